Background: an optimization exercise with open tools, aiming at small area and a short achievable clock period. Do not read the settings as production practice.
At most, simulation tests tie the RTL to the original design; equivalence was not proved.
Runs are listed by start time; runs that overlapped did not see each other's results, and the first one shown may already differ from the original design.
Not every run is shown, and edits may drop behaviour that the tests do not exercise.
For runs 2, 3, 6, 8, 9 and 11, only the layout was checked, not whether the RTL still works.
Power is estimated from default activity; no workload was simulated.

[flow/run.sh]
#!/bin/bash
# synth_recipe.tcl (not shown) runs the flow's synth.tcl, then flattens the netlist and writes it again
# the make line also repeats each setting of config.mk as NAME=value (left out here)
make -C /OpenROAD-flow-scripts/flow DESIGN_CONFIG=/design/flow/config.mk WORK_HOME=/design/flow/orfs CLKGATE_MAP_FILE= SYNTH_SCRIPT=/design/flow/synth_recipe.tcl finish
[flow/config.mk]
export PLATFORM = sky130hd
export DESIGN_NAME = enigma_part3
export DESIGN_NICKNAME = enigma_part3
export VERILOG_FILES = /design/flow/design.v
export SDC_FILE = /design/flow/constraint.sdc
export NUM_CORES = 8
export LEC_CHECK = 0
export CAP_MARGIN = 20
export CORE_MARGIN = 2
export CORE_UTILIZATION = 20
export PLACE_DENSITY = 0.3
export SLEW_MARGIN = 20
[flow/constraint.sdc]
create_clock -name core_clock -period 30.0 [get_ports {clk}]
set_input_delay 6.0000 -clock core_clock [delete_from_list [all_inputs] [get_ports {clk}]]
set_output_delay 6.0000 -clock core_clock [all_outputs]
set_load 0.01 [all_outputs]
[flow/design.v]
module enigma_part3(clk, srst_n, load, encrypt, crypt_mode, table_idx, code_in, code_out, code_valid);
input clk;                
input srst_n;             
input load;               
input encrypt;            
input crypt_mode;         
input [2-1:0] table_idx;  
input [6-1:0] code_in;		 
output reg [6-1:0] code_out;    
output reg code_valid;          
parameter IDLE = 2'b00, LOAD = 2'b01, READY = 2'b10;
integer i, j, k;
reg [1:0] state, n_state;
reg [6-1:0] index, n_index;
reg [6-1:0] plug_board_table[0:64-1];
reg [6-1:0] n_plug_board_table[0:64-1];
reg [6-1:0] rotorA_table[0:64-1];
reg [6-1:0] n_rotorA_table[0:64-1];
reg [6-1:0] rotorB_table[0:64-1];
reg [6-1:0] n_rotorB_table[0:64-1];
reg [6-1:0] t_rotorB_table[0:64-1];
reg [6-1:0] reflector_table[0:64-1];
reg [6-1:0] PB_o;
reg [6-1:0] rotA_o;
reg [6-1:0] rotB_o;
reg [6-1:0] ref_o;
reg [6-1:0] rotA_b;
reg [6-1:0] rotB_b;
reg swap, n_swap;
reg [6-1:0] swap_temp, n_swap_temp;
reg [2-1:0] rotA_mode;
reg [3-1:0] rotB_mode;
reg [6-1:0] n_code_out;
reg n_code_valid;
always @*  begin
	case(state)
		IDLE: n_state = LOAD;
		LOAD: begin
			if (load)  n_state = LOAD;
			else      n_state = READY;
		end
		READY: n_state = READY;
		default: n_state = LOAD;
	endcase
  for (i=0; i<64; i=i+1) reflector_table[i] = 63-i;
end
always @* begin
	for (k=63; k>=0; k=k-1) begin
    n_rotorA_table[k] = rotorA_table[k];
    n_rotorB_table[k] = rotorB_table[k];
    n_plug_board_table[k] = plug_board_table[k];
  end
  n_swap = swap; 
  n_swap_temp = swap_temp;
  n_index = index;
	n_code_out = code_out;
	n_code_valid = code_valid;
	if(state == LOAD) begin
		if(((index < 63)&(table_idx != 2'b00))|((index < 31)&(table_idx == 2'b00))) n_index = index + 1;
		else n_index = 0;
		case(table_idx)
      2'b00:begin
        if(load) begin
          if(!swap) begin
            n_swap = 1'b1;
            n_swap_temp = plug_board_table[code_in];
          end
          else begin
            n_swap = 1'b0;
            n_swap_temp = 0;
            n_plug_board_table[swap_temp] = plug_board_table[code_in];
            n_plug_board_table[code_in] = swap_temp; 
          end
        end
        n_rotorA_table[index] = rotorA_table[index];
        n_rotorB_table[index] = rotorB_table[index];
        n_code_out = 0;
        n_code_valid = 0;
      end      
			2'b01:begin
				if(load) n_rotorA_table[index] = code_in;
        n_rotorB_table[index] = rotorB_table[index];
        n_plug_board_table[index] = plug_board_table[index];
				n_code_out = 0;
				n_code_valid = 0;
			end
      2'b10:begin
				if(load) n_rotorB_table[index] = code_in;
        n_rotorA_table[index] = rotorA_table[index];
        n_plug_board_table[index] = plug_board_table[index];
				n_code_out = 0;
				n_code_valid = 0;
			end
			default:begin
				n_rotorA_table[index] = rotorA_table[index];
        n_rotorB_table[index] = rotorB_table[index];
        n_plug_board_table[index] = plug_board_table[index];
				n_code_out = 0;
				n_code_valid = 0;
			end
		endcase
	end
	else if(state == READY) begin
		n_index = 0;
		if(encrypt) begin
      PB_o = plug_board_table[code_in];
      rotA_o = rotorA_table[PB_o]; 
      rotB_o = rotorB_table[rotA_o];  
      ref_o = reflector_table[rotB_o];
      rotB_b = 0;
      rotA_b = 0;
      for (j=0; j<64; j=j+1)
        if(rotorB_table[j] == ref_o) rotB_b = j;
      for(j=0; j<64; j=j+1)
        if(rotorA_table[j] == rotB_b) rotA_b = j;
      for (j=0; j<64; j=j+1)
        if(plug_board_table[j] == rotA_b) n_code_out = j;
			n_code_valid = 1;
      if(!crypt_mode) begin
        rotA_mode = rotA_o%4;
        rotB_mode = rotB_o%8;
      end
      else begin
        rotA_mode = rotB_b%4;
        rotB_mode = ref_o%8;
      end
			case (rotA_mode)
				2'b01:begin
					n_rotorA_table[0] = rotorA_table[63];
					for (k=62; k>=0; k=k-1) n_rotorA_table[k+1] = rotorA_table[k];
				end
				2'b10:begin
					n_rotorA_table[0] = rotorA_table[62];
					n_rotorA_table[1] = rotorA_table[63];
					for (k=61; k>=0; k=k-1) n_rotorA_table[k+2] = rotorA_table[k];
				end
				2'b11:begin
					n_rotorA_table[0] = rotorA_table[61];
					n_rotorA_table[1] = rotorA_table[62];
					n_rotorA_table[2] = rotorA_table[63];
					for (k=60; k>=0; k=k-1) n_rotorA_table[k+3] = rotorA_table[k];
				end
				default:begin
					for (k=63; k>=0; k=k-1) n_rotorA_table[k] = rotorA_table[k];
				end
			endcase
      case(rotB_mode)
        3'd0 : begin
          for(j=0; j<8; j=j+1) begin
            t_rotorB_table[0+(8*j)] = rotorB_table[0+(8*j)];
            t_rotorB_table[1+(8*j)] = rotorB_table[1+(8*j)];
            t_rotorB_table[2+(8*j)] = rotorB_table[2+(8*j)];
            t_rotorB_table[3+(8*j)] = rotorB_table[3+(8*j)];
            t_rotorB_table[4+(8*j)] = rotorB_table[4+(8*j)];
            t_rotorB_table[5+(8*j)] = rotorB_table[5+(8*j)];
            t_rotorB_table[6+(8*j)] = rotorB_table[6+(8*j)];
            t_rotorB_table[7+(8*j)] = rotorB_table[7+(8*j)];
          end
        end
        3'd1 : begin
          for(j=0; j<8; j=j+1) begin
            t_rotorB_table[0+(8*j)] = rotorB_table[1+(8*j)];
            t_rotorB_table[1+(8*j)] = rotorB_table[0+(8*j)];
            t_rotorB_table[2+(8*j)] = rotorB_table[3+(8*j)];
            t_rotorB_table[3+(8*j)] = rotorB_table[2+(8*j)];
            t_rotorB_table[4+(8*j)] = rotorB_table[5+(8*j)];
            t_rotorB_table[5+(8*j)] = rotorB_table[4+(8*j)];
            t_rotorB_table[6+(8*j)] = rotorB_table[7+(8*j)];
            t_rotorB_table[7+(8*j)] = rotorB_table[6+(8*j)];
          end
        end
        3'd2 : begin
          for(j=0; j<8; j=j+1) begin
            t_rotorB_table[0+(8*j)] = rotorB_table[2+(8*j)];   
            t_rotorB_table[1+(8*j)] = rotorB_table[3+(8*j)];
            t_rotorB_table[2+(8*j)] = rotorB_table[0+(8*j)];
            t_rotorB_table[3+(8*j)] = rotorB_table[1+(8*j)];
            t_rotorB_table[4+(8*j)] = rotorB_table[6+(8*j)];
            t_rotorB_table[5+(8*j)] = rotorB_table[7+(8*j)];
            t_rotorB_table[6+(8*j)] = rotorB_table[4+(8*j)];
            t_rotorB_table[7+(8*j)] = rotorB_table[5+(8*j)];
          end
        end
        3'd3 : begin
          for(j=0; j<8; j=j+1) begin
            t_rotorB_table[0+(8*j)] = rotorB_table[0+(8*j)];    
            t_rotorB_table[1+(8*j)] = rotorB_table[4+(8*j)];
            t_rotorB_table[2+(8*j)] = rotorB_table[5+(8*j)];
            t_rotorB_table[3+(8*j)] = rotorB_table[6+(8*j)];
            t_rotorB_table[4+(8*j)] = rotorB_table[1+(8*j)];
            t_rotorB_table[5+(8*j)] = rotorB_table[2+(8*j)];
            t_rotorB_table[6+(8*j)] = rotorB_table[3+(8*j)];
            t_rotorB_table[7+(8*j)] = rotorB_table[7+(8*j)];
          end
        end
        3'd4 : begin
          for(j=0; j<8; j=j+1) begin
            t_rotorB_table[0+(8*j)] = rotorB_table[4+(8*j)];    
            t_rotorB_table[1+(8*j)] = rotorB_table[5+(8*j)];
            t_rotorB_table[2+(8*j)] = rotorB_table[6+(8*j)];
            t_rotorB_table[3+(8*j)] = rotorB_table[7+(8*j)];
            t_rotorB_table[4+(8*j)] = rotorB_table[0+(8*j)];
            t_rotorB_table[5+(8*j)] = rotorB_table[1+(8*j)];
            t_rotorB_table[6+(8*j)] = rotorB_table[2+(8*j)];
            t_rotorB_table[7+(8*j)] = rotorB_table[3+(8*j)];
          end
        end
        3'd5 : begin
          for(j=0; j<8; j=j+1) begin
            t_rotorB_table[0+(8*j)] = rotorB_table[5+(8*j)];    
            t_rotorB_table[1+(8*j)] = rotorB_table[6+(8*j)];
            t_rotorB_table[2+(8*j)] = rotorB_table[7+(8*j)];
            t_rotorB_table[3+(8*j)] = rotorB_table[3+(8*j)];
            t_rotorB_table[4+(8*j)] = rotorB_table[4+(8*j)];
            t_rotorB_table[5+(8*j)] = rotorB_table[0+(8*j)];
            t_rotorB_table[6+(8*j)] = rotorB_table[1+(8*j)];
            t_rotorB_table[7+(8*j)] = rotorB_table[2+(8*j)];
          end
        end
        3'd6 : begin
          for(j=0; j<8; j=j+1) begin
            t_rotorB_table[0+(8*j)] = rotorB_table[6+(8*j)];    
            t_rotorB_table[1+(8*j)] = rotorB_table[7+(8*j)];
            t_rotorB_table[2+(8*j)] = rotorB_table[3+(8*j)];
            t_rotorB_table[3+(8*j)] = rotorB_table[2+(8*j)];
            t_rotorB_table[4+(8*j)] = rotorB_table[5+(8*j)];
            t_rotorB_table[5+(8*j)] = rotorB_table[4+(8*j)];
            t_rotorB_table[6+(8*j)] = rotorB_table[0+(8*j)];
            t_rotorB_table[7+(8*j)] = rotorB_table[1+(8*j)];
          end
        end
        3'd7 : begin
          for(j=0; j<8; j=j+1) begin
            t_rotorB_table[0+(8*j)] = rotorB_table[7+(8*j)];    
            t_rotorB_table[1+(8*j)] = rotorB_table[6+(8*j)];
            t_rotorB_table[2+(8*j)] = rotorB_table[5+(8*j)];
            t_rotorB_table[3+(8*j)] = rotorB_table[4+(8*j)];
            t_rotorB_table[4+(8*j)] = rotorB_table[3+(8*j)];
            t_rotorB_table[5+(8*j)] = rotorB_table[2+(8*j)];
            t_rotorB_table[6+(8*j)] = rotorB_table[1+(8*j)];
            t_rotorB_table[7+(8*j)] = rotorB_table[0+(8*j)];
          end
        end
        default : begin
          for(j=0; j<8; j=j+1) begin
            t_rotorB_table[0+(8*j)] = rotorB_table[0+(8*j)];    
            t_rotorB_table[1+(8*j)] = rotorB_table[1+(8*j)];
            t_rotorB_table[2+(8*j)] = rotorB_table[2+(8*j)];
            t_rotorB_table[3+(8*j)] = rotorB_table[3+(8*j)];
            t_rotorB_table[4+(8*j)] = rotorB_table[4+(8*j)];
            t_rotorB_table[5+(8*j)] = rotorB_table[5+(8*j)];
            t_rotorB_table[6+(8*j)] = rotorB_table[6+(8*j)];
            t_rotorB_table[7+(8*j)] = rotorB_table[7+(8*j)];
          end
        end
      endcase
      n_rotorB_table[0]  = t_rotorB_table[20];
      n_rotorB_table[1]  = t_rotorB_table[50];
      n_rotorB_table[2]  = t_rotorB_table[8];
      n_rotorB_table[3]  = t_rotorB_table[36];
      n_rotorB_table[4]  = t_rotorB_table[48];
      n_rotorB_table[5]  = t_rotorB_table[26];
      n_rotorB_table[6]  = t_rotorB_table[55];
      n_rotorB_table[7]  = t_rotorB_table[13];
      n_rotorB_table[8]  = t_rotorB_table[44];
      n_rotorB_table[9]  = t_rotorB_table[43];
      n_rotorB_table[10] = t_rotorB_table[10];
      n_rotorB_table[11] = t_rotorB_table[52];
      n_rotorB_table[12] = t_rotorB_table[54];
      n_rotorB_table[13] = t_rotorB_table[25];
      n_rotorB_table[14] = t_rotorB_table[41];
      n_rotorB_table[15] = t_rotorB_table[0];
      n_rotorB_table[16] = t_rotorB_table[63];
      n_rotorB_table[17] = t_rotorB_table[16];
      n_rotorB_table[18] = t_rotorB_table[34];
      n_rotorB_table[19] = t_rotorB_table[6];
      n_rotorB_table[20] = t_rotorB_table[61];
      n_rotorB_table[21] = t_rotorB_table[30];
      n_rotorB_table[22] = t_rotorB_table[7];
      n_rotorB_table[23] = t_rotorB_table[5];
      n_rotorB_table[24] = t_rotorB_table[47];
      n_rotorB_table[25] = t_rotorB_table[17];
      n_rotorB_table[26] = t_rotorB_table[11];
      n_rotorB_table[27] = t_rotorB_table[38];
      n_rotorB_table[28] = t_rotorB_table[12];
      n_rotorB_table[29] = t_rotorB_table[27];
      n_rotorB_table[30] = t_rotorB_table[3];
      n_rotorB_table[31] = t_rotorB_table[9];
      n_rotorB_table[32] = t_rotorB_table[35];
      n_rotorB_table[33] = t_rotorB_table[14];
      n_rotorB_table[34] = t_rotorB_table[40];
      n_rotorB_table[35] = t_rotorB_table[56];
      n_rotorB_table[36] = t_rotorB_table[32];
      n_rotorB_table[37] = t_rotorB_table[57];
      n_rotorB_table[38] = t_rotorB_table[49];
      n_rotorB_table[39] = t_rotorB_table[21];
      n_rotorB_table[40] = t_rotorB_table[19];
      n_rotorB_table[41] = t_rotorB_table[45];
      n_rotorB_table[42] = t_rotorB_table[18];
      n_rotorB_table[43] = t_rotorB_table[60];
      n_rotorB_table[44] = t_rotorB_table[15];
      n_rotorB_table[45] = t_rotorB_table[22];
      n_rotorB_table[46] = t_rotorB_table[53];
      n_rotorB_table[47] = t_rotorB_table[4];
      n_rotorB_table[48] = t_rotorB_table[1];
      n_rotorB_table[49] = t_rotorB_table[46];
      n_rotorB_table[50] = t_rotorB_table[2];
      n_rotorB_table[51] = t_rotorB_table[62];
      n_rotorB_table[52] = t_rotorB_table[28];
      n_rotorB_table[53] = t_rotorB_table[31];
      n_rotorB_table[54] = t_rotorB_table[23];
      n_rotorB_table[55] = t_rotorB_table[58];
      n_rotorB_table[56] = t_rotorB_table[29];
      n_rotorB_table[57] = t_rotorB_table[33];
      n_rotorB_table[58] = t_rotorB_table[51];
      n_rotorB_table[59] = t_rotorB_table[42];
      n_rotorB_table[60] = t_rotorB_table[24];
      n_rotorB_table[61] = t_rotorB_table[39];
      n_rotorB_table[62] = t_rotorB_table[37];
      n_rotorB_table[63] = t_rotorB_table[59];
      for(j=0;j<64;j=j+1) n_plug_board_table[j] = plug_board_table[j];
		end
	end
	else begin
		for (k=63; k>=0; k=k-1) begin
      n_rotorA_table[k] = 0;
      n_rotorB_table[k] = 0;
      n_plug_board_table[k] = plug_board_table[k];
    end
    n_index = 0;
		n_code_out = 0;
		n_code_valid = 0;
	end
end
always @(posedge clk) begin
	if (~srst_n) begin
    swap <= 0;
    swap_temp <= 0;
		state <= IDLE;
		index <= 0;
		code_out <= 0;
		code_valid <= 0;
		for(i=0;i<64;i=i+1) begin
      rotorA_table[i] <= 0;
      rotorB_table[i] <= 0;
      plug_board_table[i] <= i;
    end
	end
	else begin
    swap <= n_swap;
    swap_temp <= n_swap_temp;
		state <= n_state;
		index <= n_index;
		code_out <= n_code_out;
		code_valid <= n_code_valid;
		for(i=0;i<64;i=i+1) begin
      rotorA_table[i] <= n_rotorA_table[i];
      rotorB_table[i] <= n_rotorB_table[i];
      plug_board_table[i] <= n_plug_board_table[i];
    end
  end
end
endmodule
==> summary.md, run 1 <==
| Metric | Value |
|---|---|
| Global Route Usage Sum | `47.8%` |
| Setup Buffers After CTS | `0` |
| Fin crit period | `27,080 ps` |
| Yosys cell types | `124` |
| Post-route ant nets | `0` |
| Starting DRT DRC Count | `33,565` |
| Ys flop type | `dfxtp_1` |
| Vias in the first global route | `144,072` |
| Setup_tns | `0 ps` |
| CP max stage delay | `roughly 1100 ps` |
| Synth Net Count | `16,470` |
| Final core occ | `24.2%` |
| Cts hold-fix bufs | `0` |
| Critical path origin | `code_in[0]` |
| Share of layout cells above drive strength 1 | `16.9%` |
| Max FO, Critical Path | `36` |
| Die area | `579,000 µm²` |
| Max_cap viols | `0` |
| RSZ-0062 raised after global routing | `no` |
| Mapped cell area | `115,000 µm²` |
| Worst r2r src | `plug_board_table[20][3]` |
| Arrival time at the worst endpoint | `27,960 ps` |
| Skew-Pair Late Insertion Delay | `between 1000 and 1500 ps` |
| Setup crit start kind | `primary input` |
| Die Y | `761 µm` |
| Total gr overflow | `0` |
| DR vias | `around 170k` |
| Hold Slack | `497 ps` |
| Status | `finished clean` |
| Sink Count | `1,174` |
| Final period util | `roughly 90%` |
| Yosys reg bits | `1,174` |
| Initial antenna violation count | `406` |
| Critical path's slowest cell | `nor4_1` |
| Core area | `572,000 µm²` |
| Fmax | `36.9 MHz` |
| Final slew viol count | `0` |
| DR pass1 iterations | `11` |
| Leading area contributor after synthesis | `dfxtp_1` |
| Most frequent cell after synthesis | `clkbuf_1` |
| Synth top area share | `20.5%` |
| Critical Path End Type | `flop` |
| Starting Density | `between 20% and 30%` |
| WP data required | `30,880 ps` |
| Fillers | `between 60,000 and 70,000` |
| Post-synthesis async set-or-reset flop share | `0%` |
| Synth Warn # | `9` |
| Ports | `20` |
| R2r setup slk | `8960 ps` |
| Largest net degree at the start of global routing | `209` |
| Syn_area_per_cell | `6.97 µm²` |
| DP HPWL | `1090 mm` |
| Setup crit end | `code_out[2]` |
| Hold Fails Final Rpt | `0` |
| WS Path Type | `primary input to flop` |
| Commonest cells post-synth | `clkbuf_1 (1,882), nand2_1 (1,839), o21ai_0 (1,526)` |
| Std cell rows | `278` |
| Area growth from synthesis to layout | `21.0%` |
| Post-CTS Resized | `0` |
| Min-delay worst type | `flop to flop` |
| I/O Buffers | `19` |
| Drt drc | `0` |
| First-pass GRT wire length | `1800 mm` |
| DR WL/cell | `60.8 µm` |
| Post-Route Skew | `99.9 ps` |
| Syn Inst Count | `16,450` |
| Register area share after synthesis | `20.5%` |
| CTS tree | `built` |
| Nets@finish | `between 15,000 and 20,000` |
| Slew at the pin with the worst max-slew slack | `1480 ps` |
| Die width | `approximately 760 µm` |
| Mean number of vias per cell | `7.03` |
| Num CTS Buffers | `183` |
| Largest cells by area after synthesis | `dfxtp_1 (20%), o21ai_0 (6.7%), clkbuf_1 (6.2%), nand2_1 (6.0%), o211ai_1 (6.0%)` |
| Clk root buf | `clkbuf_16` |
| Setup violators final | `0` |
| RePlAce Congestion | `1.16` |
| Clk slew on worst S/H paths | `60 ps` |
| # H-tree levels | `4` |
| Worst path most repeated cell | `buf_4` |
| Reg2Reg Depth | `50` |
| Reg-to-Reg End | `code_out[2]` |
| Post-synth EDFFs | `0` |
| Clock Tree Buf Depth | `4` |
| Final WL | `1460 mm` |
| Rel. slew slack | `1.59%` |
==> registers in the layout (all words and copies together) (netlist names) <==
signal            cells
swap_temp             6
plug_board_table    384
state                 2
rotorA_table        384
code_out              6
swap                  1
rotorB_table        384
code_valid            1
index                 6
==> area by class of cell <==
class	count	area, µm²	share of cell area (%)
Tap cell	7560	9460	6.82
Multi-Input combinational cell	12744	83300	60.1
Timing Repair Buffer	1912	15200	11.0
Antenna cell	259	648	0.467
Clock buffer	267	5390	3.88
Clock inverter	56	756	0.545
Sequential cell	1174	23600	17.0
Inverter	106	398	0.287
==> per-stage QoR <==
step                      cell area, µm²  instances  setup slack, ps
after floorplan                   115000      16450            12370
after global placement            132000      23485             2320
after detailed placement          132000      23492             3670
after CTS                         138000      23815             4650
after global routing              138000      23890             4070
final                             139000      24078             2920
==> cell usage in the layout (no fill, tap or decap), types with 61 or more instances in the layout <==
cell type | Yosys | routed
a2111oi_0 | 71 | 64
a211oi_1 | 151 | 87
a211oi_2 | 3 | 61
a21oi_1 | 521 | 503
a221oi_1 | 147 | 146
a222oi_1 | 278 | 278
a22o_1 | 159 | 159
a22oi_1 | 699 | 697
a31oi_1 | 844 | 843
and3_1 | 244 | 244
and4_1 | 61 | 61
buf_12 | 0 | 64
buf_4 | 52 | 1821
clkbuf_16 | 0 | 184
dfxtp_1 | 1174 | 1145
diode_2 | 0 | 259
inv_1 | 105 | 105
mux2i_1 | 498 | 496
nand2_1 | 1839 | 1823
nand3_1 | 975 | 974
nand4_1 | 300 | 300
nor2_1 | 829 | 730
nor2_4 | 2 | 90
nor3_1 | 235 | 221
nor4_1 | 181 | 157
o2111ai_1 | 67 | 67
o211a_1 | 185 | 184
o211ai_1 | 919 | 919
o21ai_0 | 1526 | 1490
or3_1 | 66 | 64
xnor2_1 | 653 | 649
xor2_1 | 181 | 177
==> how the worst min path moves through the flow <==
stage | startpoint | endpoint | slack [ps] | depth (start not counted)
2_1_floorplan | index[0] | index[0] | 440 | 1
3_3_place_gp | index[0] | index[0] | 470 | 1
3_5_place_dp | index[0] | index[0] | 480 | 1
4_1_cts | index[0] | index[0] | 490 | 1
5_1_grt | plug_board_table[43][2] | plug_board_table[43][2] | 530 | 1
6_report | index[0] | index[0] | 500 | 1
==> logic make-up after synthesis <==
family          count (synthesis)  synth area share [%]
compound gates               6236                  37.7
xor+xnor                      836                  6.40
fa+ha+maj                       8                0.0851
buf+inv                      2532                  8.91
flops                        1174                  20.5
mux                           565                  5.10
simple gates                 5099                  21.3
==> worst max-delay path, delay by kind of cell <==
family	cells	cell delay, ps
AO/OA/AOI/OAI	20	8870
buffers and inverters	16	5290
AND/OR/NAND/NOR	16	7090
XOR/XNOR	2	310
==> layer usage <==
layer  global-route usage (%)  part of all wire, %  vias up
met5                     5.82                 0.34        -
met1                     60.0                   40    87211
met4                     32.6                  8.3      155
met2                     61.9                   37    15713
li1                         -                    -    62119
met3                     24.3                   14     4072
Power of run 1 is not shown: the default activity estimate is doubtful for this run.
==> inputs of run 2 (changes only) <==
==> flow/design.v (replaced) <==
module enigma_part3(clk, srst_n, load, encrypt, crypt_mode, table_idx, code_in, code_out, code_valid);
input clk;
input srst_n;
input load;
input encrypt;
input crypt_mode;
input [1:0] table_idx;
input [5:0] code_in;
output [5:0] code_out;
output code_valid;
integer k;
reg idle_q, ready_q;
reg valid_q;
reg cm_q;
reg [5:0] off_q;
reg [1:0] dA_q;
reg [5:0] rB_q;
reg [5:0] pb [0:31];
reg [5:0] a0 [0:63];
reg [5:0] br [0:63];
wire [5:0] bn [0:63];
wire in_load = ~idle_q & ~ready_q & load;
wire ld_pb = in_load & (table_idx == 2'd0);
wire ld_a  = in_load & (table_idx == 2'd1);
wire ld_b  = in_load & (table_idx == 2'd2);
wire sym   = ready_q & encrypt;
assign code_valid = valid_q;
wire [5:0] ref_v = ~rB_q;
reg [5:0] rotB_b;
reg [5:0] ka;
always @* begin
  rotB_b = 6'd0;
  for (k = 0; k < 64; k = k + 1)
    if (br[k] == ref_v) rotB_b = rotB_b | k[5:0];
  ka = 6'd0;
  for (k = 0; k < 64; k = k + 1)
    if (a0[k] == rotB_b) ka = ka | k[5:0];
end
wire [5:0] rotA_b = ka + off_q;
reg [5:0] pb_b;
reg hit_b;
always @* begin
  pb_b = 6'd0; hit_b = 1'b0;
  for (k = 0; k < 32; k = k + 1)
    if (pb[k] == rotA_b) begin pb_b = pb_b | pb[k ^ 1]; hit_b = 1'b1; end
end
assign code_out = {6{valid_q}} & (hit_b ? pb_b : rotA_b);
wire [1:0] d_a = valid_q ? (cm_q ? rotB_b[1:0] : dA_q) : 2'd0;
wire [5:0] off_e = off_q + {4'd0, d_a};
wire [2:0] m_e = valid_q ? (rB_q[2:0] ^ {3{cm_q}}) : 3'd0;
reg [5:0] pb_f;
reg hit_f;
always @* begin
  pb_f = 6'd0; hit_f = 1'b0;
  for (k = 0; k < 32; k = k + 1)
    if (pb[k] == code_in) begin pb_f = pb_f | pb[k ^ 1]; hit_f = 1'b1; end
end
wire [5:0] pbo = hit_f ? pb_f : code_in;
wire [5:0] aidx = pbo - off_e;
wire [5:0] rotA_o = a0[aidx];
wire [5:0] rotB_o = bn[rotA_o];
assign bn[0] = (m_e == 3'd0) ? br[20] : (m_e == 3'd1) ? br[21] : (m_e == 3'd2) ? br[22] : (m_e == 3'd3) ? br[17] : (m_e == 3'd4) ? br[16] : (m_e == 3'd5) ? br[20] : (m_e == 3'd6) ? br[21] : br[19];
assign bn[1] = (m_e == 3'd0) ? br[50] : (m_e == 3'd1) ? br[51] : (m_e == 3'd2) ? br[48] : (m_e == 3'd3) ? br[53] : (m_e == 3'd4) ? br[54] : (m_e == 3'd5) ? br[55] : (m_e == 3'd6) ? br[51] : br[53];
assign bn[2] = (m_e == 3'd0) ? br[8] : (m_e == 3'd1) ? br[9] : (m_e == 3'd2) ? br[10] : (m_e == 3'd3) ? br[8] : (m_e == 3'd4) ? br[12] : (m_e == 3'd5) ? br[13] : (m_e == 3'd6) ? br[14] : br[15];
assign bn[3] = (m_e == 3'd0) ? br[36] : (m_e == 3'd1) ? br[37] : (m_e == 3'd2) ? br[38] : (m_e == 3'd3) ? br[33] : (m_e == 3'd4) ? br[32] : (m_e == 3'd5) ? br[36] : (m_e == 3'd6) ? br[37] : br[35];
assign bn[4] = (m_e == 3'd0) ? br[48] : (m_e == 3'd1) ? br[49] : (m_e == 3'd2) ? br[50] : (m_e == 3'd3) ? br[48] : (m_e == 3'd4) ? br[52] : (m_e == 3'd5) ? br[53] : (m_e == 3'd6) ? br[54] : br[55];
assign bn[5] = (m_e == 3'd0) ? br[26] : (m_e == 3'd1) ? br[27] : (m_e == 3'd2) ? br[24] : (m_e == 3'd3) ? br[29] : (m_e == 3'd4) ? br[30] : (m_e == 3'd5) ? br[31] : (m_e == 3'd6) ? br[27] : br[29];
assign bn[6] = (m_e == 3'd0) ? br[55] : (m_e == 3'd1) ? br[54] : (m_e == 3'd2) ? br[53] : (m_e == 3'd3) ? br[55] : (m_e == 3'd4) ? br[51] : (m_e == 3'd5) ? br[50] : (m_e == 3'd6) ? br[49] : br[48];
assign bn[7] = (m_e == 3'd0) ? br[13] : (m_e == 3'd1) ? br[12] : (m_e == 3'd2) ? br[15] : (m_e == 3'd3) ? br[10] : (m_e == 3'd4) ? br[9] : (m_e == 3'd5) ? br[8] : (m_e == 3'd6) ? br[12] : br[10];
assign bn[8] = (m_e == 3'd0) ? br[44] : (m_e == 3'd1) ? br[45] : (m_e == 3'd2) ? br[46] : (m_e == 3'd3) ? br[41] : (m_e == 3'd4) ? br[40] : (m_e == 3'd5) ? br[44] : (m_e == 3'd6) ? br[45] : br[43];
assign bn[9] = (m_e == 3'd0) ? br[43] : (m_e == 3'd1) ? br[42] : (m_e == 3'd2) ? br[41] : (m_e == 3'd3) ? br[46] : (m_e == 3'd4) ? br[47] : (m_e == 3'd5) ? br[43] : (m_e == 3'd6) ? br[42] : br[44];
assign bn[10] = (m_e == 3'd0) ? br[10] : (m_e == 3'd1) ? br[11] : (m_e == 3'd2) ? br[8] : (m_e == 3'd3) ? br[13] : (m_e == 3'd4) ? br[14] : (m_e == 3'd5) ? br[15] : (m_e == 3'd6) ? br[11] : br[13];
assign bn[11] = (m_e == 3'd0) ? br[52] : (m_e == 3'd1) ? br[53] : (m_e == 3'd2) ? br[54] : (m_e == 3'd3) ? br[49] : (m_e == 3'd4) ? br[48] : (m_e == 3'd5) ? br[52] : (m_e == 3'd6) ? br[53] : br[51];
assign bn[12] = (m_e == 3'd0) ? br[54] : (m_e == 3'd1) ? br[55] : (m_e == 3'd2) ? br[52] : (m_e == 3'd3) ? br[51] : (m_e == 3'd4) ? br[50] : (m_e == 3'd5) ? br[49] : (m_e == 3'd6) ? br[48] : br[49];
assign bn[13] = (m_e == 3'd0) ? br[25] : (m_e == 3'd1) ? br[24] : (m_e == 3'd2) ? br[27] : (m_e == 3'd3) ? br[28] : (m_e == 3'd4) ? br[29] : (m_e == 3'd5) ? br[30] : (m_e == 3'd6) ? br[31] : br[30];
assign bn[14] = (m_e == 3'd0) ? br[41] : (m_e == 3'd1) ? br[40] : (m_e == 3'd2) ? br[43] : (m_e == 3'd3) ? br[44] : (m_e == 3'd4) ? br[45] : (m_e == 3'd5) ? br[46] : (m_e == 3'd6) ? br[47] : br[46];
assign bn[15] = (m_e == 3'd0) ? br[0] : (m_e == 3'd1) ? br[1] : (m_e == 3'd2) ? br[2] : (m_e == 3'd3) ? br[0] : (m_e == 3'd4) ? br[4] : (m_e == 3'd5) ? br[5] : (m_e == 3'd6) ? br[6] : br[7];
assign bn[16] = (m_e == 3'd0) ? br[63] : (m_e == 3'd1) ? br[62] : (m_e == 3'd2) ? br[61] : (m_e == 3'd3) ? br[63] : (m_e == 3'd4) ? br[59] : (m_e == 3'd5) ? br[58] : (m_e == 3'd6) ? br[57] : br[56];
assign bn[17] = (m_e == 3'd0) ? br[16] : (m_e == 3'd1) ? br[17] : (m_e == 3'd2) ? br[18] : (m_e == 3'd3) ? br[16] : (m_e == 3'd4) ? br[20] : (m_e == 3'd5) ? br[21] : (m_e == 3'd6) ? br[22] : br[23];
assign bn[18] = (m_e == 3'd0) ? br[34] : (m_e == 3'd1) ? br[35] : (m_e == 3'd2) ? br[32] : (m_e == 3'd3) ? br[37] : (m_e == 3'd4) ? br[38] : (m_e == 3'd5) ? br[39] : (m_e == 3'd6) ? br[35] : br[37];
assign bn[19] = (m_e == 3'd0) ? br[6] : (m_e == 3'd1) ? br[7] : (m_e == 3'd2) ? br[4] : (m_e == 3'd3) ? br[3] : (m_e == 3'd4) ? br[2] : (m_e == 3'd5) ? br[1] : (m_e == 3'd6) ? br[0] : br[1];
assign bn[20] = (m_e == 3'd0) ? br[61] : (m_e == 3'd1) ? br[60] : (m_e == 3'd2) ? br[63] : (m_e == 3'd3) ? br[58] : (m_e == 3'd4) ? br[57] : (m_e == 3'd5) ? br[56] : (m_e == 3'd6) ? br[60] : br[58];
assign bn[21] = (m_e == 3'd0) ? br[30] : (m_e == 3'd1) ? br[31] : (m_e == 3'd2) ? br[28] : (m_e == 3'd3) ? br[27] : (m_e == 3'd4) ? br[26] : (m_e == 3'd5) ? br[25] : (m_e == 3'd6) ? br[24] : br[25];
assign bn[22] = (m_e == 3'd0) ? br[7] : (m_e == 3'd1) ? br[6] : (m_e == 3'd2) ? br[5] : (m_e == 3'd3) ? br[7] : (m_e == 3'd4) ? br[3] : (m_e == 3'd5) ? br[2] : (m_e == 3'd6) ? br[1] : br[0];
assign bn[23] = (m_e == 3'd0) ? br[5] : (m_e == 3'd1) ? br[4] : (m_e == 3'd2) ? br[7] : (m_e == 3'd3) ? br[2] : (m_e == 3'd4) ? br[1] : (m_e == 3'd5) ? br[0] : (m_e == 3'd6) ? br[4] : br[2];
assign bn[24] = (m_e == 3'd0) ? br[47] : (m_e == 3'd1) ? br[46] : (m_e == 3'd2) ? br[45] : (m_e == 3'd3) ? br[47] : (m_e == 3'd4) ? br[43] : (m_e == 3'd5) ? br[42] : (m_e == 3'd6) ? br[41] : br[40];
assign bn[25] = (m_e == 3'd0) ? br[17] : (m_e == 3'd1) ? br[16] : (m_e == 3'd2) ? br[19] : (m_e == 3'd3) ? br[20] : (m_e == 3'd4) ? br[21] : (m_e == 3'd5) ? br[22] : (m_e == 3'd6) ? br[23] : br[22];
assign bn[26] = (m_e == 3'd0) ? br[11] : (m_e == 3'd1) ? br[10] : (m_e == 3'd2) ? br[9] : (m_e == 3'd3) ? br[14] : (m_e == 3'd4) ? br[15] : (m_e == 3'd5) ? br[11] : (m_e == 3'd6) ? br[10] : br[12];
assign bn[27] = (m_e == 3'd0) ? br[38] : (m_e == 3'd1) ? br[39] : (m_e == 3'd2) ? br[36] : (m_e == 3'd3) ? br[35] : (m_e == 3'd4) ? br[34] : (m_e == 3'd5) ? br[33] : (m_e == 3'd6) ? br[32] : br[33];
assign bn[28] = (m_e == 3'd0) ? br[12] : (m_e == 3'd1) ? br[13] : (m_e == 3'd2) ? br[14] : (m_e == 3'd3) ? br[9] : (m_e == 3'd4) ? br[8] : (m_e == 3'd5) ? br[12] : (m_e == 3'd6) ? br[13] : br[11];
assign bn[29] = (m_e == 3'd0) ? br[27] : (m_e == 3'd1) ? br[26] : (m_e == 3'd2) ? br[25] : (m_e == 3'd3) ? br[30] : (m_e == 3'd4) ? br[31] : (m_e == 3'd5) ? br[27] : (m_e == 3'd6) ? br[26] : br[28];
assign bn[30] = (m_e == 3'd0) ? br[3] : (m_e == 3'd1) ? br[2] : (m_e == 3'd2) ? br[1] : (m_e == 3'd3) ? br[6] : (m_e == 3'd4) ? br[7] : (m_e == 3'd5) ? br[3] : (m_e == 3'd6) ? br[2] : br[4];
assign bn[31] = (m_e == 3'd0) ? br[9] : (m_e == 3'd1) ? br[8] : (m_e == 3'd2) ? br[11] : (m_e == 3'd3) ? br[12] : (m_e == 3'd4) ? br[13] : (m_e == 3'd5) ? br[14] : (m_e == 3'd6) ? br[15] : br[14];
assign bn[32] = (m_e == 3'd0) ? br[35] : (m_e == 3'd1) ? br[34] : (m_e == 3'd2) ? br[33] : (m_e == 3'd3) ? br[38] : (m_e == 3'd4) ? br[39] : (m_e == 3'd5) ? br[35] : (m_e == 3'd6) ? br[34] : br[36];
assign bn[33] = (m_e == 3'd0) ? br[14] : (m_e == 3'd1) ? br[15] : (m_e == 3'd2) ? br[12] : (m_e == 3'd3) ? br[11] : (m_e == 3'd4) ? br[10] : (m_e == 3'd5) ? br[9] : (m_e == 3'd6) ? br[8] : br[9];
assign bn[34] = (m_e == 3'd0) ? br[40] : (m_e == 3'd1) ? br[41] : (m_e == 3'd2) ? br[42] : (m_e == 3'd3) ? br[40] : (m_e == 3'd4) ? br[44] : (m_e == 3'd5) ? br[45] : (m_e == 3'd6) ? br[46] : br[47];
assign bn[35] = (m_e == 3'd0) ? br[56] : (m_e == 3'd1) ? br[57] : (m_e == 3'd2) ? br[58] : (m_e == 3'd3) ? br[56] : (m_e == 3'd4) ? br[60] : (m_e == 3'd5) ? br[61] : (m_e == 3'd6) ? br[62] : br[63];
assign bn[36] = (m_e == 3'd0) ? br[32] : (m_e == 3'd1) ? br[33] : (m_e == 3'd2) ? br[34] : (m_e == 3'd3) ? br[32] : (m_e == 3'd4) ? br[36] : (m_e == 3'd5) ? br[37] : (m_e == 3'd6) ? br[38] : br[39];
assign bn[37] = (m_e == 3'd0) ? br[57] : (m_e == 3'd1) ? br[56] : (m_e == 3'd2) ? br[59] : (m_e == 3'd3) ? br[60] : (m_e == 3'd4) ? br[61] : (m_e == 3'd5) ? br[62] : (m_e == 3'd6) ? br[63] : br[62];
assign bn[38] = (m_e == 3'd0) ? br[49] : (m_e == 3'd1) ? br[48] : (m_e == 3'd2) ? br[51] : (m_e == 3'd3) ? br[52] : (m_e == 3'd4) ? br[53] : (m_e == 3'd5) ? br[54] : (m_e == 3'd6) ? br[55] : br[54];
assign bn[39] = (m_e == 3'd0) ? br[21] : (m_e == 3'd1) ? br[20] : (m_e == 3'd2) ? br[23] : (m_e == 3'd3) ? br[18] : (m_e == 3'd4) ? br[17] : (m_e == 3'd5) ? br[16] : (m_e == 3'd6) ? br[20] : br[18];
assign bn[40] = (m_e == 3'd0) ? br[19] : (m_e == 3'd1) ? br[18] : (m_e == 3'd2) ? br[17] : (m_e == 3'd3) ? br[22] : (m_e == 3'd4) ? br[23] : (m_e == 3'd5) ? br[19] : (m_e == 3'd6) ? br[18] : br[20];
assign bn[41] = (m_e == 3'd0) ? br[45] : (m_e == 3'd1) ? br[44] : (m_e == 3'd2) ? br[47] : (m_e == 3'd3) ? br[42] : (m_e == 3'd4) ? br[41] : (m_e == 3'd5) ? br[40] : (m_e == 3'd6) ? br[44] : br[42];
assign bn[42] = (m_e == 3'd0) ? br[18] : (m_e == 3'd1) ? br[19] : (m_e == 3'd2) ? br[16] : (m_e == 3'd3) ? br[21] : (m_e == 3'd4) ? br[22] : (m_e == 3'd5) ? br[23] : (m_e == 3'd6) ? br[19] : br[21];
assign bn[43] = (m_e == 3'd0) ? br[60] : (m_e == 3'd1) ? br[61] : (m_e == 3'd2) ? br[62] : (m_e == 3'd3) ? br[57] : (m_e == 3'd4) ? br[56] : (m_e == 3'd5) ? br[60] : (m_e == 3'd6) ? br[61] : br[59];
assign bn[44] = (m_e == 3'd0) ? br[15] : (m_e == 3'd1) ? br[14] : (m_e == 3'd2) ? br[13] : (m_e == 3'd3) ? br[15] : (m_e == 3'd4) ? br[11] : (m_e == 3'd5) ? br[10] : (m_e == 3'd6) ? br[9] : br[8];
assign bn[45] = (m_e == 3'd0) ? br[22] : (m_e == 3'd1) ? br[23] : (m_e == 3'd2) ? br[20] : (m_e == 3'd3) ? br[19] : (m_e == 3'd4) ? br[18] : (m_e == 3'd5) ? br[17] : (m_e == 3'd6) ? br[16] : br[17];
assign bn[46] = (m_e == 3'd0) ? br[53] : (m_e == 3'd1) ? br[52] : (m_e == 3'd2) ? br[55] : (m_e == 3'd3) ? br[50] : (m_e == 3'd4) ? br[49] : (m_e == 3'd5) ? br[48] : (m_e == 3'd6) ? br[52] : br[50];
assign bn[47] = (m_e == 3'd0) ? br[4] : (m_e == 3'd1) ? br[5] : (m_e == 3'd2) ? br[6] : (m_e == 3'd3) ? br[1] : (m_e == 3'd4) ? br[0] : (m_e == 3'd5) ? br[4] : (m_e == 3'd6) ? br[5] : br[3];
assign bn[48] = (m_e == 3'd0) ? br[1] : (m_e == 3'd1) ? br[0] : (m_e == 3'd2) ? br[3] : (m_e == 3'd3) ? br[4] : (m_e == 3'd4) ? br[5] : (m_e == 3'd5) ? br[6] : (m_e == 3'd6) ? br[7] : br[6];
assign bn[49] = (m_e == 3'd0) ? br[46] : (m_e == 3'd1) ? br[47] : (m_e == 3'd2) ? br[44] : (m_e == 3'd3) ? br[43] : (m_e == 3'd4) ? br[42] : (m_e == 3'd5) ? br[41] : (m_e == 3'd6) ? br[40] : br[41];
assign bn[50] = (m_e == 3'd0) ? br[2] : (m_e == 3'd1) ? br[3] : (m_e == 3'd2) ? br[0] : (m_e == 3'd3) ? br[5] : (m_e == 3'd4) ? br[6] : (m_e == 3'd5) ? br[7] : (m_e == 3'd6) ? br[3] : br[5];
assign bn[51] = (m_e == 3'd0) ? br[62] : (m_e == 3'd1) ? br[63] : (m_e == 3'd2) ? br[60] : (m_e == 3'd3) ? br[59] : (m_e == 3'd4) ? br[58] : (m_e == 3'd5) ? br[57] : (m_e == 3'd6) ? br[56] : br[57];
assign bn[52] = (m_e == 3'd0) ? br[28] : (m_e == 3'd1) ? br[29] : (m_e == 3'd2) ? br[30] : (m_e == 3'd3) ? br[25] : (m_e == 3'd4) ? br[24] : (m_e == 3'd5) ? br[28] : (m_e == 3'd6) ? br[29] : br[27];
assign bn[53] = (m_e == 3'd0) ? br[31] : (m_e == 3'd1) ? br[30] : (m_e == 3'd2) ? br[29] : (m_e == 3'd3) ? br[31] : (m_e == 3'd4) ? br[27] : (m_e == 3'd5) ? br[26] : (m_e == 3'd6) ? br[25] : br[24];
assign bn[54] = (m_e == 3'd0) ? br[23] : (m_e == 3'd1) ? br[22] : (m_e == 3'd2) ? br[21] : (m_e == 3'd3) ? br[23] : (m_e == 3'd4) ? br[19] : (m_e == 3'd5) ? br[18] : (m_e == 3'd6) ? br[17] : br[16];
assign bn[55] = (m_e == 3'd0) ? br[58] : (m_e == 3'd1) ? br[59] : (m_e == 3'd2) ? br[56] : (m_e == 3'd3) ? br[61] : (m_e == 3'd4) ? br[62] : (m_e == 3'd5) ? br[63] : (m_e == 3'd6) ? br[59] : br[61];
assign bn[56] = (m_e == 3'd0) ? br[29] : (m_e == 3'd1) ? br[28] : (m_e == 3'd2) ? br[31] : (m_e == 3'd3) ? br[26] : (m_e == 3'd4) ? br[25] : (m_e == 3'd5) ? br[24] : (m_e == 3'd6) ? br[28] : br[26];
assign bn[57] = (m_e == 3'd0) ? br[33] : (m_e == 3'd1) ? br[32] : (m_e == 3'd2) ? br[35] : (m_e == 3'd3) ? br[36] : (m_e == 3'd4) ? br[37] : (m_e == 3'd5) ? br[38] : (m_e == 3'd6) ? br[39] : br[38];
assign bn[58] = (m_e == 3'd0) ? br[51] : (m_e == 3'd1) ? br[50] : (m_e == 3'd2) ? br[49] : (m_e == 3'd3) ? br[54] : (m_e == 3'd4) ? br[55] : (m_e == 3'd5) ? br[51] : (m_e == 3'd6) ? br[50] : br[52];
assign bn[59] = (m_e == 3'd0) ? br[42] : (m_e == 3'd1) ? br[43] : (m_e == 3'd2) ? br[40] : (m_e == 3'd3) ? br[45] : (m_e == 3'd4) ? br[46] : (m_e == 3'd5) ? br[47] : (m_e == 3'd6) ? br[43] : br[45];
assign bn[60] = (m_e == 3'd0) ? br[24] : (m_e == 3'd1) ? br[25] : (m_e == 3'd2) ? br[26] : (m_e == 3'd3) ? br[24] : (m_e == 3'd4) ? br[28] : (m_e == 3'd5) ? br[29] : (m_e == 3'd6) ? br[30] : br[31];
assign bn[61] = (m_e == 3'd0) ? br[39] : (m_e == 3'd1) ? br[38] : (m_e == 3'd2) ? br[37] : (m_e == 3'd3) ? br[39] : (m_e == 3'd4) ? br[35] : (m_e == 3'd5) ? br[34] : (m_e == 3'd6) ? br[33] : br[32];
assign bn[62] = (m_e == 3'd0) ? br[37] : (m_e == 3'd1) ? br[36] : (m_e == 3'd2) ? br[39] : (m_e == 3'd3) ? br[34] : (m_e == 3'd4) ? br[33] : (m_e == 3'd5) ? br[32] : (m_e == 3'd6) ? br[36] : br[34];
assign bn[63] = (m_e == 3'd0) ? br[59] : (m_e == 3'd1) ? br[58] : (m_e == 3'd2) ? br[57] : (m_e == 3'd3) ? br[62] : (m_e == 3'd4) ? br[63] : (m_e == 3'd5) ? br[59] : (m_e == 3'd6) ? br[58] : br[60];
always @(posedge clk) begin
  if (~srst_n) begin
    idle_q <= 1'b1;
    ready_q <= 1'b0;
    valid_q <= 1'b0;
    off_q <= 6'd0;
  end else begin
    idle_q <= 1'b0;
    if (~idle_q & ~load) ready_q <= 1'b1;
    if (sym) begin
      valid_q <= 1'b1;
      off_q <= off_e;
    end
  end
end
always @(posedge clk) begin
  if (sym) begin
    cm_q <= crypt_mode;
    dA_q <= rotA_o[1:0];
    rB_q <= rotB_o;
  end
end
always @(posedge clk) begin
  if (ld_pb) begin
    for (k = 0; k < 31; k = k + 1) pb[k] <= pb[k + 1];
    pb[31] <= code_in;
  end
end
always @(posedge clk) begin
  if (ld_a) begin
    for (k = 0; k < 63; k = k + 1) a0[k] <= a0[k + 1];
    a0[63] <= code_in;
  end
end
always @(posedge clk) begin
  if (ld_b) begin
    br[20] <= br[50];
    br[50] <= br[8];
    br[8] <= br[36];
    br[36] <= br[48];
    br[48] <= br[26];
    br[26] <= br[55];
    br[55] <= br[13];
    br[13] <= br[44];
    br[44] <= br[43];
    br[43] <= br[10];
    br[10] <= br[52];
    br[52] <= br[54];
    br[54] <= br[25];
    br[25] <= br[41];
    br[41] <= br[0];
    br[0] <= br[63];
    br[63] <= br[16];
    br[16] <= br[34];
    br[34] <= br[6];
    br[6] <= br[61];
    br[61] <= br[30];
    br[30] <= br[7];
    br[7] <= br[5];
    br[5] <= br[47];
    br[47] <= br[17];
    br[17] <= br[11];
    br[11] <= br[38];
    br[38] <= br[12];
    br[12] <= br[27];
    br[27] <= br[3];
    br[3] <= br[9];
    br[9] <= br[35];
    br[35] <= br[14];
    br[14] <= br[40];
    br[40] <= br[56];
    br[56] <= br[32];
    br[32] <= br[57];
    br[57] <= br[49];
    br[49] <= br[21];
    br[21] <= br[19];
    br[19] <= br[45];
    br[45] <= br[18];
    br[18] <= br[60];
    br[60] <= br[15];
    br[15] <= br[22];
    br[22] <= br[53];
    br[53] <= br[4];
    br[4] <= br[1];
    br[1] <= br[46];
    br[46] <= br[2];
    br[2] <= br[62];
    br[62] <= br[28];
    br[28] <= br[31];
    br[31] <= br[23];
    br[23] <= br[58];
    br[58] <= br[29];
    br[29] <= br[33];
    br[33] <= br[51];
    br[51] <= br[42];
    br[42] <= br[24];
    br[24] <= br[39];
    br[39] <= br[37];
    br[37] <= br[59];
    br[59] <= code_in;
  end else if (sym) begin
    for (k = 0; k < 64; k = k + 1) br[k] <= bn[k];
  end
end
endmodule
==> summary.md, run 2 <==
| Metric | Value |
|---|---|
| Clk slew on worst S/H paths | `approximately 60 ps` |
| R2r setup slk | `15,320 ps` |
| Hold Fails Final Rpt | `0` |
| Slew at the pin with the worst max-slew slack | `~1200 ps` |
| CP max stage delay | `860 ps` |
| Arrival time at the worst endpoint | `14,450 ps` |
| Syn Inst Count | `about 11,000` |
| Yosys reg bits | `978` |
| Critical path's slowest cell | `buf_4` |
| Clk root buf | `clkbuf_16` |
| WS Path Type | `flop to primary output` |
| Starting Density | `20.1%` |
| Most frequent cell after synthesis | `nor2_1` |
| Mean number of vias per cell | `5.81` |
| # H-tree levels | `4` |
| Register area share after synthesis | `34.1%` |
| Num CTS Buffers | `142` |
| Critical path origin | `rB_q[4]` |
| RePlAce Congestion | `1.00` |
| CTS tree | `built` |
| Largest regs | `a0 x384, br x384, pb x192` |
| Ys flop type | `edfxtp_1` |
| Syn_area_per_cell | `7.85 µm²` |
| Clock Tree Buf Depth | `4` |
| Die Y | `659 µm` |
| Setup crit start kind | `flop` |
| Post-route ant nets | `0` |
| Drt drc | `0` |
| Fin crit period | `20,450 ps` |
| Area growth from synthesis to layout | `12.5%` |
| Setup Buffers After CTS | `0` |
| Commonest non-fill, non-tap cell in the layout | `nor2_1` |
| Core area | `427,000 µm²` |
| Largest cells by area after synthesis | `edfxtp_1 (34%), a21oi_1 (6.6%), nor2_1 (6.1%), nand2_1 (5.7%), xnor2_1 (5.6%)` |
| Post-synth EDFFs | `969` |
| Max FO, Critical Path | `69` |
| DR WL/cell | `41.0 µm` |
| Global Route Usage Sum | `29.0%` |
| Ports | `20` |
| Cts hold-fix bufs | `0` |
| Nets@finish | `10,225` |
| Final period util | `68.2%` |
| Worst r2r src | `rB_q[3]` |
| Synth Warn # | `4` |
| Synth Net Count | `10,960` |
| DP HPWL | `464 mm` |
| Rel. slew slack | `18.2%` |
| Post-Route Skew | `67.8 ps` |
| Leading area contributor after synthesis | `edfxtp_1` |
| Min-delay worst type | `flop to flop` |
| Max_cap viols | `0` |
| Vias in the first global route | `86,320` |
| Initial antenna violation count | `49` |
| Post-synthesis async set-or-reset flop share | `0%` |
| Mapped cell area | `about 86,000 µm²` |
| Total gr overflow | `0` |
| Starting DRT DRC Count | `11,961` |
| Reg-to-Reg End | `rB_q[4]` |
| Std cell rows | `240` |
| Setup_tns | `0 ps` |
| Die width | `659 µm` |
| WP data required | `24,000 ps` |
| I/O Buffers | `19` |
| Status | `finished clean` |
| RSZ-0062 raised after global routing | `no` |
| Critical Path End Type | `primary output` |
| Synth top area share | `between 30% and 40%` |
| Commonest cells post-synth | `nor2_1 (1,391), nand2_1 (1,304), a21oi_1 (1,129)` |
| Final slew viol count | `0` |
| Sink Count | `978` |
| Post-CTS Resized | `0` |
| Largest net degree at the start of global routing | `136` |
| Highest-count cells in the layout ignoring fill and taps | `nor2_1 (1,377), nand2_1 (1,294), a21oi_1 (1,129)` |
| Die area | `434,000 µm²` |
| DR vias | `92,938` |
| DR pass1 iterations | `7` |
| First-pass GRT wire length | `~860 mm` |
| Fmax | `48.9 MHz` |
| Share of layout cells above drive strength 1 | `8.74%` |
| Final WL | `656 mm` |
| Reg2Reg Depth | `33` |
| Setup crit end | `code_out[3]` |
| Yosys cell types | `roughly 110` |
| Setup violators final | `0` |
| Skew-Pair Late Insertion Delay | `880 ps` |
## run 2: per-layer routing
layer	global-route usage, %	vias up	part of all wire (%)
met2	46.9	5307	46
li1	-	38684	-
met5	0	-	0.022
met1	37.6	47743	42
met3	4.18	1190	6.7
met4	14.5	14	5.9
## run 2: layout make-up
type | instances | area (µm²)
Inverter | 48 | 181
Timing Repair Buffer | 527 | 4180
Clock inverter | 74 | 881
Multi-Input combinational cell | 8500 | 51000
Fill cell | 46997 | 330000
Clock buffer | 173 | 3800
Tap cell | 5687 | 7120
Sequential cell | 978 | 29300
Antenna cell | 22 | 55.1
## run 2: worst min-delay path by stage
stage,from,end,slack (ps),cells after the start
5_1_grt,a0[52][4],a0[51][4],510,0
3_5_place_dp,a0[55][4],a0[54][4],480,0
6_report,a0[39][0],a0[38][0],490,0
3_3_place_gp,a0[57][1],a0[56][1],480,0
2_1_floorplan,pb[11][5],pb[10][5],420,0
4_1_cts,a0[55][4],a0[54][4],500,0
## run 2: through the flow
step	hold slack [ps]	cell area (µm²)	util [%]	instances	setup WS, ps
global route	510	96500	22.6	15992	9090
finish	492	96500	22.6	16009	9550
floorplan	421	85800	-	10932	8350
CTS	496	96400	22.6	15986	9600
global placement	476	91700	21.5	15737	10340
detailed placement	481	91800	21.5	15739	10530
## run 2: worst max-delay path: cells and delay by family (launching register included)
family / cells / cell delay [ps]
compound gates: 9 / 2890
xor+xnor: 3 / 460
simple gates: 15 / 5920
buf+inv: 5 / 2930
flops: 1 / 810
fa+ha+maj: 1 / 280
## run 2: cells by family after synthesis
| group | share of synthesized area, % |
|---|---|
| AND/OR/NAND/NOR | 21.5 |
| AO/OA/AOI/OAI | 24.5 |
| buffers and inverters | 7.05 |
| XOR/XNOR | 11.1 |
| flip-flops | 34.1 |
| multiplexers | 1.42 |
| adder cells (fa/ha/maj) | 0.245 |
Power of run 2 is not shown: the default activity estimate is doubtful for this run.
==> inputs of run 3 (changes only) <==
==> flow/design.v (replaced) <==
module enigma_part3(clk, srst_n, load, encrypt, crypt_mode, table_idx, code_in, code_out, code_valid);
input clk;
input srst_n;
input load;
input encrypt;
input crypt_mode;
input [1:0] table_idx;
input [5:0] code_in;
output [5:0] code_out;
output code_valid;
integer k;
reg idle_q, ready_q;
reg valid_q;
reg cm_q;
reg par_q;
reg [5:0] z_q;
reg [1:0] dA_q;
reg [5:0] rB_q;
reg [5:0] pb [0:31];
reg [5:0] a0 [0:63];
reg [5:0] br [0:63];
wire [5:0] bx [0:63];
wire in_load = ~idle_q & ~ready_q & load;
wire ld_pb = in_load & (table_idx == 2'd0);
wire ld_a  = in_load & (table_idx == 2'd1);
wire ld_b  = in_load & (table_idx == 2'd2);
wire sym   = ready_q & encrypt;
assign code_valid = valid_q;
function [5:0] pbl;
  input [5:0] x;
  input par;
  reg [31:0] mt;
  reg [5:0] r;
  integer q;
  begin
    for (q = 0; q < 32; q = q + 1) mt[q] = (pb[q] == x);
    r = 6'd0;
    for (q = 0; q < 32; q = q + 1)
      if (par ? mt[(q & 1) ? (q + 1) % 32 : (q + 31) % 32] : mt[q ^ 1]) r = r | pb[q];
    pbl = (|mt) ? r : x;
  end
endfunction
wire [5:0] ref_v = ~rB_q;
reg [5:0] rotB_b;
reg [5:0] ka;
always @* begin
  rotB_b = 6'd0;
  for (k = 0; k < 64; k = k + 1)
    if (br[k] == ref_v) rotB_b = rotB_b | k[5:0];
  ka = 6'd0;
  for (k = 0; k < 64; k = k + 1)
    if (a0[k] == rotB_b) ka = ka | k[5:0];
end
wire [5:0] rotA_b = ka + z_q;
assign code_out = {6{valid_q}} & pbl(rotA_b, par_q);
wire [1:0] d_a = valid_q ? (cm_q ? rotB_b[1:0] : dA_q) : 2'd0;
wire [5:0] y_f = z_q + {4'd0, d_a};
wire [2:0] m_e = valid_q ? (rB_q[2:0] ^ {3{cm_q}}) : 3'd0;
wire [7:0] oh = {8{sym}} & (8'd1 << m_e);
wire hold = ~sym & ~ld_b;
wire [5:0] pbo = pbl(code_in, par_q);
wire [5:0] aidx = pbo - y_f;
wire [5:0] rotA_o = a0[aidx];
wire [5:0] rotB_o = bx[rotA_o];
assign bx[0] = ({6{oh[0]|oh[5]}} & br[20]) | ({6{oh[1]|oh[6]}} & br[21]) | ({6{oh[2]}} & br[22]) | ({6{oh[3]}} & br[17]) | ({6{oh[4]}} & br[16]) | ({6{oh[7]}} & br[19]) | ({6{hold}} & br[0]) | ({6{ld_b}} & br[63]);
assign bx[1] = ({6{oh[0]}} & br[50]) | ({6{oh[1]|oh[6]}} & br[51]) | ({6{oh[2]}} & br[48]) | ({6{oh[3]|oh[7]}} & br[53]) | ({6{oh[4]}} & br[54]) | ({6{oh[5]}} & br[55]) | ({6{hold}} & br[1]) | ({6{ld_b}} & br[46]);
assign bx[2] = ({6{oh[0]|oh[3]}} & br[8]) | ({6{oh[1]}} & br[9]) | ({6{oh[2]}} & br[10]) | ({6{oh[4]}} & br[12]) | ({6{oh[5]}} & br[13]) | ({6{oh[6]}} & br[14]) | ({6{oh[7]}} & br[15]) | ({6{hold}} & br[2]) | ({6{ld_b}} & br[62]);
assign bx[3] = ({6{oh[0]|oh[5]}} & br[36]) | ({6{oh[1]|oh[6]}} & br[37]) | ({6{oh[2]}} & br[38]) | ({6{oh[3]}} & br[33]) | ({6{oh[4]}} & br[32]) | ({6{oh[7]}} & br[35]) | ({6{hold}} & br[3]) | ({6{ld_b}} & br[9]);
assign bx[4] = ({6{oh[0]|oh[3]}} & br[48]) | ({6{oh[1]}} & br[49]) | ({6{oh[2]}} & br[50]) | ({6{oh[4]}} & br[52]) | ({6{oh[5]}} & br[53]) | ({6{oh[6]}} & br[54]) | ({6{oh[7]}} & br[55]) | ({6{hold}} & br[4]) | ({6{ld_b}} & br[1]);
assign bx[5] = ({6{oh[0]}} & br[26]) | ({6{oh[1]|oh[6]}} & br[27]) | ({6{oh[2]}} & br[24]) | ({6{oh[3]|oh[7]}} & br[29]) | ({6{oh[4]}} & br[30]) | ({6{oh[5]}} & br[31]) | ({6{hold}} & br[5]) | ({6{ld_b}} & br[47]);
assign bx[6] = ({6{oh[0]|oh[3]}} & br[55]) | ({6{oh[1]}} & br[54]) | ({6{oh[2]}} & br[53]) | ({6{oh[4]}} & br[51]) | ({6{oh[5]}} & br[50]) | ({6{oh[6]}} & br[49]) | ({6{oh[7]}} & br[48]) | ({6{hold}} & br[6]) | ({6{ld_b}} & br[61]);
assign bx[7] = ({6{oh[0]}} & br[13]) | ({6{oh[1]|oh[6]}} & br[12]) | ({6{oh[2]}} & br[15]) | ({6{oh[3]|oh[7]}} & br[10]) | ({6{oh[4]}} & br[9]) | ({6{oh[5]}} & br[8]) | ({6{hold}} & br[7]) | ({6{ld_b}} & br[5]);
assign bx[8] = ({6{oh[0]|oh[5]}} & br[44]) | ({6{oh[1]|oh[6]}} & br[45]) | ({6{oh[2]}} & br[46]) | ({6{oh[3]}} & br[41]) | ({6{oh[4]}} & br[40]) | ({6{oh[7]}} & br[43]) | ({6{hold}} & br[8]) | ({6{ld_b}} & br[36]);
assign bx[9] = ({6{oh[0]|oh[5]}} & br[43]) | ({6{oh[1]|oh[6]}} & br[42]) | ({6{oh[2]}} & br[41]) | ({6{oh[3]}} & br[46]) | ({6{oh[4]}} & br[47]) | ({6{oh[7]}} & br[44]) | ({6{hold}} & br[9]) | ({6{ld_b}} & br[35]);
assign bx[10] = ({6{oh[0]|hold}} & br[10]) | ({6{oh[1]|oh[6]}} & br[11]) | ({6{oh[2]}} & br[8]) | ({6{oh[3]|oh[7]}} & br[13]) | ({6{oh[4]}} & br[14]) | ({6{oh[5]}} & br[15]) | ({6{ld_b}} & br[52]);
assign bx[11] = ({6{oh[0]|oh[5]}} & br[52]) | ({6{oh[1]|oh[6]}} & br[53]) | ({6{oh[2]}} & br[54]) | ({6{oh[3]}} & br[49]) | ({6{oh[4]}} & br[48]) | ({6{oh[7]}} & br[51]) | ({6{hold}} & br[11]) | ({6{ld_b}} & br[38]);
assign bx[12] = ({6{oh[0]}} & br[54]) | ({6{oh[1]}} & br[55]) | ({6{oh[2]}} & br[52]) | ({6{oh[3]}} & br[51]) | ({6{oh[4]}} & br[50]) | ({6{oh[5]|oh[7]}} & br[49]) | ({6{oh[6]}} & br[48]) | ({6{hold}} & br[12]) | ({6{ld_b}} & br[27]);
assign bx[13] = ({6{oh[0]}} & br[25]) | ({6{oh[1]}} & br[24]) | ({6{oh[2]}} & br[27]) | ({6{oh[3]}} & br[28]) | ({6{oh[4]}} & br[29]) | ({6{oh[5]|oh[7]}} & br[30]) | ({6{oh[6]}} & br[31]) | ({6{hold}} & br[13]) | ({6{ld_b}} & br[44]);
assign bx[14] = ({6{oh[0]}} & br[41]) | ({6{oh[1]|ld_b}} & br[40]) | ({6{oh[2]}} & br[43]) | ({6{oh[3]}} & br[44]) | ({6{oh[4]}} & br[45]) | ({6{oh[5]|oh[7]}} & br[46]) | ({6{oh[6]}} & br[47]) | ({6{hold}} & br[14]);
assign bx[15] = ({6{oh[0]|oh[3]}} & br[0]) | ({6{oh[1]}} & br[1]) | ({6{oh[2]}} & br[2]) | ({6{oh[4]}} & br[4]) | ({6{oh[5]}} & br[5]) | ({6{oh[6]}} & br[6]) | ({6{oh[7]}} & br[7]) | ({6{hold}} & br[15]) | ({6{ld_b}} & br[22]);
assign bx[16] = ({6{oh[0]|oh[3]}} & br[63]) | ({6{oh[1]}} & br[62]) | ({6{oh[2]}} & br[61]) | ({6{oh[4]}} & br[59]) | ({6{oh[5]}} & br[58]) | ({6{oh[6]}} & br[57]) | ({6{oh[7]}} & br[56]) | ({6{hold}} & br[16]) | ({6{ld_b}} & br[34]);
assign bx[17] = ({6{oh[0]|oh[3]}} & br[16]) | ({6{oh[1]|hold}} & br[17]) | ({6{oh[2]}} & br[18]) | ({6{oh[4]}} & br[20]) | ({6{oh[5]}} & br[21]) | ({6{oh[6]}} & br[22]) | ({6{oh[7]}} & br[23]) | ({6{ld_b}} & br[11]);
assign bx[18] = ({6{oh[0]}} & br[34]) | ({6{oh[1]|oh[6]}} & br[35]) | ({6{oh[2]}} & br[32]) | ({6{oh[3]|oh[7]}} & br[37]) | ({6{oh[4]}} & br[38]) | ({6{oh[5]}} & br[39]) | ({6{hold}} & br[18]) | ({6{ld_b}} & br[60]);
assign bx[19] = ({6{oh[0]}} & br[6]) | ({6{oh[1]}} & br[7]) | ({6{oh[2]}} & br[4]) | ({6{oh[3]}} & br[3]) | ({6{oh[4]}} & br[2]) | ({6{oh[5]|oh[7]}} & br[1]) | ({6{oh[6]}} & br[0]) | ({6{hold}} & br[19]) | ({6{ld_b}} & br[45]);
assign bx[20] = ({6{oh[0]}} & br[61]) | ({6{oh[1]|oh[6]}} & br[60]) | ({6{oh[2]}} & br[63]) | ({6{oh[3]|oh[7]}} & br[58]) | ({6{oh[4]}} & br[57]) | ({6{oh[5]}} & br[56]) | ({6{hold}} & br[20]) | ({6{ld_b}} & br[50]);
assign bx[21] = ({6{oh[0]}} & br[30]) | ({6{oh[1]}} & br[31]) | ({6{oh[2]}} & br[28]) | ({6{oh[3]}} & br[27]) | ({6{oh[4]}} & br[26]) | ({6{oh[5]|oh[7]}} & br[25]) | ({6{oh[6]}} & br[24]) | ({6{hold}} & br[21]) | ({6{ld_b}} & br[19]);
assign bx[22] = ({6{oh[0]|oh[3]}} & br[7]) | ({6{oh[1]}} & br[6]) | ({6{oh[2]}} & br[5]) | ({6{oh[4]}} & br[3]) | ({6{oh[5]}} & br[2]) | ({6{oh[6]}} & br[1]) | ({6{oh[7]}} & br[0]) | ({6{hold}} & br[22]) | ({6{ld_b}} & br[53]);
assign bx[23] = ({6{oh[0]}} & br[5]) | ({6{oh[1]|oh[6]}} & br[4]) | ({6{oh[2]}} & br[7]) | ({6{oh[3]|oh[7]}} & br[2]) | ({6{oh[4]}} & br[1]) | ({6{oh[5]}} & br[0]) | ({6{hold}} & br[23]) | ({6{ld_b}} & br[58]);
assign bx[24] = ({6{oh[0]|oh[3]}} & br[47]) | ({6{oh[1]}} & br[46]) | ({6{oh[2]}} & br[45]) | ({6{oh[4]}} & br[43]) | ({6{oh[5]}} & br[42]) | ({6{oh[6]}} & br[41]) | ({6{oh[7]}} & br[40]) | ({6{hold}} & br[24]) | ({6{ld_b}} & br[39]);
assign bx[25] = ({6{oh[0]}} & br[17]) | ({6{oh[1]}} & br[16]) | ({6{oh[2]}} & br[19]) | ({6{oh[3]}} & br[20]) | ({6{oh[4]}} & br[21]) | ({6{oh[5]|oh[7]}} & br[22]) | ({6{oh[6]}} & br[23]) | ({6{hold}} & br[25]) | ({6{ld_b}} & br[41]);
assign bx[26] = ({6{oh[0]|oh[5]}} & br[11]) | ({6{oh[1]|oh[6]}} & br[10]) | ({6{oh[2]}} & br[9]) | ({6{oh[3]}} & br[14]) | ({6{oh[4]}} & br[15]) | ({6{oh[7]}} & br[12]) | ({6{hold}} & br[26]) | ({6{ld_b}} & br[55]);
assign bx[27] = ({6{oh[0]}} & br[38]) | ({6{oh[1]}} & br[39]) | ({6{oh[2]}} & br[36]) | ({6{oh[3]}} & br[35]) | ({6{oh[4]}} & br[34]) | ({6{oh[5]|oh[7]}} & br[33]) | ({6{oh[6]}} & br[32]) | ({6{hold}} & br[27]) | ({6{ld_b}} & br[3]);
assign bx[28] = ({6{oh[0]|oh[5]}} & br[12]) | ({6{oh[1]|oh[6]}} & br[13]) | ({6{oh[2]}} & br[14]) | ({6{oh[3]}} & br[9]) | ({6{oh[4]}} & br[8]) | ({6{oh[7]}} & br[11]) | ({6{hold}} & br[28]) | ({6{ld_b}} & br[31]);
assign bx[29] = ({6{oh[0]|oh[5]}} & br[27]) | ({6{oh[1]|oh[6]}} & br[26]) | ({6{oh[2]}} & br[25]) | ({6{oh[3]}} & br[30]) | ({6{oh[4]}} & br[31]) | ({6{oh[7]}} & br[28]) | ({6{hold}} & br[29]) | ({6{ld_b}} & br[33]);
assign bx[30] = ({6{oh[0]|oh[5]}} & br[3]) | ({6{oh[1]|oh[6]}} & br[2]) | ({6{oh[2]}} & br[1]) | ({6{oh[3]}} & br[6]) | ({6{oh[4]|ld_b}} & br[7]) | ({6{oh[7]}} & br[4]) | ({6{hold}} & br[30]);
assign bx[31] = ({6{oh[0]}} & br[9]) | ({6{oh[1]}} & br[8]) | ({6{oh[2]}} & br[11]) | ({6{oh[3]}} & br[12]) | ({6{oh[4]}} & br[13]) | ({6{oh[5]|oh[7]}} & br[14]) | ({6{oh[6]}} & br[15]) | ({6{hold}} & br[31]) | ({6{ld_b}} & br[23]);
assign bx[32] = ({6{oh[0]|oh[5]}} & br[35]) | ({6{oh[1]|oh[6]}} & br[34]) | ({6{oh[2]}} & br[33]) | ({6{oh[3]}} & br[38]) | ({6{oh[4]}} & br[39]) | ({6{oh[7]}} & br[36]) | ({6{hold}} & br[32]) | ({6{ld_b}} & br[57]);
assign bx[33] = ({6{oh[0]}} & br[14]) | ({6{oh[1]}} & br[15]) | ({6{oh[2]}} & br[12]) | ({6{oh[3]}} & br[11]) | ({6{oh[4]}} & br[10]) | ({6{oh[5]|oh[7]}} & br[9]) | ({6{oh[6]}} & br[8]) | ({6{hold}} & br[33]) | ({6{ld_b}} & br[51]);
assign bx[34] = ({6{oh[0]|oh[3]}} & br[40]) | ({6{oh[1]}} & br[41]) | ({6{oh[2]}} & br[42]) | ({6{oh[4]}} & br[44]) | ({6{oh[5]}} & br[45]) | ({6{oh[6]}} & br[46]) | ({6{oh[7]}} & br[47]) | ({6{hold}} & br[34]) | ({6{ld_b}} & br[6]);
assign bx[35] = ({6{oh[0]|oh[3]}} & br[56]) | ({6{oh[1]}} & br[57]) | ({6{oh[2]}} & br[58]) | ({6{oh[4]}} & br[60]) | ({6{oh[5]}} & br[61]) | ({6{oh[6]}} & br[62]) | ({6{oh[7]}} & br[63]) | ({6{hold}} & br[35]) | ({6{ld_b}} & br[14]);
assign bx[36] = ({6{oh[0]|oh[3]}} & br[32]) | ({6{oh[1]}} & br[33]) | ({6{oh[2]}} & br[34]) | ({6{oh[4]|hold}} & br[36]) | ({6{oh[5]}} & br[37]) | ({6{oh[6]}} & br[38]) | ({6{oh[7]}} & br[39]) | ({6{ld_b}} & br[48]);
assign bx[37] = ({6{oh[0]}} & br[57]) | ({6{oh[1]}} & br[56]) | ({6{oh[2]|ld_b}} & br[59]) | ({6{oh[3]}} & br[60]) | ({6{oh[4]}} & br[61]) | ({6{oh[5]|oh[7]}} & br[62]) | ({6{oh[6]}} & br[63]) | ({6{hold}} & br[37]);
assign bx[38] = ({6{oh[0]}} & br[49]) | ({6{oh[1]}} & br[48]) | ({6{oh[2]}} & br[51]) | ({6{oh[3]}} & br[52]) | ({6{oh[4]}} & br[53]) | ({6{oh[5]|oh[7]}} & br[54]) | ({6{oh[6]}} & br[55]) | ({6{hold}} & br[38]) | ({6{ld_b}} & br[12]);
assign bx[39] = ({6{oh[0]}} & br[21]) | ({6{oh[1]|oh[6]}} & br[20]) | ({6{oh[2]}} & br[23]) | ({6{oh[3]|oh[7]}} & br[18]) | ({6{oh[4]}} & br[17]) | ({6{oh[5]}} & br[16]) | ({6{hold}} & br[39]) | ({6{ld_b}} & br[37]);
assign bx[40] = ({6{oh[0]|oh[5]}} & br[19]) | ({6{oh[1]|oh[6]}} & br[18]) | ({6{oh[2]}} & br[17]) | ({6{oh[3]}} & br[22]) | ({6{oh[4]}} & br[23]) | ({6{oh[7]}} & br[20]) | ({6{hold}} & br[40]) | ({6{ld_b}} & br[56]);
assign bx[41] = ({6{oh[0]}} & br[45]) | ({6{oh[1]|oh[6]}} & br[44]) | ({6{oh[2]}} & br[47]) | ({6{oh[3]|oh[7]}} & br[42]) | ({6{oh[4]|hold}} & br[41]) | ({6{oh[5]}} & br[40]) | ({6{ld_b}} & br[0]);
assign bx[42] = ({6{oh[0]}} & br[18]) | ({6{oh[1]|oh[6]}} & br[19]) | ({6{oh[2]}} & br[16]) | ({6{oh[3]|oh[7]}} & br[21]) | ({6{oh[4]}} & br[22]) | ({6{oh[5]}} & br[23]) | ({6{hold}} & br[42]) | ({6{ld_b}} & br[24]);
assign bx[43] = ({6{oh[0]|oh[5]}} & br[60]) | ({6{oh[1]|oh[6]}} & br[61]) | ({6{oh[2]}} & br[62]) | ({6{oh[3]}} & br[57]) | ({6{oh[4]}} & br[56]) | ({6{oh[7]}} & br[59]) | ({6{hold}} & br[43]) | ({6{ld_b}} & br[10]);
assign bx[44] = ({6{oh[0]|oh[3]}} & br[15]) | ({6{oh[1]}} & br[14]) | ({6{oh[2]}} & br[13]) | ({6{oh[4]}} & br[11]) | ({6{oh[5]}} & br[10]) | ({6{oh[6]}} & br[9]) | ({6{oh[7]}} & br[8]) | ({6{hold}} & br[44]) | ({6{ld_b}} & br[43]);
assign bx[45] = ({6{oh[0]}} & br[22]) | ({6{oh[1]}} & br[23]) | ({6{oh[2]}} & br[20]) | ({6{oh[3]}} & br[19]) | ({6{oh[4]|ld_b}} & br[18]) | ({6{oh[5]|oh[7]}} & br[17]) | ({6{oh[6]}} & br[16]) | ({6{hold}} & br[45]);
assign bx[46] = ({6{oh[0]}} & br[53]) | ({6{oh[1]|oh[6]}} & br[52]) | ({6{oh[2]}} & br[55]) | ({6{oh[3]|oh[7]}} & br[50]) | ({6{oh[4]}} & br[49]) | ({6{oh[5]}} & br[48]) | ({6{hold}} & br[46]) | ({6{ld_b}} & br[2]);
assign bx[47] = ({6{oh[0]|oh[5]}} & br[4]) | ({6{oh[1]|oh[6]}} & br[5]) | ({6{oh[2]}} & br[6]) | ({6{oh[3]}} & br[1]) | ({6{oh[4]}} & br[0]) | ({6{oh[7]}} & br[3]) | ({6{hold}} & br[47]) | ({6{ld_b}} & br[17]);
assign bx[48] = ({6{oh[0]}} & br[1]) | ({6{oh[1]}} & br[0]) | ({6{oh[2]}} & br[3]) | ({6{oh[3]}} & br[4]) | ({6{oh[4]}} & br[5]) | ({6{oh[5]|oh[7]}} & br[6]) | ({6{oh[6]}} & br[7]) | ({6{hold}} & br[48]) | ({6{ld_b}} & br[26]);
assign bx[49] = ({6{oh[0]}} & br[46]) | ({6{oh[1]}} & br[47]) | ({6{oh[2]}} & br[44]) | ({6{oh[3]}} & br[43]) | ({6{oh[4]}} & br[42]) | ({6{oh[5]|oh[7]}} & br[41]) | ({6{oh[6]}} & br[40]) | ({6{hold}} & br[49]) | ({6{ld_b}} & br[21]);
assign bx[50] = ({6{oh[0]}} & br[2]) | ({6{oh[1]|oh[6]}} & br[3]) | ({6{oh[2]}} & br[0]) | ({6{oh[3]|oh[7]}} & br[5]) | ({6{oh[4]}} & br[6]) | ({6{oh[5]}} & br[7]) | ({6{hold}} & br[50]) | ({6{ld_b}} & br[8]);
assign bx[51] = ({6{oh[0]}} & br[62]) | ({6{oh[1]}} & br[63]) | ({6{oh[2]}} & br[60]) | ({6{oh[3]}} & br[59]) | ({6{oh[4]}} & br[58]) | ({6{oh[5]|oh[7]}} & br[57]) | ({6{oh[6]}} & br[56]) | ({6{hold}} & br[51]) | ({6{ld_b}} & br[42]);
assign bx[52] = ({6{oh[0]|oh[5]}} & br[28]) | ({6{oh[1]|oh[6]}} & br[29]) | ({6{oh[2]}} & br[30]) | ({6{oh[3]}} & br[25]) | ({6{oh[4]}} & br[24]) | ({6{oh[7]}} & br[27]) | ({6{hold}} & br[52]) | ({6{ld_b}} & br[54]);
assign bx[53] = ({6{oh[0]|oh[3]}} & br[31]) | ({6{oh[1]}} & br[30]) | ({6{oh[2]}} & br[29]) | ({6{oh[4]}} & br[27]) | ({6{oh[5]}} & br[26]) | ({6{oh[6]}} & br[25]) | ({6{oh[7]}} & br[24]) | ({6{hold}} & br[53]) | ({6{ld_b}} & br[4]);
assign bx[54] = ({6{oh[0]|oh[3]}} & br[23]) | ({6{oh[1]}} & br[22]) | ({6{oh[2]}} & br[21]) | ({6{oh[4]}} & br[19]) | ({6{oh[5]}} & br[18]) | ({6{oh[6]}} & br[17]) | ({6{oh[7]}} & br[16]) | ({6{hold}} & br[54]) | ({6{ld_b}} & br[25]);
assign bx[55] = ({6{oh[0]}} & br[58]) | ({6{oh[1]|oh[6]}} & br[59]) | ({6{oh[2]}} & br[56]) | ({6{oh[3]|oh[7]}} & br[61]) | ({6{oh[4]}} & br[62]) | ({6{oh[5]}} & br[63]) | ({6{hold}} & br[55]) | ({6{ld_b}} & br[13]);
assign bx[56] = ({6{oh[0]}} & br[29]) | ({6{oh[1]|oh[6]}} & br[28]) | ({6{oh[2]}} & br[31]) | ({6{oh[3]|oh[7]}} & br[26]) | ({6{oh[4]}} & br[25]) | ({6{oh[5]}} & br[24]) | ({6{hold}} & br[56]) | ({6{ld_b}} & br[32]);
assign bx[57] = ({6{oh[0]}} & br[33]) | ({6{oh[1]}} & br[32]) | ({6{oh[2]}} & br[35]) | ({6{oh[3]}} & br[36]) | ({6{oh[4]}} & br[37]) | ({6{oh[5]|oh[7]}} & br[38]) | ({6{oh[6]}} & br[39]) | ({6{hold}} & br[57]) | ({6{ld_b}} & br[49]);
assign bx[58] = ({6{oh[0]|oh[5]}} & br[51]) | ({6{oh[1]|oh[6]}} & br[50]) | ({6{oh[2]}} & br[49]) | ({6{oh[3]}} & br[54]) | ({6{oh[4]}} & br[55]) | ({6{oh[7]}} & br[52]) | ({6{hold}} & br[58]) | ({6{ld_b}} & br[29]);
assign bx[59] = ({6{oh[0]}} & br[42]) | ({6{oh[1]|oh[6]}} & br[43]) | ({6{oh[2]}} & br[40]) | ({6{oh[3]|oh[7]}} & br[45]) | ({6{oh[4]}} & br[46]) | ({6{oh[5]}} & br[47]) | ({6{hold}} & br[59]) | ({6{ld_b}} & code_in);
assign bx[60] = ({6{oh[0]|oh[3]}} & br[24]) | ({6{oh[1]}} & br[25]) | ({6{oh[2]}} & br[26]) | ({6{oh[4]}} & br[28]) | ({6{oh[5]}} & br[29]) | ({6{oh[6]}} & br[30]) | ({6{oh[7]}} & br[31]) | ({6{hold}} & br[60]) | ({6{ld_b}} & br[15]);
assign bx[61] = ({6{oh[0]|oh[3]}} & br[39]) | ({6{oh[1]}} & br[38]) | ({6{oh[2]}} & br[37]) | ({6{oh[4]}} & br[35]) | ({6{oh[5]}} & br[34]) | ({6{oh[6]}} & br[33]) | ({6{oh[7]}} & br[32]) | ({6{hold}} & br[61]) | ({6{ld_b}} & br[30]);
assign bx[62] = ({6{oh[0]}} & br[37]) | ({6{oh[1]|oh[6]}} & br[36]) | ({6{oh[2]}} & br[39]) | ({6{oh[3]|oh[7]}} & br[34]) | ({6{oh[4]}} & br[33]) | ({6{oh[5]}} & br[32]) | ({6{hold}} & br[62]) | ({6{ld_b}} & br[28]);
assign bx[63] = ({6{oh[0]|oh[5]}} & br[59]) | ({6{oh[1]|oh[6]}} & br[58]) | ({6{oh[2]}} & br[57]) | ({6{oh[3]}} & br[62]) | ({6{oh[4]|hold}} & br[63]) | ({6{oh[7]}} & br[60]) | ({6{ld_b}} & br[16]);
always @(posedge clk) begin
  if (~srst_n) begin
    idle_q <= 1'b1;
    ready_q <= 1'b0;
    valid_q <= 1'b0;
  end else begin
    idle_q <= 1'b0;
    if (~idle_q & ~load) ready_q <= 1'b1;
    if (sym) valid_q <= 1'b1;
  end
end
always @(posedge clk) begin
  par_q <= ~ld_pb & ~par_q;
  z_q <= ld_a ? 6'd0 : (sym ? y_f : z_q) + 6'd1;
  if (sym) begin
    cm_q <= crypt_mode;
    dA_q <= rotA_o[1:0];
    rB_q <= rotB_o;
  end
end
always @(posedge clk) begin
  for (k = 0; k < 31; k = k + 1) pb[k] <= pb[k + 1];
  pb[31] <= ld_pb ? code_in : pb[0];
  for (k = 0; k < 63; k = k + 1) a0[k] <= a0[k + 1];
  a0[63] <= ld_a ? code_in : a0[0];
  for (k = 0; k < 64; k = k + 1) br[k] <= bx[k];
end
endmodule
==> flow/flow/run.sh (new file) <==
#!/bin/bash
# Standard layout through standard.sh, with timing repair asked for a
# setup margin so that the gates on the long paths get sized up.
cd "$(dirname "$0")/.."
bash standard.sh SETUP_SLACK_MARGIN=18 finish > standard.log 2>&1
==> flow/standard.sh (new file) <==
#!/bin/bash
# synth_recipe.tcl (not shown) runs the flow's synth.tcl, then flattens the netlist and writes it again
# the make line also repeats each setting of config.mk as NAME=value (left out here)
make -C /OpenROAD-flow-scripts/flow DESIGN_CONFIG=/design/flow/config.mk WORK_HOME=/design/flow/orfs CLKGATE_MAP_FILE= SYNTH_SCRIPT=/design/flow/synth_recipe.tcl "${@:-finish}"
--- a/flow/config.mk
+++ b/flow/config.mk
@@ -8,5 +8,6 @@
 export CAP_MARGIN = 20
 export CORE_MARGIN = 2
-export CORE_UTILIZATION = 20
-export PLACE_DENSITY = 0.3
+export CORE_UTILIZATION = 35
+export MIN_ROUTING_LAYER = met2
+export PLACE_DENSITY = 0.5
 export SLEW_MARGIN = 20
removed: flow/run.sh
==> summary.md, run 3 <==
| Metric | Value |
|---|---|
| Die Y | `434 µm` |
| Synth Net Count | `7,987` |
| Die width | `434 µm` |
| Syn_area_per_cell | `8.13 µm²` |
| Placed Cells incl. Taps | `9,750` |
| Std cell rows | `157` |
| Stop Error | `[ERROR GRT-0116] Global routing finished with congestion. Check the congestion regions in the DRC Viewer.` |
| Failed at | `global routing` |
| Yosys cell types | `96` |
| Leading area contributor after synthesis | `dfxtp_1` |
| Starting Density | `35.3%` |
| Largest net degree at the start of global routing | `163` |
| Synth Warn # | `4` |
| DP HPWL | `~340 mm` |
| Num CTS Buffers | `116` |
| Commonest cells post-synth | `dfxtp_1 (970), nand2_1 (859), clkbuf_1 (746)` |
| Global Route Usage Sum | `89.1%` |
| Total gr overflow | `1,582` |
| Sink Count | `979` |
| Clock Tree Buf Depth | `3` |
| I/O Buffers | `19` |
| RePlAce Congestion | `approximately 1.4` |
| Clk root buf | `clkbuf_16` |
| Synth top area share | `30.0%` |
| Post-synthesis async set-or-reset flop share | `0%` |
| Largest cells by area after synthesis | `dfxtp_1 (30%), xnor2_1 (7.9%), xor2_1 (7.4%), a22oi_1 (7.3%), a221oi_1 (6.1%)` |
| Yosys reg bits | `approximately 980` |
| Post-synth EDFFs | `9` |
| Syn Inst Count | `7,958` |
| Mapped cell area | `64,700 µm²` |
| Register area share after synthesis | `30.4%` |
| Vias in the first global route | `123,095` |
| First-pass GRT wire length | `802 mm` |
| # H-tree levels | `3` |
| Ys flop type | `dfxtp_1` |
| Status | `stopped before the end` |
| Ports | `20` |
| Most frequent cell after synthesis | `dfxtp_1` |
[run 3: metal layers]
metal  global-route usage (%)  GRT overflow
met2                     90.0           251
met4                     80.5           252
met1                        -             -
met5                     81.8           156
met3                     93.9           923
[run 3: worst min path at each step]
stage,startpoint,to,slack (ps),depth (start not counted)
4_1_cts,a0[28][0],a0[27][0],350,0
3_5_place_dp,a0[37][2],a0[36][2],360,0
3_3_place_gp,a0[37][2],a0[36][2],360,0
2_1_floorplan,pb[9][5],pb[8][5],330,0
[run 3: logic make-up after synthesis]
| logic type | count (synthesis) | synth area share (%) |
|---|---|---|
| adders and majority gates | 16 | 0.344 |
| buffers and inverters | 1102 | 6.95 |
| AOI/OAI and AO/OA | 2205 | 26.6 |
| xor gates and xnor gates | 1132 | 15.4 |
| muxes | 46 | 0.762 |
| and+or+nand+nor | 2478 | 19.5 |
| DFF | 979 | 30.4 |
[run 3: what timing repair did]
item | CTS
pin swaps | 188
hold buffers | 0
setup buffers | 353
gates resized for setup | 740
setup endpoints to repair | 14
cloned | 42
[run 3: stage by stage]
stage                     area, µm²  util, %  setup slack, ps  hold WS, ps
after floorplan               65900        -            16890          326
after global placement        67600     36.9            11820          358
after detailed placement      67800     37.0            12060          360
after CTS                     80300     43.8            14550          352
==> inputs of run 4 (changes only) <==
--- a/flow/design.v
+++ b/flow/design.v
@@ -16,5 +16,6 @@
 reg [5:0] z_q;
 reg [1:0] dA_q;
-reg [5:0] rB_q;
+reg [2:0] rB_q;
+reg [63:0] hb_q;
 reg [5:0] pb [0:31];
 reg [5:0] a0 [0:63];
@@ -41,5 +42,4 @@
   end
 endfunction
-wire [5:0] ref_v = ~rB_q;
 reg [5:0] rotB_b;
 reg [5:0] ka;
@@ -47,5 +47,5 @@
   rotB_b = 6'd0;
   for (k = 0; k < 64; k = k + 1)
-    if (br[k] == ref_v) rotB_b = rotB_b | k[5:0];
+    if (hb_q[k]) rotB_b = rotB_b | k[5:0];
   ka = 6'd0;
   for (k = 0; k < 64; k = k + 1)
@@ -63,4 +63,6 @@
 wire [5:0] rotA_o = a0[aidx];
 wire [5:0] rotB_o = bx[rotA_o];
+reg [63:0] hb;
+always @* for (k = 0; k < 64; k = k + 1) hb[k] = (bx[k] == ~rotB_o);
 assign bx[0] = ({6{oh[0]|oh[5]}} & br[20]) | ({6{oh[1]|oh[6]}} & br[21]) | ({6{oh[2]}} & br[22]) | ({6{oh[3]}} & br[17]) | ({6{oh[4]}} & br[16]) | ({6{oh[7]}} & br[19]) | ({6{hold}} & br[0]) | ({6{ld_b}} & br[63]);
 assign bx[1] = ({6{oh[0]}} & br[50]) | ({6{oh[1]|oh[6]}} & br[51]) | ({6{oh[2]}} & br[48]) | ({6{oh[3]|oh[7]}} & br[53]) | ({6{oh[4]}} & br[54]) | ({6{oh[5]}} & br[55]) | ({6{hold}} & br[1]) | ({6{ld_b}} & br[46]);
@@ -144,5 +146,6 @@
     cm_q <= crypt_mode;
     dA_q <= rotA_o[1:0];
-    rB_q <= rotB_o;
+    rB_q <= rotB_o[2:0];
+    hb_q <= hb;
   end
 end
==> flow/flow/run.sh (replaced) <==
#!/bin/bash
# Layout through standard.sh, with timing repair asked for a setup
# margin so that the gates on the long paths get sized up.
cd "$(dirname "$0")/.."
bash standard.sh SETUP_SLACK_MARGIN=17 finish > standard.log 2>&1
--- a/flow/config.mk
+++ b/flow/config.mk
@@ -9,5 +9,6 @@
 export CORE_MARGIN = 2
 export CORE_UTILIZATION = 35
-export MIN_ROUTING_LAYER = met2
+export CTS_BUF_LIST = sky130_fd_sc_hd__clkbuf_8
 export PLACE_DENSITY = 0.5
 export SLEW_MARGIN = 20
+export TNS_END_PERCENT = 5
==> summary.md, run 4 <==
| Metric | Value |
|---|---|
| Leading area contributor after synthesis | `dfxtp_1` |
| Drt drc | `0` |
| WP data required | `30,830 ps` |
| DR vias | `between 90,000 and 100k` |
| Synth top area share | `26.4%` |
| Status | `finished clean` |
| Die width | `462 µm` |
| Sink Count | `1,039` |
| Post-route insts no fill | `12,096` |
| Worst path most repeated cell | `buf_12` |
| Fmax | `around 67 MHz` |
| Num CTS Buffers | `about 190` |
| Total gr overflow | `0` |
| Area growth from synthesis to layout | `22.1%` |
| WS Path Type | `primary input to flop` |
| Mean number of vias per cell | `7.57` |
| Hold Fails Final Rpt | `0` |
| Largest regs | `a0 x384, br x384, pb x192` |
| Core area | `between 200,000 and 250,000 µm²` |
| Bufs and invs on worst path | `14` |
| Placed Cells incl. Taps | `11,355` |
| Post-Route Skew | `90.4 ps` |
| Final WL | `556 mm` |
| Register area share after synthesis | `29.2%` |
| Die area | `~210,000 µm²` |
| # H-tree levels | `4` |
| Clock Tree Buf Depth | `3` |
| Syn Inst Count | `9,331` |
| Commonest cells post-synth | `dfxtp_1 (970), nand2_1 (862), clkbuf_1 (833)` |
| Largest net degree at the start of global routing | `118` |
| Starting DRT DRC Count | `19,527` |
| Ys flop type | `dfxtp_1` |
| Vias in the first global route | `~83,000` |
| Rel. slew slack | `14.9%` |
| Syn_area_per_cell | `7.88 µm²` |
| Highest-count cells in the layout ignoring fill and taps | `dfxtp_1 (969), nand2_1 (818), nand3_1 (548)` |
| Arrival time at the worst endpoint | `between 15,000 and 20,000 ps` |
| RePlAce Congestion | `1.14` |
| Commonest non-fill, non-tap cell in the layout | `dfxtp_1` |
| Post-route ant nets | `0` |
| Slew at the pin with the worst max-slew slack | `between 1000 and 1500 ps` |
| DP HPWL | `approximately 360 mm` |
| Setup slack after layout | `15,030 ps` |
| Clk slew on worst S/H paths | `60 ps` |
| Most frequent cell after synthesis | `dfxtp_1` |
| Global Route Usage Sum | `49.8%` |
| Max_cap viols | `0` |
| Largest cells by area after synthesis | `dfxtp_1 (26%), xnor2_1 (5.3%), xor2_1 (4.7%), a222oi_1 (4.4%), nand2_1 (4.4%)` |
| Mapped cell area | `around 74,000 µm²` |
| Std cell rows | `between 150 and 200` |
| DR pass1 iterations | `14` |
| Final slew viol count | `0` |
| Synth Net Count | `9,360` |
| I/O Buffers | `19` |
| Setup_tns | `0 ps` |
| DR WL/cell | `46.0 µm` |
| Yosys cell types | `114` |
| CTS tree | `built` |
| Yosys reg bits | `a little over 1,000` |
| Critical path's slowest cell | `nand4_1` |
| Initial antenna violation count | `59` |
| Post-synth EDFFs | `69` |
| Final core occ | `42.9%` |
| Setup violators final | `0` |
| Max FO, Critical Path | `31` |
| Starting Density | `35.1%` |
| Clk root buf | `clkbuf_8` |
| Share of layout cells above drive strength 1 | `19.0%` |
| Final period util | `49.9%` |
| Skew-Pair Late Insertion Delay | `1090 ps` |
| Die Y | `462 µm` |
| Critical Path End Type | `flop` |
| Place WS | `10,600 ps` |
| Min-delay worst type | `flop to flop` |
| Crit-path leading delay family | `simple AND/OR/NAND/NOR gates` |
| Synth Warn # | `4` |
| Nets@finish | `approximately 9,100` |
| Post-synthesis async set-or-reset flop share | `0%` |
| CP max stage delay | `930 ps` |
| Ports | `20` |
| RSZ-0062 raised after global routing | `yes` |
| Fin crit period | `~15,000 ps` |
| First-pass GRT wire length | `743 mm` |
| Setup crit start kind | `primary input` |
[run 4: changes by cell type after synthesis, sizes merged, moves of 120 or more]
cell     delta
a222oi    +162
a22oi     -267
inv       +209
mux2i     +127
nand3     +276
nor2      +198
nor4      +228
o2111ai   +120
o21ai     +212
xnor2     -139
xor2      -152
[run 4: area by class of cell]
type	count	area, µm²
multi-input combinational	6869	50800
antenna	42	105
sequential	1039	21500
inverter	259	978
clock buffer	242	3330
timing repair buffer	727	8580
tap	2805	3510
clock inverter	113	926
fill	20891	119000
[run 4: worst reg2reg max path, delay by kind of cell (launching register included)]
kind / cells / cell delay, ps
AND/OR/NAND/NOR: 13 / 4160
AO/OA/AOI/OAI: 8 / 1920
multiplexers: 1 / 190
buffers and inverters: 12 / 3370
adder cells (fa/ha/maj): 1 / 500
flip-flops: 1 / 440
[run 4: timing repair]
item                                    CTS  global route
hold buffers                              0             0
endpoints found under the setup margin   73            72
setup buffers                           203            59
gates cloned                             67            11
hold endpoints to repair                  0             0
resized for setup                       850           159
pin swaps                               162            52
[run 4: cell families (layout without fill, tap and decap cells)]
| logic type | Yosys count | in the layout | synth area share, % |
|---|---|---|---|
| other cells | 0 | 42 | 0 |
| flops | 1039 | 1039 | 29.2 |
| xor+xnor | 840 | 840 | 10.0 |
| fa+ha+maj | 16 | 16 | 0.303 |
| compound gates | 2612 | 2614 | 27.4 |
| simple gates | 3204 | 3215 | 22.4 |
| buf+inv | 1436 | 1341 | 8.02 |
| mux | 184 | 184 | 2.59 |
[run 4: per-layer routing]
| layer | GRT usage [%] | vias to the layer above | share of wire [%] | wire [µm] |
|---|---|---|---|---|
| li1 | - | 35328 | - | - |
| met1 | 59.0 | 44692 | 35 | 196000 |
| met2 | 71.1 | 8830 | 40 | 222000 |
| met3 | 17.8 | 2696 | 13 | 74700 |
| met4 | 42.9 | 34 | 11 | 62800 |
| met5 | 0.973 | - | 0.082 | 458 |
[run 4: final timing paths]
| path | cells after the start | end | startpoint | slack [ps] |
|---|---|---|---|---|
| min reg2reg | 0 | a0[50][1] | a0[51][1] | 360 |
| max reg2reg | 35 | hb_q[20] | par_q | 19160 |
| max | 39 | hb_q[20] | code_in[4] | 15030 |
| min | 0 | a0[50][1] | a0[51][1] | 360 |
[run 4: stage by stage]
stage	cell area, µm²	hold slack (ps)
2_1_floorplan	73900	326
3_3_place_gp	75800	368
3_5_place_dp	75800	371
4_1_cts	88000	353
5_1_grt	89700	355
6_report	89800	360
Power of run 4 is left out: the tool's default activity adds up to more than one toggle a clock period on the data nets, which glitch-free logic cannot reach.
==> inputs of run 5 (changes only) <==
--- a/flow/config.mk
+++ b/flow/config.mk
@@ -8,7 +8,7 @@
 export CAP_MARGIN = 20
 export CORE_MARGIN = 2
-export CORE_UTILIZATION = 35
+export CORE_UTILIZATION = 25
 export CTS_BUF_LIST = sky130_fd_sc_hd__clkbuf_8
-export PLACE_DENSITY = 0.5
+export PLACE_DENSITY = 0.35
 export SLEW_MARGIN = 20
 export TNS_END_PERCENT = 5
==> summary.md, run 5 <==
| Metric | Value |
|---|---|
| Arrival time at the worst endpoint | `15,560 ps` |
| Num CTS Buffers | `212` |
| Syn Inst Count | `9,331` |
| Largest net degree at the start of global routing | `approximately 120` |
| RePlAce Congestion | `roughly 1.0` |
| Register Area | `21,500 µm²` |
| DR vias | `around 91,000` |
| CP max stage delay | `630 ps` |
| Final slew viol count | `0` |
| Setup_tns | `0 ps` |
| Nets@finish | `9,321` |
| Setup violators final | `0` |
| Vias in the first global route | `83,670` |
| Largest regs | `a0 x384, br x384, pb x192` |
| Status | `finished clean` |
| # H-tree levels | `4` |
| Hold Fails Final Rpt | `0` |
| Rel. slew slack | `15.5%` |
| Initial antenna violation count | `48` |
| Fin crit period | `14,770 ps` |
| Reg2Reg Depth | `39` |
| Slew at the pin with the worst max-slew slack | `1270 ps` |
| Yosys reg bits | `1,039` |
| Setup crit start kind | `primary input` |
| Most frequent cell after synthesis | `dfxtp_1` |
| Yosys cell types | `114` |
| Sink Count | `around 1,000` |
| DP HPWL | `a little over 400 mm` |
| Total gr overflow | `0` |
| Leading area contributor after synthesis | `dfxtp_1` |
| Clk root buf | `clkbuf_8` |
| Std cell rows | `199` |
| RSZ-0062 raised after global routing | `yes` |
| Critical Path End Type | `flop` |
| First-pass GRT wire length | `806 mm` |
| Register area share after synthesis | `between 20 and 30%` |
| Die width | `546 µm` |
| Clock Tree Buf Depth | `4` |
| Area of the multi-input gates | `51,200 µm²` |
| Area growth from synthesis to layout | `27.6%` |
| Mapped cell area | `73,500 µm²` |
| Final WL | `613 mm` |
| Fmax | `67.7 MHz` |
| Post-synth EDFFs | `69` |
| Mean number of vias per cell | `6.76` |
| Post-synthesis async set-or-reset flop share | `0%` |
| Starting Density | `25.1%` |
| Commonest cells post-synth | `dfxtp_1 (970), nand2_1 (862), clkbuf_1 (833)` |
| R2r setup slk | `19,050 ps` |
| Largest cells by area after synthesis | `dfxtp_1 (26%), xnor2_1 (5.3%), xor2_1 (4.7%), a222oi_1 (4.4%), nand2_1 (4.4%)` |
| Skew-Pair Late Insertion Delay | `1110 ps` |
| Reg-to-Reg End | `hb_q[28]` |
| Post-route ant nets | `0` |
| I/O Buffers | `19` |
| Post-Route Skew | `between 100 and 150 ps` |
| Die area | `298,000 µm²` |
| Worst path most repeated cell | `buf_12` |
| WS Path Type | `primary input to flop` |
| Ys flop type | `dfxtp_1` |
| Max_cap viols | `0` |
| Critical path's slowest cell | `or4_4` |
| Ports | `20` |
| Global Route Usage Sum | `38.8%` |
| Starting DRT DRC Count | `15,811` |
| Die Y | `~550 µm` |
| Synth top area share | `approximately a quarter` |
| Synth Warn # | `4` |
| Drt drc | `0` |
| Core area | `between 200,000 and 300,000 µm²` |
| Fillers | `between 30,000 and 40,000` |
| Max FO, Critical Path | `18` |
| DR pass1 iterations | `9` |
| Clk slew on worst S/H paths | `70 ps` |
| Setup crit end | `hb_q[28]` |
| Share of layout cells above drive strength 1 | `21.2%` |
| Syn_area_per_cell | `7.88 µm²` |
| CTS tree | `built` |
| Critical path origin | `code_in[2]` |
| Synth Net Count | `9,360` |
| WP data required | `just over 30,000 ps` |
| Final period util | `49.2%` |
| Commonest non-fill, non-tap cell in the layout | `dfxtp_1` |
| Min-delay worst type | `flop to flop` |
| Worst r2r src | `par_q` |
| DR WL/cell | `45.7 µm` |
| Highest-count cells in the layout ignoring fill and taps | `dfxtp_1 (969), nand2_1 (813), buf_4 (644)` |
-- run 5: critical path, delay by kind of cell --
kind	cells	cell delay [ps]
simple gates	14	3650
mux	1	190
fa+ha+maj	1	620
compound gates	7	2180
buf+inv	16	2510
xor+xnor	1	290
-- run 5: kinds of logic after synthesis --
logic type,after synthesis,synth area share [%]
adder cells (fa/ha/maj),16,0.303
buffers and inverters,1436,8.02
multiplexers,184,2.59
AND/OR/NAND/NOR,3204,22.4
flip-flops,1039,29.2
XOR/XNOR,840,10.0
AO/OA/AOI/OAI,2612,27.4
-- run 5: worst min-delay path by stage --
stage | from | to | slack (ps) | depth (start not counted)
after floorplan | pb[26][5] | pb[25][5] | 330 | 0
after global placement | a0[25][4] | a0[24][4] | 370 | 0
after detailed placement | a0[20][4] | a0[19][4] | 370 | 0
after CTS | a0[53][5] | a0[52][5] | 340 | 0
after global routing | a0[41][4] | a0[40][4] | 360 | 0
final | a0[53][5] | a0[52][5] | 350 | 0
-- run 5: through the flow --
stage | util (%) | std cells | hold WS, ps | instance area [µm²] | setup WS [ps]
5_1_grt | 31.9 | 13389 | 363 | 93700 | 15440
2_1_floorplan | - | 9331 | 326 | 73900 | 16370
6_report | 32.0 | 13419 | 345 | 93800 | 15240
3_5_place_dp | 26.5 | 12514 | 371 | 77700 | 10500
3_3_place_gp | 26.5 | 12512 | 366 | 77700 | 10110
4_1_cts | 31.2 | 13260 | 338 | 91500 | 15700
-- run 5: cell type report --
| class | count | area share (%) |
|---|---|---|
| diodes | 35 | 0.0934 |
| clock buffers | 257 | 3.77 |
| clock inverters | 130 | 1.30 |
| inverters | 259 | 1.08 |
| multi-input cells | 6871 | 54.6 |
| flip-flops and latches | 1039 | 22.9 |
| well taps | 3919 | 5.23 |
| repair buffers | 909 | 11.0 |
-- run 5: per-layer routing --
layer / vias up / routed length (µm) / GRT usage [%]
met5: - / 207 / 0
met4: 28 / 58800 / 29.1
met3: 2018 / 62600 / 9.46
met2: 7183 / 258000 / 58.3
met1: 45709 / 233000 / 47.9
li1: 35750 / - / -
-- run 5: timing repair --
action | CTS | global route
setup buffers | 294 | 102
resized for setup | 968 | 168
setup endpoints to repair | 74 | 72
gates cloned | 65 | 18
pin swaps | 227 | 119
hold buffers | 0 | 0
Power of run 5 is left out for the same reason.
==> inputs of run 6 (changes only) <==
--- a/flow/design.v
+++ b/flow/design.v
@@ -60,6 +60,11 @@
 wire hold = ~sym & ~ld_b;
 wire [5:0] pbo = pbl(code_in, par_q);
-wire [5:0] aidx = pbo - y_f;
-wire [5:0] rotA_o = a0[aidx];
+wire [5:0] w_f = -y_f;
+wire [3:0] alo = {1'b0, pbo[2:0]} + {1'b0, w_f[2:0]};
+wire [2:0] ahi0 = pbo[5:3] + w_f[5:3];
+wire [2:0] ahi1 = ahi0 + 3'd1;
+reg [5:0] ag [0:7];
+always @* for (k = 0; k < 8; k = k + 1) ag[k] = a0[{k[2:0], alo[2:0]}];
+wire [5:0] rotA_o = alo[3] ? ag[ahi1] : ag[ahi0];
 wire [5:0] rotB_o = bx[rotA_o];
 reg [63:0] hb;
==> flow/flow/run.sh (replaced) <==
#!/bin/bash
# Layout through standard.sh. Synthesis is the standard flow's script with abc run on
# flow/yos.abc (yosys's default mapping script) instead of ORFS's speed script;
# clock tree without dummy loads; timing repair is asked for a setup margin so
# the long paths get sized up.
cd "$(dirname "$0")/.."
export MY_ABC_SCRIPT=$PWD/flow/yos.abc
bash standard.sh SYNTH_SCRIPT=$PWD/flow/my_synth.tcl synth > synth.log 2>&1
bash standard.sh SETUP_SLACK_MARGIN=15 "CTS_ARGS=-sink_clustering_enable -repair_clock_nets -dont_use_dummy_load -buf_list sky130_fd_sc_hd__clkbuf_4" finish > standard.log 2>&1
==> flow/flow/my_synth.tcl (new file) <==
# The standard flow's synthesis script (synth_recipe.tcl), with abc run on the script named in MY_ABC_SCRIPT.
proc synth {args} { yosys synth -nofsm -noshare {*}$args }

proc abc {args} {
  set i [lsearch -exact $args -script]
  if {$i >= 0 && [info exists ::env(MY_ABC_SCRIPT)] && $::env(MY_ABC_SCRIPT) ne ""} {
    set args [lreplace $args [expr {$i + 1}] [expr {$i + 1}] $::env(MY_ABC_SCRIPT)]
  }
  if {[info exists ::env(MY_ABC_DONT_USE)]} {
    foreach c $::env(MY_ABC_DONT_USE) { lappend args -dont_use $c }
  }
  puts "abc (own script): $args"
  yosys abc {*}$args
}
source $::env(SCRIPTS_DIR)/synth.tcl
# left out here: clear keep_hierarchy, flatten, clean up, hide names made inside functions, write 1_2_yosys.v
==> flow/flow/yos.abc (new file) <==
strash
&get -n
&fraig -x
&put
scorr
dc2
dretime
strash
&get -n
&dch -f
&nf
&put
buffer
upsize
dnsize
stime -p
--- a/flow/config.mk
+++ b/flow/config.mk
@@ -9,5 +9,4 @@
 export CORE_MARGIN = 2
 export CORE_UTILIZATION = 25
-export CTS_BUF_LIST = sky130_fd_sc_hd__clkbuf_8
 export PLACE_DENSITY = 0.35
 export SLEW_MARGIN = 20
==> summary.md, run 6 <==
| Metric | Value |
|---|---|
| DR pass1 iterations | `14` |
| Mapped cell area | `60,700 µm²` |
| Post-route ant nets | `0` |
| Post-synth EDFFs | `69` |
| Critical Path End Type | `flop` |
| # H-tree levels | `5` |
| Fmax | `between 60 and 70 MHz` |
| Max_cap viols | `0` |
| Critical path's slowest cell | `a222oi_1` |
| Synth top area share | `32.0%` |
| Share of power burned in registers | `21.1%` |
| Rel. slew slack | `21.0%` |
| Die area | `between 200,000 and 250,000 µm²` |
| R2r setup slk | `18,740 ps` |
| Hold Fails Final Rpt | `0` |
| Largest net degree at the start of global routing | `around 120` |
| DP HPWL | `313 mm` |
| Arrival time at the worst endpoint | `16,590 ps` |
| Commonest cells post-synth | `dfxtp_1 (970), a222oi_1 (946), clkbuf_1 (541)` |
| Yosys reg bits | `1,039` |
| Total gr overflow | `0` |
| Cts hold-fix bufs | `0` |
| Syn Inst Count | `6,813` |
| Final WL | `450 mm` |
| Leading area contributor after synthesis | `dfxtp_1` |
| Mean number of vias per cell | `6.92` |
| Clk slew on worst S/H paths | `60 ps` |
| Min-delay worst type | `flop to flop` |
| Worst path most repeated cell | `buf_4` |
| First-pass GRT wire length | `606 mm` |
| Starting Density | `~25%` |
| Num CTS Buffers | `337` |
| Die Y | `a little under 500 µm` |
| Worst r2r src | `par_q` |
| Die width | `roughly 500 µm` |
| Clk root buf | `clkbuf_4` |
| Ys flop type | `dfxtp_1` |
| RePlAce Congestion | `1.07` |
| Slew at the pin with the worst max-slew slack | `1170 ps` |
| DR WL/cell | `approximately 45 µm` |
| CTS tree | `built` |
| Core area | `241,000 µm²` |
| Post-Route Skew | `around 150 ps` |
| Skew-Pair Late Insertion Delay | `1500 ps` |
| Clock Tree Buf Depth | `4` |
| NetSw | `between 4 and 5 mW` |
| Synth Net Count | `6,845` |
| Initial antenna violation count | `47` |
| Min-delay src | `a0[15][4]` |
| Setup_tns | `0 ps` |
| I/O Buffers | `19` |
| Internal power | `3.46 mW` |
| Most frequent cell after synthesis | `dfxtp_1` |
| Post-synthesis async set-or-reset flop share | `0%` |
| Total chip power | `7.82 mW` |
| Global Route Usage Sum | `34.7%` |
| Final slew viol count | `0` |
| Setup crit start kind | `primary input` |
| Max FO, Critical Path | `between 40 and 50` |
| Syn_area_per_cell | `between 8 and 9 µm²` |
| Register Area | `21,500 µm²` |
| DR vias | `roughly 70,000` |
| Register area share after synthesis | `35.4%` |
| Status | `finished clean` |
| Largest cells by area after synthesis | `dfxtp_1 (32%), a222oi_1 (16%), xnor2_1 (7.7%), xor2_1 (4.8%), a22oi_1 (3.6%)` |
| RSZ-0062 raised after global routing | `yes` |
| Largest regs | `a0 x384, br x384, pb x192` |
| Sink Count | `1,039` |
| Clock power frac | `14.9%` |
| Comb power frac | `64.0%` |
| Yosys cell types | `89` |
| Final period util | `51.2%` |
| Commonest non-fill, non-tap cell in the layout | `dfxtp_1` |
| WP data required | `31,210 ps` |
| Ports | `20` |
| Peak supply drop | `approximately 170 µV` |
| Fin crit period | `15,370 ps` |
| Std cell rows | `180` |
| Net Sw Frac | `55.8%` |
| Vias in the first global route | `65,460` |
| Synth Warn # | `5` |
| Starting DRT DRC Count | `17,496` |
| Area growth from synthesis to layout | `17.9%` |
| Fillers | `between 20,000 and 30,000` |
| Setup violators final | `0` |
| CP max stage delay | `750 ps` |
| PD cells | `roughly 110 nW/µm²` |
| WS Path Type | `primary input to flop` |
| Critical path origin | `code_in[3]` |
| Static leakage | `25.5 nW` |
| Highest-count cells in the layout ignoring fill and taps | `dfxtp_1 (969), a222oi_1 (946), xnor2_1 (522)` |
| Area of the multi-input gates | `37,400 µm²` |
| Nets@finish | `just under 7,000` |
| Drt drc | `0` |
| Share of layout cells above drive strength 1 | `17.4%` |
[run 6: worst paths after layout]
kind | endpoint | depth (start not counted)
min | a0[14][4] | 0
max | hb_q[12] | 37
max reg2reg | hb_q[12] | 34
min reg2reg | a0[14][4] | 0
[run 6: worst max-delay path: cells and delay by family]
| kind | cells | cell delay, ps |
|---|---|---|
| buf+inv | 9 | 2260 |
| simple gates | 15 | 4130 |
| fa+ha+maj | 1 | 640 |
| compound gates | 9 | 2610 |
| xor+xnor | 3 | 790 |
[run 6: final cells by class]
type | instances | area share, %
diodes | 23 | 0.0804
clock buffers | 337 | 3.53
inverters | 256 | 1.37
multi-input cells | 4764 | 52.2
flip-flops and latches | 1039 | 30.0
well taps | 3185 | 5.57
repair buffers | 497 | 7.22
repair inverters | 1 | 0.00699
[run 6: power by group through the flow]
stage / combinational [mW] / clock [mW] / sequential [mW]
floorplan: 2.63 / 0 / 1.54
global placement: 4.31 / 0 / 1.67
detailed placement: 4.24 / 0 / 1.66
CTS: 4.63 / 1.20 / 1.64
global route: 5.03 / 1.26 / 1.65
finish: 5.01 / 1.16 / 1.65
[run 6: repair_timing]
action	in CTS	in global routing
gates resized for setup	399	97
pin swaps	78	61
gates cloned	30	1
setup buffers	148	37
endpoints found under the setup margin	72	72
[run 6: per-stage QoR]
step | util [%] | setup WS, ps | hold WS, ps | cell area [µm²] | instances
2_1_floorplan | - | 16200 | 358 | 60700 | 6813
3_3_place_gp | 26.7 | 10540 | 371 | 64300 | 9522
3_5_place_dp | 26.7 | 10840 | 369 | 64300 | 9524
4_1_cts | 29.4 | 14730 | 278 | 70800 | 10039
5_1_grt | 29.7 | 14530 | 267 | 71600 | 10088
6_report | 29.7 | 14630 | 310 | 71600 | 10102
[run 6: cell families after synthesis]
family / Yosys count / synth area share, %
buf+inv: 1012 / 6.74
flops: 1039 / 35.4
compound gates: 2172 / 30.2
fa+ha+maj: 19 / 0.441
xor+xnor: 864 / 12.5
mux: 40 / 0.690
simple gates: 1667 / 14.1
[run 6: layer usage]
layer	share of wire, %	track usage [%]
met3	12	10.2
met5	0.042	0
met4	4.2	12.1
met2	41	49.8
met1	43	48.9
==> inputs of run 7 (changes only) <==
--- a/flow/design.v
+++ b/flow/design.v
@@ -60,11 +60,6 @@
 wire hold = ~sym & ~ld_b;
 wire [5:0] pbo = pbl(code_in, par_q);
-wire [5:0] w_f = -y_f;
-wire [3:0] alo = {1'b0, pbo[2:0]} + {1'b0, w_f[2:0]};
-wire [2:0] ahi0 = pbo[5:3] + w_f[5:3];
-wire [2:0] ahi1 = ahi0 + 3'd1;
-reg [5:0] ag [0:7];
-always @* for (k = 0; k < 8; k = k + 1) ag[k] = a0[{k[2:0], alo[2:0]}];
-wire [5:0] rotA_o = alo[3] ? ag[ahi1] : ag[ahi0];
+wire [5:0] aidx = pbo - y_f;
+wire [5:0] rotA_o = a0[aidx];
 wire [5:0] rotB_o = bx[rotA_o];
 reg [63:0] hb;
==> flow/flow/run.sh (replaced) <==
#!/bin/bash
# Layout through standard.sh. Synthesis is the standard flow's script with abc run on
# flow/yos.abc (yosys's default mapping script) instead of ORFS's speed script;
# timing repair is asked for a setup margin so the long paths get sized up.
cd "$(dirname "$0")/.."
export MY_ABC_SCRIPT=$PWD/flow/yos.abc
bash standard.sh SYNTH_SCRIPT=$PWD/flow/my_synth.tcl synth > synth.log 2>&1
bash standard.sh SETUP_SLACK_MARGIN=16 finish > standard.log 2>&1
--- a/flow/config.mk
+++ b/flow/config.mk
@@ -9,4 +9,5 @@
 export CORE_MARGIN = 2
 export CORE_UTILIZATION = 25
+export CTS_BUF_LIST = sky130_fd_sc_hd__clkbuf_8
 export PLACE_DENSITY = 0.35
 export SLEW_MARGIN = 20
==> summary.md, run 7 <==
| Metric | Value |
|---|---|
| Slew at the pin with the worst max-slew slack | `1120 ps` |
| Met3 Use GR | `10.2%` |
| Core area | `246,000 µm²` |
| Initial antenna violation count | `52` |
| Highest-count cells in the layout ignoring fill and taps | `dfxtp_1 (969), a222oi_1 (885), xnor2_1 (518)` |
| Final core occ | `31.0%` |
| Reg2Reg Depth | `31` |
| Hold depth | `0` |
| Clk slew on worst S/H paths | `roughly 60 ps` |
| Most frequent cell after synthesis | `dfxtp_1` |
| Clock Tree Buf Depth | `3` |
| Area share of fa/ha/maj cells after synthesis | `0.360%` |
| Mean number of vias per cell | `approximately 7.0` |
| Worst r2r src | `par_q` |
| Largest net degree at the start of global routing | `109` |
| Grt met1 use | `52.0%` |
| Commonest cells post-synth | `dfxtp_1 (970), a222oi_1 (885), xnor2_1 (563)` |
| Setup violators final | `0` |
| Die Y | `501 µm` |
| Total gr overflow | `0` |
| Syn_area_per_cell | `8.92 µm²` |
| Largest regs | `a0 x384, br x384, pb x192` |
| Post-synthesis async set-or-reset flop share | `0%` |
| Synth Warn # | `4` |
| Drt drc | `0` |
| R2r setup slk | `18,840 ps` |
| Final slew viol count | `0` |
| # H-tree levels | `4` |
| Mapped cell area | `61,900 µm²` |
| Post-synth EDFFs | `69` |
| Top Usage Layer GRT | `met1` |
| Min-delay worst type | `flop to flop` |
| RSZ-0062 raised after global routing | `yes` |
| Compound-gate portion of the synthesized area | `30.7%` |
| Arrival time at the worst endpoint | `15,990 ps` |
| Die area | `251,000 µm²` |
| CTS tree | `built` |
| Global Route Usage Sum | `36.5%` |
| Synth Net Count | `6,964` |
| Met2 global-route usage | `between 50% and 60%` |
| Starting Density | `25.2%` |
| Skew-Pair Late Insertion Delay | `1040 ps` |
| DR WL/cell | `46.5 µm` |
| Nets@finish | `6,951` |
| Largest cells by area after synthesis | `dfxtp_1 (31%), a222oi_1 (14%), xnor2_1 (8.0%), a22oi_1 (4.1%), xor2_1 (3.7%)` |
| Post-route ant nets | `0` |
| Critical Path End Type | `flop` |
| Syn Inst Count | `a little under 7,000` |
| RePlAce Congestion | `1.04` |
| Final WL | `just under 500 mm` |
| Ys flop type | `dfxtp_1` |
| Stages on the worst setup path | `36` |
| Area growth from synthesis to layout | `23.4%` |
| CP max stage delay | `810 ps` |
| Register area share after synthesis | `34.7%` |
| WP data required | `30,740 ps` |
| DP HPWL | `336 mm` |
| Leading area contributor after synthesis | `dfxtp_1` |
| Std cell rows | `182` |
| Fmax | `about 66 MHz` |
| Num CTS Buffers | `a little over 200` |
| Bufs and invs on worst path | `8` |
| Hold Fails Final Rpt | `0` |
| Reg-to-Reg End | `hb_q[1]` |
| Synth top area share | `31.4%` |
| Setup_tns | `0 ps` |
| Max FO, Critical Path | `21` |
| XOR/XNOR Fraction of Synth Area | `around an eighth` |
| Crit-path leading delay family | `simple AND/OR/NAND/NOR gates` |
| Min-delay src | `a0[56][5]` |
| I/O Buffers | `19` |
| Starting DRT DRC Count | `18,581` |
| Synth Area in Simple Gates | `14.9%` |
| Share of layout cells above drive strength 1 | `18.7%` |
| First-pass GRT wire length | `638 mm` |
| Final period util | `50.9%` |
| DR pass1 iterations | `17` |
| Status | `finished clean` |
| Commonest non-fill, non-tap cell in the layout | `dfxtp_1` |
| Die width | `501 µm` |
| WS Path Type | `primary input to flop` |
| Setup crit start kind | `primary input` |
| Clk root buf | `clkbuf_8` |
| Post-synthesis mux area share | `0.388%` |
| Hold EP | `a0[55][5]` |
| Fin crit period | `~15,000 ps` |
| Yosys reg bits | `~1,000` |
| Sink Count | `1,039` |
| Rel. slew slack | `24.6%` |
| Yosys cell types | `94` |
| Hold Slack | `348 ps` |
| DR vias | `71,761` |
| Vias in the first global route | `66,057` |
| Ports | `20` |
| Post-Route Skew | `81.5 ps` |
| Critical path's slowest cell | `nor4_2` |
| Main combinational cell family by area after synthesis | `compound AO/OA/AOI/OAI gates` |
| Max_cap viols | `0` |
==> run 7: area by class of cell <==
type / instances / area [µm²]
Fill cell: 25586 / 170000
Multi-Input combinational cell: 4819 / 39000
Tap cell: 3220 / 4030
Inverter: 328 / 1280
Clock inverter: 108 / 903
Timing Repair Buffer: 531 / 6080
Clock buffer: 257 / 3540
Sequential cell: 1039 / 21500
Antenna cell: 20 / 50.0
==> run 7: worst register-to-register path: cells and delay by family (launching register included) <==
| family | cells | cell delay, ps |
|---|---|---|
| buffers and inverters | 5 | 1880 |
| DFF | 1 | 850 |
| AOI/OAI and AO/OA | 11 | 3120 |
| and+or+nand+nor | 13 | 4420 |
| adders and majority gates | 1 | 310 |
| xor gates and xnor gates | 1 | 260 |
==> run 7: worst max path at each step <==
stage                           from          end  slack [ps]
after global routing        hb_q[25]  code_out[3]       14890
after global placement    code_in[1]     hb_q[17]        9770
after CTS                   hb_q[47]  code_out[4]       15280
final                     code_in[4]      hb_q[1]       14740
after floorplan           code_in[3]     hb_q[58]       15990
after detailed placement  code_in[1]     hb_q[17]        9950
==> run 7: metrics by stage <==
stage          setup WS (ps)  std cells  area (µm²)
2_1_floorplan          15990       6935       61900
3_3_place_gp            9770       9665       65200
3_5_place_dp            9950       9668       65200
4_1_cts                15280      10250       75300
5_1_grt                14890      10303       76300
6_report               14740      10322       76400
==> run 7: what timing repair did <==
item | CTS | global route
endpoints found under the setup margin | 72 | 72
pin swaps | 141 | 59
cloned | 42 | 3
buffers inserted | 175 | 48
gates resized for setup | 607 | 92
hold buffers | 0 | 0
==> run 7: kinds of logic after synthesis <==
group | Yosys count
mux | 22
xor+xnor | 826
compound gates | 2219
fa+ha+maj | 16
flops | 1039
buf+inv | 1079
simple gates | 1734
==> run 7: layer usage <==
metal	wire [µm]	share of wire, %
met4	21000	4.4
met2	194000	41
met3	58400	12
met5	122	0.025
met1	206000	43
Power of run 7 is not shown: the default activity estimate is doubtful for this run.
==> inputs of run 8 (changes only) <==
--- a/flow/design.v
+++ b/flow/design.v
@@ -13,5 +13,4 @@
 reg valid_q;
 reg cm_q;
-reg par_q;
 reg [5:0] z_q;
 reg [1:0] dA_q;
@@ -30,5 +29,4 @@
 function [5:0] pbl;
   input [5:0] x;
-  input par;
   reg [31:0] mt;
   reg [5:0] r;
@@ -38,5 +36,5 @@
     r = 6'd0;
     for (q = 0; q < 32; q = q + 1)
-      if (par ? mt[(q & 1) ? (q + 1) % 32 : (q + 31) % 32] : mt[q ^ 1]) r = r | pb[q];
+      if (mt[q ^ 1]) r = r | pb[q];
     pbl = (|mt) ? r : x;
   end
@@ -53,5 +51,5 @@
 end
 wire [5:0] rotA_b = ka + z_q;
-assign code_out = {6{valid_q}} & pbl(rotA_b, par_q);
+assign code_out = {6{valid_q}} & pbl(rotA_b);
 wire [1:0] d_a = valid_q ? (cm_q ? rotB_b[1:0] : dA_q) : 2'd0;
 wire [5:0] y_f = z_q + {4'd0, d_a};
@@ -59,7 +57,12 @@
 wire [7:0] oh = {8{sym}} & (8'd1 << m_e);
 wire hold = ~sym & ~ld_b;
-wire [5:0] pbo = pbl(code_in, par_q);
-wire [5:0] aidx = pbo - y_f;
-wire [5:0] rotA_o = a0[aidx];
+wire [5:0] pbo = pbl(code_in);
+wire [5:0] w_f = -y_f;
+wire [3:0] alo = {1'b0, pbo[2:0]} + {1'b0, w_f[2:0]};
+wire [2:0] ahi0 = pbo[5:3] + w_f[5:3];
+wire [2:0] ahi1 = ahi0 + 3'd1;
+reg [5:0] ag [0:7];
+always @* for (k = 0; k < 8; k = k + 1) ag[k] = a0[{k[2:0], alo[2:0]}];
+wire [5:0] rotA_o = alo[3] ? ag[ahi1] : ag[ahi0];
 wire [5:0] rotB_o = bx[rotA_o];
 reg [63:0] hb;
@@ -141,5 +144,4 @@
 end
 always @(posedge clk) begin
-  par_q <= ~ld_pb & ~par_q;
   z_q <= ld_a ? 6'd0 : (sym ? y_f : z_q) + 6'd1;
   if (sym) begin
@@ -151,6 +153,8 @@
 end
 always @(posedge clk) begin
-  for (k = 0; k < 31; k = k + 1) pb[k] <= pb[k + 1];
-  pb[31] <= ld_pb ? code_in : pb[0];
+  if (ld_pb) begin
+    for (k = 0; k < 31; k = k + 1) pb[k] <= pb[k + 1];
+    pb[31] <= code_in;
+  end
   for (k = 0; k < 63; k = k + 1) a0[k] <= a0[k + 1];
   a0[63] <= ld_a ? code_in : a0[0];
==> flow/flow/run.sh (replaced) <==
#!/bin/bash
# Layout through standard.sh. Synthesis is the standard flow's script with abc run on
# flow/yos.abc (yosys's default mapping script) instead of ORFS's speed script;
# clock tree without dummy loads; timing repair is asked for a setup margin so
# the long paths get sized up.
cd "$(dirname "$0")/.."
export MY_ABC_SCRIPT=$PWD/flow/yos.abc
bash standard.sh SYNTH_SCRIPT=$PWD/flow/my_synth.tcl synth > synth.log 2>&1
bash standard.sh SETUP_SLACK_MARGIN=15 "CTS_ARGS=-sink_clustering_enable -repair_clock_nets -dont_use_dummy_load -buf_list sky130_fd_sc_hd__clkbuf_4" finish > standard.log 2>&1
--- a/flow/config.mk
+++ b/flow/config.mk
@@ -9,5 +9,4 @@
 export CORE_MARGIN = 2
 export CORE_UTILIZATION = 25
-export CTS_BUF_LIST = sky130_fd_sc_hd__clkbuf_8
 export PLACE_DENSITY = 0.35
 export SLEW_MARGIN = 20
==> summary.md, run 8 <==
| Metric | Value |
|---|---|
| Status | `finished clean` |
| Clock power frac | `14.4%` |
| Drt drc | `0` |
| Cts hold-fix bufs | `0` |
| Std cell rows | `around 180` |
| Arrival time at the worst endpoint | `9190 ps` |
| Area growth from synthesis to layout | `15.6%` |
| Synth top area share | `25.2%` |
| Nets@finish | `between 6,000 and 7,000` |
| Final WL | `420 mm` |
| Syn_area_per_cell | `9.29 µm²` |
| Highest-count cells in the layout ignoring fill and taps | `a222oi_1 (954), dfxtp_1 (777), xnor2_1 (561)` |
| Commonest non-fill, non-tap cell in the layout | `a222oi_1` |
| RSZ-0062 raised after global routing | `yes` |
| Share of power burned in registers | `21.3%` |
| Mapped cell area | `61,700 µm²` |
| CTS tree | `built` |
| Post-Route Skew | `199 ps` |
| Global Route Usage Sum | `32.0%` |
| Max_cap viols | `0` |
| First-pass GRT wire length | `571 mm` |
| Fillers | `25,793` |
| DR vias | `~67,000` |
| Critical path's slowest cell | `a222oi_1` |
| Hold Fails Final Rpt | `0` |
| Num CTS Buffers | `332` |
| Largest cells by area after synthesis | `dfxtp_1 (25%), a222oi_1 (15%), edfxtp_1 (13%), xnor2_1 (8.2%), xor2_1 (4.9%)` |
| Starting DRT DRC Count | `16,731` |
| Register area share after synthesis | `37.9%` |
| Internal power | `3.52 mW` |
| # H-tree levels | `5` |
| Starting Density | `25.1%` |
| Reg-to-Reg End | `hb_q[22]` |
| Clock Tree Buf Depth | `4` |
| Ys flop type | `dfxtp_1` |
| PD cells | `110 nW/µm²` |
| Die width | `501 µm` |
| Hold depth | `0` |
| Mean number of vias per cell | `6.79` |
| Worst r2r src | `hb_q[6]` |
| Setup violators final | `0` |
| DR pass1 iterations | `15` |
| Static leakage | `24.8 nW` |
| Reg2Reg Depth | `35` |
| Synth Warn # | `5` |
| Vias in the first global route | `63,390` |
| Area of the multi-input gates | `between 30,000 and 40,000 µm²` |
| Largest net degree at the start of global routing | `130` |
| Clk root buf | `clkbuf_4` |
| Min-delay src | `a0[14][3]` |
| CP max stage delay | `640 ps` |
| Yosys reg bits | `approximately 1,000` |
| Ports | `20` |
| Rel. slew slack | `approximately 18%` |
| Die Y | `501 µm` |
| Setup_tns | `0 ps` |
| Max FO, Critical Path | `8` |
| Peak supply drop | `roughly 180 µV` |
| Final slew viol count | `0` |
| Most frequent cell after synthesis | `a222oi_1` |
| RePlAce Congestion | `between 1 and 1.5` |
| I/O Buffers | `19` |
| NetSw | `~4.4 mW` |
| Total gr overflow | `0` |
| Syn Inst Count | `about 6,600` |
| Post-synthesis async set-or-reset flop share | `0%` |
| Final period util | `50.6%` |
| Fin crit period | `15,190 ps` |
| Post-route ant nets | `0` |
| Total chip power | `7.88 mW` |
| Sink Count | `1,038` |
| Skew-Pair Late Insertion Delay | `1470 ps` |
| Comb power frac | `64.3%` |
| WP data required | `24,000 ps` |
| Fmax | `about 66 MHz` |
| WS Path Type | `flop to primary output` |
| Setup crit start kind | `flop` |
| Synth Net Count | `6,672` |
| Die area | `251,000 µm²` |
| Critical Path End Type | `primary output` |
| Share of layout cells above drive strength 1 | `15.3%` |
| Core area | `about 250,000 µm²` |
| Slew at the pin with the worst max-slew slack | `between 1000 and 1500 ps` |
| Largest regs | `a0 x384, br x384, pb x192` |
| Post-synth EDFFs | `261` |
| Clk slew on worst S/H paths | `60 ps` |
| Initial antenna violation count | `37` |
| DP HPWL | `285 mm` |
| Leading area contributor after synthesis | `dfxtp_1` |
| Commonest cells post-synth | `a222oi_1 (954), dfxtp_1 (777), xnor2_1 (581)` |
| Hold EP | `a0[13][3]` |
| Yosys cell types | `93` |
| DR WL/cell | `around 42 µm` |
| R2r setup slk | `19,030 ps` |
| Register Area | `23,400 µm²` |
| Min-delay worst type | `flop to flop` |
| Net Sw Frac | `55.4%` |
==> run 8: changes by cell type in the layout (fill, tap and decap cells not counted), sizes merged, moves of 54 or more <==
cell	change
o22ai	-54
dfxtp	-193
a222oi	+69
inv	-128
nor3	+70
buf	-102
clkbuf	+79
and3	-133
nand3	+130
xor2	+80
edfxtp	+192
==> run 8: how the worst max path moves through the flow <==
stage               startpoint     endpoint  slack [ps]  depth (start not counted)
floorplan                 load     pb[0][0]       15940                          2
global placement    code_in[1]     hb_q[31]       10470                         34
detailed placement  code_in[1]     hb_q[43]       10560                         34
CTS                 code_in[4]     hb_q[38]       14920                         36
global route          hb_q[47]  code_out[4]       14600                         33
finish                hb_q[63]  code_out[5]       14810                         32
==> run 8: final cells by class <==
class / instances / area share, %
diodes: 23 / 0.0806
clock buffers: 332 / 3.49
inverters: 258 / 1.37
multi-input cells: 4632 / 50.3
flip-flops and latches: 1038 / 32.8
well taps: 3220 / 5.65
repair buffers: 426 / 6.29
==> run 8: per-stage QoR <==
stage               hold WS (ps)  std cells  cell area (µm²)  util, %  worst slack [ps]
floorplan                    359       6640            61700        -             15940
global placement             369       9420            65400     26.6             10470
global route                 297       9914            71300     29.0             14600
CTS                          290       9876            70800     28.8             14920
finish                       294       9929            71400     29.0             14810
detailed placement           372       9421            65400     26.6             10560
==> run 8: layer usage <==
layer | up-vias | GRT usage (%) | wire length [µm] | share of wire, %
met2 | 5392 | 45.9 | 173000 | 41
met3 | 893 | 9.77 | 50100 | 12
met5 | - | 0 | 172 | 0.041
li1 | 26911 | - | - | -
met1 | 34178 | 45.0 | 180000 | 43
met4 | 24 | 11.1 | 16500 | 3.9
==> run 8: cells by family (layout without fill, tap and decap cells) <==
group | Yosys count | after routing | synth area share (%)
buffers and inverters | 974 | 1016 | 6.44
other | 0 | 23 | 0
AO/OA/AOI/OAI | 2038 | 2042 | 28.3
multiplexers | 1 | 1 | 0.0162
adder cells (fa/ha/maj) | 19 | 19 | 0.434
flip-flops | 1038 | 1038 | 37.9
AND/OR/NAND/NOR | 1646 | 1646 | 13.8
XOR/XNOR | 924 | 924 | 13.1
==> run 8: power by group through the flow <==
stage | combinational [mW] | clock (mW) | sequential, mW
2_1_floorplan | 2.87 | 0 | 1.58
3_3_place_gp | 4.52 | 0 | 1.70
3_5_place_dp | 4.49 | 0 | 1.70
4_1_cts | 4.80 | 1.17 | 1.67
5_1_grt | 5.11 | 1.23 | 1.68
6_report | 5.07 | 1.13 | 1.68
==> run 8: what timing repair did <==
action                     in CTS  in global routing
pin swaps                      73                 45
resized for setup             249                 62
setup endpoints to repair      72                 69
gates cloned                   26                  0
buffers inserted               97                 27
==> run 8: critical path: cells and delay by family (launching register included) <==
| kind | cells | cell delay [ps] |
|---|---|---|
| AOI/OAI and AO/OA | 7 | 1880 |
| xor gates and xnor gates | 4 | 600 |
| adders and majority gates | 1 | 240 |
| buffers and inverters | 9 | 1860 |
| DFF | 1 | 470 |
| and+or+nand+nor | 11 | 2740 |
==> inputs of run 9 (changes only) <==
--- a/flow/design.v
+++ b/flow/design.v
@@ -16,5 +16,5 @@
 reg [1:0] dA_q;
 reg [2:0] rB_q;
-reg [63:0] hb_q;
+reg [7:0] bhi_q, blo_q;
 reg [5:0] pb [0:31];
 reg [5:0] a0 [0:63];
@@ -41,14 +41,21 @@
 endfunction
 reg [5:0] rotB_b;
+always @* begin
+  rotB_b = 6'd0;
+  for (k = 0; k < 8; k = k + 1) begin
+    if (bhi_q[k]) rotB_b[5:3] = rotB_b[5:3] | k[2:0];
+    if (blo_q[k]) rotB_b[2:0] = rotB_b[2:0] | k[2:0];
+  end
+end
 reg [5:0] ka;
 always @* begin
-  rotB_b = 6'd0;
-  for (k = 0; k < 64; k = k + 1)
-    if (hb_q[k]) rotB_b = rotB_b | k[5:0];
   ka = 6'd0;
   for (k = 0; k < 64; k = k + 1)
     if (a0[k] == rotB_b) ka = ka | k[5:0];
 end
-wire [5:0] rotA_b = ka + z_q;
+wire [3:0] blo_s = {1'b0, ka[2:0]} + {1'b0, z_q[2:0]};
+wire [2:0] bhi_s0 = ka[5:3] + z_q[5:3];
+wire [2:0] bhi_s1 = bhi_s0 + 3'd1;
+wire [5:0] rotA_b = {blo_s[3] ? bhi_s1 : bhi_s0, blo_s[2:0]};
 assign code_out = {6{valid_q}} & pbl(rotA_b);
 wire [1:0] d_a = valid_q ? (cm_q ? rotB_b[1:0] : dA_q) : 2'd0;
@@ -66,6 +73,12 @@
 wire [5:0] rotA_o = alo[3] ? ag[ahi1] : ag[ahi0];
 wire [5:0] rotB_o = bx[rotA_o];
-reg [63:0] hb;
-always @* for (k = 0; k < 64; k = k + 1) hb[k] = (bx[k] == ~rotB_o);
+reg [7:0] bhi, blo;
+always @* begin
+  bhi = 8'd0; blo = 8'd0;
+  for (k = 0; k < 64; k = k + 1) if (bx[k] == ~rotB_o) begin
+    bhi[k >> 3] = 1'b1;
+    blo[k & 7] = 1'b1;
+  end
+end
 assign bx[0] = ({6{oh[0]|oh[5]}} & br[20]) | ({6{oh[1]|oh[6]}} & br[21]) | ({6{oh[2]}} & br[22]) | ({6{oh[3]}} & br[17]) | ({6{oh[4]}} & br[16]) | ({6{oh[7]}} & br[19]) | ({6{hold}} & br[0]) | ({6{ld_b}} & br[63]);
 assign bx[1] = ({6{oh[0]}} & br[50]) | ({6{oh[1]|oh[6]}} & br[51]) | ({6{oh[2]}} & br[48]) | ({6{oh[3]|oh[7]}} & br[53]) | ({6{oh[4]}} & br[54]) | ({6{oh[5]}} & br[55]) | ({6{hold}} & br[1]) | ({6{ld_b}} & br[46]);
@@ -149,5 +162,6 @@
     dA_q <= rotA_o[1:0];
     rB_q <= rotB_o[2:0];
-    hb_q <= hb;
+    bhi_q <= bhi;
+    blo_q <= blo;
   end
 end
==> flow/flow/run.sh (replaced) <==
#!/bin/bash
# Layout through standard.sh. Synthesis is the standard flow's script with abc run on
# flow/yos.abc (yosys's default mapping script) instead of ORFS's speed script;
# ports buffered with buf_4; clock tree without dummy loads; timing repair is asked for a setup margin so
# the long paths get sized up.
cd "$(dirname "$0")/.."
export MY_ABC_SCRIPT=$PWD/flow/yos.abc
bash standard.sh SYNTH_SCRIPT=$PWD/flow/my_synth.tcl synth > synth.log 2>&1
bash standard.sh SETUP_SLACK_MARGIN=15 "BUFFER_PORTS_ARGS=-inputs -outputs -buffer_cell sky130_fd_sc_hd__buf_4" "CTS_ARGS=-sink_clustering_enable -repair_clock_nets -dont_use_dummy_load -buf_list sky130_fd_sc_hd__clkbuf_4" finish > standard.log 2>&1
==> summary.md, run 9 <==
| Metric | Value |
|---|---|
| Status | `finished clean` |
| Final period util | `50.6%` |
| Die area | `244,000 µm²` |
| CP max stage delay | `around 640 ps` |
| First-pass GRT wire length | `569 mm` |
| Share of layout cells above drive strength 1 | `13.7%` |
| Highest-count cells in the layout ignoring fill and taps | `a222oi_1 (939), dfxtp_1 (777), xnor2_1 (566)` |
| Met3 Use GR | `a little under a tenth` |
| Grt met1 use | `47.1%` |
| Syn Inst Count | `6,547` |
| DP HPWL | `302 mm` |
| Die width | `about 490 µm` |
| Area growth from synthesis to layout | `13.5%` |
| Critical path's slowest cell | `xnor2_1` |
| Max_cap viols | `0` |
| Placed Area | `63,300 µm²` |
| Starting Density | `between 20% and 30%` |
| Clk slew on worst S/H paths | `60 ps` |
| I/O Buffers | `19` |
| Critical path origin | `code_in[3]` |
| Yosys cell types | `85` |
| Top Usage Layer GRT | `met1` |
| Syn_area_per_cell | `about 9.1 µm²` |
| Post-route cell area | `68,000 µm²` |
| Starting DRT DRC Count | `17,039` |
| Most frequent cell after synthesis | `a222oi_1` |
| DR WL/cell | `44.2 µm` |
| Fillers | `25,160` |
| Largest regs | `a0 x384, br x384, pb x192` |
| Vias in the first global route | `about 62,000` |
| Synth top area share | `26.0%` |
| Commonest cells post-synth | `a222oi_1 (939), dfxtp_1 (777), xnor2_1 (584)` |
| Sink Count | `989` |
| Commonest non-fill, non-tap cell in the layout | `a222oi_1` |
| Fin crit period | `approximately 15,000 ps` |
| Final slew viol count | `0` |
| WS Path Type | `primary input to flop` |
| # H-tree levels | `5` |
| Largest net degree at the start of global routing | `153` |
| Fmax | `65.9 MHz` |
| PD cells | `roughly 130 nW/µm²` |
| Total chip power | `8.59 mW` |
| Nets@finish | `6,498` |
| Core area | `238,000 µm²` |
| Post-synth EDFFs | `212` |
| Slew at the pin with the worst max-slew slack | `~1400 ps` |
| Arrival time at the worst endpoint | `about 16,000 ps` |
| Post-synthesis async set-or-reset flop share | `0%` |
| Critical Path End Type | `flop` |
| Post-Route Skew | `141 ps` |
| Cts hold-fix bufs | `0` |
| Met2 global-route usage | `a little under half` |
| Global Route Usage Sum | `33.1%` |
| RePlAce Congestion | `1.07` |
| Peak supply drop | `179 µV` |
| Hold Fails Final Rpt | `0` |
| Largest cells by area after synthesis | `dfxtp_1 (26%), a222oi_1 (16%), edfxtp_1 (11%), xnor2_1 (8.5%), a22oi_1 (5.1%)` |
| Setup_tns | `0 ps` |
| Post-route ant nets | `0` |
| DR vias | `around 67,000` |
| Mapped cell area | `59,900 µm²` |
| Die Y | `494 µm` |
| Min-delay worst type | `flop to flop` |
| Static leakage | `23.0 nW` |
| Yosys reg bits | `slightly below 1,000` |
| WP data required | `around 31,000 ps` |
| Skew-Pair Late Insertion Delay | `1460 ps` |
| Min-delay src | `a0[4][4]` |
| Setup crit start kind | `primary input` |
| Total gr overflow | `0` |
| Mean number of vias per cell | `6.93` |
| DR pass1 iterations | `15` |
| RSZ-0062 raised after global routing | `yes` |
| Register area share after synthesis | `about 37%` |
| Drt drc | `0` |
| Std cell rows | `179` |
| Ys flop type | `dfxtp_1` |
| Worst r2r src | `blo_q[7]` |
| Final WL | `between 400 and 500 mm` |
| Num CTS Buffers | `324` |
| Rel. slew slack | `under 10%` |
| Ports | `20` |
| Max FO, Critical Path | `35` |
| Place WS | `10,530 ps` |
| Worst path most repeated cell | `nand4_1` |
| Synth Net Count | `between 6,000 and 7,000` |
| CTS tree | `built` |
| Setup slack after layout | `~15,000 ps` |
| Synth Warn # | `5` |
| Initial antenna violation count | `45` |
| Setup violators final | `0` |
| Clock Tree Buf Depth | `4` |
| Hold Slack | `278 ps` |
| Clk root buf | `clkbuf_4` |
| Leading area contributor after synthesis | `dfxtp_1` |
==> run 9: cell types whose count changed in the layout (fill, tap and decap cells not counted), moves of 31 or more <==
cell	change
xor2_1	-79
a221oi_1	+31
and3_1	+76
nand3_1	-97
o2111ai_1	-33
buf_4	-47
o21ai_0	-51
o22ai_1	+67
a21oi_1	-41
a22oi_1	+81
edfxtp_1	-49
==> run 9: path summary, 6_finish.rpt <==
path / end / slack (ps) / cells after the start
max: bhi_q[5] / 14820 / 37
min: a0[3][4] / 280 / 0
max reg2reg: bhi_q[5] / 18900 / 36
min reg2reg: a0[3][4] / 280 / 0
==> run 9: metrics by stage <==
step	cells	utilization [%]
after global routing	9638	28.6
after CTS	9593	28.2
after global placement	9244	26.6
final	9645	28.6
after floorplan	6547	-
after detailed placement	9246	26.6
==> run 9: report_power, final <==
group	switching, mW	internal [mW]	total, mW	leakage [nW]
clock	0.618	0.487	1.11	1.49
combinational	4.27	1.64	5.92	13.3
sequential	0.148	1.41	1.56	8.21
total	5.04	3.55	8.59	23.0
==> run 9: logic make-up (layout without fill, tap and decap cells) <==
group / after synthesis / in the layout / share of synthesized area (%)
AOI/OAI and AO/OA: 2109 / 2111 / 30.3
and+or+nand+nor: 1605 / 1605 / 13.5
DFF: 989 / 989 / 36.6
buffers and inverters: 972 / 886 / 6.60
xor gates and xnor gates: 851 / 851 / 12.4
adders and majority gates: 20 / 20 / 0.480
muxes: 1 / 1 / 0.0167
other: 0 / 15 / 0
==> run 9: cell type report <==
type / instances / area (µm²) / area share, %
multi-input cells: 4588 / 35600 / 52.3
flip-flops and latches: 989 / 21900 / 32.2
well taps: 3167 / 3960 / 5.83
repair buffers: 327 / 3160 / 4.65
clock buffers: 324 / 2430 / 3.58
inverters: 235 / 900 / 1.32
diodes: 15 / 37.5 / 0.0552
==> run 9: critical path: cells and delay by family <==
kind	cells	cell delay, ps
simple gates	18	4720
buf+inv	7	1530
compound gates	9	2480
fa+ha+maj	2	800
xor+xnor	1	640
==> run 9: per-layer routing <==
metal	vias up	wire (µm)
met5	-	256
met4	36	19000
met3	885	49800
met2	5304	174000
met1	34178	183000
li1	26449	-
==> run 9: repair_timing <==
action	4_1_cts	5_1_grt
endpoints found under the setup margin	23	20
buffers inserted	22	30
gates resized for setup	237	103
cloned	1	7
pin swaps	14	30
==> inputs of run 10 (changes only) <==
--- a/flow/design.v
+++ b/flow/design.v
@@ -54,8 +54,5 @@
     if (a0[k] == rotB_b) ka = ka | k[5:0];
 end
-wire [3:0] blo_s = {1'b0, ka[2:0]} + {1'b0, z_q[2:0]};
-wire [2:0] bhi_s0 = ka[5:3] + z_q[5:3];
-wire [2:0] bhi_s1 = bhi_s0 + 3'd1;
-wire [5:0] rotA_b = {blo_s[3] ? bhi_s1 : bhi_s0, blo_s[2:0]};
+wire [5:0] rotA_b = ka + z_q;
 assign code_out = {6{valid_q}} & pbl(rotA_b);
 wire [1:0] d_a = valid_q ? (cm_q ? rotB_b[1:0] : dA_q) : 2'd0;
==> flow/flow/run.sh (replaced) <==
#!/bin/bash
# Layout through standard.sh. Synthesis is the standard flow's script with abc run on
# flow/yos.abc (yosys's default mapping script) instead of ORFS's speed script;
# clock tree without dummy loads; timing repair is asked for a setup margin so
# the long paths get sized up.
cd "$(dirname "$0")/.."
export MY_ABC_SCRIPT=$PWD/flow/yos.abc
bash standard.sh SYNTH_SCRIPT=$PWD/flow/my_synth.tcl synth > synth.log 2>&1
bash standard.sh SETUP_SLACK_MARGIN=15 "CTS_ARGS=-sink_clustering_enable -repair_clock_nets -dont_use_dummy_load -buf_list sky130_fd_sc_hd__clkbuf_4" finish > standard.log 2>&1
==> summary.md, run 10 <==
| Metric | Value |
|---|---|
| Starting Density | `25.1%` |
| Nets@finish | `~6,300` |
| Register Area | `approximately 22,000 µm²` |
| Die width | `a little under 500 µm` |
| Max FO, Critical Path | `23` |
| Post-Route Skew | `174 ps` |
| Arrival time at the worst endpoint | `~16,000 ps` |
| Peak supply drop | `~180 µV` |
| Ys flop type | `dfxtp_1` |
| Post-synthesis async set-or-reset flop share | `0%` |
| Min-delay src | `a0[60][0]` |
| Clk slew on worst S/H paths | `about 60 ps` |
| DR vias | `between 60,000 and 70,000` |
| Final period util | `roughly half` |
| Leading area contributor after synthesis | `dfxtp_1` |
| Drt drc | `0` |
| CP max stage delay | `570 ps` |
| Mapped cell area | `60,200 µm²` |
| Area of the multi-input gates | `35,700 µm²` |
| Commonest cells post-synth | `a222oi_1 (1,077), dfxtp_1 (777), xnor2_1 (582)` |
| Die Y | `495 µm` |
| WP data required | `31,200 ps` |
| Synth Net Count | `6,400` |
| Static leakage | `22.9 nW` |
| Highest-count cells in the layout ignoring fill and taps | `a222oi_1 (1,077), dfxtp_1 (777), xnor2_1 (560)` |
| Fillers | `25,443` |
| Sink Count | `989` |
| Total gr overflow | `0` |
| First-pass GRT wire length | `a little under 600 mm` |
| Syn_area_per_cell | `9.45 µm²` |
| Hold Slack | `322 ps` |
| Critical path's slowest cell | `or4_1` |
| Die area | `approximately 240,000 µm²` |
| Ports | `20` |
| Fmax | `65.9 MHz` |
| Synth Warn # | `5` |
| Largest regs | `a0 x384, br x384, pb x192` |
| Post-synth EDFFs | `212` |
| Final WL | `435 mm` |
| Setup violators final | `0` |
| Synth top area share | `roughly a quarter` |
| Worst r2r src | `blo_q[5]` |
| Register area share after synthesis | `36.4%` |
| DR WL/cell | `between 40 and 50 µm` |
| Area growth from synthesis to layout | `13.9%` |
| Largest cells by area after synthesis | `dfxtp_1 (26%), a222oi_1 (18%), edfxtp_1 (11%), xnor2_1 (8.5%), a22oi_1 (4.1%)` |
| Most frequent cell after synthesis | `a222oi_1` |
| Starting DRT DRC Count | `16,773` |
| Hold Fails Final Rpt | `0` |
| DP HPWL | `305 mm` |
| Vias in the first global route | `62,486` |
| I/O Buffers | `19` |
| Setup crit start kind | `primary input` |
| Slew at the pin with the worst max-slew slack | `~1200 ps` |
| Yosys cell types | `106` |
| Largest net degree at the start of global routing | `136` |
| Cts hold-fix bufs | `0` |
| Core area | `240,000 µm²` |
| Std cell rows | `180` |
| Initial antenna violation count | `40` |
| Fin crit period | `~15,000 ps` |
| Clk root buf | `clkbuf_4` |
| RePlAce Congestion | `1.06` |
| DR pass1 iterations | `17` |
| Share of layout cells above drive strength 1 | `15.0%` |
| Worst path most repeated cell | `nand4_1` |
| WS Path Type | `primary input to flop` |
| Mean number of vias per cell | `around 7` |
| Max_cap viols | `0` |
| Syn Inst Count | `6,368` |
| # H-tree levels | `5` |
| Commonest non-fill, non-tap cell in the layout | `a222oi_1` |
| Rel. slew slack | `19.1%` |
| Critical path origin | `code_in[1]` |
| Setup_tns | `0 ps` |
| Num CTS Buffers | `321` |
| Global Route Usage Sum | `between 30 and 40%` |
| Critical Path End Type | `flop` |
| Clock Tree Buf Depth | `4` |
| Final slew viol count | `0` |
| Status | `finished clean` |
| CTS tree | `built` |
| Post-route ant nets | `0` |
| Min-delay worst type | `flop to flop` |
| RSZ-0062 raised after global routing | `yes` |
| Skew-Pair Late Insertion Delay | `between 1000 and 1500 ps` |
| PD cells | `123 nW/µm²` |
| Yosys reg bits | `989` |
[run 10: worst paths after layout]
path | end | cells after the start | slack [ps]
setup / recovery | blo_q[5] | 38 | 14820
hold / removal | a0[59][0] | 0 | 320
setup reg to reg | blo_q[5] | 38 | 18860
hold reg to reg | a0[59][0] | 0 | 320
[run 10: stage by stage]
stage / instances / worst slack (ps) / cell area, µm² / utilization (%) / total power [mW]
2_1_floorplan: 6368 / 15940 / 60200 / - / 4.46
3_3_place_gp: 9069 / 10180 / 63300 / 26.4 / 6.38
3_5_place_dp: 9069 / 10840 / 63400 / 26.4 / 6.31
4_1_cts: 9437 / 14980 / 67800 / 28.3 / 7.92
5_1_grt: 9480 / 14870 / 68500 / 28.6 / 8.50
6_report: 9495 / 14820 / 68500 / 28.6 / 8.41
[run 10: timing repair]
item,in CTS,in global routing
gates cloned,14,6
resized for setup,284,76
pin swaps,32,21
endpoints found under the setup margin,23,20
setup buffers,33,31
[run 10: power breakdown]
part | internal [mW] | total [mW] | switching [mW]
combinational | 1.65 | 5.75 | 4.10
sequential | 1.42 | 1.57 | 0.157
clock | 0.483 | 1.09 | 0.605
total | 3.55 | 8.41 | 4.86
[run 10: layer usage]
metal / GRT usage (%) / part of all wire, % / wire length (µm) / vias up
li1: - / - / - / 26146
met1: 47.9 / 43 / 187000 / 34006
met2: 48.1 / 41 / 178000 / 5334
met3: 8.91 / 11 / 49000 / 945
met4: 13.9 / 4.7 / 20600 / 26
met5: 0 / 0.043 / 187 / -
[run 10: critical path: cells and delay by family]
kind | cells | cell delay, ps
compound gates | 6 | 1410
buf+inv | 8 | 1420
xor+xnor | 3 | 900
fa+ha+maj | 3 | 890
simple gates | 18 | 5600
[run 10: final cells by class]
class,count,area share [%]
Multi-Input combinational cell,4358,52.0
Sequential cell,989,32.0
Tap cell,3185,5.81
Timing Repair Buffer,338,5.01
Clock buffer,321,3.52
Inverter,283,1.57
Antenna cell,21,0.0767
[run 10: kinds of logic after synthesis]
kind of cell | count (synthesis) | synth area share (%)
AOI/OAI and AO/OA | 2099 | 30.9
xor gates and xnor gates | 839 | 12.2
adders and majority gates | 19 | 0.445
buffers and inverters | 1024 | 7.18
DFF | 989 | 36.4
muxes | 2 | 0.0354
and+or+nand+nor | 1396 | 12.8
==> inputs of run 11 (changes only) <==
--- a/flow/design.v
+++ b/flow/design.v
@@ -54,5 +54,8 @@
     if (a0[k] == rotB_b) ka = ka | k[5:0];
 end
-wire [5:0] rotA_b = ka + z_q;
+wire [3:0] blo_s = {1'b0, ka[2:0]} + {1'b0, z_q[2:0]};
+wire [2:0] bhi_s0 = ka[5:3] + z_q[5:3];
+wire [2:0] bhi_s1 = bhi_s0 + 3'd1;
+wire [5:0] rotA_b = {blo_s[3] ? bhi_s1 : bhi_s0, blo_s[2:0]};
 assign code_out = {6{valid_q}} & pbl(rotA_b);
 wire [1:0] d_a = valid_q ? (cm_q ? rotB_b[1:0] : dA_q) : 2'd0;
==> flow/flow/run.sh (replaced) <==
#!/bin/bash
# Layout through standard.sh. Synthesis is the standard flow's script with abc run on
# flow/yos.abc (yosys's default mapping script) instead of ORFS's speed script;
# ports buffered with buf_4; clock tree without dummy loads; timing repair is asked for a setup margin so
# the long paths get sized up.
cd "$(dirname "$0")/.."
export MY_ABC_SCRIPT=$PWD/flow/yos.abc
# the weakest sizes of the slow OR gates kept out of the mapping
export MY_ABC_DONT_USE="sky130_fd_sc_hd__or4_1 sky130_fd_sc_hd__or4b_1 sky130_fd_sc_hd__or3_1 sky130_fd_sc_hd__or3b_1 sky130_fd_sc_hd__a2111oi_0"
bash standard.sh SYNTH_SCRIPT=$PWD/flow/my_synth.tcl synth > synth.log 2>&1
bash standard.sh SETUP_SLACK_MARGIN=15 "BUFFER_PORTS_ARGS=-inputs -outputs -buffer_cell sky130_fd_sc_hd__buf_4" "CTS_ARGS=-sink_clustering_enable -repair_clock_nets -dont_use_dummy_load -buf_list sky130_fd_sc_hd__clkbuf_4" finish > standard.log 2>&1
==> summary.md, run 11 <==
| Metric | Value |
|---|---|
| Main combinational cell family by area after synthesis | `compound AO/OA/AOI/OAI gates` |
| Max FO, Critical Path | `34` |
| Sink Count | `roughly 990` |
| Post-route ant nets | `0` |
| Highest-count cells in the layout ignoring fill and taps | `a222oi_1 (938), dfxtp_1 (777), xnor2_1 (585)` |
| Commonest non-fill, non-tap cell in the layout | `a222oi_1` |
| Static leakage | `22.9 nW` |
| Final WL | `approximately 410 mm` |
| RePlAce Congestion | `1.03` |
| Clock Tree Buf Depth | `4` |
| Fillers | `25,392` |
| Mapped cell area | `60,200 µm²` |
| Share of layout cells above drive strength 1 | `12.9%` |
| Setup violators final | `0` |
| Max_cap viols | `0` |
| Post-synthesis mux area share | `0%` |
| Hold Fails Final Rpt | `0` |
| DP HPWL | `approximately 290 mm` |
| Synth Area in Simple Gates | `13.9%` |
| Peak supply drop | `203 µV` |
| Mean number of vias per cell | `between 6 and 7` |
| Compound-gate portion of the synthesized area | `between 20% and 30%` |
| Clk slew on worst S/H paths | `60 ps` |
| Std cell rows | `180` |
| Drt drc | `0` |
| Fin crit period | `15,190 ps` |
| Nets@finish | `6,519` |
| Clk root buf | `clkbuf_4` |
| Min-delay worst type | `flop to flop` |
| PD cells | `roughly 120 nW/µm²` |
| Die Y | `495 µm` |
| WP data required | `around 31,000 ps` |
| Slew at the pin with the worst max-slew slack | `1140 ps` |
| WS Path Type | `primary input to flop` |
| Met2 wire length | `171 mm` |
| Critical path's slowest cell | `a222oi_1` |
| Starting Density | `~25%` |
| DR WL/cell | `42.8 µm` |
| Ports | `20` |
| First-pass GRT wire length | `about 560 mm` |
| DR pass1 iterations | `14` |
| RSZ-0062 raised after global routing | `yes` |
| Core area | `about 240,000 µm²` |
| R2r setup slk | `19,190 ps` |
| Synth top area share | `25.9%` |
| Critical Path End Type | `flop` |
| Syn Inst Count | `6,590` |
| Final slew viol count | `0` |
| Cts hold-fix bufs | `0` |
| Die area | `245,000 µm²` |
| Arrival time at the worst endpoint | `16,380 ps` |
| Fmax | `65.9 MHz` |
| Most frequent cell after synthesis | `a222oi_1` |
| Highest routed layer | `met5` |
| Rel. slew slack | `23.9%` |
| Commonest cells post-synth | `a222oi_1 (938), dfxtp_1 (777), xnor2_1 (593)` |
| WL met1 | `179 mm` |
| Post-Route Skew | `171 ps` |
| Comb power frac | `roughly two thirds` |
| Ys flop type | `dfxtp_1` |
| Largest net degree at the start of global routing | `140` |
| Area growth from synthesis to layout | `12.3%` |
| CTS tree | `built` |
| Leading area contributor after synthesis | `dfxtp_1` |
| Die width | `495 µm` |
| Largest cells by area after synthesis | `dfxtp_1 (26%), a222oi_1 (16%), edfxtp_1 (11%), xnor2_1 (8.6%), a22oi_1 (5.0%)` |
| Internal power | `roughly 3.4 mW` |
| Routed length on met3 | `between 40 and 50 mm` |
| Total chip power | `7.85 mW` |
| Area share of fa/ha/maj cells after synthesis | `0.478%` |
| Initial antenna violation count | `35` |
| Share of power burned in registers | `19.9%` |
| Synth Net Count | `6,623` |
| Post-synthesis async set-or-reset flop share | `0%` |
| Post-synth EDFFs | `212` |
| Net Sw Frac | `56.4%` |
| Yosys cell types | `81` |
| Global Route Usage Sum | `approximately 32%` |
| Final period util | `50.6%` |
| Syn_area_per_cell | `approximately 9.1 µm²` |
| NetSw | `4.43 mW` |
| Setup crit start kind | `primary input` |
| Yosys reg bits | `a little under 1,000` |
| Starting DRT DRC Count | `about 16,000` |
| Clock power frac | `13.9%` |
| Status | `finished clean` |
| I/O Buffers | `19` |
| Vias in the first global route | `slightly above 60,000` |
| DR vias | `~66,000` |
| Total gr overflow | `0` |
| Skew-Pair Late Insertion Delay | `1430 ps` |
| Num CTS Buffers | `roughly 320` |
| XOR/XNOR Fraction of Synth Area | `between 10% and 20%` |
| # H-tree levels | `5` |
| Register area share after synthesis | `36.4%` |
| Largest regs | `a0 x384, br x384, pb x192` |
| Synth Warn # | `5` |
| CP max stage delay | `710 ps` |
| Setup_tns | `0 ps` |
## run 11: cells by family (layout without fill, tap and decap cells)
| family | after synthesis | in the layout |
|---|---|---|
| fa+ha+maj | 20 | 20 |
| buf+inv | 981 | 872 |
| flops | 989 | 989 |
| other cells | 0 | 16 |
| compound gates | 2097 | 2098 |
| xor+xnor | 862 | 862 |
| simple gates | 1641 | 1643 |
## run 11: final cells by class
| class | instances | area, µm² | share of cell area, % |
|---|---|---|---|
| multi-input combinational | 4623 | 35300 | 52.2 |
| sequential | 989 | 21900 | 32.4 |
| tap | 3185 | 3990 | 5.90 |
| timing repair buffer | 305 | 2960 | 4.38 |
| clock buffer | 323 | 2420 | 3.59 |
| inverter | 243 | 928 | 1.37 |
| antenna | 16 | 40.0 | 0.0593 |
| timing repair inverter | 1 | 7.51 | 0.0111 |
## run 11: power groups by stage
stage | clock network (mW) | registers (mW) | logic [mW]
3_3_place_gp | 0 | 1.59 | 4.54
3_5_place_dp | 0 | 1.58 | 4.51
2_1_floorplan | 0 | 1.49 | 2.81
6_report | 1.09 | 1.57 | 5.19
4_1_cts | 1.13 | 1.56 | 4.83
5_1_grt | 1.19 | 1.56 | 5.22
## run 11: layer usage
layer  global-route usage, %  vias up
met2                    45.9     5242
met3                    8.65      869
met5                       0        -
met4                    12.5       20
li1                        -    26437
met1                    45.9    33771
## run 11: stage by stage
step	utilization, %	worst slack [ps]	hold WS (ps)	instance area [µm²]	cells
floorplan	-	15940	360	60200	6590
global placement	26.4	10670	368	63300	9279
detailed placement	26.4	10950	371	63300	9281
CTS	27.8	14900	298	66800	9640
global route	28.2	14930	288	67500	9672
finish	28.2	14810	301	67600	9685
## run 11: final timing paths
check / from / to / cells past startpoint
max: code_in[1] / bhi_q[5] / 40
min: a0[51][1] / a0[50][1] / 0
max reg2reg: blo_q[7] / bhi_q[5] / 36
min reg2reg: a0[51][1] / a0[50][1] / 0
## run 11: repair_timing
action / 4_1_cts / 5_1_grt
endpoints found under the setup margin: 23 / 20
resized for setup: 154 / 91
gates cloned: 4 / 4
setup buffers: 32 / 25
pin swaps: 20 / 28
## run 11: worst max-delay path, delay by kind of cell
| family | cells | cell delay [ps] |
|---|---|---|
| AO/OA/AOI/OAI | 6 | 1840 |
| XOR/XNOR | 2 | 770 |
| adder cells (fa/ha/maj) | 2 | 630 |
| buffers and inverters | 10 | 2040 |
| AND/OR/NAND/NOR | 20 | 4970 |
==> inputs of run 12 (changes only) <==
--- a/flow/design.v
+++ b/flow/design.v
@@ -72,5 +72,7 @@
 always @* for (k = 0; k < 8; k = k + 1) ag[k] = a0[{k[2:0], alo[2:0]}];
 wire [5:0] rotA_o = alo[3] ? ag[ahi1] : ag[ahi0];
-wire [5:0] rotB_o = bx[rotA_o];
+reg [5:0] bm1 [0:7];
+always @* for (k = 0; k < 8; k = k + 1) bm1[k] = bx[{k[2:0], rotA_o[2:0]}];
+wire [5:0] rotB_o = bm1[rotA_o[5:3]];
 reg [7:0] bhi, blo;
 always @* begin
--- a/flow/flow/run.sh
+++ b/flow/flow/run.sh
@@ -6,6 +6,4 @@
 cd "$(dirname "$0")/.."
 export MY_ABC_SCRIPT=$PWD/flow/yos.abc
-# the weakest sizes of the slow OR gates kept out of the mapping
-export MY_ABC_DONT_USE="sky130_fd_sc_hd__or4_1 sky130_fd_sc_hd__or4b_1 sky130_fd_sc_hd__or3_1 sky130_fd_sc_hd__or3b_1 sky130_fd_sc_hd__a2111oi_0"
 bash standard.sh SYNTH_SCRIPT=$PWD/flow/my_synth.tcl synth > synth.log 2>&1
 bash standard.sh SETUP_SLACK_MARGIN=15 "BUFFER_PORTS_ARGS=-inputs -outputs -buffer_cell sky130_fd_sc_hd__buf_4" "CTS_ARGS=-sink_clustering_enable -repair_clock_nets -dont_use_dummy_load -buf_list sky130_fd_sc_hd__clkbuf_4" finish > standard.log 2>&1
==> summary.md, run 12 <==
| Metric | Value |
|---|---|
| Nets@finish | `6,442` |
| Die Y | `about 490 µm` |
| Starting Density | `25.1%` |
| Initial antenna violation count | `30` |
| Placed Area | `63,200 µm²` |
| CTS tree | `built` |
| Synth Area in Simple Gates | `13.4%` |
| Most frequent cell after synthesis | `a222oi_1` |
| Die width | `just under 500 µm` |
| Critical path's slowest cell | `o22ai_1` |
| DR WL/cell | `40.2 µm` |
| DP HPWL | `266 mm` |
| Post-synthesis async set-or-reset flop share | `0%` |
| RePlAce Congestion | `approximately 1.0` |
| Num CTS Buffers | `322` |
| Synth Warn # | `6` |
| Highest-count cells in the layout ignoring fill and taps | `a222oi_1 (981), dfxtp_1 (777), nand2_1 (592)` |
| Starting DRT DRC Count | `15,946` |
| Vias in the first global route | `61,549` |
| WS Path Type | `primary input to flop` |
| Status | `finished clean` |
| Fmax | `66.6 MHz` |
| Register area share after synthesis | `between 30% and 40%` |
| Syn Inst Count | `6,593` |
| Largest net degree at the start of global routing | `137` |
| Final core occ | `27.8%` |
| Ports | `20` |
| RSZ-0062 raised after global routing | `yes` |
| Area share of fa/ha/maj cells after synthesis | `0.479%` |
| Clk slew on worst S/H paths | `60 ps` |
| # H-tree levels | `5` |
| Clk root buf | `clkbuf_4` |
| Largest regs | `a0 x384, br x384, pb x192` |
| Hold Fails Final Rpt | `0` |
| DR pass1 iterations | `19` |
| Post-synthesis mux area share | `0.0354%` |
| Sink Count | `989` |
| Share of layout cells above drive strength 1 | `12.0%` |
| Main combinational cell family by area after synthesis | `compound AO/OA/AOI/OAI gates` |
| Fin crit period | `15,010 ps` |
| Place WS | `about 11,000 ps` |
| Setup crit start kind | `primary input` |
| Final slew viol count | `0` |
| Yosys cell types | `82` |
| Commonest non-fill, non-tap cell in the layout | `a222oi_1` |
| Final WL | `386 mm` |
| Mean number of vias per cell | `6.84` |
| Drt drc | `0` |
| Setup_tns | `0 ps` |
| CP max stage delay | `750 ps` |
| WP data required | `31,020 ps` |
| Synth top area share | `25.9%` |
| I/O Buffers | `19` |
| Post-Route Skew | `155 ps` |
| DR vias | `65,707` |
| Static leakage | `22.1 nW` |
| Core area | `240,000 µm²` |
| Area growth from synthesis to layout | `11.0%` |
| First-pass GRT wire length | `534 mm` |
| Max_cap viols | `0` |
| Setup violators final | `0` |
| Syn_area_per_cell | `9.12 µm²` |
| Max FO, Critical Path | `48` |
| Global Route Usage Sum | `30.2%` |
| Synth Net Count | `about 6,600` |
| Fillers | `25,366` |
| Bufs and invs on worst path | `7` |
| Final period util | `between 50% and 60%` |
| Slew at the pin with the worst max-slew slack | `1210 ps` |
| Yosys reg bits | `989` |
| Arrival time at the worst endpoint | `16,030 ps` |
| Setup slack after layout | `roughly 15,000 ps` |
| Rel. slew slack | `about a fifth` |
| Die area | `roughly 240,000 µm²` |
| Critical Path End Type | `flop` |
| Commonest cells post-synth | `a222oi_1 (981), dfxtp_1 (777), nand2_1 (597)` |
| Leading area contributor after synthesis | `dfxtp_1` |
| Clock Tree Buf Depth | `4` |
| Peak supply drop | `~130 µV` |
| Mapped cell area | `60,100 µm²` |
| Skew-Pair Late Insertion Delay | `1470 ps` |
| Post-route cell area | `between 60,000 and 70,000 µm²` |
| Crit-path leading delay family | `simple AND/OR/NAND/NOR gates` |
| Std cell rows | `180` |
| PD cells | `118 nW/µm²` |
| Post-synth EDFFs | `~210` |
| Compound-gate portion of the synthesized area | `32.1%` |
| Post-route ant nets | `0` |
| Largest cells by area after synthesis | `dfxtp_1 (26%), a222oi_1 (16%), edfxtp_1 (11%), xnor2_1 (8.0%), a22oi_1 (4.9%)` |
| XOR/XNOR Fraction of Synth Area | `11.6%` |
| Min-delay worst type | `flop to flop` |
| Ys flop type | `dfxtp_1` |
| Total gr overflow | `0` |
-- run 12: cell count changes in the layout (fill, tap and decap cells not counted), sizes merged, moves of 63 or more --
cell,change
nor3,-71
a21oi,+105
nand2,+110
inv,-142
nor2,-70
nand4,-63
nand3,+147
and3,-148
-- run 12: power by group --
part / total (mW) / leakage [nW] / switching (mW) / internal [mW]
logic: 5.19 / 12.4 / 3.70 / 1.49
registers: 1.56 / 8.21 / 0.148 / 1.41
clock network: 1.09 / 1.48 / 0.610 / 0.485
-- run 12: metrics by stage --
stage | hold WS (ps) | power (mW) | instances
floorplan | 360 | 4.16 | 6593
global route | 306 | 8.01 | 9598
global placement | 370 | 6.24 | 9238
detailed placement | 370 | 6.19 | 9238
CTS | 284 | 7.56 | 9580
finish | 311 | 7.84 | 9606
-- run 12: per-layer routing --
layer | global-route usage, % | wire [µm]
met1 | 44.1 | 171000
met2 | 43.8 | 161000
met3 | 6.96 | 41400
met4 | 8.68 | 12300
met5 | 0 | 95
-- run 12: logic make-up after synthesis --
| kind of cell | count (synthesis) |
|---|---|
| xor gates and xnor gates | 798 |
| adders and majority gates | 20 |
| and+or+nand+nor | 1606 |
| muxes | 2 |
| DFF | 989 |
| buffers and inverters | 864 |
| AOI/OAI and AO/OA | 2314 |
-- run 12: layout make-up --
type / instances / area (µm²) / area share [%]
Inverter: 100 / 392 / 0.587
Sequential cell: 989 / 21900 / 32.8
Clock buffer: 322 / 2420 / 3.62
Timing Repair Buffer: 254 / 2340 / 3.50
Antenna cell: 14 / 35.0 / 0.0525
Multi-Input combinational cell: 4742 / 35700 / 53.4
Tap cell: 3185 / 3990 / 5.97
-- run 12: what timing repair did --
action,in CTS,in global routing
endpoints found under the hold margin,0,0
setup endpoints to repair,23,20
gates cloned,3,0
setup buffers,17,11
pin swaps,9,12
gates resized for setup,112,75
hold buffers,0,0
-- run 12: path summary, 6_finish.rpt --
kind,startpoint,endpoint,slack [ps],cells after the start
setup / recovery,code_in[1],blo_q[6],14990,34
hold / removal,a0[48][1],a0[47][1],310,0
setup reg to reg,pb[10][4],blo_q[6],19410,33
hold reg to reg,a0[48][1],a0[47][1],310,0
-- run 12: worst reg2reg max path, delay by kind of cell, from the launching register on --
kind	cells	cell delay, ps
compound gates	10	3610
flops	1	580
xor+xnor	1	330
fa+ha+maj	2	710
buf+inv	6	1290
simple gates	14	3660
==> inputs of run 13 (changes only) <==
--- a/flow/flow/run.sh
+++ b/flow/flow/run.sh
@@ -7,3 +7,3 @@
 export MY_ABC_SCRIPT=$PWD/flow/yos.abc
 bash standard.sh SYNTH_SCRIPT=$PWD/flow/my_synth.tcl synth > synth.log 2>&1
-bash standard.sh SETUP_SLACK_MARGIN=15 "BUFFER_PORTS_ARGS=-inputs -outputs -buffer_cell sky130_fd_sc_hd__buf_4" "CTS_ARGS=-sink_clustering_enable -repair_clock_nets -dont_use_dummy_load -buf_list sky130_fd_sc_hd__clkbuf_4" finish > standard.log 2>&1
+bash standard.sh SETUP_SLACK_MARGIN=16.5 "BUFFER_PORTS_ARGS=-inputs -outputs -buffer_cell sky130_fd_sc_hd__buf_4" "CTS_ARGS=-sink_clustering_enable -repair_clock_nets -dont_use_dummy_load -buf_list sky130_fd_sc_hd__clkbuf_4" finish > standard.log 2>&1
==> summary.md, run 13 <==
| Metric | Value |
|---|---|
| Status | `finished clean` |
| Final WL | `413 mm` |
| Total chip power | `9.07 mW` |
| Area growth from synthesis to layout | `18.5%` |
| Post-synthesis async set-or-reset flop share | `0%` |
| Mapped cell area | `60,100 µm²` |
| Setup_tns | `0 ps` |
| Static leakage | `24.1 nW` |
| Share of layout cells above drive strength 1 | `16.8%` |
| Clk slew on worst S/H paths | `60 ps` |
| Num CTS Buffers | `about 320` |
| Initial antenna violation count | `32` |
| Post-Route Skew | `154 ps` |
| Final period util | `47.6%` |
| Highest-count cells in the layout ignoring fill and taps | `a222oi_1 (981), dfxtp_1 (777), nand2_1 (584)` |
| R2r setup slk | `between 15,000 and 20,000 ps` |
| Yosys reg bits | `between 900 and 1,000` |
| Setup violators final | `0` |
| RePlAce Congestion | `~1.0` |
| Clk root buf | `clkbuf_4` |
| CTS tree | `built` |
| Fin crit period | `14,270 ps` |
| Mean number of vias per cell | `roughly 6.9` |
| Synth top area share | `between 20 and 30%` |
| Register area share after synthesis | `36.5%` |
| DP HPWL | `~270 mm` |
| WS Path Type | `flop to primary output` |
| Yosys cell types | `82` |
| Drt drc | `0` |
| Syn_area_per_cell | `9.12 µm²` |
| DR vias | `68,244` |
| Reg-to-Reg End | `blo_q[4]` |
| WP data required | `24,000 ps` |
| Max FO, Critical Path | `7` |
| I/O Buffers | `19` |
| Max_cap viols | `0` |
| Die width | `494 µm` |
| Commonest non-fill, non-tap cell in the layout | `a222oi_1` |
| Die area | `244,000 µm²` |
| # H-tree levels | `5` |
| Synth Net Count | `6,626` |
| Clock Tree Buf Depth | `4` |
| Worst r2r src | `blo_q[7]` |
| DR pass1 iterations | `15` |
| Peak supply drop | `around 170 µV` |
| Min-delay worst type | `flop to flop` |
| Critical path origin | `blo_q[6]` |
| Post-synth EDFFs | `212` |
| DR WL/cell | `42.0 µm` |
| Syn Inst Count | `6,593` |
| Synth Warn # | `6` |
| Global Route Usage Sum | `a little under a third` |
| Reg2Reg Depth | `37` |
| Most frequent cell after synthesis | `a222oi_1` |
| Commonest cells post-synth | `a222oi_1 (981), dfxtp_1 (777), nand2_1 (597)` |
| Slew at the pin with the worst max-slew slack | `1120 ps` |
| Die Y | `approximately 500 µm` |
| Ports | `20` |
| RSZ-0062 raised after global routing | `yes` |
| Final slew viol count | `0` |
| Vias in the first global route | `about 63,000` |
| Starting DRT DRC Count | `around 17,000` |
| Largest regs | `a0 x384, br x384, pb x192` |
| Std cell rows | `180` |
| Total gr overflow | `0` |
| Setup crit end | `code_out[5]` |
| Largest cells by area after synthesis | `dfxtp_1 (26%), a222oi_1 (16%), edfxtp_1 (11%), xnor2_1 (8.0%), a22oi_1 (4.9%)` |
| Rel. slew slack | `around a quarter` |
| Leading area contributor after synthesis | `dfxtp_1` |
| Cts hold-fix bufs | `0` |
| Fmax | `70.1 MHz` |
| Ys flop type | `dfxtp_1` |
| Critical Path End Type | `primary output` |
| Sink Count | `989` |
| Starting Density | `25.1%` |
| PD cells | `127 nW/µm²` |
| Core area | `240,000 µm²` |
| Setup crit start kind | `flop` |
| Largest net degree at the start of global routing | `approximately 150` |
| Post-route ant nets | `0` |
| Arrival time at the worst endpoint | `8270 ps` |
| Nets@finish | `6,654` |
| Skew-Pair Late Insertion Delay | `1400 ps` |
| First-pass GRT wire length | `556 mm` |
| Hold Fails Final Rpt | `0` |
-- run 13: cell count changes in the layout (fill, tap and decap cells not counted), moves of 15 or more --
cell	change
buf_4	+111
buf_12	+45
buf_16	+24
nor4_4	+19
clkbuf_16	+16
diode_2	+16
nor4_1	-15
-- run 13: cells by family after synthesis --
| family | count (synthesis) | share of synthesized area, % |
|---|---|---|
| AO/OA/AOI/OAI | 2314 | 32.1 |
| buffers and inverters | 864 | 5.84 |
| flip-flops | 989 | 36.5 |
| AND/OR/NAND/NOR | 1606 | 13.4 |
| multiplexers | 2 | 0.0354 |
| XOR/XNOR | 798 | 11.6 |
| adder cells (fa/ha/maj) | 20 | 0.479 |
-- run 13: how the worst min path moves through the flow --
stage	start	endpoint	slack [ps]	depth (start not counted)
finish	a0[63][2]	a0[62][2]	290	0
global route	a0[39][0]	a0[38][0]	270	0
CTS	a0[63][2]	a0[62][2]	260	0
detailed placement	a0[51][4]	a0[50][4]	370	0
global placement	a0[59][5]	a0[58][5]	370	0
floorplan	a0[35][3]	a0[34][3]	360	0
-- run 13: area by class of cell --
cell class	instances	area, µm²
tap	3185	3990
sequential	989	21900
multi-input combinational	4745	36900
antenna	30	75.1
timing repair buffer	464	5500
inverter	100	424
fill	25243	169000
clock buffer	321	2410
-- run 13: per-layer routing --
| layer | vias up | wire, µm | global-route usage (%) |
|---|---|---|---|
| met5 | - | 106 | 0 |
| met4 | 16 | 13900 | 9.55 |
| met3 | 797 | 48800 | 8.16 |
| met2 | 5427 | 174000 | 46.3 |
| met1 | 34821 | 176000 | 45.3 |
| li1 | 27183 | - | - |
-- run 13: repair_timing --
action,CTS,global route
pin swaps,70,77
hold endpoints to repair,0,0
resized for setup,351,161
setup buffers,91,107
cloned,30,16
endpoints found under the setup margin,23,22
-- run 13: critical path, stage by stage (launching register included) --
cell and delay (ps):
edfxtp_1 520, buf_6 180, nor4_4 180, buf_4 190, clkbuf_16 170, buf_4 190
buf_12 130, xnor2_1 110, nor4_1 90, nand2_1 240, nand4_1 250, nor3_2 350
nand4_1 460, ha_4 420, a21oi_4 260, nand2b_4 210, xnor2_4 100, xnor2_4 240
buf_12 210, buf_4 150, xnor2_2 120, nor3_4 130, a222oi_1 510, nand2_1 270
a221oi_2 300, nand4_1 290, o311a_1 450, buf_6 130
-- run 13: power breakdown --
| group | switching [mW] | leakage (nW) | internal (mW) | total (mW) |
|---|---|---|---|---|
| Combinational | 4.30 | 14.4 | 2.10 | 6.40 |
| Clock | 0.620 | 1.48 | 0.483 | 1.10 |
| Sequential | 0.152 | 8.21 | 1.41 | 1.57 |
| Total | 5.08 | 24.1 | 4.00 | 9.07 |
-- run 13: stage by stage --
stage	worst slack [ps]	hold WS [ps]	util (%)	cell area, µm²	instances
2_1_floorplan	15990	360	-	60200	6593
3_3_place_gp	11260	369	26.4	63300	9237
3_5_place_dp	11410	369	26.4	63300	9239
4_1_cts	15870	265	28.8	69100	9681
5_1_grt	15730	270	29.7	71200	9810
6_report	15730	294	29.7	71200	9834
==> inputs of run 14 (changes only) <==
==> flow/flow/run.sh (replaced) <==
#!/bin/bash
# Layout through standard.sh. Synthesis is the standard flow's script with abc run on
# flow/yos.abc (yosys's default mapping script) instead of ORFS's speed script,
# and with adders left to abc rather than mapped to full-adder cells;
# ports buffered with buf_4; clock tree without dummy loads; timing repair is asked for a setup margin so
# the long paths get sized up.
cd "$(dirname "$0")/.."
export MY_ABC_SCRIPT=$PWD/flow/yos.abc
bash standard.sh SYNTH_SCRIPT=$PWD/flow/my_synth.tcl ADDER_MAP_FILE= synth > synth.log 2>&1
bash standard.sh SETUP_SLACK_MARGIN=16.5 "BUFFER_PORTS_ARGS=-inputs -outputs -buffer_cell sky130_fd_sc_hd__buf_4" "CTS_ARGS=-sink_clustering_enable -repair_clock_nets -dont_use_dummy_load -buf_list sky130_fd_sc_hd__clkbuf_4" finish > standard.log 2>&1
==> summary.md, run 14 <==
| Metric | Value |
|---|---|
| Leading area contributor after synthesis | `dfxtp_1` |
| Rel. slew slack | `approximately 20%` |
| Post-Route Skew | `207 ps` |
| Yosys cell types | `93` |
| Die Y | `roughly 500 µm` |
| Yosys reg bits | `989` |
| Worst path most repeated cell | `buf_4` |
| Final slew viol count | `0` |
| DR WL/cell | `41.6 µm` |
| Skew-Pair Late Insertion Delay | `1430 ps` |
| Setup crit end | `bhi_q[2]` |
| R2r setup slk | `about 20,000 ps` |
| Reg-to-Reg End | `bhi_q[2]` |
| Clock Tree Buf Depth | `4` |
| Largest net degree at the start of global routing | `133` |
| Starting Density | `25.1%` |
| Min-delay src | `a0[11][1]` |
| Synth top area share | `about a quarter` |
| Fin crit period | `14,090 ps` |
| Die width | `498 µm` |
| Nets@finish | `6,920` |
| Max FO, Critical Path | `68` |
| Cts hold-fix bufs | `0` |
| Highest-count cells in the layout ignoring fill and taps | `a222oi_1 (933), dfxtp_1 (777), nand2_1 (661)` |
| CTS tree | `built` |
| DP HPWL | `274 mm` |
| Sink Count | `989` |
| Reg2Reg Depth | `32` |
| DR vias | `69,065` |
| Hold Fails Final Rpt | `0` |
| Core area | `between 200,000 and 250,000 µm²` |
| Final period util | `47.0%` |
| Global Route Usage Sum | `32.1%` |
| Commonest cells post-synth | `a222oi_1 (933), dfxtp_1 (777), nand2_1 (666)` |
| Largest cells by area after synthesis | `dfxtp_1 (25%), a222oi_1 (15%), edfxtp_1 (10%), xnor2_1 (6.5%), a22oi_1 (4.1%)` |
| Setup crit start kind | `primary input` |
| Clk slew on worst S/H paths | `roughly 60 ps` |
| Critical path origin | `code_in[4]` |
| Setup violators final | `0` |
| RSZ-0062 raised after global routing | `yes` |
| Largest regs | `a0 x384, br x384, pb x192` |
| Synth Warn # | `6` |
| Mean number of vias per cell | `around 6.8` |
| Status | `finished clean` |
| Synth Net Count | `6,929` |
| Max_cap viols | `0` |
| Ports | `20` |
| Post-synth EDFFs | `212` |
| Drt drc | `0` |
| WS Path Type | `primary input to flop` |
| Critical Path End Type | `flop` |
| Area growth from synthesis to layout | `16.3%` |
| Vias in the first global route | `64,957` |
| CP max stage delay | `540 ps` |
| Mapped cell area | `61,100 µm²` |
| Std cell rows | `181` |
| Total gr overflow | `0` |
| Die area | `248,000 µm²` |
| Arrival time at the worst endpoint | `15,120 ps` |
| Num CTS Buffers | `328` |
| First-pass GRT wire length | `572 mm` |
| Register area share after synthesis | `a little over a third` |
| Min-delay worst type | `flop to flop` |
| Most frequent cell after synthesis | `a222oi_1` |
| Commonest non-fill, non-tap cell in the layout | `a222oi_1` |
| Final WL | `422 mm` |
| RePlAce Congestion | `0.967` |
| Slew at the pin with the worst max-slew slack | `approximately 1200 ps` |
| Critical path's slowest cell | `or4_4` |
| Worst r2r src | `blo_q[5]` |
| DR pass1 iterations | `15` |
| Share of layout cells above drive strength 1 | `15.3%` |
| Syn_area_per_cell | `slightly below 9 µm²` |
| WP data required | `31,040 ps` |
| Starting DRT DRC Count | `16,097` |
| I/O Buffers | `19` |
| Initial antenna violation count | `26` |
| Setup_tns | `0 ps` |
| Syn Inst Count | `6,916` |
| # H-tree levels | `5` |
| Post-synthesis async set-or-reset flop share | `0%` |
| Clk root buf | `clkbuf_4` |
| Ys flop type | `dfxtp_1` |
| Fillers | `25,684` |
| Fmax | `71.0 MHz` |
| Post-route ant nets | `0` |
[run 14: changes by cell type in the layout (fill, tap and decap cells not counted), moves of 43 or more]
cell      delta
o21ai_0    +168
xnor2_1    -105
nand3_1     -92
or3_1       +79
nand2_1     +77
inv_1       +68
nor3b_1     +57
a22oi_1     -55
a222oi_1    -48
xor2_1      +43
[run 14: logic make-up after synthesis]
kind of cell / share of synthesized area, %
adder cells (fa/ha/maj): 0.0389
buffers and inverters: 6.53
XOR/XNOR: 10.7
AND/OR/NAND/NOR: 15.4
AO/OA/AOI/OAI: 31.4
flip-flops: 35.9
[run 14: per-stage QoR]
| stage | std cells | cell area [µm²] | hold slack, ps | util [%] | worst slack, ps |
|---|---|---|---|---|---|
| after global placement | 9536 | 64100 | 335 | 26.4 | 11740 |
| after CTS | 10012 | 69400 | 245 | 28.6 | 15920 |
| after floorplan | 6916 | 61100 | 331 | - | 16410 |
| after detailed placement | 9538 | 64100 | 336 | 26.4 | 11590 |
| after global routing | 10116 | 71000 | 269 | 29.2 | 15920 |
| final | 10124 | 71000 | 252 | 29.2 | 15910 |
[run 14: area by class of cell]
class,instances,area [µm²],share of cell area (%)
tap,3202,4010,5.64
antenna,17,42.5,0.0599
sequential,989,21900,30.9
multi-input combinational,4960,37000,52.0
inverter,165,654,0.921
clock buffer,328,2460,3.47
timing repair buffer,463,4990,7.03
[run 14: critical path, delay by kind of cell]
family                     cells  cell delay [ps]
and+or+nand+nor               13             3490
AOI/OAI and AO/OA              8             2510
buffers and inverters         11             2230
adders and majority gates      1              420
xor gates and xnor gates       1              300
[run 14: worst min-delay path by stage]
stage	endpoint	slack [ps]	depth (start not counted)
floorplan	a0[14][0]	330	0
global placement	a0[36][3]	340	0
detailed placement	a0[44][3]	340	0
CTS	a0[46][0]	240	0
global route	a0[10][5]	270	0
finish	a0[10][1]	250	0
[run 14: what timing repair did]
item / in CTS / in global routing
resized for setup: 254 / 152
pin swaps: 60 / 61
setup endpoints to repair: 23 / 22
cloned: 35 / 10
buffers inserted: 111 / 85
[run 14: routing by layer]
layer	vias to the layer above	part of all wire, %	track usage, %
li1	27990	-	-
met1	34855	39	41.4
met2	5179	45	50.8
met3	1025	9.7	6.62
met4	16	5.9	15.6
met5	-	0.025	0
Power of run 14 is not shown: the default activity estimate is doubtful for this run.
==> inputs of run 15 (changes only) <==
--- a/flow/flow/run.sh
+++ b/flow/flow/run.sh
@@ -7,4 +7,6 @@
 cd "$(dirname "$0")/.."
 export MY_ABC_SCRIPT=$PWD/flow/yos.abc
+# the weakest sizes of the slow OR gates kept out of the mapping
+export MY_ABC_DONT_USE="sky130_fd_sc_hd__or4_1 sky130_fd_sc_hd__or4b_1 sky130_fd_sc_hd__or3_1 sky130_fd_sc_hd__or3b_1 sky130_fd_sc_hd__a2111oi_0"
 bash standard.sh SYNTH_SCRIPT=$PWD/flow/my_synth.tcl ADDER_MAP_FILE= synth > synth.log 2>&1
-bash standard.sh SETUP_SLACK_MARGIN=16.5 "BUFFER_PORTS_ARGS=-inputs -outputs -buffer_cell sky130_fd_sc_hd__buf_4" "CTS_ARGS=-sink_clustering_enable -repair_clock_nets -dont_use_dummy_load -buf_list sky130_fd_sc_hd__clkbuf_4" finish > standard.log 2>&1
+bash standard.sh SETUP_SLACK_MARGIN=15.8 "BUFFER_PORTS_ARGS=-inputs -outputs -buffer_cell sky130_fd_sc_hd__buf_4" "CTS_ARGS=-sink_clustering_enable -repair_clock_nets -dont_use_dummy_load -buf_list sky130_fd_sc_hd__clkbuf_4" finish > standard.log 2>&1
==> summary.md, run 15 <==
| Metric | Value |
|---|---|
| Status | `finished clean` |
| Hold depth | `0` |
| Core area | `approximately 250,000 µm²` |
| Starting Density | `25.1%` |
| Reg2Reg Depth | `31` |
| Compound-gate portion of the synthesized area | `31.0%` |
| CTS tree | `built` |
| Synth Net Count | `6,967` |
| WP data required | `31,140 ps` |
| Setup crit start kind | `primary input` |
| Final WL | `~400 mm` |
| RePlAce Congestion | `1.03` |
| Max_cap viols | `0` |
| Yosys cell types | `100` |
| Area of the multi-input gates | `36,900 µm²` |
| Worst path most repeated cell | `buf_4` |
| Std cell rows | `182` |
| Vias in the first global route | `64,286` |
| I/O Buffers | `19` |
| Critical path's slowest cell | `nor4b_2` |
| Syn_area_per_cell | `8.88 µm²` |
| Post-synthesis async set-or-reset flop share | `0%` |
| Die area | `approximately 250,000 µm²` |
| Fin crit period | `14,370 ps` |
| Rel. slew slack | `between 20 and 30%` |
| Final slew viol count | `0` |
| Commonest cells post-synth | `a222oi_1 (934), dfxtp_1 (777), nand2_1 (670)` |
| Highest-count cells in the layout ignoring fill and taps | `a222oi_1 (934), dfxtp_1 (777), nand2_1 (667)` |
| Register area share after synthesis | `35.5%` |
| Min-delay worst type | `flop to flop` |
| Mapped cell area | `61,800 µm²` |
| Nets@finish | `roughly 6,800` |
| Ys flop type | `dfxtp_1` |
| Max FO, Critical Path | `59` |
| Share of layout cells above drive strength 1 | `12.6%` |
| Area share of fa/ha/maj cells after synthesis | `0.0344%` |
| Clock Tree Buf Depth | `4` |
| WS Path Type | `primary input to flop` |
| Skew-Pair Late Insertion Delay | `1400 ps` |
| Register Area | `around 22,000 µm²` |
| Yosys reg bits | `989` |
| Clk slew on worst S/H paths | `70 ps` |
| Fmax | `69.6 MHz` |
| Global Route Usage Sum | `approximately 30%` |
| Mean number of vias per cell | `slightly below 7` |
| Final period util | `47.9%` |
| DR WL/cell | `39.9 µm` |
| Critical Path End Type | `flop` |
| Post-route ant nets | `0` |
| Ports | `20` |
| Slew at the pin with the worst max-slew slack | `about 1100 ps` |
| Synth top area share | `~25%` |
| Sink Count | `989` |
| Arrival time at the worst endpoint | `15,510 ps` |
| Initial antenna violation count | `14` |
| Post-synthesis mux area share | `0%` |
| Hold Fails Final Rpt | `0` |
| # H-tree levels | `5` |
| XOR/XNOR Fraction of Synth Area | `around 11%` |
| Total gr overflow | `0` |
| Syn Inst Count | `6,954` |
| Setup_tns | `0 ps` |
| Num CTS Buffers | `329` |
| Die Y | `between 500 and 600 µm` |
| DR pass1 iterations | `17` |
| Starting DRT DRC Count | `about 15,000` |
| Post-Route Skew | `between 150 and 200 ps` |
| Final core occ | `28.3%` |
| Post-synth EDFFs | `212` |
| Drt drc | `0` |
| DR vias | `slightly below 70,000` |
| Setup violators final | `0` |
| Synth Area in Simple Gates | `about 16%` |
| RSZ-0062 raised after global routing | `yes` |
| Area growth from synthesis to layout | `12.5%` |
| Leading area contributor after synthesis | `dfxtp_1` |
| Largest regs | `a0 x384, br x384, pb x192` |
| First-pass GRT wire length | `between 500 and 600 mm` |
| Commonest non-fill, non-tap cell in the layout | `a222oi_1` |
| DP HPWL | `268 mm` |
| Main combinational cell family by area after synthesis | `compound AO/OA/AOI/OAI gates` |
| Die width | `around 500 µm` |
| Clk root buf | `clkbuf_4` |
| CP max stage delay | `approximately 740 ps` |
| Largest cells by area after synthesis | `dfxtp_1 (25%), a222oi_1 (15%), edfxtp_1 (10%), xnor2_1 (6.3%), xor2_1 (4.1%)` |
| Fillers | `roughly 26,000` |
| Largest net degree at the start of global routing | `117` |
| Synth Warn # | `6` |
| Most frequent cell after synthesis | `a222oi_1` |
-- run 15: logic make-up (layout without fill, tap and decap cells) --
family	Yosys count	after routing
buffers and inverters	980	811
adders and majority gates	2	2
xor gates and xnor gates	745	745
other	0	15
AOI/OAI and AO/OA	2343	2344
DFF	989	989
and+or+nand+nor	1895	1899
-- run 15: final timing paths --
check,slack (ps),endpoint,startpoint
setup reg to reg,20330,bhi_q[1],valid_q
hold reg to reg,300,a0[33][5],a0[34][5]
hold / removal,300,a0[33][5],a0[34][5]
setup / recovery,15630,bhi_q[1],code_in[5]
-- run 15: timing repair --
| action | 4_1_cts | 5_1_grt |
|---|---|---|
| gates cloned | 24 | 1 |
| pin swaps | 34 | 16 |
| buffers inserted | 71 | 9 |
| hold buffers | 0 | 0 |
| setup endpoints to repair | 23 | 20 |
| gates resized for setup | 170 | 51 |
-- run 15: layout make-up --
cell class | instances | area share [%]
Sequential cell | 989 | 31.5
Timing Repair Buffer | 315 | 4.98
Clock buffer | 329 | 3.55
Inverter | 167 | 0.920
Multi-Input combinational cell | 4990 | 53.1
Tap cell | 3220 | 5.80
Antenna cell | 15 | 0.0540
-- run 15: worst max-delay path, delay by kind of cell --
| family | cells | cell delay, ps |
|---|---|---|
| simple gates | 12 | 3640 |
| compound gates | 8 | 2610 |
| buf+inv | 8 | 2380 |
| fa+ha+maj | 1 | 410 |
| xor+xnor | 2 | 310 |
-- run 15: stage by stage --
step | area, µm² | hold slack [ps] | worst slack, ps | std cells
6_report | 69500 | 297 | 15630 | 10025
5_1_grt | 69500 | 298 | 15700 | 10018
4_1_cts | 69100 | 280 | 15780 | 10000
3_5_place_dp | 64500 | 337 | 12430 | 9576
3_3_place_gp | 64400 | 333 | 12470 | 9572
2_1_floorplan | 61800 | 331 | 15940 | 6954
-- run 15: metal layers --
metal  track usage, %  up-vias  part of all wire (%)
li1                 -    27756                     -
met3             5.74      897                   9.1
met4             14.7        4                   5.5
met1             40.6    34348                    41
met5                0        -                0.0057
met2             47.0     4886                    44
Power of run 15 is not shown: the default activity estimate is doubtful for this run.
==> inputs of run 16 (changes only) <==
--- a/flow/flow/run.sh
+++ b/flow/flow/run.sh
@@ -7,6 +7,4 @@
 cd "$(dirname "$0")/.."
 export MY_ABC_SCRIPT=$PWD/flow/yos.abc
-# the weakest sizes of the slow OR gates kept out of the mapping
-export MY_ABC_DONT_USE="sky130_fd_sc_hd__or4_1 sky130_fd_sc_hd__or4b_1 sky130_fd_sc_hd__or3_1 sky130_fd_sc_hd__or3b_1 sky130_fd_sc_hd__a2111oi_0"
 bash standard.sh SYNTH_SCRIPT=$PWD/flow/my_synth.tcl ADDER_MAP_FILE= synth > synth.log 2>&1
 bash standard.sh SETUP_SLACK_MARGIN=15.8 "BUFFER_PORTS_ARGS=-inputs -outputs -buffer_cell sky130_fd_sc_hd__buf_4" "CTS_ARGS=-sink_clustering_enable -repair_clock_nets -dont_use_dummy_load -buf_list sky130_fd_sc_hd__clkbuf_4" finish > standard.log 2>&1
==> summary.md, run 16 <==
| Metric | Value |
|---|---|
| Starting DRT DRC Count | `~16,000` |
| Syn_area_per_cell | `8.83 µm²` |
| Setup_tns | `0 ps` |
| Final slew viol count | `0` |
| # H-tree levels | `5` |
| Post-route ant nets | `0` |
| Most frequent cell after synthesis | `a222oi_1` |
| WP data required | `31,150 ps` |
| Commonest non-fill, non-tap cell in the layout | `a222oi_1` |
| Post-synthesis async set-or-reset flop share | `0%` |
| Setup crit start kind | `primary input` |
| Max_cap viols | `0` |
| Die area | `248,000 µm²` |
| Status | `finished clean` |
| RePlAce Congestion | `between 0.9 and 1` |
| Commonest cells post-synth | `a222oi_1 (933), dfxtp_1 (777), nand2_1 (666)` |
| Nets@finish | `6,811` |
| Initial antenna violation count | `22` |
| Highest routed layer | `met5` |
| WS Path Type | `primary input to flop` |
| Critical path's slowest cell | `nor4_1` |
| DP HPWL | `274 mm` |
| Register area share after synthesis | `35.9%` |
| Cts hold-fix bufs | `0` |
| Largest cells by area after synthesis | `dfxtp_1 (25%), a222oi_1 (15%), edfxtp_1 (10%), xnor2_1 (6.5%), a22oi_1 (4.1%)` |
| Num CTS Buffers | `roughly 320` |
| Setup crit end | `blo_q[7]` |
| Clk root buf | `clkbuf_4` |
| Max FO, Critical Path | `70` |
| Worst r2r src | `blo_q[3]` |
| Fmax | `a little over 70 MHz` |
| DR pass1 iterations | `15` |
| Met2 wire length | `188 mm` |
| Synth Warn # | `6` |
| Starting Density | `25.1%` |
| Hold Fails Final Rpt | `0` |
| Ys flop type | `dfxtp_1` |
| Slew at the pin with the worst max-slew slack | `around 1200 ps` |
| Setup violators final | `0` |
| Critical Path End Type | `flop` |
| Vias in the first global route | `63,850` |
| WL met1 | `between 150 and 200 mm` |
| Drt drc | `0` |
| Clock Tree Buf Depth | `4` |
| Ports | `20` |
| Post-Route Skew | `173 ps` |
| Synth top area share | `25.5%` |
| Post-synth EDFFs | `212` |
| Highest-count cells in the layout ignoring fill and taps | `a222oi_1 (933), dfxtp_1 (777), nand2_1 (662)` |
| I/O Buffers | `19` |
| Clk slew on worst S/H paths | `70 ps` |
| Total gr overflow | `0` |
| Reg-to-Reg End | `bhi_q[3]` |
| Die Y | `roughly 500 µm` |
| R2r setup slk | `19,800 ps` |
| Final WL | `~410 mm` |
| First-pass GRT wire length | `between 500 and 600 mm` |
| Routed length on met3 | `between 30 and 40 mm` |
| Std cell rows | `181` |
| Mapped cell area | `61,100 µm²` |
| Arrival time at the worst endpoint | `15,320 ps` |
| CTS tree | `built` |
| CP max stage delay | `700 ps` |
| Yosys reg bits | `989` |
| Rel. slew slack | `between 20 and 25%` |
| Skew-Pair Late Insertion Delay | `1450 ps` |
| Mean number of vias per cell | `between 6 and 7` |
| Final period util | `47.2%` |
| DR vias | `68,265` |
| Reg2Reg Depth | `32` |
| Fin crit period | `around 14,000 ps` |
| Core area | `about 240,000 µm²` |
| Leading area contributor after synthesis | `dfxtp_1` |
| Sink Count | `around 1,000` |
| DR WL/cell | `41.1 µm` |
| Largest net degree at the start of global routing | `129` |
| Yosys cell types | `93` |
| RSZ-0062 raised after global routing | `yes` |
| Share of layout cells above drive strength 1 | `13.3%` |
| Min-delay worst type | `flop to flop` |
| Largest regs | `a0 x384, br x384, pb x192` |
| Critical path origin | `code_in[4]` |
| Fillers | `approximately 26,000` |
| Die width | `about 500 µm` |
| Area growth from synthesis to layout | `13.9%` |
| Syn Inst Count | `approximately 6,900` |
| Global Route Usage Sum | `roughly 31%` |
| Synth Net Count | `6,929` |
[run 16: worst min-delay path by stage]
stage	from	endpoint	slack, ps	cells past startpoint
final	a0[2][1]	a0[1][1]	290	0
after global routing	a0[2][1]	a0[1][1]	280	0
after global placement	a0[23][3]	a0[22][3]	340	0
after detailed placement	a0[53][3]	a0[52][3]	340	0
after CTS	a0[2][1]	a0[1][1]	260	0
after floorplan	a0[15][0]	a0[14][0]	330	0
[run 16: kinds of logic after synthesis]
family	count (synthesis)	synth area share [%]
flops	989	35.9
fa+ha+maj	2	0.0389
simple gates	1852	15.4
xor+xnor	741	10.7
buf+inv	976	6.53
compound gates	2356	31.4
[run 16: final cells by class]
| type | count | area, µm² | share of cell area (%) |
|---|---|---|---|
| Multi-Input combinational cell | 4954 | 36600 | 52.5 |
| Sequential cell | 989 | 21900 | 31.5 |
| Tap cell | 3202 | 4010 | 5.76 |
| Timing Repair Buffer | 364 | 3990 | 5.72 |
| Clock buffer | 324 | 2430 | 3.49 |
| Inverter | 165 | 641 | 0.920 |
| Antenna cell | 27 | 67.6 | 0.0971 |
[run 16: worst max-delay path: cells and delay by family]
kind,cells,cell delay [ps]
buffers and inverters,8,2290
XOR/XNOR,1,190
AO/OA/AOI/OAI,9,2170
AND/OR/NAND/NOR,13,4080
adder cells (fa/ha/maj),1,350
[run 16: through the flow]
step / cell area (µm²) / utilization, % / hold WS [ps] / setup slack [ps] / instances
5_1_grt: 69600 / 28.6 / 281 / 15720 / 10005
4_1_cts: 68600 / 28.2 / 257 / 15790 / 9943
2_1_floorplan: 61100 / - / 331 / 15940 / 6916
3_5_place_dp: 64200 / 26.4 / 336 / 11970 / 9545
6_report: 69600 / 28.6 / 287 / 15830 / 10025
3_3_place_gp: 64200 / 26.4 / 337 / 12060 / 9545
[run 16: layer usage]
layer | up-vias | global-route usage, %
li1 | 27777 | -
met2 | 4932 | 50.8
met1 | 34564 | 40.4
met4 | 12 | 14.0
met3 | 980 | 5.46
met5 | - | 0
[run 16: timing repair]
item,4_1_cts,5_1_grt
endpoints found under the setup margin,23,20
buffers inserted,52,46
gates resized for setup,224,94
gates cloned,22,9
endpoints found under the hold margin,0,0
pin swaps,31,40
Power of run 16 is not shown: the default activity estimate is doubtful for this run.
==> inputs of run 17 (changes only) <==
--- a/flow/flow/run.sh
+++ b/flow/flow/run.sh
@@ -8,3 +8,3 @@
 export MY_ABC_SCRIPT=$PWD/flow/yos.abc
 bash standard.sh SYNTH_SCRIPT=$PWD/flow/my_synth.tcl ADDER_MAP_FILE= synth > synth.log 2>&1
-bash standard.sh SETUP_SLACK_MARGIN=15.8 "BUFFER_PORTS_ARGS=-inputs -outputs -buffer_cell sky130_fd_sc_hd__buf_4" "CTS_ARGS=-sink_clustering_enable -repair_clock_nets -dont_use_dummy_load -buf_list sky130_fd_sc_hd__clkbuf_4" finish > standard.log 2>&1
+bash standard.sh SETUP_SLACK_MARGIN=15.3 "BUFFER_PORTS_ARGS=-inputs -outputs -buffer_cell sky130_fd_sc_hd__buf_4" "CTS_ARGS=-sink_clustering_enable -repair_clock_nets -dont_use_dummy_load -buf_list sky130_fd_sc_hd__clkbuf_4" finish > standard.log 2>&1
==> summary.md, run 17 <==
| Metric | Value |
|---|---|
| DR vias | `67,490` |
| Area growth from synthesis to layout | `11.5%` |
| Grt met1 use | `40.3%` |
| Post-Route Skew | `~180 ps` |
| Met3 Use GR | `5.08%` |
| Setup_tns | `0 ps` |
| Syn Inst Count | `6,916` |
| Std cell rows | `181` |
| Most frequent cell after synthesis | `a222oi_1` |
| Final period util | `49.0%` |
| Nets@finish | `just under 7,000` |
| WP data required | `31,170 ps` |
| RSZ-0062 raised after global routing | `yes` |
| Final WL | `just over 400 mm` |
| Ports | `20` |
| DR WL/cell | `~40 µm` |
| Final slew viol count | `0` |
| RePlAce Congestion | `0.952` |
| Fin crit period | `about 15,000 ps` |
| R2r setup slk | `about 20,000 ps` |
| Met2 global-route usage | `roughly 50%` |
| First-pass GRT wire length | `555 mm` |
| Top Usage Layer GRT | `met2` |
| Post-synthesis async set-or-reset flop share | `0%` |
| Max_cap viols | `0` |
| Setup violators final | `0` |
| Share of layout cells above drive strength 1 | `11.7%` |
| CTS tree | `built` |
| Largest cells by area after synthesis | `dfxtp_1 (25%), a222oi_1 (15%), edfxtp_1 (10%), xnor2_1 (6.5%), a22oi_1 (4.1%)` |
| Rel. slew slack | `22.7%` |
| Skew-Pair Late Insertion Delay | `1430 ps` |
| Largest net degree at the start of global routing | `approximately 130` |
| Arrival time at the worst endpoint | `about 16,000 ps` |
| Post-route ant nets | `0` |
| Yosys cell types | `93` |
| I/O Buffers | `19` |
| Post-synth EDFFs | `212` |
| Fmax | `68.1 MHz` |
| Min-delay src | `a0[2][1]` |
| Global Route Usage Sum | `a little under a third` |
| Largest regs | `a0 x384, br x384, pb x192` |
| Leading area contributor after synthesis | `dfxtp_1` |
| Cts hold-fix bufs | `0` |
| Yosys reg bits | `a little under 1,000` |
| Highest-count cells in the layout ignoring fill and taps | `a222oi_1 (933), dfxtp_1 (777), nand2_1 (664)` |
| Hold EP | `a0[1][1]` |
| Synth top area share | `between 20% and 30%` |
| Reg-to-Reg End | `blo_q[1]` |
| Starting DRT DRC Count | `about 15,000` |
| Hold depth | `0` |
| DR pass1 iterations | `15` |
| Worst path most repeated cell | `buf_4` |
| Synth Warn # | `6` |
| Status | `finished clean` |
| Min-delay worst type | `flop to flop` |
| Mapped cell area | `61,100 µm²` |
| Starting Density | `25.1%` |
| Critical Path End Type | `flop` |
| Initial antenna violation count | `23` |
| Total gr overflow | `0` |
| Vias in the first global route | `63,442` |
| Die width | `498 µm` |
| Slew at the pin with the worst max-slew slack | `approximately 1200 ps` |
| Max FO, Critical Path | `between 70 and 80` |
| # H-tree levels | `5` |
| Drt drc | `0` |
| Critical path's slowest cell | `nor4_1` |
| Commonest cells post-synth | `a222oi_1 (933), dfxtp_1 (777), nand2_1 (666)` |
| Num CTS Buffers | `about 320` |
| Die area | `248,000 µm²` |
| Clock Tree Buf Depth | `4` |
| Mean number of vias per cell | `just under 7` |
| Register area share after synthesis | `35.9%` |
| Synth Net Count | `6,929` |
| Reg2Reg Depth | `29` |
| Worst r2r src | `blo_q[3]` |
| DP HPWL | `274 mm` |
| Sink Count | `about 990` |
| Setup crit start kind | `primary input` |
| WS Path Type | `primary input to flop` |
| Commonest non-fill, non-tap cell in the layout | `a222oi_1` |
| Ys flop type | `dfxtp_1` |
| CP max stage delay | `680 ps` |
| Clk slew on worst S/H paths | `~60 ps` |
| Die Y | `498 µm` |
| Clk root buf | `clkbuf_4` |
| Hold Fails Final Rpt | `0` |
| Core area | `243,000 µm²` |
| Syn_area_per_cell | `8.83 µm²` |
run 17: cell types whose count changed in the layout (fill, tap and decap cells not counted), sizes merged:
cell,previous run,this run
clkbuf,334,330
diode,27,20
buf,341,270
bufbuf,13,8
run 17: critical path, delay by kind of cell:
| family | cells | cell delay [ps] |
|---|---|---|
| xor gates and xnor gates | 2 | 510 |
| adders and majority gates | 1 | 450 |
| and+or+nand+nor | 13 | 3650 |
| buffers and inverters | 7 | 2350 |
| AOI/OAI and AO/OA | 8 | 2710 |
run 17: metal layers:
metal  up-vias  routed length, µm
met5         -                 94
met4        12              20400
met3       868              36200
met2      4938             187000
met1     34071             161000
li1      27601                  -
run 17: cell families after synthesis:
family	Yosys count	share of synthesized area, %
AO/OA/AOI/OAI	2356	31.4
AND/OR/NAND/NOR	1852	15.4
flip-flops	989	35.9
buffers and inverters	976	6.53
XOR/XNOR	741	10.7
adder cells (fa/ha/maj)	2	0.0389
run 17: how the worst max path moves through the flow:
| stage | startpoint | endpoint | depth (start not counted) |
|---|---|---|---|
| 3_3_place_gp | code_in[1] | bhi_q[2] | 29 |
| 2_1_floorplan | load | pb[0][0] | 2 |
| 5_1_grt | bhi_q[7] | code_out[3] | 29 |
| 6_report | code_in[0] | blo_q[1] | 31 |
| 3_5_place_dp | code_in[1] | bhi_q[2] | 31 |
| 4_1_cts | blo_q[5] | code_out[3] | 25 |
run 17: metrics by stage:
stage	instances	worst slack (ps)	utilization, %	cell area [µm²]	hold WS [ps]
2_1_floorplan	6916	15940	-	61100	331
3_3_place_gp	9545	12060	26.4	64200	337
3_5_place_dp	9545	11970	26.4	64200	336
4_1_cts	9906	15250	27.8	67600	257
5_1_grt	9927	15140	28.0	68100	281
6_report	9938	15310	28.0	68100	294
run 17: what timing repair did:
| item | CTS | global route |
|---|---|---|
| cloned | 13 | 5 |
| endpoints found under the setup margin | 22 | 20 |
| gates resized for setup | 129 | 58 |
| setup buffers | 24 | 7 |
| pin swaps | 17 | 16 |
run 17: cell type report:
class	instances	area, µm²
Antenna cell	20	50.0
Clock buffer	324	2430
Fill cell	25912	175000
Inverter	165	633
Multi-Input combinational cell	4954	36200
Sequential cell	989	21900
Tap cell	3202	4010
Timing Repair Buffer	284	2880
Power of run 17 is not shown: the default activity estimate is doubtful for this run.
==> inputs of run 18 (changes only) <==
--- a/flow/flow/run.sh
+++ b/flow/flow/run.sh
@@ -8,3 +8,3 @@
 export MY_ABC_SCRIPT=$PWD/flow/yos.abc
 bash standard.sh SYNTH_SCRIPT=$PWD/flow/my_synth.tcl ADDER_MAP_FILE= synth > synth.log 2>&1
-bash standard.sh SETUP_SLACK_MARGIN=15.3 "BUFFER_PORTS_ARGS=-inputs -outputs -buffer_cell sky130_fd_sc_hd__buf_4" "CTS_ARGS=-sink_clustering_enable -repair_clock_nets -dont_use_dummy_load -buf_list sky130_fd_sc_hd__clkbuf_4" finish > standard.log 2>&1
+bash standard.sh SETUP_SLACK_MARGIN=15.8 "BUFFER_PORTS_ARGS=-inputs -outputs -buffer_cell sky130_fd_sc_hd__buf_4" "CTS_ARGS=-sink_clustering_enable -repair_clock_nets -dont_use_dummy_load -buf_list sky130_fd_sc_hd__clkbuf_4" finish > standard.log 2>&1
--- a/flow/config.mk
+++ b/flow/config.mk
@@ -11,3 +11,3 @@
 export PLACE_DENSITY = 0.35
 export SLEW_MARGIN = 20
-export TNS_END_PERCENT = 5
+export TNS_END_PERCENT = 25
==> summary.md, run 18 <==
| Metric | Value |
|---|---|
| Worst r2r src | `blo_q[3]` |
| Place WS | `11,970 ps` |
| Slew at the pin with the worst max-slew slack | `1150 ps` |
| Yosys cell types | `93` |
| Reg-to-Reg End | `bhi_q[3]` |
| Starting Density | `25.1%` |
| Min-delay worst type | `flop to flop` |
| Drt drc | `0` |
| Commonest cells post-synth | `a222oi_1 (933), dfxtp_1 (777), nand2_1 (666)` |
| WS Path Type | `primary input to flop` |
| Post-synthesis async set-or-reset flop share | `0%` |
| Critical Path End Type | `flop` |
| Hold Fails Final Rpt | `0` |
| Share of layout cells above drive strength 1 | `13.3%` |
| Area growth from synthesis to layout | `14.0%` |
| Commonest non-fill, non-tap cell in the layout | `a222oi_1` |
| Crit-path leading delay family | `simple AND/OR/NAND/NOR gates` |
| DR vias | `68,182` |
| Ports | `20` |
| Global Route Usage Sum | `between 30 and 40%` |
| Setup crit start kind | `primary input` |
| Largest regs | `a0 x384, br x384, pb x192` |
| Largest net degree at the start of global routing | `129` |
| CP max stage delay | `roughly 730 ps` |
| First-pass GRT wire length | `between 500 and 600 mm` |
| DR pass1 iterations | `17` |
| WP data required | `~31,000 ps` |
| Post-route insts no fill | `about 10,000` |
| Hold depth | `0` |
| Setup_tns | `0 ps` |
| DR WL/cell | `41.2 µm` |
| CTS tree | `built` |
| Post-synth EDFFs | `212` |
| Std cell rows | `~180` |
| Clk root buf | `clkbuf_4` |
| Max_cap viols | `0` |
| Core area | `243,000 µm²` |
| Mean number of vias per cell | `about 6.8` |
| Max FO, Critical Path | `68` |
| Skew-Pair Late Insertion Delay | `1400 ps` |
| # H-tree levels | `5` |
| Starting DRT DRC Count | `15,591` |
| Highest-count cells in the layout ignoring fill and taps | `a222oi_1 (933), dfxtp_1 (777), nand2_1 (662)` |
| RSZ-0062 raised after global routing | `yes` |
| Synth Net Count | `6,929` |
| Synth Warn # | `6` |
| I/O Buffers | `19` |
| Status | `finished clean` |
| Syn_area_per_cell | `8.83 µm²` |
| Post-route cell area | `69,600 µm²` |
| Fin crit period | `14,240 ps` |
| Arrival time at the worst endpoint | `between 15,000 and 20,000 ps` |
| Rel. slew slack | `23.2%` |
| R2r setup slk | `19,910 ps` |
| Post-Route Skew | `174 ps` |
| Sink Count | `989` |
| RePlAce Congestion | `between 0.9 and 1` |
| Clk slew on worst S/H paths | `roughly 60 ps` |
| Nets@finish | `6,815` |
| Hold EP | `a0[1][1]` |
| Setup violators final | `0` |
| Synth top area share | `25.5%` |
| Yosys reg bits | `between 900 and 1,000` |
| Placed Area | `64,200 µm²` |
| Worst path most repeated cell | `buf_4` |
| Vias in the first global route | `63,850` |
| Fmax | `approximately 70 MHz` |
| Critical path's slowest cell | `nor4_1` |
| Total gr overflow | `0` |
| Register area share after synthesis | `35.9%` |
| Leading area contributor after synthesis | `dfxtp_1` |
| Ys flop type | `dfxtp_1` |
| Clock Tree Buf Depth | `4` |
| Final WL | `413 mm` |
| Setup slack after layout | `15,760 ps` |
| Die width | `498 µm` |
| Final slew viol count | `0` |
| Placed Cells incl. Taps | `9,545` |
| Reg2Reg Depth | `32` |
| Die Y | `498 µm` |
| Syn Inst Count | `6,916` |
| Initial antenna violation count | `22` |
| Post-route ant nets | `0` |
| Final period util | `47.5%` |
| Most frequent cell after synthesis | `a222oi_1` |
| Die area | `248,000 µm²` |
| Num CTS Buffers | `324` |
| DP HPWL | `274 mm` |
| Largest cells by area after synthesis | `dfxtp_1 (25%), a222oi_1 (15%), edfxtp_1 (10%), xnor2_1 (6.5%), a22oi_1 (4.1%)` |
| Mapped cell area | `a little over 60,000 µm²` |
| Min-delay src | `a0[2][1]` |
| Cts hold-fix bufs | `0` |
| Bufs and invs on worst path | `10` |
run 18: cell families (layout without fill, tap and decap cells):
logic type / count (synthesis) / after routing / share of synthesized area, %
xor+xnor: 741 / 741 / 10.7
flops: 989 / 989 / 35.9
fa+ha+maj: 2 / 2 / 0.0389
other cells: 0 / 16 / 0
buf+inv: 976 / 857 / 6.53
simple gates: 1852 / 1854 / 15.4
compound gates: 2356 / 2357 / 31.4
run 18: cell type report:
cell class / instances / area (µm²)
sequential: 989 / 21900
antenna: 16 / 40.0
fill: 25796 / 173000
timing repair buffer: 368 / 4030
multi-input combinational: 4954 / 36600
tap: 3202 / 4010
clock buffer: 324 / 2430
inverter: 165 / 641
run 18: worst max-delay path by stage:
stage,from,endpoint,slack [ps],cells past startpoint
final,code_in[4],bhi_q[3],15760,33
after global routing,code_in[1],bhi_q[2],15730,34
after CTS,bhi_q[7],code_out[3],15790,33
after detailed placement,code_in[1],bhi_q[2],11970,31
after global placement,code_in[1],bhi_q[2],12060,29
after floorplan,load,pb[0][0],15940,2
run 18: worst reg2reg max path: cells and delay by family, from the launching register on:
| family | cells | cell delay [ps] |
|---|---|---|
| simple gates | 12 | 3250 |
| compound gates | 8 | 2580 |
| xor+xnor | 4 | 1940 |
| buf+inv | 8 | 1660 |
| flops | 1 | 510 |
run 18: metrics by stage:
| stage | hold slack [ps] | util, % |
|---|---|---|
| after floorplan | 331 | - |
| final | 293 | 28.7 |
| after detailed placement | 336 | 26.4 |
| after CTS | 257 | 28.2 |
| after global routing | 281 | 28.6 |
| after global placement | 337 | 26.4 |
run 18: per-layer routing:
layer	up-vias	GRT usage [%]	wire length, µm
met4	10	14.0	22700
met3	975	5.46	37700
met2	5020	50.8	189000
li1	27775	-	-
met1	34402	40.4	163000
met5	-	0	64
run 18: timing repair:
item,4_1_cts,5_1_grt
gates resized for setup,224,94
endpoints found under the hold margin,0,0
pin swaps,31,44
endpoints found under the setup margin,23,20
gates cloned,22,10
setup buffers,52,49
Power of run 18 is not shown: the default activity estimate is doubtful for this run.

## what the ideal ports hide
No port has a modelled driver above. Below, the same layouts with a new extraction and two added sets of constraints.
Step 1: set_driving_cell puts a clkbuf_16 on clk and a buf_2 on each other input, an assumption about the parent block.
Step 2 times the ports against the registers' clock, not the clock port: input delays grow and output delays shrink by t, the midpoint of the rising clock arrivals with the driver on.
Three values: ideal, step 1, step 2; two values: the first two.
| run | shift t [ns] | slack for setup (ns) | worst data-port slew with drivers (ns) |
|---|---|---|---|
| run 1 | 1.135 | 2.924 / 2.730 / 1.595 | 0.48 |
| run 2 | 0.955 | 9.550 / 9.446 / 10.301 | 0.05 |
| run 4 | 1.156 | 15.029 / 15.077 / 13.921 | 0.06 |
| run 5 | 1.152 | 15.235 / 15.179 / 14.027 | 0.21 |
| run 6 | 1.521 | 14.628 / 14.609 / 13.180 | 0.05 |
| run 7 | 1.103 | 14.742 / 14.788 / 13.685 | 0.05 |
| run 8 | 1.450 | 14.813 / 14.726 / 13.437 | 0.05 |
| run 9 | 1.469 | 14.817 / 14.746 / 13.277 | 0.27 |
| run 10 | 1.416 | 14.816 / 14.844 / 13.428 | 0.07 |
| run 11 | 1.434 | 14.814 / 14.851 / 13.416 | 0.07 |
| run 12 | 1.450 | 14.992 / 15.010 / 13.560 | 0.08 |
| run 13 | 1.425 | 15.732 / 15.652 / 14.339 | 0.12 |
| run 14 | 1.423 | 15.910 / 15.890 / 14.474 | 0.23 |
| run 15 | 1.400 | 15.630 / 15.692 / 14.292 | 0.04 |
| run 16 | 1.446 | 15.831 / 15.770 / 14.410 | 0.08 |
| run 17 | 1.423 | 15.313 / 15.334 / 13.941 | 0.06 |
| run 18 | 1.402 | 15.764 / 15.790 / 14.388 | 0.08 |
After both steps setup and hold are still met in every run listed. For run 9, which loses most, drivers alone change the setup slack by -0.071 ns; drivers and shift together by -1.540 ns.
